What follows belongs to an exercise in optimizing a design on an open flow for small area, a short achievable clock period and few clock cycles; a production flow would make more cautious choices.
RTL that was checked went through simulation tests only; none was proved equivalent to the original.
Runs are listed by start time; runs that overlapped did not see each other's results, and the first one shown may already differ from the original design.
Not every run is shown, and edits may drop behaviour that the tests do not exercise.
No functional check of the RTL was part of runs 2 and 3.
Power and IR drop assume default switching activity.

--- config.mk ---
export PLATFORM = sky130hd
export DESIGN_NAME = CHIP
export DESIGN_NICKNAME = CHIP
export VERILOG_FILES = /design/flow/design.v
export SDC_FILE = /design/flow/constraint.sdc
export NUM_CORES = 8
export LEC_CHECK = 0
export CAP_MARGIN = 20
export CORE_MARGIN = 2
export CORE_UTILIZATION = 40
export SLEW_MARGIN = 20
--- constraint.sdc ---
create_clock -name core_clock -period 11.0 [get_ports {clk}]
set_input_delay 2.2000 -clock core_clock [delete_from_list [all_inputs] [get_ports {clk}]]
set_output_delay 2.2000 -clock core_clock [all_outputs]
set_load 0.01 [all_outputs]
--- run.sh ---
#!/bin/bash
# synth_recipe.tcl (not shown) runs the flow's synth.tcl, then flattens the netlist and writes it again
# the make line also repeats each setting of config.mk as NAME=value (left out here)
make -C /OpenROAD-flow-scripts/flow DESIGN_CONFIG=/design/flow/config.mk WORK_HOME=/design/flow/orfs CLKGATE_MAP_FILE= SYNTH_SCRIPT=/design/flow/synth_recipe.tcl finish
--- design.v ---
	module CHIP (	clk,
					rst_n,
					mem_read_D,
					mem_write_D,
					mem_addr_D,
					mem_wdata_D,
					mem_rdata_D,
					mem_ready_D,
					mem_read_I,
					mem_write_I,
					mem_addr_I,
					mem_wdata_I,
					mem_rdata_I,
					mem_ready_I,
					DCACHE_addr, 
					DCACHE_wdata,
					DCACHE_wen   
				);
	input			clk, rst_n;
	output			mem_read_D;
	output			mem_write_D;
	output	[31:4]	mem_addr_D;
	output	[127:0]	mem_wdata_D;
	input	[127:0]	mem_rdata_D;
	input			mem_ready_D;
	output			mem_read_I;
	output			mem_write_I;
	output	[31:4]	mem_addr_I;
	output	[127:0]	mem_wdata_I;
	input	[127:0]	mem_rdata_I;
	input			mem_ready_I;
	output	[29:0]	DCACHE_addr;
	output	[31:0]	DCACHE_wdata;
	output			DCACHE_wen;
	wire        ICACHE_ren;
	wire        ICACHE_wen;
	wire [29:0] ICACHE_addr;
	wire [31:0] ICACHE_wdata;
	wire        ICACHE_stall;
	wire [31:0] ICACHE_rdata;
	wire        DCACHE_ren;
	wire        DCACHE_wen_pipe;  
	wire [29:0] DCACHE_addr;
	wire [31:0] DCACHE_wdata;
	wire        DCACHE_stall;
	wire [31:0] DCACHE_rdata;
		RISCV_Pipeline i_RISCV(
			.clk            (clk)           , 
			.rst_n          (rst_n)         ,
			.ICACHE_ren     (ICACHE_ren)    ,
			.ICACHE_wen     (ICACHE_wen)    ,
			.ICACHE_addr    (ICACHE_addr)   ,
			.ICACHE_wdata   (ICACHE_wdata)  ,
			.ICACHE_stall   (ICACHE_stall)  ,
			.ICACHE_rdata   (ICACHE_rdata)  ,
			.DCACHE_ren     (DCACHE_ren)    ,
			.DCACHE_wen     (DCACHE_wen_pipe),
			.DCACHE_addr    (DCACHE_addr)   ,
			.DCACHE_wdata   (DCACHE_wdata)  ,
			.DCACHE_stall   (DCACHE_stall)  ,
			.DCACHE_rdata   (DCACHE_rdata)	
		);
		Dcache D_cache(
			.clk        (clk)         ,
			.proc_reset (~rst_n)      ,
			.proc_read  (DCACHE_ren)  ,
			.proc_write (DCACHE_wen_pipe),
			.proc_addr  (DCACHE_addr) ,
			.proc_rdata (DCACHE_rdata),
			.proc_wdata (DCACHE_wdata),
			.proc_stall (DCACHE_stall),
			.mem_read   (mem_read_D)  ,
			.mem_write  (mem_write_D) ,
			.mem_addr   (mem_addr_D)  ,
			.mem_wdata  (mem_wdata_D) ,
			.mem_rdata  (mem_rdata_D) ,
			.mem_ready  (mem_ready_D) 
		);
		assign DCACHE_wen = DCACHE_wen_pipe & ~DCACHE_stall & ~ICACHE_stall;
		Icache I_cache(
			.clk        (clk)         ,
			.proc_reset (~rst_n)      ,
			.proc_read  (ICACHE_ren)  ,
			.proc_write (ICACHE_wen)  ,
			.proc_addr  (ICACHE_addr) ,
			.proc_rdata (ICACHE_rdata),
			.proc_wdata (ICACHE_wdata),
			.proc_stall (ICACHE_stall),
			.mem_read   (mem_read_I)  ,
			.mem_write  (mem_write_I) ,
			.mem_addr   (mem_addr_I)  ,
			.mem_wdata  (mem_wdata_I) ,
			.mem_rdata  (mem_rdata_I) ,
			.mem_ready  (mem_ready_I)
		);
	endmodule
	module Icache(
		clk, proc_reset,
		proc_read, proc_write, proc_addr, proc_rdata, proc_wdata, proc_stall,
		mem_read, mem_write, mem_addr, mem_rdata, mem_wdata, mem_ready );
	input          clk;
	input         		proc_reset;
	input         		proc_read, proc_write;
	input	[29:0]		proc_addr;
	input   [31:0]		proc_wdata;
	output reg     		proc_stall;
	output reg [31:0]	proc_rdata;
	input  [127:0] 		mem_rdata;
	input          		mem_ready;
	output reg        	mem_read, mem_write;
	output reg [27:0]	mem_addr;
	output reg [127:0]	mem_wdata;
		parameter NUM_BLOCKS = 4;
		parameter BLOCK_ADDR_SIZE = 2;   
		parameter BLOCK_SIZE = 128;
		parameter TAG_SIZE = 28-BLOCK_ADDR_SIZE;   
		parameter BLOCK_TOTAL = 1 + BLOCK_SIZE + TAG_SIZE;
		parameter IDLE = 2'd0;
		parameter COMP = 2'd1;
		parameter ALLOC = 2'd3;
		integer i;
		wire valid1, hit1;
		wire valid2, hit2;
		wire hit;
		wire [BLOCK_ADDR_SIZE-1:0] block_addr;
		wire [TAG_SIZE-1:0] tag;
		wire [BLOCK_TOTAL-1:0] cache1_select, cache2_select;
		reg [1:0] state, state_next;
		reg [BLOCK_TOTAL-1:0] cache1 [0:NUM_BLOCKS-1];
		reg [BLOCK_TOTAL-1:0] cache1_next [0:NUM_BLOCKS-1];
		reg [BLOCK_TOTAL-1:0] cache2 [0:NUM_BLOCKS-1];
		reg [BLOCK_TOTAL-1:0] cache2_next [0:NUM_BLOCKS-1];
		reg [NUM_BLOCKS-1:0] lru, lru_next;   
		reg mem_ready_ff;
		reg [127:0] mem_rdata_ff;
		always @(*) begin
			case(state)
				IDLE: begin
					state_next = COMP;
				end
				COMP: begin
					state_next = (proc_stall==1'b0)? COMP : ALLOC;
				end
				ALLOC: begin
					state_next = mem_ready_ff? COMP : ALLOC;                
				end
				default: state_next = state;
			endcase
		end
		assign block_addr = proc_addr[1+BLOCK_ADDR_SIZE : 2];
		assign tag = proc_addr[29 : 30-TAG_SIZE];
		assign cache1_select = cache1[block_addr];
		assign cache2_select = cache2[block_addr];
		assign valid1 = cache1_select[BLOCK_TOTAL-1];
		assign valid2 = cache2_select[BLOCK_TOTAL-1];
		assign hit1 = valid1 & (cache1_select[127+TAG_SIZE : 128] == tag);
		assign hit2 = valid2 & (cache2_select[127+TAG_SIZE : 128] == tag);
		assign hit = hit1 | hit2;
		always @(*) begin
			proc_stall = ((state==COMP & hit) | !(proc_read)) ? 0 : 1;
			case ({hit1, hit2, proc_addr[1:0]})
				4'b1000: proc_rdata = cache1_select[31:0];
				4'b1001: proc_rdata = cache1_select[63:32];
				4'b1010: proc_rdata = cache1_select[95:64];
				4'b1011: proc_rdata = cache1_select[127:96];
				4'b0100: proc_rdata = cache2_select[31:0];
				4'b0101: proc_rdata = cache2_select[63:32];
				4'b0110: proc_rdata = cache2_select[95:64];
				4'b0111: proc_rdata = cache2_select[127:96];
				default: proc_rdata = 32'd0;
			endcase
			mem_read = ~mem_ready_ff && state==ALLOC;
			mem_write = 1'b0;
			mem_addr = proc_addr[29:2];
			mem_wdata = 128'd0;
		end
		always @(*) begin
			for (i=0; i<NUM_BLOCKS; i=i+1) begin
				cache1_next[i] = cache1[i];
				cache2_next[i] = cache2[i];
				lru_next[i] = lru[i];
			end
			case ({state, hit1, hit2})
				4'b0110: lru_next[block_addr] = 1'b1;
				4'b0101: lru_next[block_addr] = 1'b0;
				default: lru_next[block_addr] = lru[block_addr];
			endcase
			if (state==ALLOC & lru[block_addr]) begin
				cache2_next[block_addr][127:0] = mem_rdata_ff;
				cache2_next[block_addr][127+TAG_SIZE : 128] = tag;
				cache2_next[block_addr][BLOCK_TOTAL-1] = 1'b1;
			end else if (state==ALLOC & !lru[block_addr]) begin
				cache1_next[block_addr][127:0] = mem_rdata_ff;
				cache1_next[block_addr][127+TAG_SIZE : 128] = tag;
				cache1_next[block_addr][BLOCK_TOTAL-1] = 1'b1;
			end
		end
		always@( posedge clk ) begin
			if( proc_reset ) begin
				for (i=0; i<NUM_BLOCKS; i=i+1) begin
					cache1[i] <= {BLOCK_TOTAL{1'b0}};
					cache2[i] <= {BLOCK_TOTAL{1'b0}};
					lru[i] <= 1'b0;
				end
				state <= IDLE;
				mem_ready_ff <= 1'b0;
				mem_rdata_ff <= {BLOCK_SIZE{1'b0}};
			end else begin
				for (i=0; i<NUM_BLOCKS; i=i+1) begin
					cache1[i] <= cache1_next[i];
					cache2[i] <= cache2_next[i];
					lru[i] <= lru_next[i];
				end
				state <= state_next;
				mem_ready_ff <= mem_ready;
				mem_rdata_ff <= mem_rdata;
			end
		end
	endmodule
	module Dcache(
		clk, proc_reset,
		proc_read, proc_write, proc_addr, proc_rdata, proc_wdata, proc_stall,
		mem_read, mem_write, mem_addr, mem_rdata, mem_wdata, mem_ready );
	input          clk;
	input         		proc_reset;
	input         		proc_read, proc_write;
	input	[29:0]		proc_addr;
	input   [31:0]		proc_wdata;
	output reg     		proc_stall;
	output reg [31:0]	proc_rdata;
	input  [127:0] 		mem_rdata;
	input          		mem_ready;
	output reg        	mem_read, mem_write;
	output reg [27:0]	mem_addr;
	output reg [127:0]	mem_wdata;
		parameter NUM_BLOCKS = 4;
		parameter BLOCK_ADDR_SIZE = 2;   
		parameter BLOCK_SIZE = 128;
		parameter TAG_SIZE = 28-BLOCK_ADDR_SIZE;   
		parameter BLOCK_TOTAL = 1 + 1 + BLOCK_SIZE + TAG_SIZE;
		parameter IDLE = 2'd0;
		parameter COMP = 2'd1;
		parameter WRITE = 2'd2;
		parameter ALLOC = 2'd3;
		integer i;
		wire valid1, dirty1, hit1;
		wire valid2, dirty2, hit2;
		wire hit;
		wire [BLOCK_ADDR_SIZE-1:0] block_addr;
		wire [TAG_SIZE-1:0] tag;
		wire [BLOCK_TOTAL-1:0] cache1_select, cache2_select;
		reg [1:0] state, state_next;
		reg [BLOCK_TOTAL-1:0] cache1 [0:NUM_BLOCKS-1];
		reg [BLOCK_TOTAL-1:0] cache1_next [0:NUM_BLOCKS-1];
		reg [BLOCK_TOTAL-1:0] cache2 [0:NUM_BLOCKS-1];
		reg [BLOCK_TOTAL-1:0] cache2_next [0:NUM_BLOCKS-1];
		reg [NUM_BLOCKS-1:0] lru, lru_next;   
		reg mem_ready_ff;
		reg [127:0] mem_rdata_ff;
		always @(*) begin
			case(state)
				IDLE: begin
					state_next = COMP;
				end
				COMP: begin
					state_next = (proc_stall==1'b0)? COMP : (dirty1 & dirty2)? WRITE : ALLOC;
				end
				WRITE: begin
					state_next = mem_ready_ff? ALLOC : WRITE;
				end
				ALLOC: begin
					state_next = mem_ready_ff? COMP : ALLOC;                
				end
				default: state_next = state;
			endcase
		end
		assign block_addr = proc_addr[1+BLOCK_ADDR_SIZE : 2];
		assign tag = proc_addr[29 : 30-TAG_SIZE];
		assign cache1_select = cache1[block_addr];
		assign cache2_select = cache2[block_addr];
		assign valid1 = cache1_select[BLOCK_TOTAL-1];
		assign dirty1 = cache1_select[BLOCK_TOTAL-2];
		assign valid2 = cache2_select[BLOCK_TOTAL-1];
		assign dirty2 = cache2_select[BLOCK_TOTAL-2];
		assign hit1 = valid1 & (cache1_select[127+TAG_SIZE : 128] == tag);
		assign hit2 = valid2 & (cache2_select[127+TAG_SIZE : 128] == tag);
		assign hit = hit1 | hit2;
		always @(*) begin
			proc_stall = ((state==COMP & hit) | !(proc_read | proc_write)) ? 0 : 1;
			case ({hit1, hit2, proc_addr[1:0]})
				4'b1000: proc_rdata = cache1_select[31:0];
				4'b1001: proc_rdata = cache1_select[63:32];
				4'b1010: proc_rdata = cache1_select[95:64];
				4'b1011: proc_rdata = cache1_select[127:96];
				4'b0100: proc_rdata = cache2_select[31:0];
				4'b0101: proc_rdata = cache2_select[63:32];
				4'b0110: proc_rdata = cache2_select[95:64];
				4'b0111: proc_rdata = cache2_select[127:96];
				default: proc_rdata = 32'd0;
			endcase
			mem_read = ~mem_ready_ff && state==ALLOC;
			mem_write = ~mem_ready_ff && state==WRITE;
			case ({state, lru[block_addr]})   
				3'b100: mem_addr = {cache1_select[127+TAG_SIZE : 128], block_addr};
				3'b101: mem_addr = {cache2_select[127+TAG_SIZE : 128], block_addr};
				default: mem_addr = proc_addr[29:2];
			endcase
			mem_wdata = lru[block_addr]? cache2_select[127:0] : cache1_select[127:0];
		end
		always @(*) begin
			for (i=0; i<NUM_BLOCKS; i=i+1) begin
				cache1_next[i] = cache1[i];
				cache2_next[i] = cache2[i];
				lru_next[i] = lru[i];
			end
			case ({state, hit1, hit2})
				4'b0110: lru_next[block_addr] = 1'b1;
				4'b0101: lru_next[block_addr] = 1'b0;
				default: lru_next[block_addr] = lru[block_addr];
			endcase
			case(state)
				COMP: begin
					if (proc_write) begin
						case ({hit1, hit2, proc_addr[1:0]})
							4'b1000: cache1_next[block_addr][31:0] = proc_wdata;
							4'b1001: cache1_next[block_addr][63:32] = proc_wdata;
							4'b1010: cache1_next[block_addr][95:64] = proc_wdata;
							4'b1011: cache1_next[block_addr][127:96] = proc_wdata;
							4'b0100: cache2_next[block_addr][31:0] = proc_wdata;
							4'b0101: cache2_next[block_addr][63:32] = proc_wdata;
							4'b0110: cache2_next[block_addr][95:64] = proc_wdata;
							4'b0111: cache2_next[block_addr][127:96] = proc_wdata;
						endcase
						if (hit1) begin      
							cache1_next[block_addr][127+TAG_SIZE : 128] = tag;
							cache1_next[block_addr][BLOCK_TOTAL-1 : BLOCK_TOTAL-2] = 2'b11;
						end
						if (hit2) begin
							cache2_next[block_addr][127+TAG_SIZE : 128] = tag;
							cache2_next[block_addr][BLOCK_TOTAL-1 : BLOCK_TOTAL-2] = 2'b11;
						end
					end else begin
						cache1_next[block_addr] = cache1_select;
						cache2_next[block_addr] = cache2_select;
					end
				end
				WRITE: begin
					if (mem_ready_ff) begin
						if (lru[block_addr]) begin
							cache2_next[block_addr][BLOCK_TOTAL-1 : BLOCK_TOTAL-2] = 2'b10;
						end else begin
							cache1_next[block_addr][BLOCK_TOTAL-1 : BLOCK_TOTAL-2] = 2'b10;
						end
					end
				end
				ALLOC: begin
					if (!dirty1 & !dirty2) begin
						if (lru[block_addr]) begin
							cache2_next[block_addr][127:0] = mem_rdata_ff;
							cache2_next[block_addr][127+TAG_SIZE : 128] = tag;
							cache2_next[block_addr][BLOCK_TOTAL-1 : BLOCK_TOTAL-2] = 2'b10;
						end else begin
							cache1_next[block_addr][127:0] = mem_rdata_ff;
							cache1_next[block_addr][127+TAG_SIZE : 128] = tag;
							cache1_next[block_addr][BLOCK_TOTAL-1 : BLOCK_TOTAL-2] = 2'b10;
						end
					end else if (!dirty1) begin
						cache1_next[block_addr][127:0] = mem_rdata_ff;
						cache1_next[block_addr][127+TAG_SIZE : 128] = tag;
						cache1_next[block_addr][BLOCK_TOTAL-1 : BLOCK_TOTAL-2] = 2'b10;
					end else begin
						cache2_next[block_addr][127:0] = mem_rdata_ff;
						cache2_next[block_addr][127+TAG_SIZE : 128] = tag;
						cache2_next[block_addr][BLOCK_TOTAL-1 : BLOCK_TOTAL-2] = 2'b10;   
					end
				end
			endcase
		end
		always@( posedge clk ) begin
			if( proc_reset ) begin
				for (i=0; i<NUM_BLOCKS; i=i+1) begin
					cache1[i] <= {BLOCK_TOTAL{1'b0}};
					cache2[i] <= {BLOCK_TOTAL{1'b0}};
					lru[i] <= 1'b0;
				end
				state <= IDLE;
				mem_ready_ff <= 1'b0;
				mem_rdata_ff <= {BLOCK_SIZE{1'b0}};
			end else begin
				for (i=0; i<NUM_BLOCKS; i=i+1) begin
					cache1[i] <= cache1_next[i];
					cache2[i] <= cache2_next[i];
					lru[i] <= lru_next[i];
				end
				state <= state_next;
				mem_ready_ff <= mem_ready;
				mem_rdata_ff <= mem_rdata;
			end
		end
	endmodule
module RISCV_Pipeline(
	clk, rst_n, ICACHE_ren, ICACHE_wen, ICACHE_addr, ICACHE_wdata, ICACHE_stall, ICACHE_rdata,
				DCACHE_ren, DCACHE_wen, DCACHE_addr, DCACHE_wdata, DCACHE_stall, DCACHE_rdata
);
	input clk, rst_n;
	input ICACHE_stall, DCACHE_stall;
	input [31:0] ICACHE_rdata, DCACHE_rdata;
	output reg ICACHE_ren, ICACHE_wen, DCACHE_ren, DCACHE_wen;
	output reg [29:0] ICACHE_addr, DCACHE_addr;
	output reg [31:0] ICACHE_wdata, DCACHE_wdata;
	integer i;
	reg [31:0] PC;
	reg [31:0] PC_nxt;
	reg [31:0] PC_ID, PC_EX;
	reg [31:0] PC_B_ID, PC_jalr_ID;
	reg [31:0] PC_FA_j;
	reg PC_start;
	reg [31:0] register [0:31];
	reg [31:0] register_save [0:31];
	reg [31:0] register_save_nxt [0:31];
	wire [4:0] rs1_ID;	 
	reg [4:0] rs1_EX;	
	wire [31:0] rs1_data_ID;
	reg [31:0] rs1_data_EX;
	wire [4:0] rs2_ID;	 
	reg [4:0] rs2_EX;	
	wire [31:0] rs2_data_ID;
	reg [31:0] rs2_data_EX;
	wire [4:0] rd_ID;	 
	reg [4:0] rd_EX;	
	reg [4:0] rd_MEM;	
	reg [4:0] rd_WB;	
	reg signed [31:0] rd_w_EX;
	reg signed [31:0] rd_w_MEM_real;
	reg signed [31:0] rd_w_MEM;
	reg signed [31:0] rd_w_WB;
	reg signed [31:0] write_rd_WB;
	reg [31:0] compare_rs1;
	reg [31:0] compare_rs2;
	wire [31:0] inst_IF;
	reg [31:0] inst_ID;
	wire [6:0] op;
	wire [2:0] func3;
	wire [6:0] func7;
	reg [31:0] imme_ID;
	reg [31:0] imme_EX;
	reg signed [31:0] alu_in1;
	reg signed [31:0] alu_in2;
	reg signed [31:0] alu_in2_temp;
	reg signed [31:0] alu_out_EX;
	reg signed [31:0] alu_out_MEM;
	reg signed [31:0] alu_out_WB;
	reg [3:0]	alu_ctrl_ID;
	reg [3:0]	alu_ctrl_EX;
	reg [31:0] read_data_MEM;  
	reg [31:0] read_data_WB; 
	reg [31:0] wdata_EX;  
	reg [31:0] wdata_MEM;
	reg ctrl_jalr_ID,		ctrl_jalr_EX; 	 
	reg ctrl_jal_ID,		ctrl_jal_EX; 	
	reg ctrl_beq_ID;	 
	reg ctrl_bne_ID;	 
	reg ctrl_memread_ID,	ctrl_memread_EX, 	ctrl_memread_MEM;
	reg ctrl_memtoreg_ID,	ctrl_memtoreg_EX, 	ctrl_memtoreg_MEM, 	ctrl_memtoreg_WB;
	reg ctrl_memwrite_ID, 	ctrl_memwrite_EX, 	ctrl_memwrite_MEM; 
	reg ctrl_regwrite_ID, 	ctrl_regwrite_EX, 	ctrl_regwrite_MEM, 	ctrl_regwrite_WB;
	reg ctrl_ALUSrc_ID, 	ctrl_ALUSrc_EX;
	reg [1:0] ctrl_FA, ctrl_FB;
	reg [1:0] ctrl_FA_j, ctrl_FB_j;
	reg ctrl_lw_stall;
	reg ctrl_bj_taken;
	reg	[2:0]	inst_type;
	parameter R_type = 3'd0;
	parameter I_type = 3'd2;
	parameter S_type = 3'd1;
	parameter B_type = 3'd3;
	parameter J_type = 3'd6;
	assign inst_IF = !PC_start? 32'h00000013 : ctrl_bj_taken? 32'h00000013:ctrl_jalr_ID?32'h00000013:{ICACHE_rdata[7:0],ICACHE_rdata[15:8],ICACHE_rdata[23:16],ICACHE_rdata[31:24]};
	assign op = inst_ID[6:0];
	assign rd_ID = inst_ID[11:7];   
	assign rs1_ID = inst_ID[19:15];  
	assign rs2_ID = inst_ID[24:20];  
	assign func3 = inst_ID[14:12]; 
	assign func7 = inst_ID[31:25];
	assign rs1_data_ID = register[rs1_ID];
	assign rs2_data_ID = register[rs2_ID];
	always @(*)begin
		inst_type[2] = op[3];
		inst_type[1] = ( (!op[6])&(!op[5])) | (op[6]&op[5]) ;
		inst_type[0] = op[5] & (!op[4] & !op[2] );
	end
	always @(*)begin
		imme_ID = 0;
		ctrl_jal_ID = 0;
		ctrl_jalr_ID = 0;
		ctrl_beq_ID = 0;
		ctrl_bne_ID = 0;
		ctrl_memread_ID = 0;
		ctrl_memwrite_ID = 0;
		ctrl_memtoreg_ID = 0;
		ctrl_regwrite_ID = 0;
		ctrl_ALUSrc_ID = 0; 
		case (inst_type)
		R_type: begin  
			ctrl_regwrite_ID = 1;
			ctrl_ALUSrc_ID = 0;
		end
		I_type: begin  
			ctrl_memread_ID = !op[4] & !op[2];	 
			ctrl_memtoreg_ID = !op[4] & !op[2];	 
			ctrl_regwrite_ID = 1;
			ctrl_ALUSrc_ID = 1;	
			ctrl_jalr_ID = op[2];  
			imme_ID = { {21{inst_ID[31]}}, inst_ID[30:20]};
		end
		S_type: begin
			ctrl_memwrite_ID = 1;
			ctrl_ALUSrc_ID = 1;			
			imme_ID = { {21{inst_ID[31]}}, inst_ID[30:25], inst_ID[11:7]};  
		end
		B_type: begin
			ctrl_beq_ID = !func3[0];
			ctrl_bne_ID = func3[0];
			ctrl_ALUSrc_ID = 0;			
			imme_ID = { {20{inst_ID[31]}}, inst_ID[7], inst_ID[30:25], inst_ID[11:8], 1'b0 };  
		end
		J_type:begin
			ctrl_jal_ID = 1;
			ctrl_regwrite_ID = 1;
			ctrl_ALUSrc_ID = 1;
			imme_ID = { {12{inst_ID[31]}}, inst_ID[19:12], inst_ID[20], inst_ID[30:25], inst_ID[24:21], 1'b0 };  
		end
		default:begin
			imme_ID = 0;
			ctrl_jal_ID = 0;
			ctrl_jalr_ID = 0;
			ctrl_beq_ID = 0;
			ctrl_bne_ID = 0;
			ctrl_memread_ID = 0;
			ctrl_memwrite_ID = 0;
			ctrl_memtoreg_ID = 0;
			ctrl_regwrite_ID = 0;
			ctrl_ALUSrc_ID = 0; 
		end
		endcase
	end
	always @(*)begin
		alu_ctrl_ID[3] = !func3[1] & func3[0];
		alu_ctrl_ID[2] = (func3[2] & func3[0]) | (!func3[2] & func3[1] & op[4]);
		alu_ctrl_ID[1] = func3[2];
		alu_ctrl_ID[0] = ( (func7[5] & !func3[1]) & ((func3[2]&func3[0]) | op[5]) )  | (func3[2]&func3[1]);
	end
	always @(*)begin
		DCACHE_ren = ctrl_memread_MEM;
		DCACHE_addr = alu_out_MEM[31:2]; 
		read_data_MEM = {DCACHE_rdata[7:0],DCACHE_rdata[15:8],DCACHE_rdata[23:16],DCACHE_rdata[31:24]};
		rd_w_MEM_real = (ctrl_memread_MEM)? read_data_MEM : rd_w_MEM;  
		DCACHE_wen = ctrl_memwrite_MEM;
		wdata_EX = alu_in2_temp;  
		DCACHE_wdata = {wdata_MEM[7:0],wdata_MEM[15:8],wdata_MEM[23:16],wdata_MEM[31:24]};
		ICACHE_ren = PC_start? 1'b1:1'b0;
		ICACHE_wen = 1'b0;
		ICACHE_wdata = 0;
		ICACHE_addr = PC[31:2]; 
		case(ctrl_FA)
			2'b00: alu_in1 = rs1_data_EX;
			2'b01: alu_in1 = rd_w_MEM;
			2'b10: alu_in1 = rd_w_WB;
			default: alu_in1 = rs1_data_EX;
		endcase
		case(ctrl_FB)
			2'b00: alu_in2_temp = rs2_data_EX;
			2'b01: alu_in2_temp = rd_w_MEM;
			2'b10: alu_in2_temp = rd_w_WB;
			default:alu_in2_temp = rs2_data_EX;
		endcase
		alu_in2 = ctrl_ALUSrc_EX? imme_EX : alu_in2_temp;
		case (alu_ctrl_EX)
			4'd0: alu_out_EX = alu_in1 + alu_in2;
			4'd1: alu_out_EX = alu_in1 - alu_in2;
			4'd7: alu_out_EX = alu_in1 & alu_in2;
			4'd3: alu_out_EX = alu_in1 | alu_in2;
			4'd2: alu_out_EX = alu_in1 ^ alu_in2;
			4'd4: alu_out_EX = alu_in1 < alu_in2;
			4'd8: alu_out_EX = alu_in1 << alu_in2[4:0];
			4'd14: alu_out_EX = alu_in1 >> alu_in2[4:0];
			4'd15: alu_out_EX = alu_in1 >>> alu_in2[4:0];
			default: alu_out_EX = 0; 
		endcase
		rd_w_EX = (ctrl_jal_EX | ctrl_jalr_EX)? PC_EX+4 : alu_out_EX;
		case(ctrl_FA_j)  
			2'b00: PC_FA_j = rs1_data_ID;
			2'b10: PC_FA_j = rd_w_MEM_real;
			default: PC_FA_j = rs1_data_ID;
		endcase
		PC_jalr_ID = imme_ID + PC_FA_j;
		case(ctrl_FA_j)  
			2'b00: compare_rs1 = rs1_data_ID;
			2'b10: compare_rs1 = rd_w_MEM_real;
			default: compare_rs1 = rs1_data_ID;
		endcase
		case(ctrl_FB_j)
			2'b10: compare_rs2 = rd_w_MEM_real;
			default: compare_rs2 = rs2_data_ID;
		endcase
		PC_B_ID = PC_ID + imme_ID;
		ctrl_bj_taken = ( ((ctrl_beq_ID & compare_rs1==compare_rs2) | ctrl_bne_ID & (compare_rs1!=compare_rs2)) | ctrl_jal_ID);
		PC_nxt = ctrl_bj_taken? PC_B_ID : ctrl_jalr_ID? PC_jalr_ID : PC+4;
	end
	always @(*)begin
		write_rd_WB =  ctrl_memtoreg_WB? read_data_WB : rd_w_WB;
		register[0] = 0;
		for (i = 1; i<32; i=i+1)begin
			register[i] = (ctrl_regwrite_WB & (rd_WB==i))? write_rd_WB:register_save[i];
		end
		register_save_nxt[0] = 0;
		for (i = 1; i<32; i=i+1)begin
			register_save_nxt[i] = register[i];
		end
	end
	always @(*)begin
		if ( (ctrl_jalr_ID|ctrl_beq_ID|ctrl_bne_ID) & ctrl_regwrite_EX & rd_EX!=0 & rd_EX==rs1_ID)begin  
			ctrl_FA_j = 2'b01; 
		end
		else if ( (ctrl_jalr_ID|ctrl_beq_ID|ctrl_bne_ID) & ctrl_regwrite_MEM & rd_MEM!=0 & rd_MEM==rs1_ID)begin  
			ctrl_FA_j = 2'b10; 
		end
		else begin
			ctrl_FA_j = 2'b00;
		end
		if ( (ctrl_beq_ID|ctrl_bne_ID) & ctrl_regwrite_EX & rd_EX!=0 & rd_EX==rs2_ID)begin  
			ctrl_FB_j = 2'b01;
		end
		else if ( (ctrl_beq_ID|ctrl_bne_ID) & ctrl_regwrite_MEM & rd_MEM!=0 & rd_MEM==rs2_ID)begin  
			ctrl_FB_j = 2'b10;
		end
		else begin
			ctrl_FB_j = 2'b00;
		end
		if (ctrl_regwrite_MEM & rd_MEM!=0 & rd_MEM==rs1_EX)begin
			ctrl_FA = 2'b01; 
		end
		else if (ctrl_regwrite_WB & rd_WB!=0 & rd_WB==rs1_EX)begin
			ctrl_FA = 2'b10; 
		end
		else begin
			ctrl_FA = 2'b00;
		end
		if (ctrl_regwrite_MEM & rd_MEM!=0 & rd_MEM==rs2_EX)begin  
			ctrl_FB = 2'b01;
		end
		else if (ctrl_regwrite_WB & rd_WB!=0 & rd_WB==rs2_EX)begin
			ctrl_FB = 2'b10;
		end
		else begin
			ctrl_FB = 2'b00;
		end
		ctrl_lw_stall = (ctrl_memread_EX & (rd_EX==rs1_ID | rd_EX==rs2_ID)) | (!ctrl_FA_j[1]&ctrl_FA_j[0]) | (!ctrl_FB_j[1]&ctrl_FB_j[0]);
	end
	always @(posedge clk )begin
		if (!rst_n)begin
			for (i = 0; i<32; i=i+1)begin
				register_save[i] <= 0;
			end
			read_data_WB <= 0;			
			imme_EX <= 0 ;
			ctrl_jalr_EX <= 0;
			ctrl_jal_EX  <= 0;
			ctrl_memread_EX <= 0;
			ctrl_memread_MEM <= 0;
			ctrl_memtoreg_EX <= 0;
			ctrl_memtoreg_MEM <= 0;
			ctrl_memtoreg_WB <= 0;
			ctrl_memwrite_EX <= 0;
			ctrl_memwrite_MEM <= 0;
			ctrl_regwrite_EX <= 0;
			ctrl_regwrite_MEM <= 0;
			ctrl_regwrite_WB <= 0;
			ctrl_ALUSrc_EX <= 0;
			inst_ID <= 32'h00000013;
			alu_ctrl_EX <= 0;
			alu_out_MEM <= 0;
			alu_out_WB <= 0;
			rs1_EX <= 0;			
			rs2_EX <= 0;			
			rd_EX <= 0;
			rd_MEM <= 0;
			rd_WB <= 0;
			rs1_data_EX <= 0; 
			rs2_data_EX <= 0; 
			rd_w_MEM <= 0;
			rd_w_WB <= 0;
			PC_ID <= 0;
			PC_EX <= 0;
			PC <= 0;
			PC_start <= 0;
		end
		else if (!ICACHE_stall & !DCACHE_stall ) begin
			for (i = 0; i<32; i=i+1)begin
				register_save[i] <= register_save_nxt[i];
			end
			read_data_WB <= read_data_MEM;
			imme_EX <= (!ctrl_lw_stall)? imme_ID : 0;
			ctrl_jalr_EX <= (!ctrl_lw_stall)? ctrl_jalr_ID : 0; 
			ctrl_jal_EX  <= (!ctrl_lw_stall)? ctrl_jal_ID : 0; 
			ctrl_memread_EX <= (!ctrl_lw_stall)? ctrl_memread_ID : 0;
			ctrl_memread_MEM <= ctrl_memread_EX;
			ctrl_memtoreg_EX <= (!ctrl_lw_stall)? ctrl_memtoreg_ID : 0;
			ctrl_memtoreg_MEM <= ctrl_memtoreg_EX;
			ctrl_memtoreg_WB <= ctrl_memtoreg_MEM;
			ctrl_memwrite_EX <= (!ctrl_lw_stall)? ctrl_memwrite_ID : 0;
			ctrl_memwrite_MEM <= ctrl_memwrite_EX;
			ctrl_regwrite_EX <= (!ctrl_lw_stall)? ctrl_regwrite_ID : 0;
			ctrl_regwrite_MEM <= ctrl_regwrite_EX;
			ctrl_regwrite_WB <= ctrl_regwrite_MEM;
			ctrl_ALUSrc_EX <= (!ctrl_lw_stall)? ctrl_ALUSrc_ID : 0;
			wdata_MEM <= wdata_EX;
			inst_ID <= (!ctrl_lw_stall)? inst_IF : inst_ID;
			alu_out_MEM <= alu_out_EX;
			alu_out_WB <= alu_out_MEM;
			alu_ctrl_EX <= (!ctrl_lw_stall)? alu_ctrl_ID : 0;
			rs1_EX <= (!ctrl_lw_stall)? rs1_ID : 0;			
			rs2_EX <= (!ctrl_lw_stall)? rs2_ID : 0;			
			rd_EX  <= (!ctrl_lw_stall)? rd_ID : 0;
			rs1_data_EX <= (!ctrl_lw_stall)? rs1_data_ID : 0; 
			rs2_data_EX <= (!ctrl_lw_stall)? rs2_data_ID : 0; 
			rd_MEM <= rd_EX;
			rd_WB <= rd_MEM;
			rd_w_MEM <= rd_w_EX;
			rd_w_WB <= rd_w_MEM_real; 
			PC_ID <= (!ctrl_lw_stall)? PC : PC_ID;
			PC_EX <= (!ctrl_lw_stall)? PC_ID : 0;
			PC_start <= 1;
			PC <= (!ctrl_lw_stall)? PC_nxt : PC;
		end
		else begin 
			for (i = 0; i<32; i=i+1)begin
				register_save[i] <= register_save[i];
			end
			read_data_WB <= read_data_WB;
			ctrl_jalr_EX <= ctrl_jalr_EX;
			ctrl_jal_EX  <= ctrl_jal_EX; 
			ctrl_memread_EX <= ctrl_memread_EX;
			ctrl_memread_MEM <= ctrl_memread_MEM;
			ctrl_memtoreg_EX <= ctrl_memtoreg_EX;
			ctrl_memtoreg_MEM <= ctrl_memtoreg_MEM;
			ctrl_memtoreg_WB <= ctrl_memtoreg_WB;
			ctrl_memwrite_EX <= ctrl_memwrite_EX;
			ctrl_memwrite_MEM <= ctrl_memwrite_MEM;
			ctrl_regwrite_EX <= ctrl_regwrite_EX;
			ctrl_regwrite_MEM <= ctrl_regwrite_MEM;
			ctrl_regwrite_WB <= ctrl_regwrite_WB;
			ctrl_ALUSrc_EX <= ctrl_ALUSrc_EX;
			inst_ID <= inst_ID;
			imme_EX <= imme_EX;
			alu_ctrl_EX <= alu_ctrl_EX;
			alu_out_MEM <= alu_out_MEM;
			alu_out_WB <= alu_out_WB;
			rs1_EX <= rs1_EX;			
			rs2_EX <= rs2_EX;			
			rd_EX <= rd_EX;
			rd_MEM <= rd_MEM;
			rd_WB <= rd_WB;
			rs1_data_EX <= rs1_data_EX; 
			rs2_data_EX <= rs2_data_EX; 
			rd_w_MEM <= rd_w_MEM;
			rd_w_WB <= rd_w_WB;
			PC_ID <= PC_ID;
			PC_EX <= PC_EX;
			PC <= PC;
			PC_start <= PC_start;
		end
	end
endmodule
==> impl_metrics.ini, run 1 <==
[logic_synthesis]
ys_warn_count = 14
avgSynthCellArea_um2 = 7.871
syn-cell-area_um2 = 209500
synth_edf_count = 32
ys_top_cells_by_count = nand2_1 (5730), a21oi_1 (4131), dfxtp_1 (4056), nor2_1 (2383), clkbuf_1 (2017)
synth.largest_area_cell = dfxtp_1
yosysTopAreaCellShare = 0.3877
synthFlopType = dfxtp_1
ys_top_cells_by_area = dfxtp_1 (39%), nand2_1 (10%), a21oi_1 (9.9%)
synth_seq_area_share = 0.3923
asyncSetResetFlopFracSynth = 0
netlist_instances = 26610
synth_seq_cells = 4088
yosysMostFrequentCell = nand2_1
synth_cell_types = 109

[setup_path]
rr_endpoint = i_RISCV.PC[30]$_SDFFE_PN0P_
reg2reg_depth = 22
required_ns = 11.95
start_kind = flip-flop
reg2reg_setup_slack_ns = 1.25
path_class = flip-flop to flip-flop
arrival_ns = 10.71
r2r-start = i_RISCV.rd_WB[4]$_SDFFE_PN0P_
critPathMaxFanout = 13
crit_path_end_kind = flip-flop

[finish]
layout.nets = 26150
stdcell_count = 33190
synthToLayoutAreaGrowth_pct = 13.01
utilization = 0.4541
drive_above_1_share = 0.1147

[timing]
final-setup-viol-count = 0
worst_slack_ns = 1.248
max_freq_mhz = 102.5
tightest_slew_ns = 1.440
period_minus_slack_ns = 9.752
rsz0062_at_grt = no
finalHoldViolCount = 0
post-route-period-util = 0.8865
final.setup.tns_ns = 0
fin_skew_ns = 0.1172
timing.slew.headroom = 0.03891
final-max-slew-violation-count = 0

[die]
fp.dieW_um = 727.6
coreArea_um2 = 521200
die_h_um = 727.6
initial_utilization = 0.4019
io_pins = 639
die-area_um2 = 529400
core.rowCount = 265

[global_route]
grt_pass1_vias = 194500
grtUsageTotal = 0.4120
grt_pass1_wl_um = 1563000
grt_max_degree = 214
antenna_found_initial = 159
overflow = 0

[detailed_routing]
first_pass_iters = 11
dr.first_iter.drc_count = 37670
ant_nets = 0
post_drt_wl_per_cell_um = 34.64
routed_via_density = 6.646
num_vias = 220600
drt_wl_total_um = 1150000
drc = 0

[clock_network]
cts_hold_buf = 0
h-tree-depth = 5
cts_tree = yes
cts_setup_buffers = 0
cts_made_buffers = 448
cts.sinks = 4088
root_buffer = clkbuf_16
clockBufferDepth = 4
cts_resized = 0
clkTransAtPathRegs_ns = 0.07
insertion_delay_ns = 1.14

[worst_hold_path]
min_to = i_RISCV.imme_EX[30]$_SDFFE_PN0P_
hold_path.class = flip-flop to flip-flop
hold_depth = 2
hold_start = i_RISCV.imme_EX[30]$_SDFFE_PN0P_

[placement]
dp_hpwl_um = 758200
port_buffers = 501
dp_slack_ns = 1.877
gp_congestion = 1.059
place_inst = 32210

[power_and_ir_drop]
p_leak_nw = 75.26
ir_drop_v = 0.0001445
pwr_density_cell_nw_per_um2 = 141.0

[run]
max_cap_violations = 0

[run_status]
outcome = no timing/DRC/antenna violations
-- metrics by stage --
| stage | total power [mW] | hold WS (ns) | instance area, um2 |
|---|---|---|---|
| after global placement | 17.52 | 0.4383 | 220500 |
| final | 33.37 | 0.4502 | 236700 |
| after global routing | 34.01 | 0.4627 | 236400 |
| after floorplan | 16.68 | 0.4170 | 209900 |
| after CTS | 33.25 | 0.4510 | 236100 |
| after detailed placement | 17.53 | 0.4426 | 220700 |
-- worst max path at each step --
stage	start	end	slack (ns)	cells past startpoint
2_1_floorplan	i_RISCV.rd_WB[0]$_SDFFE_PN0P_	i_RISCV.rd_w_MEM[30]$_SDFFE_PN0P_	3.90	34
3_3_place_gp	i_RISCV.alu_out_MEM[5]$_SDFFE_PN0P_	i_RISCV.PC[30]$_SDFFE_PN0P_	1.91	26
3_5_place_dp	i_RISCV.alu_out_MEM[4]$_SDFFE_PN0P_	i_RISCV.PC[30]$_SDFFE_PN0P_	1.88	28
4_1_cts	i_RISCV.alu_out_MEM[5]$_SDFFE_PN0P_	i_RISCV.PC[30]$_SDFFE_PN0P_	1.79	29
5_1_grt	i_RISCV.alu_out_MEM[5]$_SDFFE_PN0P_	i_RISCV.PC[30]$_SDFFE_PN0P_	1.09	29
6_report	i_RISCV.rd_WB[4]$_SDFFE_PN0P_	i_RISCV.PC[30]$_SDFFE_PN0P_	1.25	22
-- critical path, cell delays in order, from the launching register on --
cell	delay, ns
dfxtp_1	0.56
buf_4	0.33
nor4b_4	0.84
nand2_1	1.00
buf_4	0.50
a21oi_1	0.31
o22ai_1	0.12
nor4_1	0.34
and4_1	0.86
o211ai_1	0.63
ha_1	0.58
nor2b_1	0.14
o21ai_0	0.15
a2111oi_0	0.89
nor2_1	0.12
a211oi_1	0.46
a211o_1	0.24
a21oi_1	0.10
o31ai_1	0.36
nor2_1	0.12
a2111oi_0	0.53
nor4_1	0.13
a211oi_1	0.24
-- final cells by class --
cell class                 instances  area, um2
antenna                          148      370.4
clock buffer                     658      13140
clock inverter                   172       2315
fill                           51700     284500
inverter                         259      987.2
multi-input combinational      19580     116700
sequential                      4088      82190
tap                             6942       8686
timing repair buffer            1348      12310
-- placed cells by master, fill, tap and decap left out, types with 252 or more instances in the layout --
| cell | n |
|---|---|
| clkbuf_16 | 450 |
| inv_1 | 252 |
| nor3_1 | 688 |
| nand2_1 | 5701 |
| nand3_1 | 287 |
| a211oi_1 | 1444 |
| nor2_1 | 2287 |
| mux4_2 | 659 |
| o21ai_0 | 550 |
| and2_1 | 284 |
| clkdlybuf4s50_1 | 500 |
| a21oi_1 | 4092 |
| dfxtp_1 | 4046 |
| o22ai_1 | 377 |
| buf_4 | 768 |
-- layer usage --
layer | track usage | wire length, um | vias to the layer above
li1 | - | - | 92240
met1 | 0.5288 | 431400 | 106200
met2 | 0.5506 | 440800 | 17480
met3 | 0.1945 | 183900 | 4576
met4 | 0.2548 | 92000 | 109
met5 | 0.006440 | 1595 | -
-- power breakdown --
part	total [mW]	switching, mW	leakage (nW)	internal (mW)
Combinational	2.06	1.48	34.6	0.579
Sequential	15.2	0.260	33.1	15.0
Clock	16.1	6.88	7.59	9.18
Total	33.4	8.63	75.3	24.7
-- cells by family (layout without fill, tap and decap cells) --
logic type	after synthesis	in the layout	synth area share
and+or+nand+nor	10120	10120	0.2013
AOI/OAI and AO/OA	7717	7717	0.2263
DFF	4088	4088	0.3923
buffers and inverters	3073	2437	0.06219
muxes	1110	1110	0.09356
xor gates and xnor gates	337	337	0.01413
adders and majority gates	168	168	0.01018
other	1	277	0.00001790
-- flip-flops by register name, summed over array words and instances (netlist names), 120 cells and up --
signal                 cells
I_cache.cache1           588
D_cache.cache2           624
D_cache.cache1           624
I_cache.mem_rdata_ff     120
I_cache.cache2           588
D_cache.mem_rdata_ff     128
i_RISCV.register_save    992
Testbench counts, summed over its fixed seeds: cycles 286,284.
==> inputs of run 2 (changes only) <==
==> design.v (replaced) <==
module CHIP (	clk,
				rst_n,
				mem_read_D,
				mem_write_D,
				mem_addr_D,
				mem_wdata_D,
				mem_rdata_D,
				mem_ready_D,
				mem_read_I,
				mem_write_I,
				mem_addr_I,
				mem_wdata_I,
				mem_rdata_I,
				mem_ready_I,
				DCACHE_addr,
				DCACHE_wdata,
				DCACHE_wen
			);
	input			clk, rst_n;
	output			mem_read_D;
	output			mem_write_D;
	output	[31:4]	mem_addr_D;
	output	[127:0]	mem_wdata_D;
	input	[127:0]	mem_rdata_D;
	input			mem_ready_D;
	output			mem_read_I;
	output			mem_write_I;
	output	[31:4]	mem_addr_I;
	output	[127:0]	mem_wdata_I;
	input	[127:0]	mem_rdata_I;
	input			mem_ready_I;
	output	[29:0]	DCACHE_addr;
	output	[31:0]	DCACHE_wdata;
	output			DCACHE_wen;
	integer k;
	function [31:0] bswap;
		input [31:0] w;
		bswap = {w[7:0], w[15:8], w[23:16], w[31:24]};
	endfunction
	function [27:0] pdec;
		input [31:0] w;
		reg [2:0] t;
		begin
			case (w[6:0])
				7'b0110011: t = 3'd0;
				7'b0010011: t = 3'd1;
				7'b0000011: t = 3'd2;
				7'b0100011: t = 3'd3;
				7'b1100011: t = 3'd4;
				7'b1101111: t = 3'd5;
				7'b1100111: t = 3'd6;
				default:    t = 3'd7;
			endcase
			pdec = {w[31:7], t};
		end
	endfunction
	function [27:0] wsel;
		input [111:0] l;
		input [1:0] w;
		case (w)
			2'd0: wsel = l[27:0];
			2'd1: wsel = l[55:28];
			2'd2: wsel = l[83:56];
			default: wsel = l[111:84];
		endcase
	endfunction
	function [31:0] rev32;
		input [31:0] x;
		integer j;
		for (j = 0; j < 32; j = j + 1) rev32[j] = x[31-j];
	endfunction
	reg  [29:0] pc;                  
	reg         id_v;
	reg  [29:0] id_pc;
	reg  [27:0] id_c;
	reg         ex_v;
	reg  [31:0] ex_a, ex_b, ex_imm;
	reg  [29:0] ex_aux;              
	reg  [4:0]  ex_rd;
	reg         ex_wr, ex_ld, ex_st, ex_br, ex_bne, ex_pred, ex_jr, ex_useimm;
	reg         ex_fa_m, ex_fa_w, ex_fb_m, ex_fb_w;
	reg         ex_add, ex_sub, ex_slt, ex_xor, ex_or, ex_and, ex_sll, ex_srl, ex_sra, ex_link;
	reg         mem_v;
	reg  [31:0] mem_res, mem_sd;
	reg  [4:0]  mem_rd;
	reg         mem_wr, mem_ld, mem_st;
	reg         wb_v, wb_st;
	reg  [31:0] wb_data, wb_sd;
	reg  [4:0]  wb_rd;
	reg         wb_wr;
	reg  [31:0] rf [1:31];
	wire mem_stall;
	wire id_stall;
	wire redirect_ex;
	wire [29:0] ex_tgt;
	reg  [111:0] ic_d0 [0:7];
	reg  [111:0] ic_d1 [0:7];
	reg  [24:0]  ic_t0 [0:7];
	reg  [24:0]  ic_t1 [0:7];
	reg  [7:0]   ic_v0, ic_v1, ic_lru;    
	reg          sb_v;
	reg  [27:0]  sb_line;
	reg  [111:0] sb_d;
	reg          i_req, i_busy;
	reg  [27:0]  i_addr;
	wire [27:0] f_line = pc[29:2];
	wire [2:0]  f_set  = pc[4:2];
	wire [24:0] f_tag  = pc[29:5];
	wire [1:0]  f_wd   = pc[1:0];
	wire [111:0] il0 = ic_d0[f_set];
	wire [111:0] il1 = ic_d1[f_set];
	wire ih0 = ic_v0[f_set] & (ic_t0[f_set] == f_tag);
	wire ih1 = ic_v1[f_set] & (ic_t1[f_set] == f_tag);
	wire ihsb = sb_v & (sb_line == f_line);
	wire i_rdy = i_busy & mem_ready_I;
	wire ihby = i_rdy & (i_addr == f_line);
	wire [111:0] i_pd = {pdec(bswap(mem_rdata_I[127:96])), pdec(bswap(mem_rdata_I[95:64])),
	                     pdec(bswap(mem_rdata_I[63:32])),  pdec(bswap(mem_rdata_I[31:0]))};
	wire        f_ok = ih0 | ih1 | ihsb | ihby;
	wire [27:0] f_inst = ih0 ? wsel(il0, f_wd) : ih1 ? wsel(il1, f_wd) :
	                     ihsb ? wsel(sb_d, f_wd) : wsel(i_pd, f_wd);
	wire i_fill = ihsb & ~ih0 & ~ih1;                
	wire [2:0] sb_set = sb_line[2:0];
	wire i_fway = ic_lru[sb_set];
	wire i_free = (~i_req & ~i_busy) | i_rdy;
	wire i_pend = (i_req | i_busy) & (i_addr == f_line);
	wire id_redir_raw;
	wire ex_redir_raw;
	wire want_dem = ~f_ok & ~i_pend & ~id_redir_raw & ~ex_redir_raw;
	wire want_pf  = i_fill | ihby;
	assign mem_read_I  = i_req;
	assign mem_write_I = 1'b0;
	assign mem_addr_I  = i_addr;
	assign mem_wdata_I = 128'd0;
	always @(posedge clk) begin
		if (!rst_n) begin
			i_req  <= 1'b0;
			i_busy <= 1'b0;
			sb_v   <= 1'b0;
			ic_v0  <= 8'd0;
			ic_v1  <= 8'd0;
			ic_lru <= 8'd0;
		end else begin
			i_req <= 1'b0;
			if (i_req) i_busy <= 1'b1;
			else if (i_rdy) i_busy <= 1'b0;
			if (i_free & (want_dem | want_pf)) begin
				i_req  <= 1'b1;
				i_addr <= want_dem ? f_line : f_line + 28'd1;
			end
			if (i_rdy) begin
				sb_v    <= 1'b1;
				sb_line <= i_addr;
				sb_d    <= i_pd;
			end
			if (i_fill) begin
				if (i_fway) begin
					ic_d1[sb_set] <= sb_d;
					ic_t1[sb_set] <= sb_line[27:3];
					ic_v1[sb_set] <= 1'b1;
				end else begin
					ic_d0[sb_set] <= sb_d;
					ic_t0[sb_set] <= sb_line[27:3];
					ic_v0[sb_set] <= 1'b1;
				end
				ic_lru[sb_set] <= ~i_fway;
			end else if (ih0) begin
				ic_lru[f_set] <= 1'b1;
			end else if (ih1) begin
				ic_lru[f_set] <= 1'b0;
			end
		end
	end
	wire [31:0] I = {id_c[27:3], 7'd0};
	wire [2:0]  id_t = id_c[2:0];
	wire isR  = (id_t == 3'd0);
	wire isI  = (id_t == 3'd1);
	wire isL  = (id_t == 3'd2);
	wire isS  = (id_t == 3'd3);
	wire isB  = (id_t == 3'd4);
	wire isJ  = (id_t == 3'd5);
	wire isJR = (id_t == 3'd6);
	wire [4:0] rd  = I[11:7];
	wire [4:0] rs1 = I[19:15];
	wire [4:0] rs2 = I[24:20];
	wire [2:0] f3  = I[14:12];
	wire b30 = I[30];
	wire [31:0] immI = {{20{I[31]}}, I[31:20]};
	wire [31:0] immS = {{20{I[31]}}, I[31:25], I[11:7]};
	wire [29:0] immB = {{19{I[31]}}, I[31], I[7], I[30:25], I[11:9]};       
	wire [29:0] immJ = {{11{I[31]}}, I[31], I[19:12], I[20], I[30:22]};     
	wire use1 = isR | isI | isL | isS | isB | isJR;
	wire use2 = isR | isS | isB;
	wire id_wr = (isR | isI | isL | isJ | isJR) & (rd != 5'd0);
	wire pred_t = isB & I[31];
	wire [29:0] id_tgt = id_pc + (isJ ? immJ : immB);
	wire [29:0] id_pc1 = id_pc + 30'd1;
	assign id_stall = id_v & ex_v & ex_ld & ex_wr &
	                  ((use1 & (ex_rd == rs1)) | (use2 & (ex_rd == rs2)));
	assign id_redir_raw = id_v & (isJ | pred_t);
	wire redirect_id = id_redir_raw & ~id_stall & ~mem_stall & ~redirect_ex;
	wire wb_we = wb_v & wb_wr;
	wire [31:0] rf1 = (rs1 == 5'd0) ? 32'd0 : (wb_we & (wb_rd == rs1)) ? wb_data : rf[rs1];
	wire [31:0] rf2 = (rs2 == 5'd0) ? 32'd0 : (wb_we & (wb_rd == rs2)) ? wb_data : rf[rs2];
	wire fa_m = ex_v & ex_wr & (ex_rd == rs1);
	wire fa_w = mem_v & mem_wr & (mem_rd == rs1);
	wire fb_m = ex_v & ex_wr & (ex_rd == rs2);
	wire fb_w = mem_v & mem_wr & (mem_rd == rs2);
	wire [31:0] A  = ex_fa_m ? mem_res : ex_fa_w ? wb_data : ex_a;
	wire [31:0] R2 = ex_fb_m ? mem_res : ex_fb_w ? wb_data : ex_b;
	wire [31:0] Bop = ex_useimm ? ex_imm : R2;
	wire sub = ex_sub | ex_slt;
	wire [31:0] sum = A + (Bop ^ {32{sub}}) + {31'd0, sub};
	wire slt = (A[31] ^ Bop[31]) ? A[31] : sum[31];
	wire [4:0] shamt = Bop[4:0];
	wire [31:0] shin = ex_sll ? rev32(A) : A;
	wire [32:0] shx = {ex_sra & A[31], shin};
	wire [32:0] shr = $signed(shx) >>> shamt;
	wire [31:0] shres = ex_sll ? rev32(shr[31:0]) : shr[31:0];
	wire [31:0] ex_res = ({32{ex_add | ex_sub}} & sum) |
	                     {31'd0, ex_slt & slt} |
	                     ({32{ex_xor}} & (A ^ Bop)) |
	                     ({32{ex_or}}  & (A | Bop)) |
	                     ({32{ex_and}} & (A & Bop)) |
	                     ({32{ex_sll | ex_srl | ex_sra}} & shres) |
	                     ({32{ex_link}} & {ex_aux, 2'b00});
	wire eq = (A == R2);
	wire taken = ex_bne ? ~eq : eq;
	assign ex_redir_raw = ex_v & ((ex_br & (taken ^ ex_pred)) | ex_jr);
	assign redirect_ex = ex_redir_raw & ~mem_stall;
	assign ex_tgt = ex_jr ? sum[31:2] : ex_aux;
	reg  [127:0] dc_d0 [0:3];
	reg  [127:0] dc_d1 [0:3];
	reg  [25:0]  dc_t0 [0:3];
	reg  [25:0]  dc_t1 [0:3];
	reg  [3:0]   dc_v0, dc_v1, dc_dt0, dc_dt1, dc_lru;
	reg          d_req, d_isw, d_busy, d_rdpend;
	reg  [27:0]  d_addr;
	reg          wbf_v;
	reg  [27:0]  wbf_addr;
	reg  [127:0] wbf_d;
	wire [1:0]  d_set = mem_res[5:4];
	wire [25:0] d_tag = mem_res[31:6];
	wire [1:0]  d_wd  = mem_res[3:2];
	wire [127:0] dl0 = dc_d0[d_set];
	wire [127:0] dl1 = dc_d1[d_set];
	wire dh0 = dc_v0[d_set] & (dc_t0[d_set] == d_tag);
	wire dh1 = dc_v1[d_set] & (dc_t1[d_set] == d_tag);
	wire dacc = mem_v & (mem_ld | mem_st);
	assign mem_stall = dacc & ~dh0 & ~dh1;
	wire [31:0]  dw0 = dl0[d_wd*32 +: 32];
	wire [31:0]  dw1 = dl1[d_wd*32 +: 32];
	wire [31:0]  ld_word = bswap(dh0 ? dw0 : dw1);
	wire d_rdy  = d_busy & mem_ready_D;
	wire d_free = (~d_req & ~d_busy) | d_rdy;
	wire wbf_busy = wbf_v & ~(d_rdy & d_isw);
	wire d_vw = dc_lru[d_set];
	wire d_vdirty = d_vw ? (dc_v1[d_set] & dc_dt1[d_set]) : (dc_v0[d_set] & dc_dt0[d_set]);
	wire d_issue_rd = mem_stall & ~d_rdpend & d_free & ~wbf_busy;
	wire d_fill = d_rdy & ~d_isw;
	wire [1:0] f_dset = d_addr[1:0];
	wire f_dway = dc_lru[f_dset];
	assign mem_read_D  = d_req & ~d_isw;
	assign mem_write_D = d_req & d_isw;
	assign mem_addr_D  = d_addr;
	assign mem_wdata_D = wbf_d;
	wire [31:0] st_word = bswap(mem_sd);
	wire st_hit = mem_v & mem_st & (dh0 | dh1);
	always @(posedge clk) begin
		if (!rst_n) begin
			d_req    <= 1'b0;
			d_busy   <= 1'b0;
			d_rdpend <= 1'b0;
			wbf_v    <= 1'b0;
			dc_v0    <= 4'd0;
			dc_v1    <= 4'd0;
			dc_lru   <= 4'd0;
		end else begin
			d_req <= 1'b0;
			if (d_req) d_busy <= 1'b1;
			else if (d_rdy) d_busy <= 1'b0;
			if (d_rdy & d_isw) wbf_v <= 1'b0;
			if (d_issue_rd) begin
				d_req    <= 1'b1;
				d_isw    <= 1'b0;
				d_addr   <= mem_res[31:4];
				d_rdpend <= 1'b1;
				if (d_vdirty) begin
					wbf_v    <= 1'b1;
					wbf_d    <= d_vw ? dl1 : dl0;
					wbf_addr <= {d_vw ? dc_t1[d_set] : dc_t0[d_set], d_set};
				end
			end else if (d_free & wbf_v & ~(d_rdy & d_isw)) begin
				d_req  <= 1'b1;
				d_isw  <= 1'b1;
				d_addr <= wbf_addr;
			end
			if (d_fill) begin
				d_rdpend <= 1'b0;
				if (f_dway) begin
					dc_d1[f_dset] <= mem_rdata_D;
					dc_t1[f_dset] <= d_addr[27:2];
					dc_v1[f_dset] <= 1'b1;
					dc_dt1[f_dset] <= 1'b0;
				end else begin
					dc_d0[f_dset] <= mem_rdata_D;
					dc_t0[f_dset] <= d_addr[27:2];
					dc_v0[f_dset] <= 1'b1;
					dc_dt0[f_dset] <= 1'b0;
				end
			end
			if (st_hit) begin
				if (dh0) begin
					dc_d0[d_set][d_wd*32 +: 32] <= st_word;
					dc_dt0[d_set] <= 1'b1;
				end else begin
					dc_d1[d_set][d_wd*32 +: 32] <= st_word;
					dc_dt1[d_set] <= 1'b1;
				end
			end
			if (dacc & (dh0 | dh1)) dc_lru[d_set] <= dh0;
		end
	end
	wire adv_id = ~mem_stall & ~id_stall;
	always @(posedge clk) begin
		if (!rst_n) begin
			pc    <= 30'd1;
			id_v  <= 1'b0;
			ex_v  <= 1'b0;
			mem_v <= 1'b0;
			wb_v  <= 1'b0;
			wb_st <= 1'b0;
		end else begin
			if (redirect_ex) pc <= ex_tgt;
			else if (adv_id) begin
				if (redirect_id) pc <= id_tgt;
				else if (f_ok) pc <= pc + 30'd1;
			end
			if (redirect_ex) id_v <= 1'b0;
			else if (adv_id) begin
				id_v  <= f_ok & ~redirect_id;
				id_c  <= f_inst;
				id_pc <= pc;
			end
			if (~mem_stall) begin
				ex_v    <= id_v & ~id_stall & ~redirect_ex;
				ex_a    <= rf1;
				ex_b    <= rf2;
				ex_imm  <= isS ? immS : immI;
				ex_aux  <= (isB & ~pred_t) ? id_tgt : id_pc1;
				ex_rd   <= rd;
				ex_wr   <= id_wr;
				ex_ld   <= isL;
				ex_st   <= isS;
				ex_br   <= isB;
				ex_bne  <= f3[0];
				ex_pred <= pred_t;
				ex_jr   <= isJR;
				ex_useimm <= isI | isL | isS | isJR;
				ex_fa_m <= fa_m;
				ex_fa_w <= fa_w;
				ex_fb_m <= fb_m;
				ex_fb_w <= fb_w;
				ex_add  <= ((isR & ~b30 | isI) & (f3 == 3'd0)) | isL | isS;
				ex_sub  <= isR & b30 & (f3 == 3'd0);
				ex_slt  <= (isR | isI) & (f3 == 3'd2);
				ex_xor  <= (isR | isI) & (f3 == 3'd4);
				ex_or   <= (isR | isI) & (f3 == 3'd6);
				ex_and  <= (isR | isI) & (f3 == 3'd7);
				ex_sll  <= (isR | isI) & (f3 == 3'd1);
				ex_srl  <= (isR | isI) & (f3 == 3'd5) & ~b30;
				ex_sra  <= (isR | isI) & (f3 == 3'd5) & b30;
				ex_link <= isJ | isJR;
			end else begin
				ex_a    <= A;
				ex_b    <= R2;
				ex_fa_m <= 1'b0;
				ex_fa_w <= 1'b0;
				ex_fb_m <= 1'b0;
				ex_fb_w <= 1'b0;
			end
			if (~mem_stall) begin
				mem_v   <= ex_v;
				mem_res <= ex_res;
				mem_sd  <= R2;
				mem_rd  <= ex_rd;
				mem_wr  <= ex_wr;
				mem_ld  <= ex_ld;
				mem_st  <= ex_st;
			end
			wb_v  <= mem_v & ~mem_stall;
			wb_st <= mem_v & mem_st & ~mem_stall;
		end
		wb_data <= mem_ld ? ld_word : mem_res;
		wb_sd   <= st_word;
		wb_rd   <= mem_rd;
		wb_wr   <= mem_wr;
		if (wb_we) rf[wb_rd] <= wb_data;
	end
	assign DCACHE_wen   = wb_st;
	assign DCACHE_addr  = wb_data[31:2];
	assign DCACHE_wdata = wb_sd;
endmodule
==> run 2 against run 1 <==
Effect of this change:
- synthesized cell count shrank 45%
- critical endpoint is now ic_d0[7][20]$_DFFE_PP_
- hold slack got worse by 0.063 ns
- synthesized area increased by 12%
- final area increased by 13%
- sequential cell count increased by 1115
- register-to-register slack improved by 2.7 ns
- cell count is 30% lower
- combinational power grew to 3.1 times the previous value
- critical path depth is 8 lower
- highest routed layer unchanged
==> impl_metrics.ini, run 2 <==
[logic_synthesis]
synthFlopType = edfxtp_1
ys_top_cells_by_count = edfxtp_1 (5040), nand2_1 (1628), mux4_2 (1505), o21ai_0 (1218), clkbuf_1 (670)
ys_top_cells_by_area = edfxtp_1 (65%), mux4_2 (14%), nand2_1 (2.6%)
avgSynthCellArea_um2 = 16.14
syn-cell-area_um2 = 234400
asyncSetResetFlopFracSynth = 0
yosysMostFrequentCell = edfxtp_1
synth_edf_count = 5040
netlist_instances = 14520
ys_warn_count = 1
synth.largest_area_cell = edfxtp_1
synth_cell_types = 95
yosysTopAreaCellShare = 0.6458
synth_seq_cells = 5203
synth_seq_area_share = 0.6597

[run_status]
outcome = no timing/DRC/antenna violations

[setup_path]
start_kind = flip-flop
path_cells = buf_12, mux4_2, mux2i_1, xnor2_1, nor4_1, nand4_1, a2111o_2, buf_4, nor2b_1, nand2_1, nor2_1, nand3_1, nor2_4, buf_12
arrival_ns = 7.72
path_class = flip-flop to flip-flop
critPathMaxFanout = 126
path_common_cell = buf_12
crit_path_end_kind = flip-flop
required_ns = 11.64
crit_path_max_incr_delay_ns = 0.89
critPathSlowestCell = nor2_4

[finish]
top_regs = rf: 992 flops, ic_d0: 896 flops, ic_d1: 896 flops
layout.nets = 15240
largest_register_ffs = 992
stdcell_area_um2 = 266400
final_common_cell = edfxtp_1
synthToLayoutAreaGrowth_pct = 13.68
regMostFlops = rf
drive_above_1_share = 0.2152
final_cell_mix = edfxtp_1 (5040), nand2_1 (1576), mux4_2 (1504)

[detailed_routing]
post_drt_wl_per_cell_um = 31.24
first_pass_iters = 8
num_vias = 137100
dr.first_iter.drc_count = 18250
ant_nets = 0
routed_via_density = 5.936
drc = 0
drt_wl_total_um = 721600

[clock_network]
clockBufferDepth = 4
cts_made_buffers = 564
cts.sinks = 5203
clkTransAtPathRegs_ns = 0.06
root_buffer = clkbuf_16
cts_hold_buf = 0
cts_setup_buffers = 0
insertion_delay_ns = 1.10
cts_resized = 0
cts_tree = yes
h-tree-depth = 6

[global_route]
grt_most_used_layer = met2
grt_pass1_vias = 132800
grt_use_met2 = 0.3701
grtUsageMet3 = 0.04671
overflow = 0
met1_usage = 0.3282
grt_pass1_wl_um = 1010000
grtUsageTotal = 0.2367
antenna_found_initial = 102
grt_max_degree = 128

[placement]
gp_congestion = 0.9260
port_buffers = 509
dpl-instance-area_um2 = 248200
dp_hpwl_um = 441000

[die]
core.rowCount = 281
coreArea_um2 = 584700
initial_utilization = 0.4008
die_h_um = 769.5
fp.dieW_um = 769.5
die-area_um2 = 592100
io_pins = 639

[timing]
final-setup-viol-count = 0
timing.slew.headroom = 0.1106
finalHoldViolCount = 0
tightest_slew_ns = 1.297
rsz0062_at_grt = no
max_freq_mhz = 141.2
period_minus_slack_ns = 7.081
finalHoldWorstSlack_ns = 0.3870
final.setup.tns_ns = 0
post-route-period-util = 0.6437
fin_skew_ns = 0.08732
final-max-slew-violation-count = 0

[power_and_ir_drop]
pwr_density_cell_nw_per_um2 = 179.2
finalPower_mw = 47.75
p_leak_nw = 86.81
ir_drop_v = 0.0002037

[worst_hold_path]
hold_path.class = flip-flop to flip-flop

[run]
max_cap_violations = 0
-- run 2: cell type report --
| class | count | area (um2) |
|---|---|---|
| Multi-Input combinational cell | 7930 | 74470 |
| Clock inverter | 301 | 2882 |
| Tap cell | 7782 | 9737 |
| Clock buffer | 705 | 15190 |
| Fill cell | 50050 | 318300 |
| Antenna cell | 42 | 105.1 |
| Sequential cell | 5203 | 154700 |
| Timing Repair Buffer | 907 | 8509 |
| Inverter | 228 | 858.3 |
-- run 2: final timing paths --
kind	start	to	slack (ns)	cells past startpoint
worst max-delay path	flip-flop	ic_d0[7][20]$_DFFE_PP_	3.92	14
worst min-delay path	mem_wr$_DFFE_PP_	wb_wr$_DFF_P_	0.39	0
worst max register to register	flip-flop	ic_d0[7][20]$_DFFE_PP_	3.92	14
worst min register to register	mem_wr$_DFFE_PP_	wb_wr$_DFF_P_	0.39	0
-- run 2: power breakdown --
| part | total, mW | internal [mW] | switching, mW |
|---|---|---|---|
| combinational | 6.36 | 2.29 | 4.07 |
| sequential | 22.6 | 22.2 | 0.446 |
| clock | 18.8 | 10.8 | 8.00 |
| total | 47.7 | 35.2 | 12.5 |
-- run 2: cells by family after synthesis --
family | share of synthesized area
simple gates | 0.04521
flops | 0.6597
xor+xnor | 0.01424
buf+inv | 0.02781
mux | 0.1879
fa+ha+maj | 0.007645
other cells | 0.00001600
compound gates | 0.05751
-- run 2: through the flow --
step | utilization | setup WS, ns | instances
global route | 0.4555 | 3.636 | 23070
finish | 0.4557 | 3.919 | 23100
detailed placement | 0.4246 | 4.014 | 22050
floorplan | - | 0.7605 | 14650
CTS | 0.4555 | 3.970 | 23060
global placement | 0.4244 | 3.992 | 22040
-- run 2: worst max-delay path: cells and delay by family, from the launching register on --
family	cells	cell delay [ns]
buffers and inverters	3	1.82
flip-flops	1	0.78
XOR/XNOR	1	0.27
multiplexers	2	0.71
AO/OA/AOI/OAI	1	0.13
AND/OR/NAND/NOR	7	2.55
-- run 2: metal layers --
layer,wire (um),share of wire,up-vias
met5,99,0.00014,-
met4,30780,0.043,16
met3,69480,0.096,1188
met2,334100,0.46,7053
met1,287100,0.40,71060
li1,-,-,57790
==> inputs of run 3 (changes only) <==
--- a/config.mk
+++ b/config.mk
@@ -5,7 +5,9 @@
 export SDC_FILE = /design/flow/constraint.sdc
 export NUM_CORES = 8
 export LEC_CHECK = 0
+export ABC_CLOCK_PERIOD_IN_PS = 4000
 export CAP_MARGIN = 20
 export CORE_MARGIN = 2
 export CORE_UTILIZATION = 40
+export SETUP_SLACK_MARGIN = 5
 export SLEW_MARGIN = 20
==> run 3 against run 2 <==
Effect of this change:
- final area grew 0.21%
- setup slack gained 1.0 ns
- clock-buffer cell count grew 25
- sequential cell count is the same
- via count grew 0.90%
- hold slack gained 0.025 ns
- combinational power grew 2%
- critical endpoint is now wbf_d[107]$_DFFE_PP_
- highest routed layer unchanged
==> impl_metrics.ini, run 3 <==
[detailed_routing]
drt_wl_total_um = 725000
routed_via_density = 5.986
met1_length_um = 287800
num_vias = 138300
wl_met3_um = 69640
met2WireLength_um = 335300
dr.first_iter.drc_count = 19290
first_pass_iters = 7
post_drt_wl_per_cell_um = 31.37
ant_nets = 0
drc = 0
top_layer = met5

[global_route]
grt_pass1_vias = 133100
overflow = 0
grt_max_degree = 137
grtUsageTotal = 0.2382
antenna_found_initial = 88
grt_pass1_wl_um = 1017000

[logic_synthesis]
netlist_instances = 14520
synth_edf_count = 5040
ys_top_cells_by_count = edfxtp_1 (5040), nand2_1 (1628), mux4_2 (1505), o21ai_0 (1218), clkbuf_1 (670)
synth_seq_cells = 5203
ys_warn_count = 1
asyncSetResetFlopFracSynth = 0
yosysMostFrequentCell = edfxtp_1
ys_top_cells_by_area = edfxtp_1 (65%), mux4_2 (14%), nand2_1 (2.6%)
synth_seq_area_share = 0.6597
synthFlopType = edfxtp_1
synth.largest_area_cell = edfxtp_1
synth_cell_types = 95
syn-cell-area_um2 = 234400
yosysTopAreaCellShare = 0.6458
avgSynthCellArea_um2 = 16.14

[finish]
drive_above_1_share = 0.2153
stdcell_area_um2 = 267000
final_common_cell = edfxtp_1
top_regs = rf: 992 flops, ic_d0: 896 flops, ic_d1: 896 flops
fillers = 50070
stdcell_count = 23110
final_cell_mix = edfxtp_1 (5040), nand2_1 (1572), mux4_2 (1504)
synthToLayoutAreaGrowth_pct = 13.92
layout.nets = 15240
utilization = 0.4566
largest_register_ffs = 992
regMostFlops = rf

[timing]
period_minus_slack_ns = 6.035
final-setup-viol-count = 0
tightest_slew_ns = 1.260
rsz0062_at_grt = no
max_freq_mhz = 165.7
post-route-period-util = 0.5487
fin_skew_ns = 0.05001
final.setup.tns_ns = 0
final-max-slew-violation-count = 0
timing.slew.headroom = 0.1597
finalHoldViolCount = 0

[clock_network]
insertion_delay_ns = 1.07
cts.sinks = 5203
cts_hold_buf = 0
cts_tree = yes
h-tree-depth = 6
root_buffer = clkbuf_16
clockBufferDepth = 4
clkTransAtPathRegs_ns = 0.06
cts_made_buffers = 552

[run]
max_cap_violations = 0

[placement]
dpl-instance-area_um2 = 248300
port_buffers = 509
dp_hpwl_um = 446600
gp_congestion = 0.9345
place_inst = 22040

[setup_path]
critPathSlowestCell = mux4_2
required_ns = 11.52
start_kind = flip-flop
arrival_ns = 6.56
crit_path_max_incr_delay_ns = 0.58
crit_path_end_kind = flip-flop
path_class = flip-flop to flip-flop
critPathMaxFanout = 136
path_cells = buf_6, mux4_2, xnor2_1, o2111ai_1, nor3_1, nor4b_4, buf_12, o21bai_2, or2_4, nor3_2, buf_4, nand2_2, nor2_4, buf_16

[die]
initial_utilization = 0.4008
fp.dieW_um = 769.5
die-area_um2 = 592100
io_pins = 639
die_h_um = 769.5
coreArea_um2 = 584700
core.rowCount = 281

[power_and_ir_drop]
p_int_mw = 34.88
pwr_density_cell_nw_per_um2 = 177.7
share_comb_of_total_power = 0.137
finalPower_mw = 47.45
seq_power_share = 0.476
power.share.clock = 0.387
p_sw_frac = 0.2649
p_leak_nw = 86.86
p_sw_mw = 12.57
ir_drop_v = 0.0001729

[worst_hold_path]
hold_path.class = flip-flop to flip-flop

[run_status]
outcome = no timing/DRC/antenna violations
run 3: cell counts after synthesis:
Identical to the previous run, type by type.
run 3: cell type report:
cell class / instances / area, um2 / area share
Multi-Input combinational cell: 7936 / 74780 / 0.2801
Clock buffer: 730 / 14850 / 0.05564
Antenna cell: 59 / 147.6 / 0.0005530
Sequential cell: 5203 / 154700 / 0.5793
Inverter: 228 / 858.3 / 0.003215
Timing Repair Buffer: 921 / 9203 / 0.03447
Tap cell: 7782 / 9737 / 0.03647
Clock inverter: 254 / 2733 / 0.01024
run 3: critical path, delay by kind of cell (launching register included):
kind            cells  cell delay (ns)
buf+inv             4             1.27
mux                 1             0.58
compound gates      2             0.58
xor+xnor            1             0.25
flops               1             0.57
simple gates        6             1.71
run 3: logic make-up after synthesis:
group                    Yosys count  synth area share
multiplexers                    2467            0.1879
buffers and inverters           1512           0.02781
flip-flops                      5203            0.6597
AND/OR/NAND/NOR                 2533           0.04521
AO/OA/AOI/OAI                   2278           0.05751
XOR/XNOR                         381           0.01424
other                              1        0.00001600
adder cells (fa/ha/maj)          142          0.007645
run 3: path summary, 6_finish.rpt:
check | start | slack (ns) | to | cells after the start
max reg2reg | flip-flop | 4.96 | wbf_d[107]$_DFFE_PP_ | 14
min | mem_wr$_DFFE_PP_ | 0.41 | wb_wr$_DFF_P_ | 0
max | flip-flop | 4.96 | wbf_d[107]$_DFFE_PP_ | 14
min reg2reg | mem_wr$_DFFE_PP_ | 0.41 | wb_wr$_DFF_P_ | 0
run 3: routing by layer:
layer / global-route usage / vias to the layer above
li1: - / 57880
met1: 0.3335 / 71630
met2: 0.3703 / 7559
met3: 0.04247 / 1262
met4: 0.09600 / 18
met5: 0 / -
run 3: through the flow:
stage | hold WS [ns] | worst slack [ns]
3_3_place_gp | 0.3988 | 3.788
2_1_floorplan | 0.3489 | 3.937
5_1_grt | 0.4048 | 5.002
4_1_cts | 0.3967 | 5.007
3_5_place_dp | 0.4006 | 3.921
6_report | 0.4122 | 4.965
run 3: power groups by stage:
stage          sequential (mW)  clock [mW]  combinational (mW)
2_1_floorplan             22.8           0                3.59
3_3_place_gp              23.0           0                6.22
3_5_place_dp              23.0           0                6.25
4_1_cts                   22.6        18.6                6.31
5_1_grt                   22.6        19.3                6.72
6_report                  22.6        18.4                6.48
run 3: what timing repair did:
| item | in CTS | in global routing |
|---|---|---|
| endpoints found under the setup margin | 3373 | 1124 |
| buffers inserted | 13 | 7 |
| cloned | 13 | 0 |
| resized for setup | 60 | 25 |
| pin swaps | 9 | 2 |
==> inputs of run 4 (changes only) <==
--- a/design.v
+++ b/design.v
@@ -74,11 +74,11 @@
 	reg  [29:0] id_pc;
 	reg  [27:0] id_c;
 	reg         ex_v;
-	reg  [31:0] ex_a, ex_b, ex_imm;
+	reg  [31:0] ex_a, ex_b;
 	reg  [29:0] ex_aux;              
 	reg  [4:0]  ex_rd;
-	reg         ex_wr, ex_ld, ex_st, ex_br, ex_bne, ex_pred, ex_jr, ex_useimm;
-	reg         ex_fa_m, ex_fa_w, ex_fb_m, ex_fb_w;
+	reg         ex_wr, ex_ld, ex_st, ex_br, ex_bne, ex_pred, ex_jr;
+	reg         ex_fa_m, ex_fb_m;
 	reg         ex_add, ex_sub, ex_slt, ex_xor, ex_or, ex_and, ex_sll, ex_srl, ex_sra, ex_link;
 	reg         mem_v;
 	reg  [31:0] mem_res, mem_sd;
@@ -119,7 +119,8 @@
 	wire        f_ok = ih0 | ih1 | ihsb | ihby;
 	wire [27:0] f_inst = ih0 ? wsel(il0, f_wd) : ih1 ? wsel(il1, f_wd) :
 	                     ihsb ? wsel(sb_d, f_wd) : wsel(i_pd, f_wd);
-	wire i_fill = ihsb & ~ih0 & ~ih1;                
+	reg  i_fill;
+	wire i_sbuse = ihsb & ~ih0 & ~ih1 & ~i_fill;
 	wire [2:0] sb_set = sb_line[2:0];
 	wire i_fway = ic_lru[sb_set];
 	wire i_free = (~i_req & ~i_busy) | i_rdy;
@@ -127,7 +128,7 @@
 	wire id_redir_raw;
 	wire ex_redir_raw;
 	wire want_dem = ~f_ok & ~i_pend & ~id_redir_raw & ~ex_redir_raw;
-	wire want_pf  = i_fill | ihby;
+	wire want_pf  = i_sbuse | ihby;
 	assign mem_read_I  = i_req;
 	assign mem_write_I = 1'b0;
 	assign mem_addr_I  = i_addr;
@@ -136,12 +137,14 @@
 		if (!rst_n) begin
 			i_req  <= 1'b0;
 			i_busy <= 1'b0;
+			i_fill <= 1'b0;
 			sb_v   <= 1'b0;
 			ic_v0  <= 8'd0;
 			ic_v1  <= 8'd0;
 			ic_lru <= 8'd0;
 		end else begin
 			i_req <= 1'b0;
+			i_fill <= i_sbuse & ~i_rdy;
 			if (i_req) i_busy <= 1'b1;
 			else if (i_rdy) i_busy <= 1'b0;
 			if (i_free & (want_dem | want_pf)) begin
@@ -206,75 +209,85 @@
 	wire fa_w = mem_v & mem_wr & (mem_rd == rs1);
 	wire fb_m = ex_v & ex_wr & (ex_rd == rs2);
 	wire fb_w = mem_v & mem_wr & (mem_rd == rs2);
-	wire [31:0] A  = ex_fa_m ? mem_res : ex_fa_w ? wb_data : ex_a;
-	wire [31:0] R2 = ex_fb_m ? mem_res : ex_fb_w ? wb_data : ex_b;
-	wire [31:0] Bop = ex_useimm ? ex_imm : R2;
-	wire sub = ex_sub | ex_slt;
-	wire [31:0] sum = A + (Bop ^ {32{sub}}) + {31'd0, sub};
-	wire slt = (A[31] ^ Bop[31]) ? A[31] : sum[31];
-	wire [4:0] shamt = Bop[4:0];
+	wire [31:0] mem_fwd;
+	wire [31:0] opa  = fa_w ? mem_fwd : rf1;
+	wire [31:0] rs2v = fb_w ? mem_fwd : rf2;
+	wire id_useimm = isI | isL | isS | isJR;
+	wire id_sub = (isR & b30 & (f3 == 3'd0)) | ((isR | isI) & (f3 == 3'd2));
+	wire [31:0] opb = id_useimm ? (isS ? immS : immI) : rs2v;
+	reg  [31:0] ex_bop;                
+	reg         ex_fbop_m, ex_subm;
+	wire [31:0] A  = ex_fa_m ? mem_res : ex_a;
+	wire [31:0] R2 = ex_fb_m ? mem_res : ex_b;
+	wire [31:0] Bx = ex_fbop_m ? (mem_res ^ {32{ex_subm}}) : ex_bop;
+	wire [31:0] sum = A + Bx + {31'd0, ex_subm};
+	wire slt = (A[31] == Bx[31]) ? A[31] : sum[31];
+	wire [4:0] shamt = Bx[4:0];
 	wire [31:0] shin = ex_sll ? rev32(A) : A;
-	wire [32:0] shx = {ex_sra & A[31], shin};
-	wire [32:0] shr = $signed(shx) >>> shamt;
+	wire signed [32:0] shx = {ex_sra & A[31], shin};
+	wire signed [32:0] shr = shx >>> shamt;
 	wire [31:0] shres = ex_sll ? rev32(shr[31:0]) : shr[31:0];
 	wire [31:0] ex_res = ({32{ex_add | ex_sub}} & sum) |
 	                     {31'd0, ex_slt & slt} |
-	                     ({32{ex_xor}} & (A ^ Bop)) |
-	                     ({32{ex_or}}  & (A | Bop)) |
-	                     ({32{ex_and}} & (A & Bop)) |
+	                     ({32{ex_xor}} & (A ^ Bx)) |
+	                     ({32{ex_or}}  & (A | Bx)) |
+	                     ({32{ex_and}} & (A & Bx)) |
 	                     ({32{ex_sll | ex_srl | ex_sra}} & shres) |
 	                     ({32{ex_link}} & {ex_aux, 2'b00});
 	wire eq = (A == R2);
 	wire taken = ex_bne ? ~eq : eq;
+	wire [31:0] jt = A + ex_bop;        
 	assign ex_redir_raw = ex_v & ((ex_br & (taken ^ ex_pred)) | ex_jr);
 	assign redirect_ex = ex_redir_raw & ~mem_stall;
-	assign ex_tgt = ex_jr ? sum[31:2] : ex_aux;
-	reg  [127:0] dc_d0 [0:3];
-	reg  [127:0] dc_d1 [0:3];
-	reg  [25:0]  dc_t0 [0:3];
-	reg  [25:0]  dc_t1 [0:3];
-	reg  [3:0]   dc_v0, dc_v1, dc_dt0, dc_dt1, dc_lru;
+	assign ex_tgt = ex_jr ? jt[31:2] : ex_aux;
+	localparam DN = 8;
+	reg  [127:0] dc_d [0:DN-1];
+	reg  [27:0]  dc_t [0:DN-1];
+	reg  [DN-1:0] dc_v, dc_dt;
+	reg  [2:0]   dc_ptr;               
 	reg          d_req, d_isw, d_busy, d_rdpend;
 	reg  [27:0]  d_addr;
 	reg          wbf_v;
 	reg  [27:0]  wbf_addr;
 	reg  [127:0] wbf_d;
-	wire [1:0]  d_set = mem_res[5:4];
-	wire [25:0] d_tag = mem_res[31:6];
-	wire [1:0]  d_wd  = mem_res[3:2];
-	wire [127:0] dl0 = dc_d0[d_set];
-	wire [127:0] dl1 = dc_d1[d_set];
-	wire dh0 = dc_v0[d_set] & (dc_t0[d_set] == d_tag);
-	wire dh1 = dc_v1[d_set] & (dc_t1[d_set] == d_tag);
+	wire [27:0] d_line = mem_res[31:4];
+	wire [1:0]  d_wd   = mem_res[3:2];
+	reg  [DN-1:0] dh;
+	reg  [31:0] dword;
+	integer s, j;
+	always @(*) begin
+		dword = 32'd0;
+		for (s = 0; s < DN; s = s + 1) begin
+			dh[s] = dc_v[s] & (dc_t[s] == d_line);
+			dword = dword | ({32{dh[s]}} & dc_d[s][d_wd*32 +: 32]);
+		end
+	end
+	wire dhit = |dh;
 	wire dacc = mem_v & (mem_ld | mem_st);
-	assign mem_stall = dacc & ~dh0 & ~dh1;
-	wire [31:0]  dw0 = dl0[d_wd*32 +: 32];
-	wire [31:0]  dw1 = dl1[d_wd*32 +: 32];
-	wire [31:0]  ld_word = bswap(dh0 ? dw0 : dw1);
+	wire d_fill;
+	assign mem_stall = dacc & ~dhit & ~d_fill;
+	wire [31:0] ld_word = bswap(d_fill ? mem_rdata_D[d_wd*32 +: 32] : dword);
+	assign mem_fwd = mem_ld ? ld_word : mem_res;
 	wire d_rdy  = d_busy & mem_ready_D;
 	wire d_free = (~d_req & ~d_busy) | d_rdy;
 	wire wbf_busy = wbf_v & ~(d_rdy & d_isw);
-	wire d_vw = dc_lru[d_set];
-	wire d_vdirty = d_vw ? (dc_v1[d_set] & dc_dt1[d_set]) : (dc_v0[d_set] & dc_dt0[d_set]);
+	wire d_vdirty = dc_v[dc_ptr] & dc_dt[dc_ptr];
 	wire d_issue_rd = mem_stall & ~d_rdpend & d_free & ~wbf_busy;
-	wire d_fill = d_rdy & ~d_isw;
-	wire [1:0] f_dset = d_addr[1:0];
-	wire f_dway = dc_lru[f_dset];
+	assign d_fill = d_rdy & ~d_isw;
 	assign mem_read_D  = d_req & ~d_isw;
 	assign mem_write_D = d_req & d_isw;
 	assign mem_addr_D  = d_addr;
 	assign mem_wdata_D = wbf_d;
 	wire [31:0] st_word = bswap(mem_sd);
-	wire st_hit = mem_v & mem_st & (dh0 | dh1);
+	wire st_hit = mem_v & mem_st & dhit;
 	always @(posedge clk) begin
 		if (!rst_n) begin
 			d_req    <= 1'b0;
 			d_busy   <= 1'b0;
 			d_rdpend <= 1'b0;
 			wbf_v    <= 1'b0;
-			dc_v0    <= 4'd0;
-			dc_v1    <= 4'd0;
-			dc_lru   <= 4'd0;
+			dc_v     <= {DN{1'b0}};
+			dc_ptr   <= 3'd0;
 		end else begin
 			d_req <= 1'b0;
 			if (d_req) d_busy <= 1'b1;
@@ -283,12 +296,12 @@
 			if (d_issue_rd) begin
 				d_req    <= 1'b1;
 				d_isw    <= 1'b0;
-				d_addr   <= mem_res[31:4];
+				d_addr   <= d_line;
 				d_rdpend <= 1'b1;
 				if (d_vdirty) begin
 					wbf_v    <= 1'b1;
-					wbf_d    <= d_vw ? dl1 : dl0;
-					wbf_addr <= {d_vw ? dc_t1[d_set] : dc_t0[d_set], d_set};
+					wbf_d    <= dc_d[dc_ptr];
+					wbf_addr <= dc_t[dc_ptr];
 				end
 			end else if (d_free & wbf_v & ~(d_rdy & d_isw)) begin
 				d_req  <= 1'b1;
@@ -297,30 +310,24 @@
 			end
 			if (d_fill) begin
 				d_rdpend <= 1'b0;
-				if (f_dway) begin
-					dc_d1[f_dset] <= mem_rdata_D;
-					dc_t1[f_dset] <= d_addr[27:2];
-					dc_v1[f_dset] <= 1'b1;
-					dc_dt1[f_dset] <= 1'b0;
-				end else begin
-					dc_d0[f_dset] <= mem_rdata_D;
-					dc_t0[f_dset] <= d_addr[27:2];
-					dc_v0[f_dset] <= 1'b1;
-					dc_dt0[f_dset] <= 1'b0;
-				end
-			end
-			if (st_hit) begin
-				if (dh0) begin
-					dc_d0[d_set][d_wd*32 +: 32] <= st_word;
-					dc_dt0[d_set] <= 1'b1;
-				end else begin
-					dc_d1[d_set][d_wd*32 +: 32] <= st_word;
-					dc_dt1[d_set] <= 1'b1;
-				end
+				dc_t[dc_ptr]  <= d_addr;
+				dc_v[dc_ptr]  <= 1'b1;
+				dc_dt[dc_ptr] <= mem_st;
+				dc_ptr <= dc_ptr + 3'd1;
 			end
-			if (dacc & (dh0 | dh1)) dc_lru[d_set] <= dh0;
+			if (st_hit) dc_dt <= dc_dt | dh;
 		end
 	end
+	reg  [127:0] dc_win;
+	always @(*)
+		for (j = 0; j < 4; j = j + 1)
+			dc_win[j*32 +: 32] = (d_fill & ~(mem_st & (d_wd == j))) ? mem_rdata_D[j*32 +: 32] : st_word;
+	always @(posedge clk) begin
+		for (s = 0; s < DN; s = s + 1)
+			for (j = 0; j < 4; j = j + 1)
+				if ((d_fill & (dc_ptr == s)) | (st_hit & dh[s] & (d_wd == j)))
+					dc_d[s][j*32 +: 32] <= dc_win[j*32 +: 32];
+	end
 	wire adv_id = ~mem_stall & ~id_stall;
 	always @(posedge clk) begin
 		if (!rst_n) begin
@@ -337,16 +344,14 @@
 				else if (f_ok) pc <= pc + 30'd1;
 			end
 			if (redirect_ex) id_v <= 1'b0;
-			else if (adv_id) begin
-				id_v  <= f_ok & ~redirect_id;
-				id_c  <= f_inst;
-				id_pc <= pc;
-			end
+			else if (adv_id) id_v <= f_ok & ~redirect_id;
 			if (~mem_stall) begin
 				ex_v    <= id_v & ~id_stall & ~redirect_ex;
-				ex_a    <= rf1;
-				ex_b    <= rf2;
-				ex_imm  <= isS ? immS : immI;
+				ex_a    <= opa;
+				ex_b    <= rs2v;
+				ex_bop  <= opb ^ {32{id_sub}};
+				ex_subm <= id_sub;
+				ex_fbop_m <= fb_m & isR;
 				ex_aux  <= (isB & ~pred_t) ? id_tgt : id_pc1;
 				ex_rd   <= rd;
 				ex_wr   <= id_wr;
@@ -356,11 +361,8 @@
 				ex_bne  <= f3[0];
 				ex_pred <= pred_t;
 				ex_jr   <= isJR;
-				ex_useimm <= isI | isL | isS | isJR;
-				ex_fa_m <= fa_m;
-				ex_fa_w <= fa_w;
-				ex_fb_m <= fb_m;
-				ex_fb_w <= fb_w;
+				ex_fa_m <= fa_m & use1;
+				ex_fb_m <= fb_m & use2;
 				ex_add  <= ((isR & ~b30 | isI) & (f3 == 3'd0)) | isL | isS;
 				ex_sub  <= isR & b30 & (f3 == 3'd0);
 				ex_slt  <= (isR | isI) & (f3 == 3'd2);
@@ -371,13 +373,6 @@
 				ex_srl  <= (isR | isI) & (f3 == 3'd5) & ~b30;
 				ex_sra  <= (isR | isI) & (f3 == 3'd5) & b30;
 				ex_link <= isJ | isJR;
-			end else begin
-				ex_a    <= A;
-				ex_b    <= R2;
-				ex_fa_m <= 1'b0;
-				ex_fa_w <= 1'b0;
-				ex_fb_m <= 1'b0;
-				ex_fb_w <= 1'b0;
 			end
 			if (~mem_stall) begin
 				mem_v   <= ex_v;
@@ -391,7 +386,11 @@
 			wb_v  <= mem_v & ~mem_stall;
 			wb_st <= mem_v & mem_st & ~mem_stall;
 		end
-		wb_data <= mem_ld ? ld_word : mem_res;
+		if (adv_id) begin
+			id_c  <= f_inst;
+			id_pc <= pc;
+		end
+		wb_data <= mem_fwd;
 		wb_sd   <= st_word;
 		wb_rd   <= mem_rd;
 		wb_wr   <= mem_wr;
==> flow/run.sh (new file) <==
#!/bin/bash
set -uo pipefail
bash standard.sh SETUP_SLACK_MARGIN=7 finish > standard_make.log 2>&1
==> standard.sh (new file) <==
#!/bin/bash
# synth_recipe.tcl (not shown) runs the flow's synth.tcl, then flattens the netlist and writes it again
# the make line also repeats each setting of config.mk as NAME=value (left out here)
make -C /OpenROAD-flow-scripts/flow DESIGN_CONFIG=/design/flow/config.mk WORK_HOME=/design/flow/orfs CLKGATE_MAP_FILE= SYNTH_SCRIPT=/design/flow/synth_recipe.tcl "${@:-finish}"
--- a/config.mk
+++ b/config.mk
@@ -5,9 +5,7 @@
 export SDC_FILE = /design/flow/constraint.sdc
 export NUM_CORES = 8
 export LEC_CHECK = 0
-export ABC_CLOCK_PERIOD_IN_PS = 4000
 export CAP_MARGIN = 20
 export CORE_MARGIN = 2
 export CORE_UTILIZATION = 40
-export SETUP_SLACK_MARGIN = 5
 export SLEW_MARGIN = 20
removed: run.sh
==> run 4 against run 3 <==
Effect of this change:
- fmax rose by 43%
- sequential cell count rose by 33
- via count rose by 5.7%
- synthesized area fell by 0.79%
- synthesized cell count fell by 7.1%
- register-to-register slack improved by 1.8 ns
- clock-buffer cell count fell by 28
- largest power group unchanged
==> impl_metrics.ini, run 4 <==
[clock_network]
clkTransAtPathRegs_ns = 0.06
cts_made_buffers = 561
cts_tree = yes
cts_hold_buf = 0
root_buffer = clkbuf_16
clockBufferDepth = 4
h-tree-depth = 6
insertion_delay_ns = 1.14
cts.sinks = 5236

[finish]
regMostFlops = dc_d
top_regs = dc_d: 1024 flops, rf: 992 flops
layout.nets = 15050
synthToLayoutAreaGrowth_pct = 19.96
drive_above_1_share = 0.2966
final_common_cell = edfxtp_1
final_cell_mix = edfxtp_1 (5075), mux4_2 (1367), nand2_1 (610)
fillers = 48210
largest_register_ffs = 1024

[setup_path]
crit_path_max_incr_delay_ns = 0.58
path_class = flip-flop to flip-flop
reg2reg_depth = 16
cp.depth = 16
path_common_cell = buf_4
critPathMaxFanout = 6
crit_path_end_kind = flip-flop
critPathSlowestCell = or4b_4
cp_num_buf_inv = 5
required_ns = 11.80
path_cells = buf_12, buf_16, mux4_2, mux2i_4, xor2_2, o211ai_1, or4b_4, nor4_4, buf_4, or2_4, nand4bb_4, nand4_1, buf_4, buf_6, nand2b_4, xnor2_2
arrival_ns = 5.03
start_kind = flip-flop
crit_family = simple AND/OR/NAND/NOR gates
reg2reg_setup_slack_ns = 6.77

[logic_synthesis]
syn-cell-area_um2 = 232500
synth_edf_count = 5075
synth_seq_cells = 5236
yosysMostFrequentCell = edfxtp_1
synth_cell_types = 98
asyncSetResetFlopFracSynth = 0
avgSynthCellArea_um2 = 17.24
ys_top_cells_by_area = edfxtp_1 (66%), mux4_2 (13%), mux2_2 (2.3%)
synthFlopType = edfxtp_1
ys_top_cells_by_count = edfxtp_1 (5075), mux4_2 (1367), clkbuf_1 (646), nand2_1 (616), nor2_1 (568)
ys_warn_count = 2
netlist_instances = 13490
synth_seq_area_share = 0.6693
yosysTopAreaCellShare = 0.6554
synth.largest_area_cell = edfxtp_1

[timing]
tightest_slew_ns = 1.389
final.setup.tns_ns = 0
final-max-slew-violation-count = 0
fin_skew_ns = 0.1163
rsz0062_at_grt = yes
timing.slew.headroom = 0.07422
post-route-period-util = 0.3842
finalHoldWorstSlack_ns = 0.3933
finalHoldViolCount = 0
final-setup-viol-count = 0
period_minus_slack_ns = 4.226
max_freq_mhz = 236.6

[detailed_routing]
post_drt_wl_per_cell_um = 36.23
drt_wl_total_um = 829200
first_pass_iters = 10
dr.first_iter.drc_count = 23040
drc = 0
routed_via_density = 6.393
num_vias = 146300
ant_nets = 0

[placement]
port_buffers = 509
gp_congestion = 0.9359
dp_hpwl_um = 466400

[die]
die-area_um2 = 587400
fp.dieW_um = 766.4
die_h_um = 766.4
io_pins = 639
initial_utilization = 0.4008
coreArea_um2 = 580200
core.rowCount = 280

[worst_hold_path]
hold_path.class = flip-flop to flip-flop
hold_depth = 0

[global_route]
overflow = 0
grt_max_degree = 126
grt_pass1_wl_um = 1126000
grtUsageTotal = 0.2694
grt_pass1_vias = 139900
antenna_found_initial = 40

[power_and_ir_drop]
pwr_density_cell_nw_per_um2 = 161.0
p_leak_nw = 89.98
ir_drop_v = 0.0001729

[run_status]
outcome = no timing/DRC/antenna violations

[run]
max_cap_violations = 0
run 4: cell types whose count changed after synthesis, sizes merged, moves of 81 or more:
cell,before,now
a211oi,105,232
a221oi,17,163
a222oi,112,240
a22o,11,113
a22oi,53,222
a31oi,38,119
buf,613,460
mux2i,552,413
mux4,1505,1367
nand2,1628,619
nor2,466,569
o21ai,1225,372
xnor2,240,329
xor2,141,238
run 4: area by class of cell:
| cell class | instances | area [um2] | area share |
|---|---|---|---|
| well taps | 7755 | 9703 | 0.03479 |
| clock buffers | 702 | 14890 | 0.05337 |
| inverters | 161 | 660.6 | 0.002369 |
| diodes | 40 | 100.1 | 0.0003589 |
| multi-input cells | 7130 | 76310 | 0.2736 |
| flip-flops and latches | 5236 | 155800 | 0.5587 |
| repair inverters | 2 | 15.01 | 0.00005383 |
| repair buffers | 1553 | 18270 | 0.06551 |
| clock inverters | 306 | 3143 | 0.01127 |
run 4: cell families (layout without fill, tap and decap cells):
logic type / Yosys count / in the layout / share of synthesized area
XOR/XNOR: 567 / 567 / 0.02136
AO/OA/AOI/OAI: 2212 / 2213 / 0.06878
multiplexers: 2263 / 2263 / 0.1736
AND/OR/NAND/NOR: 1797 / 1812 / 0.03498
flip-flops: 5236 / 5236 / 0.6693
adder cells (fa/ha/maj): 146 / 146 / 0.007953
other: 1 / 169 / 0.00001613
buffers and inverters: 1267 / 2724 / 0.02407
run 4: through the flow:
step / instance area (um2) / cells / setup slack (ns) / utilization / total power, mW
final: 278900 / 22890 / 6.774 / 0.4808 / 44.90
after global routing: 278800 / 22850 / 6.696 / 0.4806 / 45.95
after CTS: 274500 / 22640 / 6.793 / 0.4731 / 44.80
after detailed placement: 247600 / 21180 / 4.294 / 0.4268 / 25.86
after global placement: 247500 / 21180 / 4.319 / 0.4266 / 25.86
after floorplan: 233200 / 13620 / 3.670 / - / 24.50
run 4: power by group:
part | switching [mW] | leakage, nW | internal [mW]
Combinational | 2.28 | 33.9 | 1.58
Sequential | 0.297 | 47.4 | 22.0
Clock | 8.24 | 8.75 | 10.5
run 4: routing by layer:
layer / global-route usage / share of wire
met5: 0 / 0.00018
met4: 0.1196 / 0.057
met3: 0.07349 / 0.12
met2: 0.4108 / 0.44
met1: 0.3629 / 0.37
run 4: path summary, 6_finish.rpt:
check | end | from
max | i_addr[9]$_DFFE_PP_ | flip-flop
max reg2reg | i_addr[9]$_DFFE_PP_ | flip-flop
min | wb_wr$_DFF_P_ | mem_wr$_DFFE_PP_
min reg2reg | wb_wr$_DFF_P_ | mem_wr$_DFFE_PP_
run 4: timing repair:
action / CTS / global route
buffers inserted: 366 / 169
cloned: 87 / 35
pin swaps: 123 / 164
resized for setup: 1614 / 461
endpoints found under the setup margin: 4825 / 1394
Testbench counts for the RTL of run 4, summed over its fixed seeds: cycles 163,005.
==> inputs of run 5 (changes only) <==
--- a/design.v
+++ b/design.v
@@ -103,6 +103,12 @@
 	reg  [111:0] sb_d;
 	reg          i_req, i_busy;
 	reg  [27:0]  i_addr;
+	reg  [7:0]  btb_v;
+	reg  [5:0]  btb_tag [0:7];
+	reg  [11:0] btb_tgt [0:7];
+	reg         id_bp;               
+	wire bt_hit = btb_v[pc[2:0]] & (btb_tag[pc[2:0]] == pc[8:3]);
+	wire [29:0] bt_pc = {pc[29:12], btb_tgt[pc[2:0]]};
 	wire [27:0] f_line = pc[29:2];
 	wire [2:0]  f_set  = pc[4:2];
 	wire [24:0] f_tag  = pc[29:5];
@@ -195,12 +201,17 @@
 	wire use1 = isR | isI | isL | isS | isB | isJR;
 	wire use2 = isR | isS | isB;
 	wire id_wr = (isR | isI | isL | isJ | isJR) & (rd != 5'd0);
-	wire pred_t = isB & I[31];
+	reg  [1:0] bht [0:15];
+	reg  [1:0] id_bc;
+	reg  [3:0] ex_bidx;
+	wire pred_t = isB & (I[31] ? (id_bc != 2'd0) : id_bc[1]);
 	wire [29:0] id_tgt = id_pc + (isJ ? immJ : immB);
 	wire [29:0] id_pc1 = id_pc + 30'd1;
 	assign id_stall = id_v & ex_v & ex_ld & ex_wr &
 	                  ((use1 & (ex_rd == rs1)) | (use2 & (ex_rd == rs2)));
-	assign id_redir_raw = id_v & (isJ | pred_t);
+	wire want_redir = isJ | pred_t;
+	assign id_redir_raw = id_v & (want_redir ? ~(id_bp & (pc == id_tgt)) : id_bp);
+	wire [29:0] id_npc = want_redir ? id_tgt : id_pc1;
 	wire redirect_id = id_redir_raw & ~id_stall & ~mem_stall & ~redirect_ex;
 	wire wb_we = wb_v & wb_wr;
 	wire [31:0] rf1 = (rs1 == 5'd0) ? 32'd0 : (wb_we & (wb_rd == rs1)) ? wb_data : rf[rs1];
@@ -328,6 +339,23 @@
 				if ((d_fill & (dc_ptr == s)) | (st_hit & dh[s] & (d_wd == j)))
 					dc_d[s][j*32 +: 32] <= dc_win[j*32 +: 32];
 	end
+	always @(posedge clk) begin
+		if (!rst_n) btb_v <= 8'd0;
+		else if (redirect_id) begin
+			btb_v[id_pc[2:0]] <= want_redir;
+			btb_tag[id_pc[2:0]] <= id_pc[8:3];
+			btb_tgt[id_pc[2:0]] <= id_tgt[11:0];
+		end
+	end
+	wire [1:0] bc = bht[ex_bidx];
+	always @(posedge clk) begin
+		if (!rst_n) begin
+			for (s = 0; s < 16; s = s + 1) bht[s] <= 2'd1;
+		end else if (ex_v & ex_br & ~mem_stall) begin
+			if (taken) bht[ex_bidx] <= (bc == 2'd3) ? 2'd3 : bc + 2'd1;
+			else       bht[ex_bidx] <= (bc == 2'd0) ? 2'd0 : bc - 2'd1;
+		end
+	end
 	wire adv_id = ~mem_stall & ~id_stall;
 	always @(posedge clk) begin
 		if (!rst_n) begin
@@ -340,8 +368,8 @@
 		end else begin
 			if (redirect_ex) pc <= ex_tgt;
 			else if (adv_id) begin
-				if (redirect_id) pc <= id_tgt;
-				else if (f_ok) pc <= pc + 30'd1;
+				if (redirect_id) pc <= id_npc;
+				else if (f_ok) pc <= bt_hit ? bt_pc : pc + 30'd1;
 			end
 			if (redirect_ex) id_v <= 1'b0;
 			else if (adv_id) id_v <= f_ok & ~redirect_id;
@@ -360,6 +388,7 @@
 				ex_br   <= isB;
 				ex_bne  <= f3[0];
 				ex_pred <= pred_t;
+				ex_bidx <= id_pc[3:0];
 				ex_jr   <= isJR;
 				ex_fa_m <= fa_m & use1;
 				ex_fb_m <= fb_m & use2;
@@ -389,6 +418,8 @@
 		if (adv_id) begin
 			id_c  <= f_inst;
 			id_pc <= pc;
+			id_bc <= bht[pc[3:0]];
+			id_bp <= bt_hit;
 		end
 		wb_data <= mem_fwd;
 		wb_sd   <= st_word;
==> run 5 against run 4 <==
Effect of this change:
- still clean on timing, DRC and antenna
- cell count rose by 4.5%
- total power increased by 3.9%
- utilization is 0.21 points higher
- largest cell class unchanged
==> impl_metrics.ini, run 5 <==
[setup_path]
arrival_ns = 5.59
path_common_cell = buf_4
crit_family = compound AO/OA/AOI/OAI gates
critPathMaxFanout = 5
cp_num_buf_inv = 5
r2r-start = id_c[1]$_DFFE_PP_
required_ns = 11.80
crit_path_end_kind = flip-flop
rr_endpoint = btb_tag[3][3]$_DFFE_PP_
reg2reg_setup_slack_ns = 6.21
crit_start = id_c[1]$_DFFE_PP_
critPathSlowestCell = edfxtp_1
start_kind = flip-flop
crit_path_max_incr_delay_ns = 0.44
path_class = flip-flop to flip-flop
reg2reg_depth = 22
path_cells = nor2b_4, buf_4, nand2_4, nand2_2, nand2_2, ha_4, buf_12, a211oi_4, o31ai_4, a211o_1, a211oi_4, xnor2_2, xor2_1, a311oi_1, and4_4, nand3_4, o21a_4, nand2_8, buf_4, nor4_4, buf_4, clkbuf_16

[finish]
utilization = 0.4829
final_common_cell = edfxtp_1
synthToLayoutAreaGrowth_pct = 20.11
drive_above_1_share = 0.3024
final_cell_mix = edfxtp_1 (5258), mux4_2 (1464), buf_4 (661)
layout.nets = 15820
largest_register_ffs = 1024
regMostFlops = dc_d
top_regs = dc_d: 1024 flops, rf: 992 flops

[global_route]
grtUsageTotal = 0.2716
grt_pass1_wl_um = 1178000
grt_max_degree = 105
grt_pass1_vias = 146600
antenna_found_initial = 55
overflow = 0

[logic_synthesis]
synth_edf_count = 5258
synth.largest_area_cell = edfxtp_1
ys_top_cells_by_count = edfxtp_1 (5258), mux4_2 (1464), clkbuf_1 (698), nor2_1 (637), nand2_1 (598)
synth_seq_cells = 5433
synth_seq_area_share = 0.6657
syn-cell-area_um2 = 242400
ys_warn_count = 2
avgSynthCellArea_um2 = 17.08
synthFlopType = edfxtp_1
yosysMostFrequentCell = edfxtp_1
synth_cell_types = 110
ys_top_cells_by_area = edfxtp_1 (65%), mux4_2 (14%), mux2_2 (2.1%)
yosysTopAreaCellShare = 0.6513
netlist_instances = 14190
asyncSetResetFlopFracSynth = 0

[die]
die-area_um2 = 612300
coreArea_um2 = 603000
die_h_um = 782.5
fp.dieW_um = 782.5
core.rowCount = 285
io_pins = 639
initial_utilization = 0.4021

[timing]
post-route-period-util = 0.4353
finalHoldViolCount = 0
tightest_slew_ns = 1.188
timing.slew.headroom = 0.2021
period_minus_slack_ns = 4.789
max_freq_mhz = 208.8
fin_skew_ns = 0.1232
final-max-slew-violation-count = 0
final.setup.tns_ns = 0
finalHoldWorstSlack_ns = 0.4122
worst_slack_ns = 6.211
final-setup-viol-count = 0
rsz0062_at_grt = yes

[clock_network]
clockBufferDepth = 4
cts_tree = yes
insertion_delay_ns = 1.17
cts_made_buffers = 583
cts_hold_buf = 0
root_buffer = clkbuf_16
h-tree-depth = 6
cts.sinks = 5433
clkTransAtPathRegs_ns = 0.06

[detailed_routing]
num_vias = 152600
drt_wl_total_um = 865200
ant_nets = 0
drc = 0
first_pass_iters = 13
dr.first_iter.drc_count = 23440
post_drt_wl_per_cell_um = 36.19
routed_via_density = 6.383

[power_and_ir_drop]
p_sw_mw = 10.98
pwr_density_cell_nw_per_um2 = 160.2
p_int_mw = 35.67
share_comb_of_total_power = 0.086
seq_power_share = 0.496
p_sw_frac = 0.2354
p_leak_nw = 94.02
power.share.clock = 0.419
ir_drop_v = 0.0001697

[placement]
gp_congestion = 0.9543
dp_slack_ns = 4.211
dp_hpwl_um = 496100
port_buffers = 509

[run]
max_cap_violations = 0

[run_status]
outcome = no timing/DRC/antenna violations

[worst_hold_path]
hold_path.class = flip-flop to flip-flop
hold_depth = 0
hold_start = mem_wr$_DFFE_PP_
min_to = wb_wr$_DFF_P_
## run 5: changes by cell type in the layout (fill, tap and decap cells not counted), moves of 49 or more
cell	before	now
mux4_2	1367	1464
inv_1	134	310
buf_4	599	661
nor2_1	498	569
a22oi_1	221	172
a21oi_1	298	355
buf_6	163	221
o21ai_2	15	64
xnor2_1	301	389
o21ai_0	290	209
edfxtp_1	5075	5258
## run 5: logic make-up after synthesis
logic type / count (synthesis) / synth area share
buf+inv: 1498 / 0.02681
other cells: 1 / 0.00001547
mux: 2304 / 0.1730
simple gates: 1863 / 0.03533
fa+ha+maj: 149 / 0.007783
flops: 5433 / 0.6657
xor+xnor: 630 / 0.02322
compound gates: 2313 / 0.06812
## run 5: timing repair
action / in CTS / in global routing
cloned: 99 / 24
pin swaps: 137 / 142
endpoints found under the hold margin: 0 / 0
setup endpoints to repair: 4869 / 2012
gates resized for setup: 1989 / 518
buffers inserted: 420 / 163
## run 5: worst max-delay path by stage
stage | to | depth (start not counted)
floorplan | ic_d1[0][0]$_DFFE_PP_ | 4
global placement | ex_b[6]$_DFFE_PP_ | 9
detailed placement | mem_res[6]$_DFFE_PP_ | 9
CTS | flip-flop | 21
global route | flip-flop | 22
finish | btb_tag[3][3]$_DFFE_PP_ | 22
## run 5: power by group through the flow
stage	sequential [mW]	combinational, mW	clock (mW)
2_1_floorplan	23.4	1.98	0
3_3_place_gp	23.6	3.14	0
3_5_place_dp	23.6	3.15	0
4_1_cts	23.1	3.74	19.7
5_1_grt	23.1	4.14	20.5
6_report	23.1	3.99	19.5
## run 5: routing by layer
layer	GRT usage	vias to the layer above	share of wire
met5	0	-	0.00026
met4	0.1287	32	0.057
met3	0.07254	2066	0.12
met2	0.4067	10630	0.44
met1	0.3701	79470	0.38
li1	-	60430	-
## run 5: metrics by stage
stage          total power, mW  instances  instance area (um2)
6_report                 46.65      23910               291200
5_1_grt                  47.75      23900               291200
4_1_cts                  46.56      23700               287200
3_5_place_dp             26.75      22150               257800
3_3_place_gp             26.74      22150               257800
2_1_floorplan            25.41      14320               243100
## run 5: area by class of cell
type                            instances  area [um2]
Timing Repair Buffer                 1653       19520
Tap cell                             8036       10050
Clock buffer                          739       15590
Multi-Input combinational cell       7395       79970
Clock inverter                        296        3048
Sequential cell                      5433      161600
Timing Repair inverter                  4       25.02
Inverter                              339        1354
Fill cell                           49900      311800
Antenna cell                           16       40.04
Testbench counts for the RTL of run 5, summed over its fixed seeds: cycles 150,948.
==> inputs of run 6 (changes only) <==
==> design.v (replaced) <==
module CHIP (	clk,
				rst_n,
				mem_read_D,
				mem_write_D,
				mem_addr_D,
				mem_wdata_D,
				mem_rdata_D,
				mem_ready_D,
				mem_read_I,
				mem_write_I,
				mem_addr_I,
				mem_wdata_I,
				mem_rdata_I,
				mem_ready_I,
				DCACHE_addr,
				DCACHE_wdata,
				DCACHE_wen
			);
	input			clk, rst_n;
	output			mem_read_D;
	output			mem_write_D;
	output	[31:4]	mem_addr_D;
	output	[127:0]	mem_wdata_D;
	input	[127:0]	mem_rdata_D;
	input			mem_ready_D;
	output			mem_read_I;
	output			mem_write_I;
	output	[31:4]	mem_addr_I;
	output	[127:0]	mem_wdata_I;
	input	[127:0]	mem_rdata_I;
	input			mem_ready_I;
	output	[29:0]	DCACHE_addr;
	output	[31:0]	DCACHE_wdata;
	output			DCACHE_wen;
	integer i, n;
	function [31:0] bswap;
		input [31:0] w;
		bswap = {w[7:0], w[15:8], w[23:16], w[31:24]};
	endfunction
	function [27:0] pdec;
		input [31:0] w;
		reg [2:0] t;
		begin
			case (w[6:0])
				7'b0110011: t = 3'd0;
				7'b0010011: t = 3'd1;
				7'b0000011: t = 3'd2;
				7'b0100011: t = 3'd3;
				7'b1100011: t = 3'd4;
				7'b1101111: t = 3'd5;
				7'b1100111: t = 3'd6;
				default:    t = 3'd7;
			endcase
			pdec = {w[31:7], t};
		end
	endfunction
	function [27:0] wsel;
		input [111:0] l;
		input [1:0] w;
		case (w)
			2'd0: wsel = l[27:0];
			2'd1: wsel = l[55:28];
			2'd2: wsel = l[83:56];
			default: wsel = l[111:84];
		endcase
	endfunction
	function [31:0] rev32;
		input [31:0] x;
		integer b;
		for (b = 0; b < 32; b = b + 1) rev32[b] = x[31-b];
	endfunction
	reg  [29:0] pc;                  
	reg         id_v;
	reg  [29:0] id_pc;
	reg  [27:0] id_c;
	reg  [1:0]  id_bc;               
	reg         id_bp;               
	reg         ex_v;
	reg  [31:0] ex_a, ex_b;
	reg  [31:0] ex_bop;              
	reg  [29:0] ex_aux;              
	reg  [4:0]  ex_rd;
	reg  [3:0]  ex_bidx;
	reg         ex_wr, ex_ld, ex_st, ex_br, ex_bne, ex_pred, ex_jr;
	reg         ex_fa_m, ex_fb_m, ex_fbop_m, ex_subm;
	reg         ex_add, ex_sub, ex_slt, ex_xor, ex_or, ex_and, ex_sll, ex_srl, ex_sra, ex_link;
	reg         mem_v;
	reg  [31:0] mem_res, mem_sd;
	reg  [4:0]  mem_rd;
	reg         mem_wr, mem_ld, mem_st;
	reg         wb_v, wb_st;
	reg  [31:0] wb_data, wb_sd;
	reg  [4:0]  wb_rd;
	reg         wb_wr;
	reg  [31:0] rf [1:31];
	wire mem_stall;
	wire id_stall;
	wire redirect_ex;
	wire [29:0] ex_tgt;
	localparam IN = 16;
	reg  [111:0] ic_d [0:IN-1];
	reg  [27:0]  ic_t [0:IN-1];
	reg  [IN-1:0] ic_v;
	reg  [3:0]   ic_ptr;                
	reg          sb_v;
	reg  [27:0]  sb_line;
	reg  [111:0] sb_d;
	reg          i_req, i_busy, i_fill;
	reg  [27:0]  i_addr;
	reg  [7:0]   btb_v;
	reg  [5:0]   btb_tag [0:7];
	reg  [11:0]  btb_tgt [0:7];
	wire bt_hit = btb_v[pc[2:0]] & (btb_tag[pc[2:0]] == pc[8:3]);
	wire [29:0] bt_pc = {pc[29:12], btb_tgt[pc[2:0]]};
	wire [27:0] f_line = pc[29:2];
	wire [1:0]  f_wd   = pc[1:0];
	wire [IN-1:0] ihv;
	wire [27:0]   iword [0:IN];
	assign iword[0] = 28'd0;
	genvar g;
	generate
		for (g = 0; g < IN; g = g + 1) begin : icl
			assign ihv[g] = ic_v[g] & (ic_t[g] == f_line);
			assign iword[g+1] = iword[g] | ({28{ihv[g]}} & wsel(ic_d[g], f_wd));
		end
	endgenerate
	wire ihit = |ihv;
	wire ihsb = sb_v & (sb_line == f_line);
	wire i_rdy = i_busy & mem_ready_I;
	wire ihby = i_rdy & (i_addr == f_line);
	wire [111:0] i_pd = {pdec(bswap(mem_rdata_I[127:96])), pdec(bswap(mem_rdata_I[95:64])),
	                     pdec(bswap(mem_rdata_I[63:32])),  pdec(bswap(mem_rdata_I[31:0]))};
	wire        f_ok = ihit | ihsb | ihby;
	wire [27:0] f_inst = ihit ? iword[IN] : ihsb ? wsel(sb_d, f_wd) : wsel(i_pd, f_wd);
	wire i_sbuse = ihsb & ~ihit & ~i_fill;
	wire i_free = (~i_req & ~i_busy) | i_rdy;
	wire i_pend = (i_req | i_busy) & (i_addr == f_line);
	wire id_redir_raw;
	wire ex_redir_raw;
	wire want_dem = ~f_ok & ~i_pend & ~id_redir_raw & ~ex_redir_raw;
	wire want_pf  = i_sbuse | ihby;
	assign mem_read_I  = i_req;
	assign mem_write_I = 1'b0;
	assign mem_addr_I  = i_addr;
	assign mem_wdata_I = 128'd0;
	always @(posedge clk) begin
		if (!rst_n) begin
			i_req  <= 1'b0;
			i_busy <= 1'b0;
			i_fill <= 1'b0;
			sb_v   <= 1'b0;
			ic_v   <= {IN{1'b0}};
			ic_ptr <= 4'd0;
		end else begin
			i_req  <= i_free & (want_dem | want_pf);
			i_fill <= i_sbuse & ~i_rdy;
			if (i_req) i_busy <= 1'b1;
			else if (i_rdy) i_busy <= 1'b0;
			if (i_rdy) sb_v <= 1'b1;
			if (i_fill) begin
				ic_v[ic_ptr] <= 1'b1;
				ic_ptr <= ic_ptr + 4'd1;
			end
		end
	end
	always @(posedge clk) begin
		if (i_free) i_addr <= f_ok ? f_line + 28'd1 : f_line;
		if (i_rdy) begin
			sb_line <= i_addr;
			sb_d    <= i_pd;
		end
		if (i_fill) begin
			ic_d[ic_ptr] <= sb_d;
			ic_t[ic_ptr] <= sb_line;
		end
	end
	wire [31:0] I = {id_c[27:3], 7'd0};
	wire [2:0]  id_t = id_c[2:0];
	wire isR  = (id_t == 3'd0);
	wire isI  = (id_t == 3'd1);
	wire isL  = (id_t == 3'd2);
	wire isS  = (id_t == 3'd3);
	wire isB  = (id_t == 3'd4);
	wire isJ  = (id_t == 3'd5);
	wire isJR = (id_t == 3'd6);
	wire [4:0] rd  = I[11:7];
	wire [4:0] rs1 = I[19:15];
	wire [4:0] rs2 = I[24:20];
	wire [2:0] f3  = I[14:12];
	wire b30 = I[30];
	wire [31:0] immI = {{20{I[31]}}, I[31:20]};
	wire [31:0] immS = {{20{I[31]}}, I[31:25], I[11:7]};
	wire [29:0] immB = {{19{I[31]}}, I[31], I[7], I[30:25], I[11:9]};       
	wire [29:0] immJ = {{11{I[31]}}, I[31], I[19:12], I[20], I[30:22]};     
	wire use1 = isR | isI | isL | isS | isB | isJR;
	wire use2 = isR | isS | isB;
	wire id_wr = (isR | isI | isL | isJ | isJR) & (rd != 5'd0);
	reg  [1:0] bht [0:15];
	wire pred_t = isB & (I[31] ? (id_bc != 2'd0) : id_bc[1]);
	wire [29:0] id_imm = isJ ? immJ : immB;
	wire [29:0] id_tgt = id_pc + id_imm;
	wire [29:0] id_pc1 = id_pc + 30'd1;
	assign id_stall = id_v & ex_v & ex_ld & ex_wr &
	                  ((use1 & (ex_rd == rs1)) | (use2 & (ex_rd == rs2)));
	wire want_redir = isJ | pred_t;
	wire [11:0] sa_r = pc[11:0] ^ id_pc[11:0] ^ id_imm[11:0];
	wire [11:0] sa_k = (id_pc[11:0] & id_imm[11:0]) | ((id_pc[11:0] | id_imm[11:0]) & sa_r);
	wire lo_ok = ~sa_r[0] & (sa_r[11:1] == sa_k[10:0]);
	wire bp_ok = lo_ok & (sa_k[11] ? (&id_imm[29:12]) : ~(|id_imm[29:12]));
	assign id_redir_raw = id_v & (want_redir ? ~(id_bp & bp_ok) : id_bp);
	wire [29:0] id_npc = want_redir ? id_tgt : id_pc1;
	wire redirect_id = id_redir_raw & ~id_stall & ~mem_stall & ~redirect_ex;
	wire btb_we = id_v & (want_redir | id_bp);
	wire wb_we = wb_v & wb_wr;
	wire [31:0] rf1 = (rs1 == 5'd0) ? 32'd0 : (wb_we & (wb_rd == rs1)) ? wb_data : rf[rs1];
	wire [31:0] rf2 = (rs2 == 5'd0) ? 32'd0 : (wb_we & (wb_rd == rs2)) ? wb_data : rf[rs2];
	wire fa_m = ex_v & ex_wr & (ex_rd == rs1);
	wire fa_w = mem_v & mem_wr & (mem_rd == rs1);
	wire fb_m = ex_v & ex_wr & (ex_rd == rs2);
	wire fb_w = mem_v & mem_wr & (mem_rd == rs2);
	wire [31:0] mem_fwd;
	wire [31:0] opa  = fa_w ? mem_fwd : rf1;
	wire [31:0] rs2v = fb_w ? mem_fwd : rf2;
	wire id_useimm = isI | isL | isS | isJR;
	wire id_sub = (isR & b30 & (f3 == 3'd0)) | ((isR | isI) & (f3 == 3'd2));
	wire [31:0] opb = id_useimm ? (isS ? immS : immI) : rs2v;
	wire [31:0] A  = ex_fa_m ? mem_res : ex_a;
	wire [31:0] R2 = ex_fb_m ? mem_res : ex_b;
	wire [31:0] Bx = ex_fbop_m ? (mem_res ^ {32{ex_subm}}) : ex_bop;
	wire [31:0] sum = A + Bx + {31'd0, ex_subm};
	wire slt = (A[31] == Bx[31]) ? A[31] : sum[31];
	wire [4:0] shamt = Bx[4:0];
	wire [31:0] shin = ex_sll ? rev32(A) : A;
	wire signed [32:0] shx = {ex_sra & A[31], shin};
	wire signed [32:0] shr = shx >>> shamt;
	wire [31:0] shres = ex_sll ? rev32(shr[31:0]) : shr[31:0];
	wire [31:0] ex_res = ({32{ex_add | ex_sub}} & sum) |
	                     {31'd0, ex_slt & slt} |
	                     ({32{ex_xor}} & (A ^ Bx)) |
	                     ({32{ex_or}}  & (A | Bx)) |
	                     ({32{ex_and}} & (A & Bx)) |
	                     ({32{ex_sll | ex_srl | ex_sra}} & shres) |
	                     ({32{ex_link}} & {ex_aux, 2'b00});
	wire eq = (A == R2);
	wire taken = ex_bne ? ~eq : eq;
	wire [31:0] jt = A + ex_bop;        
	assign ex_redir_raw = ex_v & ((ex_br & (taken ^ ex_pred)) | ex_jr);
	assign redirect_ex = ex_redir_raw & ~mem_stall;
	assign ex_tgt = ex_jr ? jt[31:2] : ex_aux;
	localparam DN = 8;
	reg  [127:0] dc_d [0:DN-1];
	reg  [27:0]  dc_t [0:DN-1];
	reg  [DN-1:0] dc_v, dc_dt;
	reg  [2:0]   dc_ptr;                
	reg          d_rreq, d_wreq, d_isw, d_busy, d_rdpend;
	reg  [27:0]  d_addr;
	reg          wbf_v;
	reg  [27:0]  wbf_addr;
	reg  [127:0] wbf_d;
	wire [27:0] d_line = mem_res[31:4];
	wire [1:0]  d_wd   = mem_res[3:2];
	wire [DN-1:0] dh;
	wire [31:0]   dword [0:DN];
	assign dword[0] = 32'd0;
	generate
		for (g = 0; g < DN; g = g + 1) begin : dcl
			assign dh[g] = dc_v[g] & (dc_t[g] == d_line);
			assign dword[g+1] = dword[g] | ({32{dh[g]}} & dc_d[g][d_wd*32 +: 32]);
		end
	endgenerate
	wire dhit = |dh;
	wire dacc = mem_v & (mem_ld | mem_st);
	wire d_req = d_rreq | d_wreq;
	wire d_rdy = d_busy & mem_ready_D;
	wire d_fill = d_rdy & ~d_isw;
	assign mem_stall = dacc & ~dhit & ~d_fill;
	wire [31:0] ld_word = bswap(d_fill ? mem_rdata_D[d_wd*32 +: 32] : dword[DN]);
	assign mem_fwd = mem_ld ? ld_word : mem_res;
	wire d_free = (~d_req & ~d_busy) | d_rdy;
	wire wbf_done = d_rdy & d_isw;
	wire d_vdirty = dc_v[dc_ptr] & dc_dt[dc_ptr];
	wire d_issue_rd = mem_stall & ~d_rdpend & d_free & ~(wbf_v & ~wbf_done);
	wire d_issue_wr = ~d_issue_rd & d_free & wbf_v & ~wbf_done;
	assign mem_read_D  = d_rreq;
	assign mem_write_D = d_wreq;
	assign mem_addr_D  = d_addr;
	assign mem_wdata_D = wbf_d;
	wire [31:0] st_word = bswap(mem_sd);
	wire st_hit = mem_v & mem_st & dhit;
	always @(posedge clk) begin
		if (!rst_n) begin
			d_rreq   <= 1'b0;
			d_wreq   <= 1'b0;
			d_busy   <= 1'b0;
			d_rdpend <= 1'b0;
			wbf_v    <= 1'b0;
			dc_v     <= {DN{1'b0}};
			dc_ptr   <= 3'd0;
		end else begin
			d_rreq <= d_issue_rd;
			d_wreq <= d_issue_wr;
			if (d_req) d_busy <= 1'b1;
			else if (d_rdy) d_busy <= 1'b0;
			if (d_issue_rd) begin
				d_rdpend <= 1'b1;
				if (d_vdirty) wbf_v <= 1'b1;
				else if (wbf_done) wbf_v <= 1'b0;
			end else if (wbf_done) wbf_v <= 1'b0;
			if (d_fill) begin
				d_rdpend <= 1'b0;
				dc_v[dc_ptr]  <= 1'b1;
				dc_dt[dc_ptr] <= mem_st;
				dc_ptr <= dc_ptr + 3'd1;
			end
			if (st_hit) dc_dt <= dc_dt | dh;
		end
	end
	always @(posedge clk) begin
		if (d_issue_rd) begin
			d_isw    <= 1'b0;
			d_addr   <= d_line;
			wbf_d    <= dc_d[dc_ptr];
			wbf_addr <= dc_t[dc_ptr];
		end else if (d_issue_wr) begin
			d_isw  <= 1'b1;
			d_addr <= wbf_addr;
		end
		if (d_fill) dc_t[dc_ptr] <= d_addr;
	end
	wire [127:0] dc_win;
	generate
		for (g = 0; g < 4; g = g + 1) begin : dwb
			assign dc_win[g*32 +: 32] = (d_fill & ~(mem_st & (d_wd == g))) ? mem_rdata_D[g*32 +: 32] : st_word;
		end
	endgenerate
	always @(posedge clk)
		for (i = 0; i < DN*4; i = i + 1)
			if ((d_fill & (dc_ptr == i/4)) | (st_hit & dh[i/4] & (d_wd == i%4)))
				dc_d[i/4][(i%4)*32 +: 32] <= dc_win[(i%4)*32 +: 32];
	always @(posedge clk) begin
		if (!rst_n) btb_v <= 8'd0;
		else if (btb_we) btb_v[id_pc[2:0]] <= want_redir;
	end
	always @(posedge clk)
		if (btb_we) begin
			btb_tag[id_pc[2:0]] <= id_pc[8:3];
			btb_tgt[id_pc[2:0]] <= id_tgt[11:0];
		end
	wire [1:0] bc = bht[ex_bidx];
	always @(posedge clk) begin
		if (!rst_n) begin
			for (n = 0; n < 16; n = n + 1) bht[n] <= 2'd1;
		end else if (ex_v & ex_br & ~mem_stall) begin
			if (taken) bht[ex_bidx] <= (bc == 2'd3) ? 2'd3 : bc + 2'd1;
			else       bht[ex_bidx] <= (bc == 2'd0) ? 2'd0 : bc - 2'd1;
		end
	end
	wire adv_id = ~mem_stall & ~id_stall;
	always @(posedge clk) begin
		if (!rst_n) begin
			pc    <= 30'd1;
			id_v  <= 1'b0;
			ex_v  <= 1'b0;
			mem_v <= 1'b0;
			wb_v  <= 1'b0;
			wb_st <= 1'b0;
		end else begin
			if (redirect_ex) pc <= ex_tgt;
			else if (adv_id) begin
				if (redirect_id) pc <= id_npc;
				else if (f_ok) pc <= bt_hit ? bt_pc : pc + 30'd1;
			end
			if (redirect_ex) id_v <= 1'b0;
			else if (adv_id) id_v <= f_ok & ~redirect_id;
			if (~mem_stall) begin
				ex_v  <= id_v & ~id_stall & ~redirect_ex;
				mem_v <= ex_v;
			end
			wb_v  <= mem_v & ~mem_stall;
			wb_st <= mem_v & mem_st & ~mem_stall;
		end
	end
	always @(posedge clk) begin
		if (adv_id) begin
			id_c  <= f_inst;
			id_pc <= pc;
			id_bc <= bht[pc[3:0]];
			id_bp <= bt_hit;
		end
		if (~mem_stall) begin
			ex_a    <= opa;
			ex_b    <= rs2v;
			ex_bop  <= opb ^ {32{id_sub}};
			ex_subm <= id_sub;
			ex_fbop_m <= fb_m & isR;
			ex_aux  <= (isB & ~pred_t) ? id_tgt : id_pc1;
			ex_rd   <= rd;
			ex_wr   <= id_wr;
			ex_ld   <= isL;
			ex_st   <= isS;
			ex_br   <= isB;
			ex_bne  <= f3[0];
			ex_pred <= pred_t;
			ex_bidx <= id_pc[3:0];
			ex_jr   <= isJR;
			ex_fa_m <= fa_m & use1;
			ex_fb_m <= fb_m & use2;
			ex_add  <= ((isR & ~b30 | isI) & (f3 == 3'd0)) | isL | isS;
			ex_sub  <= isR & b30 & (f3 == 3'd0);
			ex_slt  <= (isR | isI) & (f3 == 3'd2);
			ex_xor  <= (isR | isI) & (f3 == 3'd4);
			ex_or   <= (isR | isI) & (f3 == 3'd6);
			ex_and  <= (isR | isI) & (f3 == 3'd7);
			ex_sll  <= (isR | isI) & (f3 == 3'd1);
			ex_srl  <= (isR | isI) & (f3 == 3'd5) & ~b30;
			ex_sra  <= (isR | isI) & (f3 == 3'd5) & b30;
			ex_link <= isJ | isJR;
			mem_res <= ex_res;
			mem_sd  <= R2;
			mem_rd  <= ex_rd;
			mem_wr  <= ex_wr;
			mem_ld  <= ex_ld;
			mem_st  <= ex_st;
		end
		wb_data <= mem_fwd;
		wb_sd   <= st_word;
		wb_rd   <= mem_rd;
		wb_wr   <= mem_wr;
		if (wb_we) rf[wb_rd] <= wb_data;
	end
	assign DCACHE_wen   = wb_st;
	assign DCACHE_addr  = wb_data[31:2];
	assign DCACHE_wdata = wb_sd;
endmodule
==> run 6 against run 5 <==
Effect of this change:
- still clean on timing, DRC and antenna
- hold slack better by 0.0055 ns
- wire length up 5.5%
- first-iteration DRC count increased by 13%
- clock skew shrank 0.010 ns
- utilization down 0.20 points
- via count grew 6.5%
- fmax increased by 13%
- register-to-register slack improved by 0.55 ns
- final area is 0.48% lower
- critical path depth decreased by 1
- die area fell by 0.17%
- largest power group unchanged
==> impl_metrics.ini, run 6 <==
[power_and_ir_drop]
share_comb_of_total_power = 0.071
p_sw_frac = 0.2350
finalPower_mw = 46.27
seq_power_share = 0.506
power.share.clock = 0.423
pwr_density_cell_nw_per_um2 = 159.6
ir_drop_v = 0.0001802
p_leak_nw = 94.41
p_int_mw = 35.40
p_sw_mw = 10.87

[placement]
dp_hpwl_um = 526300
dp_slack_ns = 3.949
port_buffers = 509
gp_congestion = 0.9777

[logic_synthesis]
synth.largest_area_cell = edfxtp_1
synthFlopType = edfxtp_1
ys_warn_count = 2
yosysTopAreaCellShare = 0.6582
synth_seq_area_share = 0.6724
syn-cell-area_um2 = 242000
netlist_instances = 15470
avgSynthCellArea_um2 = 15.64
ys_top_cells_by_area = edfxtp_1 (66%), mux4_2 (8.2%), a222oi_1 (2.6%)
synth_cell_types = 106
asyncSetResetFlopFracSynth = 0
synth_seq_cells = 5476
ys_top_cells_by_count = edfxtp_1 (5305), nor2_1 (1055), mux4_2 (884), a21oi_1 (763), clkbuf_1 (718)
synth_edf_count = 5305
yosysMostFrequentCell = edfxtp_1

[timing]
max_freq_mhz = 235.8
fin_skew_ns = 0.1129
rsz0062_at_grt = yes
final-setup-viol-count = 0
tightest_slew_ns = 1.200
final-max-slew-violation-count = 0
timing.slew.headroom = 0.1983
final.setup.tns_ns = 0
finalHoldViolCount = 0
period_minus_slack_ns = 4.241
post-route-period-util = 0.3855
worst_slack_ns = 6.759

[die]
initial_utilization = 0.4016
core.rowCount = 285
die_h_um = 781.9
io_pins = 639
fp.dieW_um = 781.9
coreArea_um2 = 602600
die-area_um2 = 611300

[detailed_routing]
post_drt_wl_per_cell_um = 36.35
ant_nets = 0
routed_via_density = 6.470
drt_wl_total_um = 913000
drc = 0
first_pass_iters = 14
num_vias = 162500
dr.first_iter.drc_count = 26380

[global_route]
grt_pass1_wl_um = 1237000
antenna_found_initial = 54
grtUsageTotal = 0.2849
grt_pass1_vias = 153200
overflow = 0
grt_max_degree = 178

[finish]
fillers = 51130
synthToLayoutAreaGrowth_pct = 19.74
top_regs = ic_d: 1792 flops, dc_d: 1024 flops, rf: 992 flops
final_common_cell = edfxtp_1
final_cell_mix = edfxtp_1 (5305), nor2_1 (982), mux4_2 (884)
multi_input_area_um2 = 77740
largest_register_ffs = 1792
regMostFlops = ic_d
layout.nets = 17000
drive_above_1_share = 0.2403
regArea_um2 = 163000

[worst_hold_path]
hold_path.class = flip-flop to flip-flop

[clock_network]
h-tree-depth = 6
clkTransAtPathRegs_ns = 0.06
root_buffer = clkbuf_16
cts.sinks = 5476
cts_tree = yes
clockBufferDepth = 4
insertion_delay_ns = 1.15
cts_made_buffers = 584

[setup_path]
start_kind = flip-flop
required_ns = 11.80
path_class = flip-flop to flip-flop
arrival_ns = 5.04
crit_path_end_kind = flip-flop
critPathMaxFanout = 4

[run]
max_cap_violations = 0

[run_status]
outcome = no timing/DRC/antenna violations
[run 6: changes by cell type after synthesis, moves of 190 or more]
cell,before,now
xor2_1,198,414
a21oi_1,438,763
mux2_2,443,253
nor2_1,637,1055
a222oi_1,241,633
mux4_2,1464,884
[run 6: power groups by stage]
stage / Combinational, mW / Sequential [mW] / Clock, mW
2_1_floorplan: 1.61 / 23.6 / 0
3_3_place_gp: 2.64 / 23.9 / 0
3_5_place_dp: 2.64 / 23.9 / 0
4_1_cts: 3.01 / 23.4 / 19.7
5_1_grt: 3.41 / 23.4 / 20.5
6_report: 3.28 / 23.4 / 19.6
[run 6: cell type report]
| class | instances | area share |
|---|---|---|
| inverters | 189 | 0.002746 |
| diodes | 18 | 0.0001554 |
| multi-input cells | 8622 | 0.2683 |
| clock inverters | 310 | 0.01113 |
| repair inverters | 8 | 0.0002159 |
| clock buffers | 752 | 0.05374 |
| repair buffers | 1708 | 0.06656 |
| flip-flops and latches | 5476 | 0.5625 |
| well taps | 8036 | 0.03469 |
[run 6: path summary, 6_finish.rpt]
path	start	end	slack (ns)	cells after the start
worst max-delay path	mem_res[31]$_DFFE_PN_	ex_bop[5]$_DFFE_PN_	6.76	21
worst min-delay path	mem_wr$_DFFE_PN_	wb_wr$_DFF_P_	0.42	0
worst max register to register	mem_res[31]$_DFFE_PN_	ex_bop[5]$_DFFE_PN_	6.76	21
worst min register to register	mem_wr$_DFFE_PN_	wb_wr$_DFF_P_	0.42	0
[run 6: worst max-delay path: stages (launching register included)]
cell       delay, ns
edfxtp_1        0.42
buf_12          0.16
buf_12          0.14
xor2_4          0.15
nor3_4          0.32
nand4_1         0.34
nor4_4          0.25
buf_6           0.16
buf_12          0.12
buf_6           0.09
buf_12          0.12
buf_16          0.12
buf_12          0.14
buf_12          0.11
a221oi_2        0.05
buf_4           0.13
and3_4          0.24
o31ai_4         0.25
buf_12          0.19
o2bb2ai_4       0.12
mux2_4          0.16
xnor2_1         0.06
[run 6: layer usage]
metal	share of wire	GRT usage	wire length, um	vias up
li1	-	-	-	64930
met1	0.37	0.3835	337800	83450
met2	0.44	0.4305	402700	11810
met3	0.13	0.07124	115100	2308
met4	0.063	0.1449	57200	28
met5	0.00019	0	175	-
[run 6: kinds of logic after synthesis]
family	Yosys count	share of synthesized area
muxes	1422	0.1058
buffers and inverters	1512	0.02807
and+or+nand+nor	2513	0.04704
DFF	5476	0.6724
adders and majority gates	154	0.008003
AOI/OAI and AO/OA	3384	0.1020
other	1	0.00001549
xor gates and xnor gates	1010	0.03667
[run 6: what timing repair did]
| item | 4_1_cts | 5_1_grt |
|---|---|---|
| gates cloned | 75 | 28 |
| gates resized for setup | 1871 | 409 |
| endpoints found under the setup margin | 3076 | 950 |
| setup buffers | 433 | 201 |
| pin swaps | 154 | 190 |
| hold buffers | 0 | 0 |
[run 6: per-stage QoR]
step / instance area, um2 / util / instances / hold slack [ns]
after global placement: 256900 / 0.4263 / 23300 / 0.4202
final: 289800 / 0.4809 / 25120 / 0.4177
after global routing: 289800 / 0.4808 / 25110 / 0.4186
after floorplan: 242800 / - / 15600 / 0.3484
after CTS: 285600 / 0.4739 / 24870 / 0.4015
after detailed placement: 256900 / 0.4263 / 23300 / 0.3855
Testbench counts for the RTL of run 6, summed over its fixed seeds: cycles 149,915.
==> inputs of run 7 (changes only) <==
--- a/design.v
+++ b/design.v
@@ -270,23 +270,32 @@
 	endgenerate
 	wire dhit = |dh;
 	wire dacc = mem_v & (mem_ld | mem_st);
+	wire dmiss = dacc & ~dhit;
 	wire d_req = d_rreq | d_wreq;
 	wire d_rdy = d_busy & mem_ready_D;
 	wire d_fill = d_rdy & ~d_isw;
-	assign mem_stall = dacc & ~dhit & ~d_fill;
-	wire [31:0] ld_word = bswap(d_fill ? mem_rdata_D[d_wd*32 +: 32] : dword[DN]);
-	assign mem_fwd = mem_ld ? ld_word : mem_res;
 	wire d_free = (~d_req & ~d_busy) | d_rdy;
 	wire wbf_done = d_rdy & d_isw;
 	wire d_vdirty = dc_v[dc_ptr] & dc_dt[dc_ptr];
-	wire d_issue_rd = mem_stall & ~d_rdpend & d_free & ~(wbf_v & ~wbf_done);
+	wire d_can = ~d_rdpend & d_free & ~(wbf_v & ~wbf_done);
+	wire d_issue_rd = dmiss & d_can;
 	wire d_issue_wr = ~d_issue_rd & d_free & wbf_v & ~wbf_done;
+	reg          ps_v;
+	reg  [1:0]   ps_wd;
+	reg  [31:0]  ps_data;
+	wire st_go = dmiss & mem_st & d_can;
+	wire serve_ld = d_fill & ~ps_v;
+	wire st_hit = mem_v & mem_st & dhit;
+	wire st_wait = d_fill & ps_v & st_hit;
+	assign mem_stall = (dmiss & ~serve_ld & ~st_go) | st_wait;
+	wire st_do = st_hit & ~st_wait;
+	wire [31:0] ld_word = bswap(serve_ld ? mem_rdata_D[d_wd*32 +: 32] : dword[DN]);
+	assign mem_fwd = mem_ld ? ld_word : mem_res;
 	assign mem_read_D  = d_rreq;
 	assign mem_write_D = d_wreq;
 	assign mem_addr_D  = d_addr;
 	assign mem_wdata_D = wbf_d;
 	wire [31:0] st_word = bswap(mem_sd);
-	wire st_hit = mem_v & mem_st & dhit;
 	always @(posedge clk) begin
 		if (!rst_n) begin
 			d_rreq   <= 1'b0;
@@ -294,6 +303,7 @@
 			d_busy   <= 1'b0;
 			d_rdpend <= 1'b0;
 			wbf_v    <= 1'b0;
+			ps_v     <= 1'b0;
 			dc_v     <= {DN{1'b0}};
 			dc_ptr   <= 3'd0;
 		end else begin
@@ -303,19 +313,26 @@
 			else if (d_rdy) d_busy <= 1'b0;
 			if (d_issue_rd) begin
 				d_rdpend <= 1'b1;
+				dc_v[dc_ptr] <= 1'b0;           
 				if (d_vdirty) wbf_v <= 1'b1;
 				else if (wbf_done) wbf_v <= 1'b0;
 			end else if (wbf_done) wbf_v <= 1'b0;
+			if (st_go) ps_v <= 1'b1;
 			if (d_fill) begin
 				d_rdpend <= 1'b0;
+				ps_v <= 1'b0;
 				dc_v[dc_ptr]  <= 1'b1;
-				dc_dt[dc_ptr] <= mem_st;
+				dc_dt[dc_ptr] <= ps_v;
 				dc_ptr <= dc_ptr + 3'd1;
 			end
-			if (st_hit) dc_dt <= dc_dt | dh;
+			if (st_do) dc_dt <= dc_dt | dh;
 		end
 	end
 	always @(posedge clk) begin
+		if (st_go) begin
+			ps_wd   <= d_wd;
+			ps_data <= st_word;
+		end
 		if (d_issue_rd) begin
 			d_isw    <= 1'b0;
 			d_addr   <= d_line;
@@ -330,12 +347,13 @@
 	wire [127:0] dc_win;
 	generate
 		for (g = 0; g < 4; g = g + 1) begin : dwb
-			assign dc_win[g*32 +: 32] = (d_fill & ~(mem_st & (d_wd == g))) ? mem_rdata_D[g*32 +: 32] : st_word;
+			assign dc_win[g*32 +: 32] = ~d_fill ? st_word :
+			                            (ps_v & (ps_wd == g)) ? ps_data : mem_rdata_D[g*32 +: 32];
 		end
 	endgenerate
 	always @(posedge clk)
 		for (i = 0; i < DN*4; i = i + 1)
-			if ((d_fill & (dc_ptr == i/4)) | (st_hit & dh[i/4] & (d_wd == i%4)))
+			if ((d_fill & (dc_ptr == i/4)) | (st_do & dh[i/4] & (d_wd == i%4)))
 				dc_d[i/4][(i%4)*32 +: 32] <= dc_win[(i%4)*32 +: 32];
 	always @(posedge clk) begin
 		if (!rst_n) btb_v <= 8'd0;
--- a/config.mk
+++ b/config.mk
@@ -7,5 +7,7 @@
 export LEC_CHECK = 0
 export CAP_MARGIN = 20
 export CORE_MARGIN = 2
-export CORE_UTILIZATION = 40
+export CORE_UTILIZATION = 50
+export CTS_CLUSTER_DIAMETER = 100
+export CTS_CLUSTER_SIZE = 25
 export SLEW_MARGIN = 20
==> run 7 against run 6 <==
Effect of this change:
- the layout now fails its checks (antenna violations)
- die area shrank 19%
- combinational power grew 2%
- synthesized cell count grew 3.1%
- wire length shrank 1.2%
- sequential cell count grew 35
- critical path type unchanged
- critical endpoint is now pc[28]$_SDFFE_PN0P_
- largest power group unchanged
==> impl_metrics.ini, run 7 <==
[logic_synthesis]
ys_top_cells_by_area = edfxtp_1 (66%), mux4_2 (8.2%), a222oi_1 (2.7%)
synth_seq_area_share = 0.6709
synth_cell_types = 108
ys_top_cells_by_count = edfxtp_1 (5339), nor2_1 (1127), nand2_1 (900), mux4_2 (888), a21oi_1 (859)
ys_warn_count = 2
yosysTopAreaCellShare = 0.6568
synthFlopType = edfxtp_1
syn-cell-area_um2 = 244100
asyncSetResetFlopFracSynth = 0
synth.largest_area_cell = edfxtp_1
yosysMostFrequentCell = edfxtp_1
netlist_instances = 15950
synth_edf_count = 5339
avgSynthCellArea_um2 = 15.30
synth_seq_cells = 5511

[finish]
top_regs = ic_d: 1792 flops, dc_d: 1024 flops, rf: 992 flops
layout.nets = 16980
synthToLayoutAreaGrowth_pct = 13.51
final_common_cell = edfxtp_1
regMostFlops = ic_d
largest_register_ffs = 1792
drive_above_1_share = 0.1908
final_cell_mix = edfxtp_1 (5339), nor2_1 (1053), mux4_2 (888)

[setup_path]
crit_start = ex_fa_m$_DFFE_PN_
start_kind = flip-flop
r2r-start = ex_fa_m$_DFFE_PN_
crit_end = pc[28]$_SDFFE_PN0P_
critPathMaxFanout = 11
arrival_ns = 5.24
rr_endpoint = pc[28]$_SDFFE_PN0P_
required_ns = 11.90
reg2reg_depth = 17
reg2reg_setup_slack_ns = 6.66
crit_path_end_kind = flip-flop
crit_path_max_incr_delay_ns = 0.61
path_cells = buf_12, buf_16, mux2i_4, buf_4, buf_6, buf_6, and2_4, nor4b_4, nand4b_1, or4_4, o22a_1, a211oi_4, buf_12, or2_4, o21ai_4, buf_4, a2111oi_2
critPathSlowestCell = or4_4
path_class = flip-flop to flip-flop

[clock_network]
cts_tree = yes
clkTransAtPathRegs_ns = 0.10
root_buffer = clkbuf_16
insertion_delay_ns = 1.05
clockBufferDepth = 4
cts_made_buffers = 263
cts.sinks = 5511
h-tree-depth = 5
cts_hold_buf = 0

[timing]
fin_skew_ns = 0.09522
final-max-slew-violation-count = 0
max_freq_mhz = 230.4
post-route-period-util = 0.3946
final-setup-viol-count = 0
rsz0062_at_grt = yes
tightest_slew_ns = 1.277
finalHoldViolCount = 0
final.setup.tns_ns = 0
timing.slew.headroom = 0.1488
finalHoldWorstSlack_ns = 0.4275
period_minus_slack_ns = 4.340

[die]
die_h_um = 702.7
fp.dieW_um = 702.7
coreArea_um2 = 486200
core.rowCount = 256
io_pins = 639
initial_utilization = 0.5021
die-area_um2 = 493800

[detailed_routing]
num_vias = 162200
dr.first_iter.drc_count = 29990
routed_via_density = 7.005
first_pass_iters = 11
drc = 0
drt_wl_total_um = 902100
ant_nets = 1
post_drt_wl_per_cell_um = 38.95

[global_route]
grtUsageTotal = 0.3530
grt_pass1_wl_um = 1219000
grt_pass1_vias = 150500
overflow = 0
grt_max_degree = 140
antenna_found_initial = 77

[placement]
dp_hpwl_um = 518500
port_buffers = 509
gp_congestion = 0.9830

[run_status]
outcome = failed layout checks
so_faults = antenna violations

[power_and_ir_drop]
pwr_density_cell_nw_per_um2 = 138.0
ir_drop_v = 0.0001213
p_leak_nw = 88.74
finalPower_mw = 38.23

[run]
max_cap_violations = 0

[worst_hold_path]
hold_path.class = flip-flop to flip-flop
-- run 7: changes by cell type in the layout (fill, tap and decap cells not counted), sizes merged, moves of 130 or more --
cell,previous run,this run
buf,1300,1036
clkbuf,774,364
clkinv,233,22
dlygate4sd2,34,164
mux2,253,119
nand2,691,901
xnor2,594,749
xor2,414,276
-- run 7: logic make-up after synthesis --
logic type	synth area share
other cells	0.00001536
buf+inv	0.02825
fa+ha+maj	0.008001
mux	0.1023
flops	0.6709
simple gates	0.05058
xor+xnor	0.03687
compound gates	0.1032
-- run 7: through the flow --
| step | instances | area, um2 | setup slack, ns | util |
|---|---|---|---|---|
| after floorplan | 16080 | 244900 | 5.794 | - |
| after global placement | 22160 | 257100 | 4.553 | 0.5287 |
| after detailed placement | 22160 | 257100 | 4.559 | 0.5288 |
| after CTS | 22990 | 273600 | 6.752 | 0.5627 |
| after global routing | 23130 | 277000 | 6.593 | 0.5698 |
| final | 23160 | 277100 | 6.660 | 0.5699 |
-- run 7: cell type report --
type / instances / area [um2]
Tap cell: 6450 / 8070
Clock inverter: 35 / 396.6
Timing Repair inverter: 3 / 37.54
Fill cell: 38000 / 209100
Sequential cell: 5511 / 164000
Timing Repair Buffer: 1570 / 18210
Clock buffer: 337 / 7082
Antenna cell: 30 / 75.07
Multi-Input combinational cell: 8991 / 78230
Inverter: 230 / 947.2
-- run 7: per-layer routing --
metal | part of all wire | global-route usage | up-vias
met4 | 0.056 | 0.1568 | 46
met5 | 0.00058 | 0 | -
met2 | 0.43 | 0.5167 | 12250
met3 | 0.14 | 0.1013 | 2044
met1 | 0.37 | 0.4929 | 82970
li1 | - | - | 64900
-- run 7: report_power, final --
group,internal (mW),switching (mW)
sequential,23.2,0.326
clock,4.63,6.76
combinational,1.29,2.07
total,29.1,9.15
-- run 7: timing repair --
action | CTS | global route
buffers inserted | 371 | 112
endpoints found under the setup margin | 3241 | 1682
cloned | 80 | 26
pin swaps | 131 | 135
gates resized for setup | 1405 | 401
endpoints found under the hold margin | 0 | 0
-- run 7: worst min-delay path by stage --
stage	from	endpoint	slack, ns	cells past startpoint
final	mem_sd[5]$_DFFE_PN_	wb_sd[29]$_DFF_P_	0.43	0
after detailed placement	mem_sd[5]$_DFFE_PN_	wb_sd[29]$_DFF_P_	0.40	0
after global placement	mem_sd[4]$_DFFE_PN_	wb_sd[28]$_DFF_P_	0.39	0
after floorplan	mem_sd[24]$_DFFE_PN_	wb_sd[0]$_DFF_P_	0.37	0
after global routing	mem_sd[5]$_DFFE_PN_	wb_sd[29]$_DFF_P_	0.45	0
after CTS	mem_sd[5]$_DFFE_PN_	wb_sd[29]$_DFF_P_	0.43	0
-- run 7: worst max-delay path: cells and delay by family (launching register included) --
family | cells | cell delay, ns
buffers and inverters | 7 | 1.09
muxes | 1 | 0.20
and+or+nand+nor | 5 | 1.50
DFF | 1 | 0.45
AOI/OAI and AO/OA | 4 | 0.98
Testbench counts for the RTL of run 7, summed over its fixed seeds: cycles 147,173.
==> inputs of run 8 (changes only) <==
--- a/config.mk
+++ b/config.mk
@@ -7,7 +7,7 @@
 export LEC_CHECK = 0
 export CAP_MARGIN = 20
 export CORE_MARGIN = 2
-export CORE_UTILIZATION = 50
+export CORE_UTILIZATION = 60
 export CTS_CLUSTER_DIAMETER = 100
 export CTS_CLUSTER_SIZE = 25
 export SLEW_MARGIN = 20
==> run 8 against run 7 <==
Effect of this change:
- now clean on timing, DRC and antenna
- hold slack better by 0.036 ns
- critical path depth unchanged
- register-to-register slack better by 0.05 ns
- non-clock buffer count increased by 34
- die area is 17% lower
- via count up 3.3%
- final area down 0.27%
- setup slack improved by 0.046 ns
- global-route usage up 7.2 points
- clock power hardly changed
- wire length up 0.87%
- critical path type unchanged
- largest cell class unchanged
- largest power group unchanged
==> impl_metrics.ini, run 8 <==
[run_status]
outcome = no timing/DRC/antenna violations

[finish]
drive_above_1_share = 0.1949
final_cell_mix = edfxtp_1 (5339), nor2_1 (1054), mux4_2 (888)
layout.nets = 17010
final_common_cell = edfxtp_1
utilization = 0.6815
fillers = 27210
multi_input_area_um2 = 78520
regArea_um2 = 164000
largest_register_ffs = 1792
top_regs = ic_d: 1792 flops, dc_d: 1024 flops, rf: 992 flops
regMostFlops = ic_d
synthToLayoutAreaGrowth_pct = 13.20

[logic_synthesis]
ys_warn_count = 2
asyncSetResetFlopFracSynth = 0
synth.largest_area_cell = edfxtp_1
avgSynthCellArea_um2 = 15.30
synth_cell_types = 108
ys_top_cells_by_area = edfxtp_1 (66%), mux4_2 (8.2%), a222oi_1 (2.7%)
synth_seq_area_share = 0.6709
ys_top_cells_by_count = edfxtp_1 (5339), nor2_1 (1127), nand2_1 (900), mux4_2 (888), a21oi_1 (859)
synth_seq_cells = 5511
netlist_instances = 15950
yosysMostFrequentCell = edfxtp_1
synthFlopType = edfxtp_1
yosysTopAreaCellShare = 0.6568
syn-cell-area_um2 = 244100
synth_edf_count = 5339

[detailed_routing]
routed_via_density = 7.546
first_pass_iters = 14
dr.first_iter.drc_count = 32500
drt_wl_total_um = 909900
ant_nets = 0
drc = 0
num_vias = 167500
post_drt_wl_per_cell_um = 41.00

[setup_path]
arrival_ns = 5.04
crit_start = ex_fa_m$_DFFE_PN_
cp_num_buf_inv = 4
crit_family = compound AO/OA/AOI/OAI gates
crit_path_max_incr_delay_ns = 0.46
path_cells = buf_12, buf_12, mux2i_4, inv_2, ha_4, a21o_1, a21o_1, a2111oi_4, o311ai_2, buf_4, a41o_4, nor4bb_1, a211o_1, a31o_2, o211ai_1, a2bb2oi_1, o21ai_1
critPathSlowestCell = edfxtp_1
path_class = flip-flop to flip-flop
start_kind = flip-flop
crit_path_end_kind = flip-flop
r2r-start = ex_fa_m$_DFFE_PN_
required_ns = 11.74
critPathMaxFanout = 5

[die]
io_pins = 639
initial_utilization = 0.6020
die-area_um2 = 412000
fp.dieW_um = 641.9
die_h_um = 641.9
coreArea_um2 = 405500
core.rowCount = 234

[timing]
tightest_slew_ns = 1.295
final-setup-viol-count = 0
final.setup.tns_ns = 0
post-route-period-util = 0.3904
max_freq_mhz = 232.8
rsz0062_at_grt = yes
finalHoldViolCount = 0
worst_slack_ns = 6.705
final-max-slew-violation-count = 0
period_minus_slack_ns = 4.295
finalHoldWorstSlack_ns = 0.4632
fin_skew_ns = 0.08943
timing.slew.headroom = 0.1364

[power_and_ir_drop]
pwr_density_cell_nw_per_um2 = 137.9
p_leak_nw = 88.75
ir_drop_v = 0.0001524
finalPower_mw = 38.11

[placement]
dp_slack_ns = 4.535
gp_congestion = 1.027
dp_hpwl_um = 522500
port_buffers = 509

[global_route]
grt_max_degree = 157
grtUsageTotal = 0.4246
grt_pass1_wl_um = 1230000
antenna_found_initial = 103
overflow = 0
grt_pass1_vias = 157100

[clock_network]
h-tree-depth = 5
root_buffer = clkbuf_16
clockBufferDepth = 4
cts_tree = yes
insertion_delay_ns = 1.06
cts.sinks = 5511
clkTransAtPathRegs_ns = 0.11
cts_made_buffers = 262
cts_hold_buf = 0

[worst_hold_path]
hold_start = ex_ld$_DFFE_PN_
hold_path.class = flip-flop to flip-flop

[run]
max_cap_violations = 0
## run 8: cell counts after synthesis
No cell type changed its count.
## run 8: worst paths after layout
path                      endpoint  slack [ns]  depth (start not counted)
min               mem_ld$_DFFE_PN_        0.46                          0
max          mem_res[31]$_DFFE_PN_        6.71                         17
min reg2reg       mem_ld$_DFFE_PN_        0.46                          0
max reg2reg  mem_res[31]$_DFFE_PN_        6.71                         17
## run 8: per-layer routing
layer,wire [um],track usage,up-vias
li1,-,-,64980
met1,311300,0.5735,84390
met2,393300,0.6129,15170
met3,147700,0.1556,2872
met4,57030,0.2087,84
met5,586,0,-
## run 8: timing repair
| action | 4_1_cts | 5_1_grt |
|---|---|---|
| resized for setup | 1385 | 533 |
| setup endpoints to repair | 3166 | 1920 |
| pin swaps | 127 | 179 |
| cloned | 72 | 37 |
| setup buffers | 352 | 193 |
## run 8: kinds of logic after synthesis
| logic type | count (synthesis) | synth area share |
|---|---|---|
| and+or+nand+nor | 2782 | 0.05058 |
| DFF | 5511 | 0.6709 |
| other | 1 | 0.00001536 |
| xor gates and xnor gates | 1026 | 0.03687 |
| buffers and inverters | 1588 | 0.02825 |
| adders and majority gates | 155 | 0.008001 |
| AOI/OAI and AO/OA | 3526 | 0.1032 |
| muxes | 1364 | 0.1023 |
## run 8: area by class of cell
type,instances,share of cell area
Clock buffer,346,0.02556
Inverter,230,0.003495
Clock inverter,25,0.001123
Timing Repair Buffer,1604,0.06701
Timing Repair inverter,3,0.0001177
Sequential cell,5511,0.5935
Tap cell,5428,0.02458
Antenna cell,58,0.0005252
Multi-Input combinational cell,8991,0.2841
## run 8: per-stage QoR
step / instances / cell area [um2]
2_1_floorplan: 16080 / 244900
3_3_place_gp: 21100 / 255500
3_5_place_dp: 21110 / 255600
4_1_cts: 21900 / 271300
5_1_grt: 22150 / 276200
6_report: 22200 / 276300
## run 8: where the power goes
| group | internal [mW] | leakage (nW) | switching (mW) |
|---|---|---|---|
| Combinational | 1.29 | 34.7 | 2.07 |
| Clock | 4.61 | 3.57 | 6.63 |
| Sequential | 23.2 | 50.5 | 0.341 |
| Total | 29.1 | 88.8 | 9.04 |
==> inputs of run 9 (changes only) <==
--- a/design.v
+++ b/design.v
@@ -97,11 +97,11 @@
 	wire id_stall;
 	wire redirect_ex;
 	wire [29:0] ex_tgt;
-	localparam IN = 16;
+	localparam IN = 12;
 	reg  [111:0] ic_d [0:IN-1];
 	reg  [27:0]  ic_t [0:IN-1];
 	reg  [IN-1:0] ic_v;
-	reg  [3:0]   ic_ptr;                
+	reg  [IN-1:0] ic_oh;                
 	reg          sb_v;
 	reg  [27:0]  sb_line;
 	reg  [111:0] sb_d;
@@ -150,7 +150,7 @@
 			i_fill <= 1'b0;
 			sb_v   <= 1'b0;
 			ic_v   <= {IN{1'b0}};
-			ic_ptr <= 4'd0;
+			ic_oh  <= {{IN-1{1'b0}}, 1'b1};
 		end else begin
 			i_req  <= i_free & (want_dem | want_pf);
 			i_fill <= i_sbuse & ~i_rdy;
@@ -158,8 +158,8 @@
 			else if (i_rdy) i_busy <= 1'b0;
 			if (i_rdy) sb_v <= 1'b1;
 			if (i_fill) begin
-				ic_v[ic_ptr] <= 1'b1;
-				ic_ptr <= ic_ptr + 4'd1;
+				ic_v  <= ic_v | ic_oh;
+				ic_oh <= {ic_oh[IN-2:0], ic_oh[IN-1]};
 			end
 		end
 	end
@@ -169,10 +169,11 @@
 			sb_line <= i_addr;
 			sb_d    <= i_pd;
 		end
-		if (i_fill) begin
-			ic_d[ic_ptr] <= sb_d;
-			ic_t[ic_ptr] <= sb_line;
-		end
+		for (i = 0; i < IN; i = i + 1)
+			if (i_fill & ic_oh[i]) begin
+				ic_d[i] <= sb_d;
+				ic_t[i] <= sb_line;
+			end
 	end
 	wire [31:0] I = {id_c[27:3], 7'd0};
 	wire [2:0]  id_t = id_c[2:0];
@@ -251,7 +252,7 @@
 	reg  [127:0] dc_d [0:DN-1];
 	reg  [27:0]  dc_t [0:DN-1];
 	reg  [DN-1:0] dc_v, dc_dt;
-	reg  [2:0]   dc_ptr;                
+	reg  [DN-1:0] dc_oh;                
 	reg          d_rreq, d_wreq, d_isw, d_busy, d_rdpend;
 	reg  [27:0]  d_addr;
 	reg          wbf_v;
@@ -276,7 +277,17 @@
 	wire d_fill = d_rdy & ~d_isw;
 	wire d_free = (~d_req & ~d_busy) | d_rdy;
 	wire wbf_done = d_rdy & d_isw;
-	wire d_vdirty = dc_v[dc_ptr] & dc_dt[dc_ptr];
+	wire d_vdirty = |(dc_v & dc_dt & dc_oh);
+	wire [127:0] vdat [0:DN];
+	wire [27:0]  vtag [0:DN];
+	assign vdat[0] = 128'd0;
+	assign vtag[0] = 28'd0;
+	generate
+		for (g = 0; g < DN; g = g + 1) begin : vsel
+			assign vdat[g+1] = vdat[g] | ({128{dc_oh[g]}} & dc_d[g]);
+			assign vtag[g+1] = vtag[g] | ({28{dc_oh[g]}} & dc_t[g]);
+		end
+	endgenerate
 	wire d_can = ~d_rdpend & d_free & ~(wbf_v & ~wbf_done);
 	wire d_issue_rd = dmiss & d_can;
 	wire d_issue_wr = ~d_issue_rd & d_free & wbf_v & ~wbf_done;
@@ -305,7 +316,7 @@
 			wbf_v    <= 1'b0;
 			ps_v     <= 1'b0;
 			dc_v     <= {DN{1'b0}};
-			dc_ptr   <= 3'd0;
+			dc_oh    <= {{DN-1{1'b0}}, 1'b1};
 		end else begin
 			d_rreq <= d_issue_rd;
 			d_wreq <= d_issue_wr;
@@ -313,7 +324,7 @@
 			else if (d_rdy) d_busy <= 1'b0;
 			if (d_issue_rd) begin
 				d_rdpend <= 1'b1;
-				dc_v[dc_ptr] <= 1'b0;           
+				dc_v <= dc_v & ~dc_oh;          
 				if (d_vdirty) wbf_v <= 1'b1;
 				else if (wbf_done) wbf_v <= 1'b0;
 			end else if (wbf_done) wbf_v <= 1'b0;
@@ -321,11 +332,12 @@
 			if (d_fill) begin
 				d_rdpend <= 1'b0;
 				ps_v <= 1'b0;
-				dc_v[dc_ptr]  <= 1'b1;
-				dc_dt[dc_ptr] <= ps_v;
-				dc_ptr <= dc_ptr + 3'd1;
+				dc_v  <= dc_v | dc_oh;
+				dc_oh <= {dc_oh[DN-2:0], dc_oh[DN-1]};
 			end
-			if (st_do) dc_dt <= dc_dt | dh;
+			for (i = 0; i < DN; i = i + 1)
+				if (d_fill & dc_oh[i]) dc_dt[i] <= ps_v;
+				else if (st_do & dh[i]) dc_dt[i] <= 1'b1;
 		end
 	end
 	always @(posedge clk) begin
@@ -336,13 +348,14 @@
 		if (d_issue_rd) begin
 			d_isw    <= 1'b0;
 			d_addr   <= d_line;
-			wbf_d    <= dc_d[dc_ptr];
-			wbf_addr <= dc_t[dc_ptr];
+			wbf_d    <= vdat[DN];
+			wbf_addr <= vtag[DN];
 		end else if (d_issue_wr) begin
 			d_isw  <= 1'b1;
 			d_addr <= wbf_addr;
 		end
-		if (d_fill) dc_t[dc_ptr] <= d_addr;
+		for (n = 0; n < DN; n = n + 1)
+			if (d_fill & dc_oh[n]) dc_t[n] <= d_addr;
 	end
 	wire [127:0] dc_win;
 	generate
@@ -353,7 +366,7 @@
 	endgenerate
 	always @(posedge clk)
 		for (i = 0; i < DN*4; i = i + 1)
-			if ((d_fill & (dc_ptr == i/4)) | (st_do & dh[i/4] & (d_wd == i%4)))
+			if ((d_fill & dc_oh[i/4]) | (st_do & dh[i/4] & (d_wd == i%4)))
 				dc_d[i/4][(i%4)*32 +: 32] <= dc_win[(i%4)*32 +: 32];
 	always @(posedge clk) begin
 		if (!rst_n) btb_v <= 8'd0;
==> run 9 against run 8 <==
Effect of this change:
- fmax is 3.7% lower
- still clean on timing, DRC and antenna
- critical path type unchanged
- total power is 7.5% lower
- global-route usage is 0.49 points higher
- non-clock buffer count is 13 lower
- first-iteration DRC count is 10% lower
- clock power is 11% lower
- clock skew is 0.0068 ns lower
- largest cell class unchanged
==> impl_metrics.ini, run 9 <==
[global_route]
antenna_found_initial = 59
grt_pass1_wl_um = 1119000
grt_pass1_vias = 142600
overflow = 0
grtUsageTotal = 0.4295
grt_max_degree = 165

[detailed_routing]
first_pass_iters = 13
ant_nets = 0
drt_wl_total_um = 823800
routed_via_density = 7.546
drc = 0
num_vias = 152300
post_drt_wl_per_cell_um = 40.82
dr.first_iter.drc_count = 29120

[worst_hold_path]
hold_start = mem_wr$_DFFE_PN_
min_to = wb_wr$_DFF_P_
hold_path.class = flip-flop to flip-flop
hold_depth = 0

[logic_synthesis]
ys_warn_count = 5
ys_top_cells_by_area = edfxtp_1 (65%), mux4_2 (9.1%), a22oi_1 (2.4%)
synth.largest_area_cell = edfxtp_1
yosysMostFrequentCell = edfxtp_1
avgSynthCellArea_um2 = 15.27
netlist_instances = 14470
yosysTopAreaCellShare = 0.6495
synth_seq_area_share = 0.6659
synth_edf_count = 4779
syn-cell-area_um2 = 221000
synthFlopType = edfxtp_1
asyncSetResetFlopFracSynth = 0
ys_top_cells_by_count = edfxtp_1 (4779), nand2_1 (927), mux4_2 (891), nor2_1 (770), clkbuf_1 (757)
synth_seq_cells = 4960
synth_cell_types = 107

[die]
fp.dieW_um = 610.9
coreArea_um2 = 366100
die-area_um2 = 373100
io_pins = 639
initial_utilization = 0.6036
die_h_um = 610.9
core.rowCount = 222

[clock_network]
h-tree-depth = 4
cts_made_buffers = 226
clkTransAtPathRegs_ns = 0.10
root_buffer = clkbuf_16
cts_tree = yes
cts_hold_buf = 0
cts.sinks = 4960
insertion_delay_ns = 1.04
clockBufferDepth = 4

[setup_path]
arrival_ns = 5.24
path_class = flip-flop to flip-flop
cp_num_buf_inv = 4
required_ns = 11.78
crit_path_max_incr_delay_ns = 0.54
reg2reg_setup_slack_ns = 6.54
crit_start = id_c[1]$_DFFE_PP_
crit_path_end_kind = flip-flop
start_kind = flip-flop
critPathMaxFanout = 3
crit_family = compound AO/OA/AOI/OAI gates
reg2reg_depth = 18
rr_endpoint = ex_aux[26]$_DFFE_PN_
r2r-start = id_c[1]$_DFFE_PP_
path_common_cell = buf_6
critPathSlowestCell = a311o_2
path_cells = and3b_4, buf_6, buf_6, mux2i_4, inv_2, ha_4, fa_2, a211oi_2, nor2_2, o221ai_2, a31oi_4, a311o_2, a311oi_4, buf_4, o21bai_2, xor2_2, nor2_1, a21oi_2

[timing]
timing.slew.headroom = 0.1503
finalHoldWorstSlack_ns = 0.4091
final.setup.tns_ns = 0
tightest_slew_ns = 1.269
final-max-slew-violation-count = 0
period_minus_slack_ns = 4.458
max_freq_mhz = 224.3
finalHoldViolCount = 0
fin_skew_ns = 0.08261
final-setup-viol-count = 0
worst_slack_ns = 6.542
post-route-period-util = 0.4053
rsz0062_at_grt = yes

[finish]
layout.nets = 15570
final_common_cell = edfxtp_1
utilization = 0.6858
top_regs = ic_d: 1344 flops, dc_d: 1024 flops, rf: 992 flops
final_cell_mix = edfxtp_1 (4779), mux4_2 (891), nand2_1 (889)
drive_above_1_share = 0.2056
stdcell_count = 20180
synthToLayoutAreaGrowth_pct = 13.63
largest_register_ffs = 1344
stdcell_area_um2 = 251100
regMostFlops = ic_d

[placement]
dp_hpwl_um = 481600
gp_congestion = 1.024
place_inst = 19080
dp_slack_ns = 4.096
port_buffers = 509
dpl-instance-area_um2 = 231800

[power_and_ir_drop]
p_sw_frac = 0.2469
power.share.clock = 0.283
seq_power_share = 0.599
pwr_density_cell_nw_per_um2 = 140.5
share_comb_of_total_power = 0.117
ir_drop_v = 0.0001865
p_sw_mw = 8.707
p_int_mw = 26.56
finalPower_mw = 35.26
p_leak_nw = 82.44

[run_status]
outcome = no timing/DRC/antenna violations

[run]
max_cap_violations = 0
## run 9: cell count changes after synthesis, sizes merged, moves of 121 or more
cell    before   now
a21oi      861   662
a222oi     660   393
a22oi      247   703
edfxtp    5339  4779
mux2i      357   227
nand4      204   328
nor2      1130   772
o22ai      212    91
xnor2      749   519
## run 9: kinds of logic after synthesis
| group | Yosys count | share of synthesized area |
|---|---|---|
| flops | 4960 | 0.6659 |
| compound gates | 3269 | 0.1043 |
| simple gates | 2572 | 0.05343 |
| buf+inv | 1455 | 0.02859 |
| mux | 1174 | 0.1040 |
| xor+xnor | 893 | 0.03569 |
| fa+ha+maj | 144 | 0.008165 |
| other cells | 1 | 0.00001697 |
## run 9: what timing repair did
action / in CTS / in global routing
pin swaps: 120 / 199
gates cloned: 82 / 21
setup buffers: 388 / 188
gates resized for setup: 1307 / 454
endpoints found under the setup margin: 3210 / 1005
## run 9: routing by layer
metal  part of all wire  up-vias  global-route usage
li1                   -    59310                   -
met1               0.34    76530              0.5869
met2               0.43    13880              0.6154
met3               0.16     2517              0.1457
met4              0.066       46              0.2236
met5            0.00041        -            0.001033
## run 9: final cells by class
cell class              count  area, um2
flip-flops and latches   4960     147300
diodes                     34      85.08
clock inverters            29      422.9
inverters                 199      877.1
fillers                 24470     115000
multi-input cells        8195      72350
well taps                4816       6026
clock buffers             355       6203
repair inverters            2      13.76
repair buffers           1591      17740
## run 9: how the worst max path moves through the flow
stage | endpoint | depth (start not counted)
2_1_floorplan | ex_a[0]$_DFFE_PN_ | 7
3_3_place_gp | wbf_d[59]$_DFFE_PP_ | 12
3_5_place_dp | mem_sd[26]$_DFFE_PN_ | 10
4_1_cts | mem_res[28]$_DFFE_PN_ | 20
5_1_grt | pc[28]$_SDFFE_PN0P_ | 18
6_report | ex_aux[26]$_DFFE_PN_ | 18
## run 9: power groups by stage
| stage | clock [mW] | sequential (mW) | combinational [mW] |
|---|---|---|---|
| CTS | 9.97 | 21.1 | 3.76 |
| global placement | 0 | 21.6 | 3.34 |
| floorplan | 0 | 21.4 | 2.24 |
| finish | 9.99 | 21.1 | 4.13 |
| detailed placement | 0 | 21.6 | 3.37 |
| global route | 10.5 | 21.1 | 4.25 |
Testbench counts for the RTL of run 9, summed over its fixed seeds: cycles 153,981.
==> inputs of run 10 (changes only) <==
--- a/config.mk
+++ b/config.mk
@@ -5,9 +5,9 @@
 export SDC_FILE = /design/flow/constraint.sdc
 export NUM_CORES = 8
 export LEC_CHECK = 0
-export CAP_MARGIN = 20
+export CAP_MARGIN = 30
 export CORE_MARGIN = 2
 export CORE_UTILIZATION = 60
 export CTS_CLUSTER_DIAMETER = 100
 export CTS_CLUSTER_SIZE = 25
-export SLEW_MARGIN = 20
+export SLEW_MARGIN = 30
==> run 10 against run 9 <==
Effect of this change:
- combinational power about the same
- clock power about the same
- global-route usage decreased by 0.089 points
- clock-buffer cell count decreased by 12
- utilization increased by 0.29 points
- still clean on timing, DRC and antenna
- sequential share of layout area decreased by 0.25 points
- register-to-register slack improved by 0.12 ns
- highest routed layer unchanged
- sequential cell count unchanged
- via count increased by 0.55%
- die area unchanged
==> impl_metrics.ini, run 10 <==
[run_status]
outcome = no timing/DRC/antenna violations

[logic_synthesis]
netlist_instances = 14470
yosysTopAreaCellShare = 0.6495
synth_seq_area_share = 0.6659
avgSynthCellArea_um2 = 15.27
syn-cell-area_um2 = 221000
yosysMostFrequentCell = edfxtp_1
ys_warn_count = 5
asyncSetResetFlopFracSynth = 0
ys_top_cells_by_area = edfxtp_1 (65%), mux4_2 (9.1%), a22oi_1 (2.4%)
synth_cell_types = 107
synth_seq_cells = 4960
synthFlopType = edfxtp_1
synth_edf_count = 4779
synth.largest_area_cell = edfxtp_1
ys_top_cells_by_count = edfxtp_1 (4779), nand2_1 (927), mux4_2 (891), nor2_1 (770), clkbuf_1 (757)

[setup_path]
arrival_ns = 5.27
crit_path_end_kind = flip-flop
reg2reg_setup_slack_ns = 6.66
start_kind = flip-flop
path_class = flip-flop to flip-flop
critPathMaxFanout = 6
required_ns = 11.93

[timing]
post-route-period-util = 0.3945
finalHoldViolCount = 0
period_minus_slack_ns = 4.339
rsz0062_at_grt = yes
timing.slew.headroom = 0.1862
final.setup.tns_ns = 0
tightest_slew_ns = 1.208
final-setup-viol-count = 0
fin_skew_ns = 0.1243
final-max-slew-violation-count = 0
max_freq_mhz = 230.5

[global_route]
grt_pass1_vias = 142800
grtUsageTotal = 0.4286
grt_max_degree = 165
grt_pass1_wl_um = 1117000
overflow = 0
antenna_found_initial = 72

[clock_network]
cts_hold_buf = 0
h-tree-depth = 4
insertion_delay_ns = 1.04
root_buffer = clkbuf_16
cts_made_buffers = 227
cts_tree = yes
clkTransAtPathRegs_ns = 0.10
clockBufferDepth = 4
cts.sinks = 4960

[die]
fp.dieW_um = 610.9
coreArea_um2 = 366100
io_pins = 639
die-area_um2 = 373100
die_h_um = 610.9
initial_utilization = 0.6036
core.rowCount = 222

[detailed_routing]
dr.first_iter.drc_count = 29080
num_vias = 153100
drc = 0
ant_nets = 0
first_pass_iters = 13
drt_wl_total_um = 833200
post_drt_wl_per_cell_um = 41.24
routed_via_density = 7.579

[power_and_ir_drop]
pwr_density_cell_nw_per_um2 = 139.8
ir_drop_v = 0.0001852
p_leak_nw = 82.87

[worst_hold_path]
hold_path.class = flip-flop to flip-flop

[finish]
synthToLayoutAreaGrowth_pct = 14.11
utilization = 0.6887
regMostFlops = ic_d
final_cell_mix = edfxtp_1 (4779), nand2_1 (892), mux4_2 (891)
drive_above_1_share = 0.2069
final_common_cell = edfxtp_1
fillers = 24160
largest_register_ffs = 1344
top_regs = ic_d: 1344 flops, dc_d: 1024 flops, rf: 992 flops
layout.nets = 15600

[placement]
dp_hpwl_um = 482700
gp_congestion = 1.024
port_buffers = 509

[run]
max_cap_violations = 0
==> run 10: changes by cell type in the layout (fill, tap and decap cells not counted), moves of 9 or more <==
| cell | change |
|---|---|
| o21ai_2 | -10 |
| xor2_1 | +10 |
| buf_4 | -11 |
| clkbuf_16 | +10 |
| buf_12 | +28 |
| clkinvlp_4 | +10 |
| xor2_2 | -10 |
| a21oi_2 | -9 |
| diode_2 | +12 |
| clkbuf_1 | -11 |
| o21ai_1 | +13 |
| nand2_2 | -14 |
| o2bb2ai_1 | -15 |
==> run 10: layout make-up <==
class	count	area (um2)	area share
Multi-Input combinational cell	8193	72630	0.2880
Clock buffer	343	6137	0.02434
Timing Repair Buffer	1615	18480	0.07327
Clock inverter	29	490.5	0.001945
Sequential cell	4960	147300	0.5844
Timing Repair inverter	4	31.28	0.0001241
Inverter	199	893.4	0.003543
Antenna cell	46	115.1	0.0004565
Tap cell	4816	6026	0.02390
==> run 10: cells by family after synthesis <==
group / count (synthesis) / share of synthesized area
multiplexers: 1174 / 0.1040
AO/OA/AOI/OAI: 3269 / 0.1043
other: 1 / 0.00001697
AND/OR/NAND/NOR: 2572 / 0.05343
XOR/XNOR: 893 / 0.03569
buffers and inverters: 1455 / 0.02859
adder cells (fa/ha/maj): 144 / 0.008165
flip-flops: 4960 / 0.6659
==> run 10: final timing paths <==
check | from | to | cells after the start
setup / recovery | ex_fa_m$_DFFE_PN_ | pc[28]$_SDFFE_PN0P_ | 20
hold / removal | mem_wr$_DFFE_PN_ | wb_wr$_DFF_P_ | 0
setup reg to reg | ex_fa_m$_DFFE_PN_ | pc[28]$_SDFFE_PN0P_ | 20
hold reg to reg | mem_wr$_DFFE_PN_ | wb_wr$_DFF_P_ | 0
==> run 10: through the flow <==
stage	cell area, um2	hold slack (ns)	setup slack, ns	std cells	total power, mW
after floorplan	222300	0.3484	4.026	14600	23.61
after global placement	231700	0.3983	3.981	19080	24.90
after detailed placement	231900	0.3571	4.093	19090	24.94
after CTS	246400	0.4041	6.768	19890	34.83
after global routing	252000	0.4122	6.595	20170	35.93
final	252100	0.4012	6.661	20210	35.25
==> run 10: worst max-delay path: stages, from the launching register on <==
cell        delay, ns
edfxtp_1         0.45
buf_6            0.18
buf_12           0.15
buf_4            0.13
buf_6            0.11
mux2i_4          0.17
buf_6            0.16
clkinvlp_4       0.14
ha_4             0.29
and4_4           0.23
nand4_1          0.21
a2bb2oi_4        0.24
a31oi_4          0.20
o211ai_1         0.18
a31oi_2          0.25
a41oi_2          0.18
buf_4            0.18
xnor2_2          0.19
nand2_2          0.14
a22oi_1          0.23
o221a_2          0.21
==> run 10: timing repair <==
item	in CTS	in global routing
cloned	76	50
endpoints found under the setup margin	3211	1123
resized for setup	1249	553
setup buffers	347	220
pin swaps	101	248
==> run 10: metal layers <==
metal | track usage | part of all wire | vias to the layer above
li1 | - | - | 59350
met5 | 0.002196 | 0.00061 | -
met1 | 0.5806 | 0.34 | 76870
met3 | 0.1528 | 0.16 | 2721
met4 | 0.2186 | 0.069 | 47
met2 | 0.6158 | 0.43 | 14150
==> run 10: report_power, final <==
group,switching (mW),total [mW],internal (mW)
clock,5.99,10.0,4.01
sequential,0.324,21.1,20.8
combinational,2.38,4.12,1.74
total,8.70,35.2,26.6
==> inputs of run 11 (changes only) <==
--- a/design.v
+++ b/design.v
@@ -39,19 +39,36 @@
 	endfunction
 	function [27:0] pdec;
 		input [31:0] w;
+		input [29:0] a;
 		reg [2:0] t;
+		reg [31:0] x;
+		reg [11:0] sb;
+		reg [19:0] sj;
 		begin
+			x = w;
 			case (w[6:0])
 				7'b0110011: t = 3'd0;
-				7'b0010011: t = 3'd1;
 				7'b0000011: t = 3'd2;
 				7'b0100011: t = 3'd3;
 				7'b1100011: t = 3'd4;
 				7'b1101111: t = 3'd5;
 				7'b1100111: t = 3'd6;
-				default:    t = 3'd7;
+				default:    t = 3'd1;
 			endcase
-			pdec = {w[31:7], t};
+			sb = {1'b0, a[10:0]} + {1'b0, w[31], w[7], w[30:25], w[11:9]};
+			sj = {1'b0, a[18:0]} + {1'b0, w[31], w[19:12], w[20], w[30:22]};
+			if (t == 3'd4) begin
+				{x[31], x[7], x[30:25], x[11:9]} = sb[10:0];
+				x[8] = w[31];
+				x[14:13] = (sb[11] == w[31]) ? 2'b00 : sb[11] ? 2'b01 : 2'b11;
+			end else if (t == 3'd5) begin
+				{x[31], x[19:12], x[20], x[30:22]} = sj[18:0];
+				if (sj[19] != w[31]) begin
+					t = 3'd7;
+					x[21] = sj[19];
+				end
+			end
+			pdec = {x[31:7], t};
 		end
 	endfunction
 	function [27:0] wsel;
@@ -128,8 +145,10 @@
 	wire ihsb = sb_v & (sb_line == f_line);
 	wire i_rdy = i_busy & mem_ready_I;
 	wire ihby = i_rdy & (i_addr == f_line);
-	wire [111:0] i_pd = {pdec(bswap(mem_rdata_I[127:96])), pdec(bswap(mem_rdata_I[95:64])),
-	                     pdec(bswap(mem_rdata_I[63:32])),  pdec(bswap(mem_rdata_I[31:0]))};
+	wire [111:0] i_pd = {pdec(bswap(mem_rdata_I[127:96]), {i_addr, 2'd3}),
+	                     pdec(bswap(mem_rdata_I[95:64]),  {i_addr, 2'd2}),
+	                     pdec(bswap(mem_rdata_I[63:32]),  {i_addr, 2'd1}),
+	                     pdec(bswap(mem_rdata_I[31:0]),   {i_addr, 2'd0})};
 	wire        f_ok = ihit | ihsb | ihby;
 	wire [27:0] f_inst = ihit ? iword[IN] : ihsb ? wsel(sb_d, f_wd) : wsel(i_pd, f_wd);
 	wire i_sbuse = ihsb & ~ihit & ~i_fill;
@@ -182,7 +201,7 @@
 	wire isL  = (id_t == 3'd2);
 	wire isS  = (id_t == 3'd3);
 	wire isB  = (id_t == 3'd4);
-	wire isJ  = (id_t == 3'd5);
+	wire isJ  = (id_t == 3'd5) | (id_t == 3'd7);
 	wire isJR = (id_t == 3'd6);
 	wire [4:0] rd  = I[11:7];
 	wire [4:0] rs1 = I[19:15];
@@ -191,23 +210,22 @@
 	wire b30 = I[30];
 	wire [31:0] immI = {{20{I[31]}}, I[31:20]};
 	wire [31:0] immS = {{20{I[31]}}, I[31:25], I[11:7]};
-	wire [29:0] immB = {{19{I[31]}}, I[31], I[7], I[30:25], I[11:9]};       
-	wire [29:0] immJ = {{11{I[31]}}, I[31], I[19:12], I[20], I[30:22]};     
 	wire use1 = isR | isI | isL | isS | isB | isJR;
 	wire use2 = isR | isS | isB;
 	wire id_wr = (isR | isI | isL | isJ | isJR) & (rd != 5'd0);
 	reg  [1:0] bht [0:15];
-	wire pred_t = isB & (I[31] ? (id_bc != 2'd0) : id_bc[1]);
-	wire [29:0] id_imm = isJ ? immJ : immB;
-	wire [29:0] id_tgt = id_pc + id_imm;
+	wire pred_t = isB & (I[8] ? (id_bc != 2'd0) : id_bc[1]);
+	wire [18:0] tb_hi = id_pc[29:11];
+	wire [18:0] tb_hn = (I[14:13] == 2'b01) ? tb_hi + 19'd1 : (I[14:13] == 2'b11) ? tb_hi - 19'd1 : tb_hi;
+	wire [10:0] tj_hi = id_pc[29:19];
+	wire [10:0] tj_hn = (id_t != 3'd7) ? tj_hi : I[21] ? tj_hi + 11'd1 : tj_hi - 11'd1;
+	wire [29:0] id_tgt = isJ ? {tj_hn, I[31], I[19:12], I[20], I[30:22]}
+	                         : {tb_hn, I[31], I[7], I[30:25], I[11:9]};
 	wire [29:0] id_pc1 = id_pc + 30'd1;
 	assign id_stall = id_v & ex_v & ex_ld & ex_wr &
 	                  ((use1 & (ex_rd == rs1)) | (use2 & (ex_rd == rs2)));
 	wire want_redir = isJ | pred_t;
-	wire [11:0] sa_r = pc[11:0] ^ id_pc[11:0] ^ id_imm[11:0];
-	wire [11:0] sa_k = (id_pc[11:0] & id_imm[11:0]) | ((id_pc[11:0] | id_imm[11:0]) & sa_r);
-	wire lo_ok = ~sa_r[0] & (sa_r[11:1] == sa_k[10:0]);
-	wire bp_ok = lo_ok & (sa_k[11] ? (&id_imm[29:12]) : ~(|id_imm[29:12]));
+	wire bp_ok = (pc == id_tgt);
 	assign id_redir_raw = id_v & (want_redir ? ~(id_bp & bp_ok) : id_bp);
 	wire [29:0] id_npc = want_redir ? id_tgt : id_pc1;
 	wire redirect_id = id_redir_raw & ~id_stall & ~mem_stall & ~redirect_ex;
==> run 11 against run 10 <==
Effect of this change:
- sequential power rose by 3%
- register-to-register slack got worse by 0.13 ns
- sequential share of layout area fell by 1.7 points
- first-iteration DRC count grew 3.8%
- final area grew 3.0%
- clock power about the same
- combinational power rose by 73%
- die area up 2.3%
- setup slack worse by 0.13 ns
- utilization increased by 0.32 points
- highest routed layer unchanged
==> impl_metrics.ini, run 11 <==
[timing]
worst_slack_ns = 6.533
finalHoldWorstSlack_ns = 0.4677
period_minus_slack_ns = 4.467
final.setup.tns_ns = 0
timing.slew.headroom = 0.2101
final-max-slew-violation-count = 0
finalHoldViolCount = 0
tightest_slew_ns = 1.172
post-route-period-util = 0.4061
rsz0062_at_grt = yes
fin_skew_ns = 0.1076
final-setup-viol-count = 0
max_freq_mhz = 223.8

[finish]
synthToLayoutAreaGrowth_pct = 14.89
regMostFlops = ic_d
final_common_cell = edfxtp_1
utilization = 0.6919
largest_register_ffs = 1344
layout.nets = 16520
drive_above_1_share = 0.2221
final_cell_mix = edfxtp_1 (4779), nand2_1 (986), mux4_2 (881)
fillers = 24930
top_regs = ic_d: 1344 flops, dc_d: 1024 flops, rf: 992 flops

[logic_synthesis]
asyncSetResetFlopFracSynth = 0
yosysMostFrequentCell = edfxtp_1
syn-cell-area_um2 = 226000
netlist_instances = 15200
synth_cell_types = 108
synth_adder_area_share = 0.01189
ys_top_cells_by_count = edfxtp_1 (4779), nand2_1 (1012), mux4_2 (881), clkbuf_1 (795), nor2_1 (706)
ys_warn_count = 5
synth_seq_area_share = 0.6510
ys_top_cells_by_area = edfxtp_1 (63%), mux4_2 (8.8%), xnor2_1 (2.4%)
synth_seq_cells = 4960
synthMuxAreaShare = 0.1025
yosysTopAreaCellShare = 0.6350
synth.largest_area_cell = edfxtp_1
synth-compound-area-share = 0.1125
synth-xor-area-share = 0.03658
synthFlopType = edfxtp_1
avgSynthCellArea_um2 = 14.87
yosys.area_share.simple = 0.05686
synth_top_family_by_area = compound AO/OA/AOI/OAI gates
synth_edf_count = 4779

[die]
initial_utilization = 0.6023
core.rowCount = 225
die-area_um2 = 381600
coreArea_um2 = 375300
die_h_um = 617.7
fp.dieW_um = 617.7
io_pins = 639

[setup_path]
r2r-start = ex_fa_m$_DFFE_PN_
reg2reg_setup_slack_ns = 6.53
start_kind = flip-flop
critPathMaxFanout = 10
path_class = flip-flop to flip-flop
required_ns = 11.97
reg2reg_depth = 17
rr_endpoint = pc[18]$_SDFFE_PN0P_
arrival_ns = 5.44
crit_path_end_kind = flip-flop

[clock_network]
cts_hold_buf = 0
clockBufferDepth = 4
h-tree-depth = 4
insertion_delay_ns = 1.08
cts.sinks = 4960
root_buffer = clkbuf_16
cts_made_buffers = 227
cts_tree = yes
clkTransAtPathRegs_ns = 0.10

[detailed_routing]
post_drt_wl_per_cell_um = 40.94
num_vias = 160300
routed_via_density = 7.540
drc = 0
dr.first_iter.drc_count = 30190
first_pass_iters = 10
drt_wl_total_um = 870200
ant_nets = 0

[power_and_ir_drop]
share_comb_of_total_power = 0.183
p_int_mw = 28.07
ir_drop_v = 0.0001751
p_sw_frac = 0.2765
p_sw_mw = 10.73
power.share.clock = 0.258
seq_power_share = 0.559
pwr_density_cell_nw_per_um2 = 149.4
p_leak_nw = 85.02

[placement]
dp_hpwl_um = 509100
gp_congestion = 0.9835
dp_slack_ns = 3.993
port_buffers = 509

[run]
max_cap_violations = 0

[global_route]
grtUsageTotal = 0.4457
grt_max_degree = 136
grt_pass1_wl_um = 1182000
overflow = 0
antenna_found_initial = 79
grt_pass1_vias = 150900

[run_status]
outcome = no timing/DRC/antenna violations

[worst_hold_path]
hold_depth = 2
hold_start = btb_v[6]$_SDFFE_PN0P_
min_to = btb_v[6]$_SDFFE_PN0P_
hold_path.class = flip-flop to flip-flop
[run 11: changes by cell type in the layout (fill, tap and decap cells not counted), moves of 37 or more]
cell,change
buf_4,+164
o211ai_1,+98
nand2_1,+94
xnor2_1,+91
clkdlybuf4s50_1,-72
nor2_1,-64
o21ai_0,+63
xor2_1,-45
a21oi_1,-43
o21ai_2,+42
o22ai_1,-41
ha_4,+39
a21oi_2,+37
[run 11: per-stage QoR]
| stage | cells | instance area (um2) | total power, mW |
|---|---|---|---|
| global route | 21210 | 259500 | 39.51 |
| CTS | 20970 | 255600 | 38.14 |
| detailed placement | 19960 | 237800 | 27.38 |
| finish | 21260 | 259700 | 38.80 |
| global placement | 19950 | 237700 | 27.29 |
| floorplan | 15320 | 228300 | 25.21 |
[run 11: how the worst max path moves through the flow]
stage / start / end
5_1_grt: mem_rdata_I[79] / id_c[1]$_DFFE_PP_
3_5_place_dp: mem_ready_D / dc_d[7][68]$_DFFE_PP_
2_1_floorplan: mem_ready_D / bht[10][0]$_SDFFCE_PN1P_
6_report: ex_fa_m$_DFFE_PN_ / pc[18]$_SDFFE_PN0P_
3_3_place_gp: mem_ready_D / dc_d[7][100]$_DFFE_PP_
4_1_cts: mem_rdata_I[82] / id_c[9]$_DFFE_PP_
[run 11: per-layer routing]
layer  track usage  part of all wire  up-vias
met4        0.2546             0.073       56
met5             0           0.00057        -
met2        0.6312              0.42    14220
li1              -                 -    62560
met3        0.1685              0.17     2975
met1        0.5933              0.34    80450
[run 11: timing repair]
action,CTS,global route
gates cloned,85,12
pin swaps,216,241
setup endpoints to repair,3134,1428
buffers inserted,546,209
gates resized for setup,1795,440
[run 11: layout make-up]
cell class	count	area, um2	share of cell area
Antenna cell	56	140.1	0.0005397
Tap cell	4994	6248	0.02406
Inverter	236	1037	0.003995
Sequential cell	4960	147400	0.5676
Clock inverter	29	452.9	0.001744
Clock buffer	352	6170	0.02376
Timing Repair Buffer	1758	19070	0.07344
Multi-Input combinational cell	8865	79120	0.3047
Timing Repair inverter	5	36.28	0.0001397
[run 11: cell families (layout without fill, tap and decap cells)]
group / after synthesis / in the layout
flops: 4960 / 4960
xor+xnor: 944 / 944
buf+inv: 1514 / 2380
mux: 1204 / 1204
other cells: 1 / 185
compound gates: 3619 / 3620
simple gates: 2743 / 2755
fa+ha+maj: 211 / 213
[run 11: power groups by stage]
stage	combinational, mW	clock (mW)	sequential, mW
after floorplan	3.25	0	22.0
after global placement	5.07	0	22.2
after detailed placement	5.15	0	22.2
after CTS	6.53	9.97	21.6
after global routing	7.28	10.6	21.7
final	7.12	10.0	21.7
[run 11: critical path: stages (launching register included)]
cell and delay, ns:
edfxtp_1 0.47, buf_6 0.17, buf_16 0.15, buf_16 0.14
nor2_4 0.22, buf_6 0.15, a221oi_1 0.07, a2111o_1 0.48
or4_4 0.53, o31a_1 0.42, a211oi_2 0.25, nand2b_4 0.20
buf_6 0.12, nand4_4 0.13, buf_4 0.22, clkbuf_16 0.18
a2111oi_2 0.34, a211o_1 0.15
Testbench counts for the RTL of run 11, summed over its fixed seeds: cycles 153,981.
==> inputs of run 12 (changes only) <==
==> design.v: back to that of run 9 <==
--- a/config.mk
+++ b/config.mk
@@ -11,3 +11,4 @@
 export CTS_CLUSTER_DIAMETER = 100
 export CTS_CLUSTER_SIZE = 25
 export SLEW_MARGIN = 30
+export TNS_END_PERCENT = 5
==> run 12 against run 11 <==
Effect of this change:
- still clean on timing, DRC and antenna
- global-route usage shrank 3.1 points
- clock power is essentially flat
- utilization down 1.4 points
- sequential share of layout area is 2.6 points higher
- clock skew increased by 0.020 ns
- cell count shrank 6.0%
- sequential cell count did not move
- fmax rose by 2.5%
- hold slack got worse by 0.029 ns
- largest power group unchanged
==> impl_metrics.ini, run 12 <==
[timing]
tightest_slew_ns = 1.220
finalHoldViolCount = 0
post-route-period-util = 0.3962
timing.slew.headroom = 0.1782
final.setup.tns_ns = 0
fin_skew_ns = 0.1276
rsz0062_at_grt = yes
period_minus_slack_ns = 4.358
max_freq_mhz = 229.5
final-max-slew-violation-count = 0
final-setup-viol-count = 0

[die]
fp.dieW_um = 610.9
die-area_um2 = 373100
core.rowCount = 222
initial_utilization = 0.6036
die_h_um = 610.9
coreArea_um2 = 366100
io_pins = 639

[global_route]
grtUsageMet3 = 0.1305
grt_pass1_vias = 140300
grt_use_met2 = 0.6009
met1_usage = 0.5721
antenna_found_initial = 71
grt_max_degree = 199
grt_most_used_layer = met2
grt_pass1_wl_um = 1084000
overflow = 0
grtUsageTotal = 0.4146

[clock_network]
h-tree-depth = 4
clkTransAtPathRegs_ns = 0.11
insertion_delay_ns = 1.05
cts.sinks = 4960
cts_tree = yes
clockBufferDepth = 4
cts_made_buffers = 228
root_buffer = clkbuf_16

[setup_path]
start_kind = flip-flop
path_cells = buf_12, buf_12, xnor2_1, a21oi_1, ha_1, o21ai_1, nor2_1, a211oi_2, or3_4, o211ai_1, nand2_1, buf_4, buf_6, buf_4, buf_6, buf_6, xor2_1, o21ai_1
crit_family = buffers and inverters
required_ns = 11.70
crit_path_max_incr_delay_ns = 0.50
cp_num_buf_inv = 7
arrival_ns = 5.06
path_common_cell = buf_6
crit_path_end_kind = flip-flop
critPathMaxFanout = 11
critPathSlowestCell = edfxtp_1
path_class = flip-flop to flip-flop

[detailed_routing]
routed_via_density = 7.528
post_drt_wl_per_cell_um = 40.18
num_vias = 150400
dr.first_iter.drc_count = 27880
first_pass_iters = 10
drt_wl_total_um = 802600
drc = 0
ant_nets = 0

[run_status]
outcome = no timing/DRC/antenna violations

[logic_synthesis]
synth_edf_count = 4779
ys_top_cells_by_count = edfxtp_1 (4779), nand2_1 (927), mux4_2 (891), nor2_1 (770), clkbuf_1 (757)
netlist_instances = 14470
syn-cell-area_um2 = 221000
yosysMostFrequentCell = edfxtp_1
avgSynthCellArea_um2 = 15.27
synthFlopType = edfxtp_1
yosysTopAreaCellShare = 0.6495
ys_top_cells_by_area = edfxtp_1 (65%), mux4_2 (9.1%), a22oi_1 (2.4%)
asyncSetResetFlopFracSynth = 0
synth.largest_area_cell = edfxtp_1
synth_seq_area_share = 0.6659
ys_warn_count = 5
synth_seq_cells = 4960
synth_cell_types = 107

[finish]
stdcell_area_um2 = 248200
utilization = 0.6779
drive_above_1_share = 0.1790
regMostFlops = ic_d
top_regs = ic_d: 1344 flops, dc_d: 1024 flops, rf: 992 flops
regArea_um2 = 147200
fillers = 24620
largest_register_ffs = 1344
synthToLayoutAreaGrowth_pct = 12.32
stdcell_count = 19980
final_cell_mix = edfxtp_1 (4779), nand2_1 (913), mux4_2 (891)
final_common_cell = edfxtp_1
multi_input_area_um2 = 71610
layout.nets = 15380

[power_and_ir_drop]
ir_drop_v = 0.0001859
p_leak_nw = 80.82
pwr_density_cell_nw_per_um2 = 141.5
finalPower_mw = 35.12

[run]
max_cap_violations = 0

[worst_hold_path]
hold_path.class = flip-flop to flip-flop

[placement]
port_buffers = 509
place_inst = 19070
gp_congestion = 1.016
dp_hpwl_um = 480700
dpl-instance-area_um2 = 231600
==> run 12: cells by family (layout without fill, tap and decap cells) <==
family                     Yosys count  count (layout)  synth area share
AOI/OAI and AO/OA                 3269            3270            0.1043
adders and majority gates          144             144          0.008165
xor gates and xnor gates           893             893           0.03569
and+or+nand+nor                   2572            2577           0.05343
DFF                               4960            4960            0.6659
muxes                             1174            1174            0.1040
buffers and inverters             1455            1978           0.02859
other                                1             164        0.00001697
==> run 12: path summary, 6_finish.rpt <==
| path | startpoint | end | slack, ns | cells past startpoint |
|---|---|---|---|---|
| max | ex_subm$_DFFE_PN_ | mem_res[24]$_DFFE_PN_ | 6.64 | 18 |
| min | mem_wr$_DFFE_PN_ | wb_wr$_DFF_P_ | 0.44 | 0 |
| max reg2reg | ex_subm$_DFFE_PN_ | mem_res[24]$_DFFE_PN_ | 6.64 | 18 |
| min reg2reg | mem_wr$_DFFE_PN_ | wb_wr$_DFF_P_ | 0.44 | 0 |
==> run 12: power by group <==
group,internal [mW],switching (mW),leakage [nW]
clock,4.00,5.99,3.18
sequential,20.8,0.339,45.7
combinational,1.64,2.34,31.9
total,26.5,8.66,80.8
==> run 12: cell type report <==
class / count / area share
sequential: 4960 / 0.5933
multi-input combinational: 8187 / 0.2885
timing repair buffer: 1409 / 0.06320
clock buffer: 341 / 0.02486
tap: 4816 / 0.02428
inverter: 199 / 0.003423
clock inverter: 29 / 0.002052
antenna: 35 / 0.0003529
==> run 12: metrics by stage <==
step                      worst slack [ns]  hold WS (ns)
after floorplan                      4.026        0.3484
after global placement               3.783        0.3994
after detailed placement             3.771        0.3968
after CTS                            6.760        0.4428
after global routing                 6.601        0.4525
final                                6.642        0.4390
==> run 12: metal layers <==
| layer | up-vias | wire length [um] |
|---|---|---|
| li1 | 58910 | - |
| met2 | 13110 | 346900 |
| met4 | 41 | 50820 |
| met5 | - | 446 |
| met3 | 2281 | 124900 |
| met1 | 76050 | 279600 |
==> run 12: repair_timing <==
action	CTS	global route
gates cloned	36	29
hold buffers	0	0
setup endpoints to repair	3140	2041
resized for setup	709	354
pin swaps	112	120
buffers inserted	245	183
Testbench counts for the RTL of run 12, summed over its fixed seeds: cycles 153,981.
==> inputs of run 13 (changes only) <==
--- a/design.v
+++ b/design.v
@@ -102,6 +102,9 @@
 	reg  [27:0]  ic_t [0:IN-1];
 	reg  [IN-1:0] ic_v;
 	reg  [IN-1:0] ic_oh;                
+	reg  [IN-1:0] ic_ref;               
+	wire [IN-1:0] ic_vic, ic_skp;       
+	clockpick #(IN) u_icp (.p(ic_oh), .used(ic_ref), .v(ic_vic), .skip(ic_skp));
 	reg          sb_v;
 	reg  [27:0]  sb_line;
 	reg  [111:0] sb_d;
@@ -151,6 +154,7 @@
 			sb_v   <= 1'b0;
 			ic_v   <= {IN{1'b0}};
 			ic_oh  <= {{IN-1{1'b0}}, 1'b1};
+			ic_ref <= {IN{1'b0}};
 		end else begin
 			i_req  <= i_free & (want_dem | want_pf);
 			i_fill <= i_sbuse & ~i_rdy;
@@ -158,9 +162,11 @@
 			else if (i_rdy) i_busy <= 1'b0;
 			if (i_rdy) sb_v <= 1'b1;
 			if (i_fill) begin
-				ic_v  <= ic_v | ic_oh;
-				ic_oh <= {ic_oh[IN-2:0], ic_oh[IN-1]};
+				ic_v  <= ic_v | ic_vic;
+				ic_oh <= {ic_vic[IN-2:0], ic_vic[IN-1]};
 			end
+			ic_ref <= (ic_ref & ~(i_fill ? (ic_skp | ic_vic) : {IN{1'b0}}))
+			        | (ihv & ~(i_fill ? ic_vic : {IN{1'b0}}));
 		end
 	end
 	always @(posedge clk) begin
@@ -170,7 +176,7 @@
 			sb_d    <= i_pd;
 		end
 		for (i = 0; i < IN; i = i + 1)
-			if (i_fill & ic_oh[i]) begin
+			if (i_fill & ic_vic[i]) begin
 				ic_d[i] <= sb_d;
 				ic_t[i] <= sb_line;
 			end
@@ -253,6 +259,9 @@
 	reg  [27:0]  dc_t [0:DN-1];
 	reg  [DN-1:0] dc_v, dc_dt;
 	reg  [DN-1:0] dc_oh;                
+	reg  [DN-1:0] dc_ref;               
+	wire [DN-1:0] dc_vic, dc_skp;
+	clockpick #(DN) u_dcp (.p(dc_oh), .used(dc_ref), .v(dc_vic), .skip(dc_skp));
 	reg          d_rreq, d_wreq, d_isw, d_busy, d_rdpend;
 	reg  [27:0]  d_addr;
 	reg          wbf_v;
@@ -277,15 +286,15 @@
 	wire d_fill = d_rdy & ~d_isw;
 	wire d_free = (~d_req & ~d_busy) | d_rdy;
 	wire wbf_done = d_rdy & d_isw;
-	wire d_vdirty = |(dc_v & dc_dt & dc_oh);
+	wire d_vdirty = |(dc_v & dc_dt & dc_vic);
 	wire [127:0] vdat [0:DN];
 	wire [27:0]  vtag [0:DN];
 	assign vdat[0] = 128'd0;
 	assign vtag[0] = 28'd0;
 	generate
 		for (g = 0; g < DN; g = g + 1) begin : vsel
-			assign vdat[g+1] = vdat[g] | ({128{dc_oh[g]}} & dc_d[g]);
-			assign vtag[g+1] = vtag[g] | ({28{dc_oh[g]}} & dc_t[g]);
+			assign vdat[g+1] = vdat[g] | ({128{dc_vic[g]}} & dc_d[g]);
+			assign vtag[g+1] = vtag[g] | ({28{dc_vic[g]}} & dc_t[g]);
 		end
 	endgenerate
 	wire d_can = ~d_rdpend & d_free & ~(wbf_v & ~wbf_done);
@@ -317,6 +326,7 @@
 			ps_v     <= 1'b0;
 			dc_v     <= {DN{1'b0}};
 			dc_oh    <= {{DN-1{1'b0}}, 1'b1};
+			dc_ref   <= {DN{1'b0}};
 		end else begin
 			d_rreq <= d_issue_rd;
 			d_wreq <= d_issue_wr;
@@ -324,7 +334,8 @@
 			else if (d_rdy) d_busy <= 1'b0;
 			if (d_issue_rd) begin
 				d_rdpend <= 1'b1;
-				dc_v <= dc_v & ~dc_oh;          
+				dc_v <= dc_v & ~dc_vic;         
+				dc_oh <= dc_vic;                
 				if (d_vdirty) wbf_v <= 1'b1;
 				else if (wbf_done) wbf_v <= 1'b0;
 			end else if (wbf_done) wbf_v <= 1'b0;
@@ -335,6 +346,8 @@
 				dc_v  <= dc_v | dc_oh;
 				dc_oh <= {dc_oh[DN-2:0], dc_oh[DN-1]};
 			end
+			dc_ref <= (dc_ref & ~(d_issue_rd ? (dc_skp | dc_vic) : {DN{1'b0}}))
+			        | ((dacc & ~d_rdpend ? dh : {DN{1'b0}}) & ~(d_issue_rd ? dc_vic : {DN{1'b0}}));
 			for (i = 0; i < DN; i = i + 1)
 				if (d_fill & dc_oh[i]) dc_dt[i] <= ps_v;
 				else if (st_do & dh[i]) dc_dt[i] <= 1'b1;
@@ -463,3 +476,15 @@
 	assign DCACHE_addr  = wb_data[31:2];
 	assign DCACHE_wdata = wb_sd;
 endmodule
+module clockpick #(parameter N = 8) (p, used, v, skip);
+	input  [N-1:0] p, used;
+	output [N-1:0] v, skip;
+	wire [2*N-1:0] c2 = {~used, ~used};
+	wire [2*N-1:0] p2 = {{N{1'b0}}, p};
+	wire [2*N-1:0] m  = c2 & ~(p2 - 1'b1);
+	wire [2*N-1:0] f  = m & (~m + 1'b1);
+	wire [2*N-1:0] s2 = f - p2;
+	wire none = ~|(~used);
+	assign v    = none ? p : (f[N-1:0] | f[2*N-1:N]);
+	assign skip = none ? used : (s2[N-1:0] | s2[2*N-1:N]);
+endmodule
==> run 13 against run 12 <==
Effect of this change:
- still clean
- synthesized area is 1.2% higher
- register-to-register slack better by 0.09 ns
- cell count is 3.2% higher
- fmax is 1.2% higher
- global-route usage is 0.22 points higher
- non-clock buffer count is 12 higher
- utilization is 0.12 points lower
- sequential cell count is 20 higher
- sequential power hardly changed
- combinational power is 6.3% higher
- setup slack better by 0.052 ns
- synthesized cell count is 3.2% higher
- largest cell class unchanged
- largest power group unchanged
==> impl_metrics.ini, run 13 <==
[power_and_ir_drop]
ir_drop_v = 0.0001848
seq_power_share = 0.601
p_sw_frac = 0.2491
p_int_mw = 26.62
share_comb_of_total_power = 0.119
p_leak_nw = 81.01
power.share.clock = 0.280
p_sw_mw = 8.834
pwr_density_cell_nw_per_um2 = 141.0

[die]
die_h_um = 614.5
io_pins = 639
die-area_um2 = 377600
coreArea_um2 = 371600
core.rowCount = 224
fp.dieW_um = 614.5
initial_utilization = 0.6017

[clock_network]
cts_made_buffers = 228
clkTransAtPathRegs_ns = 0.10
h-tree-depth = 4
cts.sinks = 4980
insertion_delay_ns = 1.04
cts_tree = yes
root_buffer = clkbuf_16
clockBufferDepth = 4

[setup_path]
start_kind = flip-flop
critPathMaxFanout = 1
r2r-start = ex_subm$_DFFE_PN_
arrival_ns = 2.11
critPathSlowestCell = clkdlybuf4s50_1
required_ns = 8.80
cp_num_buf_inv = 1
crit_end = DCACHE_wdata[25]
crit_family = buffers and inverters
rr_endpoint = mem_res[14]$_DFFE_PN_
reg2reg_depth = 14
crit_path_end_kind = output pin
path_class = flip-flop to output pin
crit_path_max_incr_delay_ns = 0.60
crit_start = wb_sd[25]$_DFF_P_
cp.depth = 1
path_cells = clkdlybuf4s50_1
reg2reg_setup_slack_ns = 6.73

[detailed_routing]
num_vias = 155700
post_drt_wl_per_cell_um = 40.00
dr.first_iter.drc_count = 30630
routed_via_density = 7.555
drt_wl_total_um = 824200
drc = 0
ant_nets = 0
first_pass_iters = 17

[global_route]
grt_pass1_wl_um = 1112000
antenna_found_initial = 64
overflow = 0
grt_max_degree = 201
grt_pass1_vias = 145000
grtUsageTotal = 0.4169

[logic_synthesis]
synth-compound-area-share = 0.09992
yosysTopAreaCellShare = 0.6418
asyncSetResetFlopFracSynth = 0
syn-cell-area_um2 = 223600
ys_top_cells_by_count = edfxtp_1 (4779), nand2_1 (1197), nor2_1 (906), mux4_2 (891), a21oi_1 (772)
synthFlopType = edfxtp_1
synth_cell_types = 107
synth_seq_cells = 4980
synth_top_family_by_area = multiplexers
netlist_instances = 14930
yosys.area_share.simple = 0.06237
synthMuxAreaShare = 0.1035
synth.largest_area_cell = edfxtp_1
synth-xor-area-share = 0.03553
yosysMostFrequentCell = edfxtp_1
synth_adder_area_share = 0.009479
ys_top_cells_by_area = edfxtp_1 (64%), mux4_2 (9.0%), a222oi_1 (3.2%)
avgSynthCellArea_um2 = 14.98
synth_seq_area_share = 0.6598
ys_warn_count = 5
synth_edf_count = 4779

[finish]
drive_above_1_share = 0.1781
stdcell_count = 20610
top_regs = ic_d: 1344 flops, dc_d: 1024 flops, rf: 992 flops
multi_input_area_um2 = 74000
synthToLayoutAreaGrowth_pct = 12.48
final_cell_mix = edfxtp_1 (4779), nand2_1 (1183), mux4_2 (891)
final_common_cell = edfxtp_1
largest_register_ffs = 1344
regArea_um2 = 147700
regMostFlops = ic_d
fillers = 25360
stdcell_area_um2 = 251500
layout.nets = 15880

[run]
max_cap_violations = 0

[timing]
final.setup.tns_ns = 0
final-max-slew-violation-count = 0
fin_skew_ns = 0.08272
rsz0062_at_grt = yes
post-route-period-util = 0.3914
tightest_slew_ns = 1.140
finalHoldWorstSlack_ns = 0.4477
final-setup-viol-count = 0
max_freq_mhz = 232.3
finalHoldViolCount = 0
period_minus_slack_ns = 4.306
timing.slew.headroom = 0.2403

[placement]
dp_hpwl_um = 483000
place_inst = 19690
dpl-instance-area_um2 = 234400
gp_congestion = 0.9957
port_buffers = 509

[run_status]
outcome = no timing/DRC/antenna violations

[worst_hold_path]
hold_path.class = flip-flop to flip-flop
==> run 13: changes by cell type after synthesis, sizes merged, moves of 36 or more <==
cell	delta
nand2	+271
xnor2	+188
nor2	+137
a21oi	+110
xor2	-170
inv	+36
o21ai	-84
a222oi	+311
nand3	+54
a22oi	-632
o22ai	+86
==> run 13: logic make-up (layout without fill, tap and decap cells) <==
group	Yosys count	after routing
simple gates	3089	3098
mux	1191	1191
xor+xnor	907	907
compound gates	3083	3096
fa+ha+maj	169	171
buf+inv	1508	2017
flops	4980	4980
other cells	1	175
==> run 13: layout make-up <==
class                      count  area share
antenna                       46   0.0004577
timing repair inverter         3  0.00009949
multi-input combinational   8592      0.2942
inverter                     237    0.004079
sequential                  4980      0.5871
tap                         4972     0.02473
timing repair buffer        1421     0.06320
clock inverter                32    0.001776
clock buffer                 324     0.02433
==> run 13: worst min-delay path by stage <==
| stage | startpoint | to | slack, ns | cells past startpoint |
|---|---|---|---|---|
| after global placement | ex_st$_DFFE_PN_ | mem_st$_DFFE_PN_ | 0.41 | 0 |
| after floorplan | mem_wr$_DFFE_PN_ | wb_wr$_DFF_P_ | 0.35 | 0 |
| after detailed placement | mem_wr$_DFFE_PN_ | wb_wr$_DFF_P_ | 0.40 | 0 |
| final | ex_st$_DFFE_PN_ | mem_st$_DFFE_PN_ | 0.45 | 0 |
| after global routing | ex_st$_DFFE_PN_ | mem_st$_DFFE_PN_ | 0.45 | 0 |
| after CTS | mem_wr$_DFFE_PN_ | wb_wr$_DFF_P_ | 0.44 | 0 |
==> run 13: layer usage <==
metal / track usage / wire [um] / vias up
li1: - / - / 60750
met1: 0.5687 / 284600 / 78390
met2: 0.6028 / 354900 / 13860
met3: 0.1431 / 131700 / 2633
met4: 0.2041 / 52460 / 66
met5: 0 / 515 / -
==> run 13: metrics by stage <==
| step | utilization | power (mW) | worst slack, ns |
|---|---|---|---|
| final | 0.6768 | 35.46 | 6.694 |
| after global routing | 0.6765 | 36.18 | 6.670 |
| after CTS | 0.6632 | 35.02 | 6.762 |
| after detailed placement | 0.6307 | 25.25 | 3.363 |
| after global placement | 0.6303 | 25.21 | 3.493 |
| after floorplan | - | 23.82 | 5.734 |
==> run 13: what timing repair did <==
action / CTS / global route
pin swaps: 79 / 164
buffers inserted: 220 / 211
hold buffers: 0 / 0
setup endpoints to repair: 4039 / 3193
gates resized for setup: 722 / 494
cloned: 44 / 41
==> run 13: power by group through the flow <==
stage	registers (mW)	clock network, mW	logic (mW)
floorplan	21.5	0	2.31
global placement	21.7	0	3.50
detailed placement	21.7	0	3.54
CTS	21.3	9.91	3.84
global route	21.3	10.5	4.34
finish	21.3	9.94	4.23
Testbench counts for the RTL of run 13, summed over its fixed seeds: cycles 152,651.
==> inputs of run 14 (changes only) <==
==> design.v: back to that of run 9 <==
--- a/config.mk
+++ b/config.mk
@@ -7,7 +7,7 @@
 export LEC_CHECK = 0
 export CAP_MARGIN = 30
 export CORE_MARGIN = 2
-export CORE_UTILIZATION = 60
+export CORE_UTILIZATION = 65
 export CTS_CLUSTER_DIAMETER = 100
 export CTS_CLUSTER_SIZE = 25
 export SLEW_MARGIN = 30
==> run 14 against run 13 <==
Effect of this change:
- global-route usage up 1.5 points
- via count down 4.0%
- critical endpoint is now ex_bop[26]$_DFFE_PN_
- wire length down 6.9%
- highest routed layer unchanged
- largest cell class unchanged
==> impl_metrics.ini, run 14 <==
[finish]
largest_register_ffs = 1344
stdcell_area_um2 = 243800
top_regs = ic_d: 1344 flops, dc_d: 1024 flops, rf: 992 flops
multi_input_area_um2 = 70680
drive_above_1_share = 0.1602
synthToLayoutAreaGrowth_pct = 10.34
layout.nets = 15190
final_common_cell = edfxtp_1
regMostFlops = ic_d
regArea_um2 = 147200
utilization = 0.7192
final_cell_mix = edfxtp_1 (4779), nand2_1 (913), mux4_2 (891)
fillers = 21330

[setup_path]
critPathSlowestCell = edfxtp_1
critPathMaxFanout = 33
required_ns = 11.72
path_common_cell = buf_4
start_kind = flip-flop
arrival_ns = 5.35
crit_path_end_kind = flip-flop
path_class = flip-flop to flip-flop
crit_path_max_incr_delay_ns = 0.59
path_cells = buf_4, xnor2_1, nand4_1, nor4_1, buf_4, nand2_1, inv_2, buf_8, a221oi_1, buf_4, nand4_1, a31o_2, o2bb2ai_1, o211ai_1

[logic_synthesis]
synth_edf_count = 4779
avgSynthCellArea_um2 = 15.27
netlist_instances = 14470
synth_adder_area_share = 0.008165
synth-xor-area-share = 0.03569
ys_warn_count = 5
yosysTopAreaCellShare = 0.6495
synth.largest_area_cell = edfxtp_1
yosysMostFrequentCell = edfxtp_1
yosys.area_share.simple = 0.05343
ys_top_cells_by_area = edfxtp_1 (65%), mux4_2 (9.1%), a22oi_1 (2.4%)
synth_top_family_by_area = compound AO/OA/AOI/OAI gates
synth-compound-area-share = 0.1043
synth_seq_cells = 4960
ys_top_cells_by_count = edfxtp_1 (4779), nand2_1 (927), mux4_2 (891), nor2_1 (770), clkbuf_1 (757)
synthFlopType = edfxtp_1
synthMuxAreaShare = 0.1040
syn-cell-area_um2 = 221000
synth_seq_area_share = 0.6659
synth_cell_types = 107
asyncSetResetFlopFracSynth = 0

[die]
die_h_um = 587.0
initial_utilization = 0.6518
core.rowCount = 214
io_pins = 639
fp.dieW_um = 587.0
coreArea_um2 = 339000
die-area_um2 = 344600

[global_route]
grt_pass1_wl_um = 1056000
grt_pass1_vias = 141400
antenna_found_initial = 52
grtUsageTotal = 0.4323
overflow = 0
grt_max_degree = 198

[placement]
dp_slack_ns = 3.881
port_buffers = 509
dp_hpwl_um = 458900
gp_congestion = 1.035
dpl-instance-area_um2 = 230900

[clock_network]
h-tree-depth = 4
cts_hold_buf = 0
cts_made_buffers = 226
root_buffer = clkbuf_16
cts_tree = yes
cts.sinks = 4960
insertion_delay_ns = 1.06
clockBufferDepth = 4
clkTransAtPathRegs_ns = 0.10

[detailed_routing]
first_pass_iters = 14
num_vias = 149500
drc = 0
post_drt_wl_per_cell_um = 39.31
drt_wl_total_um = 767100
routed_via_density = 7.661
ant_nets = 0
dr.first_iter.drc_count = 29250

[power_and_ir_drop]
pwr_density_cell_nw_per_um2 = 142.5
p_leak_nw = 79.03
ir_drop_v = 0.0001718

[timing]
worst_slack_ns = 6.370
period_minus_slack_ns = 4.630
tightest_slew_ns = 1.142
final-setup-viol-count = 0
timing.slew.headroom = 0.2305
finalHoldWorstSlack_ns = 0.4194
final-max-slew-violation-count = 0
rsz0062_at_grt = yes
final.setup.tns_ns = 0
post-route-period-util = 0.4210
max_freq_mhz = 216.0
finalHoldViolCount = 0
fin_skew_ns = 0.08429

[worst_hold_path]
hold_path.class = flip-flop to flip-flop

[run]
max_cap_violations = 0

[run_status]
outcome = no timing/DRC/antenna violations
-- run 14: changes by cell type in the layout (fill, tap and decap cells not counted), moves of 67 or more --
cell / before / now
a22oi_1: 67 / 701
a222oi_1: 704 / 393
nand2_1: 1183 / 913
xnor2_1: 676 / 500
xor2_1: 198 / 363
nor2_1: 854 / 727
buf_4: 582 / 493
o22ai_1: 177 / 91
o21ai_0: 314 / 385
a21oi_1: 701 / 634
-- run 14: where the power goes --
| part | internal [mW] | switching [mW] | total (mW) |
|---|---|---|---|
| clock network | 3.96 | 5.92 | 9.88 |
| logic | 1.54 | 2.16 | 3.71 |
| registers | 20.8 | 0.349 | 21.2 |
-- run 14: cell families after synthesis --
family                   Yosys count
flip-flops                      4960
AO/OA/AOI/OAI                   3269
AND/OR/NAND/NOR                 2572
buffers and inverters           1455
multiplexers                    1174
XOR/XNOR                         893
adder cells (fa/ha/maj)          144
other                              1
-- run 14: routing by layer --
metal / vias up / GRT usage / wire (um)
met3: 2489 / 0.1522 / 129300
met1: 74480 / 0.5937 / 259400
li1: 58520 / - / -
met5: - / 0.004291 / 476
met4: 44 / 0.2112 / 48610
met2: 13960 / 0.6205 / 329300
-- run 14: repair_timing --
item | in CTS | in global routing
buffers inserted | 207 | 76
pin swaps | 64 | 82
cloned | 21 | 16
resized for setup | 489 | 236
setup endpoints to repair | 3191 | 1835
hold endpoints to repair | 0 | 0
-- run 14: worst paths after layout --
kind	to	slack, ns	startpoint	depth (start not counted)
setup / recovery	ex_bop[26]$_DFFE_PN_	6.37	mem_res[21]$_DFFE_PN_	14
hold / removal	wb_wr$_DFF_P_	0.42	mem_wr$_DFFE_PN_	0
setup reg to reg	ex_bop[26]$_DFFE_PN_	6.37	mem_res[21]$_DFFE_PN_	14
hold reg to reg	wb_wr$_DFF_P_	0.42	mem_wr$_DFFE_PN_	0
-- run 14: critical path, delay by kind of cell, from the launching register on --
kind | cells | cell delay [ns]
AO/OA/AOI/OAI | 4 | 1.15
XOR/XNOR | 1 | 0.36
buffers and inverters | 5 | 1.14
flip-flops | 1 | 0.59
AND/OR/NAND/NOR | 4 | 1.02
-- run 14: per-stage QoR --
stage	total power, mW	instances
floorplan	23.58	14600
global placement	24.81	18770
detailed placement	24.86	18780
CTS	34.47	19390
global route	35.42	19490
finish	34.75	19510
-- run 14: area by class of cell --
type | count | share of cell area
Clock inverter | 25 | 0.001375
Antenna cell | 25 | 0.0002566
Timing Repair Buffer | 1221 | 0.05247
Clock buffer | 362 | 0.02551
Sequential cell | 4960 | 0.6039
Multi-Input combinational cell | 8186 | 0.2899
Inverter | 199 | 0.003326
Tap cell | 4536 | 0.02328
Testbench counts for the RTL of run 14, summed over its fixed seeds: cycles 153,981.
==> inputs of run 15 (changes only) <==
==> design.v: back to that of run 13 <==
==> flow/run.sh (replaced) <==
#!/bin/bash
set -uo pipefail
bash standard.sh SETUP_SLACK_MARGIN=6.8 finish > standard_make.log 2>&1
--- a/config.mk
+++ b/config.mk
@@ -7,7 +7,7 @@
 export LEC_CHECK = 0
 export CAP_MARGIN = 30
 export CORE_MARGIN = 2
-export CORE_UTILIZATION = 65
+export CORE_UTILIZATION = 60
 export CTS_CLUSTER_DIAMETER = 100
 export CTS_CLUSTER_SIZE = 25
 export SLEW_MARGIN = 30
==> run 15 against run 14 <==
Effect of this change:
- critical path type is now input pin to flip-flop
- global-route usage is 2.0 points lower
- wire length is 4.8% higher
- total power is 1.2% higher
- utilization is 5.5 points lower
- largest power group unchanged
- hold slack better by 0.028 ns
- clock-buffer cell count is 38 lower
- combinational power is 7.3% higher
==> impl_metrics.ini, run 15 <==
[setup_path]
path_cells = clkdlybuf4s15_2, nand2_4, or3_2, buf_8, nand4_1, a31o_2, o2bb2ai_1, nand2_1, o211ai_1
critPathSlowestCell = nand4_1
crit_family = simple AND/OR/NAND/NOR gates
start_kind = input pin
required_ns = 11.73
crit_path_max_incr_delay_ns = 0.81
crit_path_end_kind = flip-flop
arrival_ns = 5.47
critPathMaxFanout = 41
cp_num_buf_inv = 2
path_class = input pin to flip-flop

[finish]
top_regs = ic_d: 1344 flops, dc_d: 1024 flops, rf: 992 flops
layout.nets = 15620
final_cell_mix = edfxtp_1 (4779), nand2_1 (1192), mux4_2 (891)
drive_above_1_share = 0.1543
synthToLayoutAreaGrowth_pct = 10.47
stdcell_area_um2 = 247000
final_common_cell = edfxtp_1
regMostFlops = ic_d
largest_register_ffs = 1344

[logic_synthesis]
synth_cell_types = 107
synth_edf_count = 4779
yosysTopAreaCellShare = 0.6418
synthFlopType = edfxtp_1
synth_seq_area_share = 0.6598
ys_top_cells_by_count = edfxtp_1 (4779), nand2_1 (1197), nor2_1 (906), mux4_2 (891), a21oi_1 (772)
synth.largest_area_cell = edfxtp_1
synth_seq_cells = 4980
avgSynthCellArea_um2 = 14.98
asyncSetResetFlopFracSynth = 0
syn-cell-area_um2 = 223600
netlist_instances = 14930
ys_top_cells_by_area = edfxtp_1 (64%), mux4_2 (9.0%), a222oi_1 (3.2%)
yosysMostFrequentCell = edfxtp_1
ys_warn_count = 5

[timing]
finalHoldWorstSlack_ns = 0.4474
period_minus_slack_ns = 4.744
max_freq_mhz = 210.8
rsz0062_at_grt = yes
fin_skew_ns = 0.08273
final-max-slew-violation-count = 0
timing.slew.headroom = 0.1968
post-route-period-util = 0.4313
final.setup.tns_ns = 0
final-setup-viol-count = 0
finalHoldViolCount = 0
tightest_slew_ns = 1.205

[global_route]
antenna_found_initial = 61
overflow = 0
grt_pass1_vias = 144200
grtUsageTotal = 0.4127
grt_max_degree = 201
grt_pass1_wl_um = 1102000

[run_status]
outcome = no timing/DRC/antenna violations

[die]
initial_utilization = 0.6017
die_h_um = 614.5
core.rowCount = 224
io_pins = 639
die-area_um2 = 377600
fp.dieW_um = 614.5
coreArea_um2 = 371600

[detailed_routing]
ant_nets = 0
first_pass_iters = 14
drc = 0
routed_via_density = 7.514
num_vias = 153000
post_drt_wl_per_cell_um = 39.49
drt_wl_total_um = 803900
dr.first_iter.drc_count = 29190

[clock_network]
cts_made_buffers = 228
cts.sinks = 4980
cts_tree = yes
root_buffer = clkbuf_16
clkTransAtPathRegs_ns = 0.10
h-tree-depth = 4
clockBufferDepth = 4
insertion_delay_ns = 1.03

[worst_hold_path]
hold_path.class = flip-flop to flip-flop

[run]
max_cap_violations = 0

[placement]
dp_hpwl_um = 483000
gp_congestion = 0.9957
port_buffers = 509
dpl-instance-area_um2 = 234400

[power_and_ir_drop]
p_leak_nw = 78.82
ir_drop_v = 0.0001861
pwr_density_cell_nw_per_um2 = 142.4
==> run 15: worst register-to-register path: cells and delay by family, from the launching register on <==
kind / cells / cell delay [ns]
simple gates: 4 / 1.49
compound gates: 5 / 1.11
buf+inv: 3 / 1.00
xor+xnor: 2 / 0.35
flops: 1 / 0.33
==> run 15: what timing repair did <==
action | in CTS | in global routing
gates resized for setup | 467 | 237
gates cloned | 34 | 10
hold buffers | 0 | 0
buffers inserted | 152 | 65
pin swaps | 56 | 43
setup endpoints to repair | 3272 | 2368
==> run 15: final timing paths <==
path                         from              endpoint  slack, ns  cells after the start
max                   mem_ready_D  ex_bop[16]$_DFFE_PN_       6.26                      9
max reg2reg  mem_res[8]$_DFFE_PN_   ex_bop[0]$_DFFE_PN_       6.48                     14
min               ex_st$_DFFE_PN_      mem_st$_DFFE_PN_       0.45                      0
min reg2reg       ex_st$_DFFE_PN_      mem_st$_DFFE_PN_       0.45                      0
==> run 15: cell families after synthesis <==
kind of cell,share of synthesized area
simple gates,0.06237
xor+xnor,0.03553
mux,0.1035
other cells,0.00001677
compound gates,0.09992
buf+inv,0.02942
fa+ha+maj,0.009479
flops,0.6598
==> run 15: layer usage <==
layer | up-vias | track usage | wire length, um
li1 | 60180 | - | -
met3 | 2262 | 0.1355 | 124400
met2 | 13240 | 0.5968 | 349000
met5 | - | 0.001768 | 481
met4 | 44 | 0.2002 | 47770
met1 | 77240 | 0.5680 | 282300
==> run 15: layout make-up <==
type / count / area, um2
Multi-Input combinational cell: 8588 / 72890
Sequential cell: 4980 / 147600
Clock inverter: 32 / 446.7
Timing Repair Buffer: 1171 / 12600
Tap cell: 4972 / 6221
Inverter: 237 / 991.0
Antenna cell: 52 / 130.1
Fill cell: 25760 / 124600
Clock buffer: 324 / 6120
Timing Repair inverter: 2 / 16.27
==> run 15: metrics by stage <==
step	setup WS (ns)	total power, mW	cells	util
after global routing	6.485	35.94	20320	0.6644
after CTS	6.523	34.95	20230	0.6593
after floorplan	5.734	23.82	15060	-
after detailed placement	3.363	25.25	19690	0.6307
after global placement	3.493	25.21	19680	0.6303
final	6.256	35.18	20360	0.6647
==> run 15: where the power goes <==
part	total [mW]	leakage [nW]	internal, mW	switching [mW]
Combinational	3.98	30.1	1.62	2.36
Clock	9.90	3.15	3.95	5.95
Sequential	21.3	45.6	20.9	0.375
Total	35.2	78.8	26.5	8.69
Testbench counts for the RTL of run 15, summed over its fixed seeds: cycles 152,651.
==> inputs of run 16 (changes only) <==
==> flow/run.sh (replaced) <==
#!/bin/bash
set -uo pipefail
bash standard.sh SETUP_SLACK_MARGIN=7.3 finish > standard_make.log 2>&1
==> run 16 against run 15 <==
Effect of this change:
- still clean
- critical path depth fell by 1
- combinational power increased by 7.0%
- clock skew shrank 0.0010 ns
- first-iteration DRC count up 7.9%
- non-clock buffer count increased by 476
- register-to-register slack better by 0.22 ns
- largest cell class unchanged
- highest routed layer unchanged
==> impl_metrics.ini, run 16 <==
[logic_synthesis]
synthFlopType = edfxtp_1
netlist_instances = 14930
synth_edf_count = 4779
synth.largest_area_cell = edfxtp_1
avgSynthCellArea_um2 = 14.98
synth_seq_cells = 4980
ys_top_cells_by_area = edfxtp_1 (64%), mux4_2 (9.0%), a222oi_1 (3.2%)
asyncSetResetFlopFracSynth = 0
ys_top_cells_by_count = edfxtp_1 (4779), nand2_1 (1197), nor2_1 (906), mux4_2 (891), a21oi_1 (772)
syn-cell-area_um2 = 223600
yosysTopAreaCellShare = 0.6418
yosysMostFrequentCell = edfxtp_1
ys_warn_count = 5
synth_seq_area_share = 0.6598
synth_cell_types = 107

[global_route]
grt_max_degree = 157
grt_pass1_wl_um = 1132000
overflow = 0
grt_pass1_vias = 146800
antenna_found_initial = 83
grtUsageTotal = 0.4256

[finish]
layout.nets = 16110
synthToLayoutAreaGrowth_pct = 14.07
drive_above_1_share = 0.1949
final_cell_mix = edfxtp_1 (4779), nand2_1 (1182), mux4_2 (891)
final_common_cell = edfxtp_1
largest_register_ffs = 1344
top_regs = ic_d: 1344 flops, dc_d: 1024 flops, rf: 992 flops
regMostFlops = ic_d

[clock_network]
clockBufferDepth = 4
cts_hold_buf = 0
insertion_delay_ns = 1.04
root_buffer = clkbuf_16
cts_made_buffers = 228
clkTransAtPathRegs_ns = 0.10
h-tree-depth = 4
cts_tree = yes
cts.sinks = 4980

[timing]
period_minus_slack_ns = 4.312
final-max-slew-violation-count = 0
tightest_slew_ns = 1.163
fin_skew_ns = 0.08173
final-setup-viol-count = 0
timing.slew.headroom = 0.2246
final.setup.tns_ns = 0
rsz0062_at_grt = yes
finalHoldViolCount = 0
max_freq_mhz = 231.9
post-route-period-util = 0.3920

[worst_hold_path]
hold_path.class = flip-flop to flip-flop

[detailed_routing]
num_vias = 157500
drc = 0
ant_nets = 0
post_drt_wl_per_cell_um = 40.53
routed_via_density = 7.562
dr.first_iter.drc_count = 31490
first_pass_iters = 20
drt_wl_total_um = 844400

[die]
io_pins = 639
initial_utilization = 0.6017
die_h_um = 614.5
die-area_um2 = 377600
core.rowCount = 224
fp.dieW_um = 614.5
coreArea_um2 = 371600

[setup_path]
start_kind = input pin
crit_path_end_kind = flip-flop
path_class = input pin to flip-flop
arrival_ns = 4.93
critPathMaxFanout = 32
required_ns = 11.62

[placement]
dp_hpwl_um = 483000
gp_congestion = 0.9957
port_buffers = 509

[power_and_ir_drop]
pwr_density_cell_nw_per_um2 = 139.1
p_leak_nw = 82.98
ir_drop_v = 0.0001848
finalPower_mw = 35.48

[run_status]
outcome = no timing/DRC/antenna violations

[run]
max_cap_violations = 0
[run 16: changes by cell type in the layout (fill, tap and decap cells not counted), moves of 27 or more]
cell             change
bufbuf_16           +27
buf_12              +96
dlygate4sd2_1      +130
clkbuf_16           +44
dfxtp_1             -28
clkdlybuf4s50_1    -150
buf_4              +282
[run 16: final cells by class]
type	instances	area (um2)
Tap cell	4972	6221
Fill cell	24970	116600
Clock inverter	32	446.7
Antenna cell	43	107.6
Timing Repair inverter	5	45.04
Sequential cell	4980	147700
Timing Repair Buffer	1647	19060
Clock buffer	324	6120
Multi-Input combinational cell	8594	74310
Inverter	237	1045
[run 16: power by group]
| group | internal [mW] | leakage (nW) | switching, mW |
|---|---|---|---|
| Sequential | 20.9 | 45.6 | 0.363 |
| Clock | 3.95 | 3.15 | 5.98 |
| Combinational | 1.77 | 34.2 | 2.50 |
| Total | 26.6 | 83.0 | 8.84 |
[run 16: layer usage]
metal  vias to the layer above  wire length (um)  track usage
li1                      61230                 -            -
met1                     78960            287100       0.5800
met2                     14370            358600       0.6124
met3                      2902            138400       0.1450
met4                        88             59220       0.2176
met5                         -              1122     0.003788
[run 16: worst max-delay path, stage by stage]
cell and delay (ns):
buf_2 0.16, nand2_4 0.12, nor2_4 0.06, buf_16 0.21, a21oi_1 0.56, a21oi_1 0.44
a21oi_4 0.21, buf_4 0.90
[run 16: per-stage QoR]
stage / area (um2) / instances / worst slack, ns / util / hold WS, ns
global placement: 234200 / 19680 / 3.493 / 0.6303 / 0.4122
floorplan: 224500 / 15060 / 5.734 / - / 0.3484
global route: 255000 / 20800 / 6.737 / 0.6861 / 0.4464
finish: 255100 / 20830 / 6.688 / 0.6864 / 0.4460
CTS: 249900 / 20480 / 6.879 / 0.6723 / 0.4405
detailed placement: 234400 / 19690 / 3.363 / 0.6307 / 0.4019
[run 16: kinds of logic (layout without fill, tap and decap cells)]
family                   count (synthesis)  count (layout)  share of synthesized area
flip-flops                            4980            4980                     0.6598
AND/OR/NAND/NOR                       3089            3100                    0.06237
AO/OA/AOI/OAI                         3083            3096                    0.09992
buffers and inverters                 1508            2245                    0.02942
multiplexers                          1191            1191                     0.1035
XOR/XNOR                               907             907                    0.03553
adder cells (fa/ha/maj)                169             171                   0.009479
other                                    1             172                 0.00001677
[run 16: what timing repair did]
action	CTS	global route
hold endpoints to repair	0	0
resized for setup	1158	374
cloned	74	62
endpoints found under the setup margin	5334	3623
buffers inserted	361	251
pin swaps	161	133
[run 16: final timing paths]
check             slack, ns  cells after the start                     to                  start
hold reg to reg        0.45                      0       mem_st$_DFFE_PN_        ex_st$_DFFE_PN_
hold / removal         0.45                      0       mem_st$_DFFE_PN_        ex_st$_DFFE_PN_
setup / recovery       6.69                      8  dc_d[0][44]$_DFFE_PP_            mem_ready_D
setup reg to reg       6.70                     15   ex_bop[11]$_DFFE_PN_  mem_res[19]$_DFFE_PN_
==> inputs of run 17 (changes only) <==
==> flow/run.sh (replaced) <==
#!/bin/bash
set -uo pipefail
bash standard.sh SETUP_SLACK_MARGIN=7 finish > standard_make.log 2>&1
--- a/config.mk
+++ b/config.mk
@@ -7,7 +7,7 @@
 export LEC_CHECK = 0
 export CAP_MARGIN = 30
 export CORE_MARGIN = 2
-export CORE_UTILIZATION = 60
+export CORE_UTILIZATION = 55
 export CTS_CLUSTER_DIAMETER = 100
 export CTS_CLUSTER_SIZE = 25
 export SLEW_MARGIN = 30
==> run 17 against run 16 <==
Effect of this change:
- clock power hardly changed
- global-route usage down 2.9 points
- register-to-register slack worse by 0.13 ns
- still clean
- hold slack better by 0.012 ns
- clock-buffer cell count grew 10
- largest power group unchanged
- synthesized cell count is the same
- via count down 1.9%
- synthesized area unchanged
- wire length is 0.70% higher
- utilization down 6.1 points
==> impl_metrics.ini, run 17 <==
[timing]
rsz0062_at_grt = yes
final-setup-viol-count = 0
period_minus_slack_ns = 4.425
fin_skew_ns = 0.06775
timing.slew.headroom = 0.1817
post-route-period-util = 0.4023
final-max-slew-violation-count = 0
finalHoldViolCount = 0
max_freq_mhz = 226.0
final.setup.tns_ns = 0
tightest_slew_ns = 1.228

[die]
core.rowCount = 234
initial_utilization = 0.5514
fp.dieW_um = 641.6
die-area_um2 = 411700
die_h_um = 641.6
io_pins = 639
coreArea_um2 = 405500

[setup_path]
arrival_ns = 5.16
critPathMaxFanout = 6
crit_path_max_incr_delay_ns = 0.71
path_cells = buf_6, buf_6, xnor2_1, nand4_1, nor4_2, buf_6, and2_4, buf_12, buf_6, buf_16, a32o_2, a221oi_4, nand4_1, a31o_4, o2bb2ai_4, nand2_1, o211ai_1
path_common_cell = buf_6
critPathSlowestCell = nand4_1
start_kind = flip-flop
path_class = flip-flop to flip-flop
crit_family = compound AO/OA/AOI/OAI gates
crit_path_end_kind = flip-flop
required_ns = 11.74
cp_num_buf_inv = 6

[logic_synthesis]
yosysMostFrequentCell = edfxtp_1
ys_warn_count = 5
syn-cell-area_um2 = 223600
synthFlopType = edfxtp_1
asyncSetResetFlopFracSynth = 0
ys_top_cells_by_count = edfxtp_1 (4779), nand2_1 (1197), nor2_1 (906), mux4_2 (891), a21oi_1 (772)
synth-xor-area-share = 0.03553
ys_top_cells_by_area = edfxtp_1 (64%), mux4_2 (9.0%), a222oi_1 (3.2%)
synth_cell_types = 107
synthMuxAreaShare = 0.1035
synth_top_family_by_area = multiplexers
synth_edf_count = 4779
yosysTopAreaCellShare = 0.6418
synth_adder_area_share = 0.009479
synth_seq_cells = 4980
synth_seq_area_share = 0.6598
netlist_instances = 14930
avgSynthCellArea_um2 = 14.98
yosys.area_share.simple = 0.06237
synth.largest_area_cell = edfxtp_1
synth-compound-area-share = 0.09992

[finish]
final_common_cell = edfxtp_1
drive_above_1_share = 0.1870
layout.nets = 15970
final_cell_mix = edfxtp_1 (4779), nand2_1 (1180), mux4_2 (891)
synthToLayoutAreaGrowth_pct = 13.41
largest_register_ffs = 1344
stdcell_count = 21170
top_regs = ic_d: 1344 flops, dc_d: 1024 flops, rf: 992 flops
regMostFlops = ic_d

[global_route]
antenna_found_initial = 80
grt_pass1_vias = 144500
grtUsageTotal = 0.3963
grt_pass1_wl_um = 1138000
grt_max_degree = 163
overflow = 0

[clock_network]
h-tree-depth = 4
root_buffer = clkbuf_16
cts.sinks = 4980
cts_made_buffers = 230
clkTransAtPathRegs_ns = 0.10
insertion_delay_ns = 1.06
cts_hold_buf = 0
clockBufferDepth = 4
cts_tree = yes

[power_and_ir_drop]
p_leak_nw = 81.78
p_int_mw = 26.76
share_comb_of_total_power = 0.119
ir_drop_v = 0.0001604
pwr_density_cell_nw_per_um2 = 140.9
power.share.clock = 0.285
p_sw_mw = 8.960
p_sw_frac = 0.2508
seq_power_share = 0.596

[detailed_routing]
num_vias = 154600
drc = 0
ant_nets = 0
drt_wl_total_um = 850300
routed_via_density = 7.303
dr.first_iter.drc_count = 28720
first_pass_iters = 14
post_drt_wl_per_cell_um = 40.18

[run]
max_cap_violations = 0

[run_status]
outcome = no timing/DRC/antenna violations

[worst_hold_path]
hold_path.class = flip-flop to flip-flop

[placement]
place_inst = 20160
dp_hpwl_um = 495500
port_buffers = 509
gp_congestion = 1.005
-- run 17: changes by cell type in the layout (fill, tap and decap cells not counted), sizes merged, moves of 2 or more --
cell,previous run,this run
clkinvlp,18,11
bufinv,0,3
bufbuf,42,24
inv,232,243
clkbuf,378,367
diode,43,49
clkinv,24,22
clkdlybuf4s50,343,402
clkdlybuf4s15,15,12
dlygate4sd2,143,93
buf,1049,937
-- run 17: final timing paths --
kind / from / depth (start not counted) / slack [ns] / endpoint
setup / recovery: mem_res[19]$_DFFE_PN_ / 17 / 6.57 / ex_bop[16]$_DFFE_PN_
hold / removal: btb_v[5]$_SDFFE_PN0P_ / 2 / 0.46 / btb_v[5]$_SDFFE_PN0P_
setup reg to reg: mem_res[19]$_DFFE_PN_ / 17 / 6.57 / ex_bop[16]$_DFFE_PN_
hold reg to reg: btb_v[5]$_SDFFE_PN0P_ / 2 / 0.46 / btb_v[5]$_SDFFE_PN0P_
-- run 17: per-stage QoR --
| stage | utilization | hold WS, ns | setup slack, ns | total power [mW] | instance area, um2 |
|---|---|---|---|---|---|
| floorplan | - | 0.3484 | 5.734 | 23.82 | 224500 |
| global placement | 0.5795 | 0.4314 | 4.104 | 25.26 | 235000 |
| detailed placement | 0.5802 | 0.4276 | 4.055 | 25.29 | 235300 |
| CTS | 0.6156 | 0.4588 | 6.749 | 35.38 | 249600 |
| global route | 0.6252 | 0.4719 | 6.522 | 36.47 | 253500 |
| finish | 0.6254 | 0.4583 | 6.575 | 35.72 | 253600 |
-- run 17: cell families after synthesis --
kind of cell,count (synthesis)
muxes,1191
xor gates and xnor gates,907
buffers and inverters,1508
and+or+nand+nor,3089
AOI/OAI and AO/OA,3083
DFF,4980
adders and majority gates,169
other,1
-- run 17: power by group through the flow --
stage / Clock, mW / Combinational [mW] / Sequential [mW]
floorplan: 0 / 2.31 / 21.5
global placement: 0 / 3.55 / 21.7
detailed placement: 0 / 3.57 / 21.7
CTS: 10.2 / 3.91 / 21.3
global route: 10.8 / 4.39 / 21.3
finish: 10.2 / 4.26 / 21.3
-- run 17: timing repair --
action / CTS / global route
gates cloned: 56 / 34
buffers inserted: 315 / 174
endpoints found under the setup margin: 4347 / 2538
pin swaps: 129 / 118
gates resized for setup: 989 / 319
-- run 17: layer usage --
| layer | vias to the layer above | global-route usage | part of all wire |
|---|---|---|---|
| li1 | 60940 | - | - |
| met1 | 78560 | 0.5480 | 0.36 |
| met3 | 2337 | 0.1155 | 0.15 |
| met5 | - | 0 | 0.00038 |
| met4 | 44 | 0.1830 | 0.058 |
| met2 | 12700 | 0.5828 | 0.44 |
-- run 17: final cells by class --
class / count / area [um2]
timing repair inverter: 5 / 50.05
timing repair buffer: 1501 / 16870
tap: 5428 / 6792
sequential: 4980 / 147700
antenna: 49 / 122.6
clock inverter: 37 / 504.2
inverter: 237 / 1076
clock buffer: 334 / 6198
fill: 29660 / 151900
multi-input combinational: 8594 / 74330
-- run 17: worst reg2reg max path: stages, from the launching register on --
cell,delay [ns]
edfxtp_1,0.52
buf_6,0.21
buf_6,0.13
xnor2_1,0.11
nand4_1,0.21
nor4_2,0.10
buf_6,0.15
and2_4,0.15
buf_12,0.15
buf_6,0.13
buf_16,0.15
a32o_2,0.25
a221oi_4,0.24
nand4_1,0.71
a31o_4,0.58
o2bb2ai_4,0.15
nand2_1,0.10
o211ai_1,0.08
==> inputs of run 18 (changes only) <==
--- a/config.mk
+++ b/config.mk
@@ -7,8 +7,8 @@
 export LEC_CHECK = 0
 export CAP_MARGIN = 30
 export CORE_MARGIN = 2
-export CORE_UTILIZATION = 55
+export CORE_UTILIZATION = 60
 export CTS_CLUSTER_DIAMETER = 100
 export CTS_CLUSTER_SIZE = 25
 export SLEW_MARGIN = 30
-export TNS_END_PERCENT = 5
+export TNS_END_PERCENT = 0
==> run 18 against run 17 <==
Effect of this change:
- via count shrank 1.5%
- first-iteration DRC count grew 1.1%
- clock skew is 0.018 ns higher
- hold slack got worse by 0.0082 ns
- setup slack worse by 0.17 ns
- sequential share of layout area up 1.7 points
- die area shrank 8.3%
- fmax fell by 3.8%
- cell count decreased by 4.1%
- clock-buffer cell count fell by 6
- sequential cell count unchanged
- critical path depth decreased by 8
- critical endpoint is now ex_bop[5]$_DFFE_PN_
- largest power group unchanged
==> impl_metrics.ini, run 18 <==
[die]
coreArea_um2 = 371600
core.rowCount = 224
io_pins = 639
die-area_um2 = 377600
fp.dieW_um = 614.5
initial_utilization = 0.6017
die_h_um = 614.5

[clock_network]
clockBufferDepth = 4
cts_made_buffers = 226
root_buffer = clkbuf_16
clkTransAtPathRegs_ns = 0.10
cts.sinks = 4980
insertion_delay_ns = 1.04
h-tree-depth = 4
cts_tree = yes

[setup_path]
path_class = input pin to flip-flop
arrival_ns = 5.33
required_ns = 11.73
reg2reg_depth = 12
rr_endpoint = ex_bop[27]$_DFFE_PN_
critPathMaxFanout = 34
start_kind = input pin
reg2reg_setup_slack_ns = 6.41
crit_path_end_kind = flip-flop
r2r-start = mem_res[19]$_DFFE_PN_

[logic_synthesis]
ys_top_cells_by_count = edfxtp_1 (4779), nand2_1 (1197), nor2_1 (906), mux4_2 (891), a21oi_1 (772)
ys_warn_count = 5
yosysMostFrequentCell = edfxtp_1
avgSynthCellArea_um2 = 14.98
netlist_instances = 14930
synth_cell_types = 107
synth.largest_area_cell = edfxtp_1
ys_top_cells_by_area = edfxtp_1 (64%), mux4_2 (9.0%), a222oi_1 (3.2%)
synth_edf_count = 4779
synth_seq_cells = 4980
synthFlopType = edfxtp_1
synth_seq_area_share = 0.6598
syn-cell-area_um2 = 223600
asyncSetResetFlopFracSynth = 0
yosysTopAreaCellShare = 0.6418

[timing]
max_freq_mhz = 217.5
post-route-period-util = 0.4181
final-max-slew-violation-count = 0
finalHoldViolCount = 0
final-setup-viol-count = 0
rsz0062_at_grt = yes
fin_skew_ns = 0.08573
period_minus_slack_ns = 4.599
final.setup.tns_ns = 0
timing.slew.headroom = 0.2029
finalHoldWorstSlack_ns = 0.4500
tightest_slew_ns = 1.183

[global_route]
antenna_found_initial = 51
grt_use_met2 = 0.6000
met1_usage = 0.5649
grt_pass1_wl_um = 1105000
grt_pass1_vias = 143900
grt_most_used_layer = met2
grtUsageTotal = 0.4135
overflow = 0
grt_max_degree = 194
grtUsageMet3 = 0.1399

[finish]
fillers = 25780
final_cell_mix = edfxtp_1 (4779), nand2_1 (1190), mux4_2 (891)
largest_register_ffs = 1344
regMostFlops = ic_d
top_regs = ic_d: 1344 flops, dc_d: 1024 flops, rf: 992 flops
final_common_cell = edfxtp_1
drive_above_1_share = 0.1496
stdcell_count = 20290
synthToLayoutAreaGrowth_pct = 10.11
layout.nets = 15570

[placement]
dp_hpwl_um = 491800
port_buffers = 509
gp_congestion = 1.024
place_inst = 19700

[detailed_routing]
first_pass_iters = 17
num_vias = 152200
drc = 0
ant_nets = 0
post_drt_wl_per_cell_um = 39.52
routed_via_density = 7.502
drt_wl_total_um = 802000
dr.first_iter.drc_count = 29040

[worst_hold_path]
hold_start = pc[17]$_SDFFE_PN0P_
hold_depth = 0
min_to = id_pc[17]$_DFFE_PP_
hold_path.class = flip-flop to flip-flop

[run_status]
outcome = no timing/DRC/antenna violations

[run]
max_cap_violations = 0

[power_and_ir_drop]
ir_drop_v = 0.0001830
pwr_density_cell_nw_per_um2 = 142.4
p_leak_nw = 78.43
[run 18: cell counts after synthesis]
No cell type changed its count.
[run 18: power breakdown]
part           switching, mW  total, mW  internal [mW]
clock                   5.95       9.87           3.91
combinational           2.34       3.90           1.56
sequential             0.371       21.3           20.9
total                   8.66       35.1           26.4
[run 18: area by class of cell]
class / instances / area [um2] / share of cell area
sequential: 4980 / 147600 / 0.5996
multi-input combinational: 8583 / 72570 / 0.2947
timing repair buffer: 1129 / 12190 / 0.04953
tap: 4972 / 6221 / 0.02527
clock buffer: 328 / 6080 / 0.02469
inverter: 237 / 977.2 / 0.003969
clock inverter: 25 / 442.9 / 0.001799
antenna: 39 / 97.59 / 0.0003964
timing repair inverter: 1 / 8.758 / 0.00003557
[run 18: cell families after synthesis]
group | synth area share
AOI/OAI and AO/OA | 0.09992
buffers and inverters | 0.02942
other | 0.00001677
xor gates and xnor gates | 0.03553
adders and majority gates | 0.009479
muxes | 0.1035
and+or+nand+nor | 0.06237
DFF | 0.6598
[run 18: repair_timing]
action | in CTS | in global routing
hold endpoints to repair | 0 | 0
setup buffers | 97 | 58
hold buffers | 0 | 0
pin swaps | 23 | 29
setup endpoints to repair | 4726 | 4036
gates resized for setup | 420 | 172
cloned | 25 | 7
[run 18: routing by layer]
layer  vias to the layer above  wire length [um]
met5                         -               269
met4                        36             48270
met3                      2336            123300
met2                     12890            347700
met1                     76950            282400
li1                      60030                 -
[run 18: worst max path at each step]
stage | startpoint | end | slack, ns | depth (start not counted)
3_5_place_dp | mem_ready_D | dc_d[3][116]$_DFFE_PP_ | 4.25 | 10
5_1_grt | ex_subm$_DFFE_PN_ | mem_res[10]$_DFFE_PN_ | 6.49 | 17
6_report | mem_ready_D | ex_bop[5]$_DFFE_PN_ | 6.40 | 9
2_1_floorplan | ic_oh[0]$_SDFFE_PN1P_ | ic_ref[2]$_SDFF_PN0_ | 5.73 | 13
4_1_cts | wb_data[24]$_DFF_P_ | DCACHE_addr[22] | 6.55 | 2
3_3_place_gp | mem_ready_D | dc_d[3][116]$_DFFE_PP_ | 4.35 | 10
[run 18: worst max-delay path, stage by stage]
cell and delay [ns]:
dlygate4sd2_1 0.36, nand2_2 0.17, or3_4 0.36, buf_4 0.62, nand4_1 0.44, a31o_2 0.53, o2bb2ai_1 0.20, mux2_2 0.30
xnor2_1 0.12
[run 18: through the flow]
step	setup WS, ns	area, um2	utilization	power (mW)
2_1_floorplan	5.734	224500	-	23.82
3_3_place_gp	4.347	234200	0.6303	25.23
3_5_place_dp	4.252	234800	0.6318	25.27
4_1_cts	6.552	244400	0.6577	34.85
5_1_grt	6.488	246100	0.6623	35.83
6_report	6.401	246200	0.6625	35.06

[port drivers added, routing unchanged]
No port has a modelled driver above. Below, the same layouts with a new extraction and two added sets of constraints.
Step 1, drivers: a clkbuf_16 drives clk and a buf_2 each remaining input, both assumed.
Step 2 moves the port delays by t, midway between the first and last clock arrival at a register: inputs arrive t later, outputs are due t later. That takes back most of the time a late clock gives input paths.
a / b / c = no drivers / after step 1 / after step 2; a / b = the first two.
| run | t, ns | setup WS [ns] | worst hold slack (ns) | latest minus earliest clock arrival (ns) | worst data-port slew with drivers (ns) |
|---|---|---|---|---|---|
| run 1 | 1.213 | 1.248 / 1.248 / 1.248 | 0.450 / 0.450 / 0.450 | 0.126 / 0.126 | 0.15 |
| run 2 | 1.183 | 3.919 / 3.919 / 3.919 | 0.387 / 0.387 / 0.387 | 0.087 / 0.087 | 0.24 |
| run 3 | 1.167 | 4.965 / 4.965 / 4.892 | 0.412 / 0.412 / 0.412 | 0.065 / 0.065 | 0.25 |
| run 4 | 1.195 | 6.774 / 6.680 / 5.727 | 0.393 / 0.393 / 0.393 | 0.131 / 0.131 | 0.27 |
| run 5 | 1.232 | 6.211 / 6.211 / 5.512 | 0.412 / 0.412 / 0.412 | 0.124 / 0.124 | 0.20 |
| run 6 | 1.250 | 6.759 / 6.753 / 5.717 | 0.418 / 0.418 / 0.418 | 0.113 / 0.113 | 0.28 |
| run 7 | 1.124 | 6.660 / 6.660 / 5.773 | 0.428 / 0.428 / 0.428 | 0.095 / 0.096 | 0.17 |
| run 8 | 1.140 | 6.705 / 6.705 / 5.835 | 0.463 / 0.463 / 0.463 | 0.090 / 0.090 | 0.22 |
| run 9 | 1.113 | 6.542 / 6.542 / 5.813 | 0.409 / 0.409 / 0.409 | 0.088 / 0.089 | 0.13 |
| run 10 | 1.100 | 6.661 / 6.661 / 5.837 | 0.401 / 0.401 / 0.401 | 0.124 / 0.124 | 0.14 |
| run 11 | 1.128 | 6.533 / 6.533 / 5.546 | 0.468 / 0.468 / 0.468 | 0.118 / 0.118 | 0.31 |
| run 12 | 1.099 | 6.642 / 6.614 / 5.839 | 0.439 / 0.439 / 0.439 | 0.130 / 0.130 | 0.12 |
| run 13 | 1.111 | 6.694 / 6.577 / 5.704 | 0.448 / 0.448 / 0.448 | 0.091 / 0.090 | 0.20 |
| run 14 | 1.107 | 6.370 / 6.370 / 5.560 | 0.419 / 0.419 / 0.419 | 0.084 / 0.084 | 0.12 |
| run 15 | 1.110 | 6.256 / 6.344 / 5.234 | 0.447 / 0.447 / 0.447 | 0.087 / 0.087 | 0.20 |
| run 16 | 1.122 | 6.688 / 6.686 / 5.660 | 0.446 / 0.446 / 0.446 | 0.099 / 0.099 | 0.19 |
| run 17 | 1.150 | 6.575 / 6.575 / 5.811 | 0.458 / 0.458 / 0.458 | 0.074 / 0.074 | 0.13 |
| run 18 | 1.109 | 6.401 / 6.386 / 5.389 | 0.450 / 0.450 / 0.450 | 0.091 / 0.092 | 0.09 |
The setup slack of run 4, which loses most, moves by -0.094 ns with the drivers and by -1.047 ns with both steps.
